Context: an optimization exercise on an open-source flow, tuned for small area and a short achievable clock period. The choices shown serve that exercise and are no tape-out recipe. Where RTL was checked, it was by simulation tests only, not by an equivalence proof against the original. The runs stand in the order in which they began. Some may have run side by side, so a run need not build on the results above it, and the first need not be the original design. The series may have gaps, and a smaller design here may also do less where the tests do not look. The RTL of runs 4, 5, 21 and 22 was laid out without a check of its function. Power figures rest on the tool's default switching activity, not on a simulated workload.

==> flow/design.v <==
module SW2dec (switches, dec, leds);
	input [9:0]	 switches;
	output [9:0] leds;
	output [3:0] dec;
	reg [9:0] leds;
	reg [3:0] dec;
	always @(switches) begin
		casex(switches)
			10'bxxxxxxxxx1:dec = 4'd0;
			10'bxxxxxxxx10:dec = 4'd1;
			10'bxxxxxxx100:dec = 4'd2;
			10'bxxxxxx1000:dec = 4'd3;
			10'bxxxxx10000:dec = 4'd4;
			10'bxxxx100000:dec = 4'd5;
			10'bxxx1000000:dec = 4'd6;
			10'bxx10000000:dec = 4'd7;
			10'bx100000000:dec = 4'd8;
			10'b1000000000:dec = 4'd9;
			default:dec = 4'd0;
		endcase
		leds = 1<<dec;
	end
endmodule
module seven_seg_driver(din,HEX);
	input [3:0] din;
	output [6:0] HEX;
	reg [6:0] HEX;
	always@(*) begin
		case(din)
			4'b0000: HEX = 7'b100_0000;
			4'b0001: HEX = 7'b111_1001;
			4'b0010: HEX = 7'b010_0100;
			4'b0011: HEX = 7'b011_0000;
			4'b0100: HEX = 7'b001_1001;
			4'b0101: HEX = 7'b001_0010;
			4'b0110: HEX = 7'b000_0010;
			4'b0111: HEX = 7'b111_1000;
			4'b1000: HEX = 7'b000_0000;
			4'b1001: HEX = 7'b001_1000;
			4'b1010: HEX = 7'b000_1000;
			4'b1011: HEX = 7'b000_0011;
			4'b1100: HEX = 7'b100_0110;            
			4'b1101: HEX = 7'b010_0001;            
			4'b1110: HEX = 7'b000_0110;            
			4'b1111: HEX = 7'b000_1110;
		endcase
	end
endmodule
module keypressed(clock, reset, enable_in, enable_out);
	input  clock;			 
	input	 reset;			 
	input  enable_in;		 
	output enable_out;	 
	reg    enable_out;
	reg [1:0] key_state, next_key_state;
	parameter [1:0] KEY_FREE = 2'b00, KEY_PRESSED = 2'b01, KEY_RELEASED = 2'b10;
	always @(posedge clock or negedge reset) begin
		if(reset == 1'b0)
			key_state <= KEY_FREE;
		else
			key_state <= next_key_state;
	end
	always@(key_state or enable_in) begin
		next_key_state = key_state;
		case(key_state)
			KEY_FREE: begin
				if(enable_in == 1'b0)
					next_key_state = KEY_PRESSED;
			end
			KEY_PRESSED: begin
				if(enable_in == 1'b1)
					next_key_state = KEY_RELEASED;
				end
			KEY_RELEASED: next_key_state = KEY_FREE;
			default: next_key_state = 2'bxx;
		endcase
	end
	always@(key_state) begin
		enable_out = 1'b0;
		case (key_state)
			KEY_FREE: enable_out = 1'b0;
			KEY_PRESSED: enable_out = 1'b0;
			KEY_RELEASED: enable_out = 1'b1;
			default: enable_out = 1'bx;
		endcase
	end
endmodule
module newton(in_dec, out_dec);
   input [23:0] in_dec;
   output [23:0] out_dec;   
   wire [31:0] inVal;
   reg  [31:0] outVal;
   assign inVal = in_dec[23:20]*20'd100000 +
						 in_dec[19:16]*20'd10000 +
						 in_dec[15:12]*20'd1000 +
						 in_dec[11:8]*20'd100 +
						 in_dec[7:4]*20'd10 +
						 in_dec[3:0];
   	assign out_dec[23:20] = (outVal/20'd100000) ;
   	assign out_dec[19:16] = (outVal - out_dec[23:20] *20'd100000) / 20'd10000;
   	assign out_dec[15:12] = (outVal - out_dec[23:20] *20'd100000 - 
										out_dec[19:16] * 20'd10000) / 20'd1000;
   	assign out_dec[11:8] = (outVal - out_dec[23:20] *20'd100000 - 
										out_dec[19:16] * 20'd10000 -
										out_dec[15:12] *20'd1000) / 20'd100;
	assign out_dec[7:4] = (outVal - out_dec[23:20] *20'd100000 - 
									out_dec[19:16] * 20'd10000 -
									out_dec[15:12] *20'd1000 - 
									out_dec[11:8]*20'd100) / 20'd10;
	assign out_dec[3:0] = (outVal - out_dec[23:20] *20'd100000 - 
									out_dec[19:16] * 20'd10000 -
									out_dec[15:12] *20'd1000 - 
									out_dec[11:8]*20'd100- 
									out_dec[7:4]*20'd10) ;
function [15:0] sqrt;
    input [31:0] num;   
    reg [31:0] a;
    reg [15:0] q;
    reg [17:0] left,right,r;    
    integer i;
begin
    a = num;
    q = 0;
    i = 0;
    left = 0;    
    right = 0;   
    r = 0;   
    for(i=0;i<16;i=i+1) begin 
        right = {q,r[17],1'b1};
        left = {r[15:0],a[31:30]};
        a = {a[29:0],2'b00};     
        if (r[17] == 1)  
            r = left + right;
        else     
            r = left - right;
        q = {q[14:0],!r[17]};       
    end
    sqrt = q;    
end
endfunction  
always @(*) begin
		outVal = sqrt(inVal);
end
endmodule
module project3Top(CLOCK_50, SW, KEY, LED, HEX0, HEX1, HEX2, HEX3, HEX4, HEX5);
	input        CLOCK_50;
	input  [9:0] SW;
	input  [2:0] KEY;
	output [9:0] LED;
	output [6:0] HEX0, HEX1, HEX2, HEX3, HEX4, HEX5;
	wire 		push, sqrt, reset;
	wire [3:0]	push_num;
	wire [23:0] sqrt_dec;
	reg [23:0] hexDigits, input_num_dec;
	reg 		state;
	parameter get_num=1'b0, get_root=1'b1;
	SW2dec F1 (.switches(SW),
			   .dec(push_num),
			   .leds(LED));
	newton F2 (.in_dec(input_num_dec), .out_dec(sqrt_dec));
	assign reset = KEY[1];
	seven_seg_driver S0(hexDigits[3:0],HEX0);
	seven_seg_driver S1(hexDigits[7:4],HEX1);
	seven_seg_driver S2(hexDigits[11:8],HEX2);
	seven_seg_driver S3(hexDigits[15:12],HEX3);
	seven_seg_driver S4(hexDigits[19:16],HEX4);
	seven_seg_driver S5(hexDigits[23:20],HEX5);
	keypressed U1 (.clock(CLOCK_50),			 
				  .reset(reset),				 
				  .enable_in(KEY[2]),			 
				  .enable_out(push));			 
	keypressed U2 (.clock(CLOCK_50),			 
				  .reset(reset),				 
				  .enable_in(KEY[0]),			 
				  .enable_out(sqrt));			 
	always @(posedge CLOCK_50 or negedge reset) begin
		if (reset==1'b0) begin
			state = get_num;
			input_num_dec = 24'h000000;
			hexDigits = 24'h000000;
		end
		else begin
			case(state)
				get_num: begin
					if(sqrt)
						state = get_root;	 
					else if(push && input_num_dec[23:20]==4'b0000) begin	 
						input_num_dec = input_num_dec<<4;	 
						input_num_dec = input_num_dec + push_num;
					end
					hexDigits = input_num_dec;
				end
				get_root: begin
					hexDigits = sqrt_dec;
				end
			endcase
		end
	end
endmodule
==> flow/run.sh <==
#!/bin/bash
# synth_recipe.tcl (not shown) runs the flow's synth.tcl, then flattens the netlist and writes it again
# the make line also repeats each setting of config.mk as NAME=value (left out here)
make -C /OpenROAD-flow-scripts/flow DESIGN_CONFIG=/design/flow/config.mk WORK_HOME=/design/flow/orfs CLKGATE_MAP_FILE= SYNTH_SCRIPT=/design/flow/synth_recipe.tcl finish
==> flow/config.mk <==
export PLATFORM = sky130hd
export DESIGN_NAME = project3Top
export DESIGN_NICKNAME = project3Top
export VERILOG_FILES = /design/flow/design.v
export SDC_FILE = /design/flow/constraint.sdc
export NUM_CORES = 4
export LEC_CHECK = 0
export ABC_CLOCK_PERIOD_IN_PS = 120000
export CAP_MARGIN = 20
export CORE_MARGIN = 2
export CORE_UTILIZATION = 40
export SETUP_SLACK_MARGIN = 5
export SLEW_MARGIN = 20
==> flow/constraint.sdc <==
create_clock -name core_clock -period 120.0 [get_ports {CLOCK_50}]
set_input_delay 24.0000 -clock core_clock [delete_from_list [all_inputs] [get_ports {CLOCK_50}]]
set_output_delay 24.0000 -clock core_clock [all_outputs]
set_load 0.01 [all_outputs]
==> flow_summary.toml, run 1 <==
[drt]
vias = 42012
wl_per_cell_um = 19.1
firstDrtPassIters = 6
ant_nets = 0
drc = 0
via_per_inst = 6.19
drt_iter0_drc = 3528
drt-total-wl_mm = 130

[synthesis]
yosysUniqueCellTypes = 157
yosysSeqAreaShare_pct = 3.43
synth_area_um2 = 38700
syn_area_per_cell_um2 = 7.00
synthArstFlopShare_pct = 100
synth_seq_cells = 53
ys.flop_type = "dfrtp_1"
ys_warn_count = 5
synth_area_leaders = "ha_1 11%, xnor2_1 9.7%, nor2_1 5.1%, nand2_1 5.1%, a21oi_1 4.7%"
synth_edf_count = 0
syn_inst = 5528
synth_top_area_share_pct = 10.9
yosysTopAreaCell = "ha_1"

[cells_and_area]
diodes = 0
num-fill-cells = 10070
nets = 5912
area_delta_synth_final_pct = 6.26
multiInputGateArea_um2 = 35900
seq_area_um2 = 1330
utilization_pct = 42.7
final_layout_size_suffix_gt1_share_pct = 7.91

[placement]
gp_congestion = 0.962
dp_hpwl_mm = 104
numPortBuffers = 65

[die]
die_h_um = 315
pin_count = 66
initial_core_util_pct = 40.2
core-area_um2 = 96300
die_x_um = 315
fp-row-count = 114
design.die.area_um2 = 99300

[clocking]
clockBufferDepth = 2
hold_buffers = 0
root_buffer = "clkbuf_16"
htree_levels = 2
numCtsBuffers = 5
cts_sinks = 53
cts_tree = "built"
clock_latency_ns = 0.31
clk_pin_slew_worst_paths_ns = 0.08

[critical_path]
r2r_setup_slack_ns = 13.37
ff2ff_path_depth = 431
r2r-end = "hexDigits[3]"
cp_max_fo = 32
end_kind = "register"
start_kind = "register"
critical_path_class = "reg -> reg"
startpoint = "input_num_dec[14]"
cp_slowest_stage_delay_ns = 0.71
worstPathRequired_ns = 120.17
path_common_cell = "a21oi_1"
arrival_ns = 106.80
rr_startpoint = "input_num_dec[14]"
crit_path_top_delay_cell = "xor2_1"

[worst_hold_path]
worstHoldStart = "input_num_dec[1]"
holdPathEnd = "input_num_dec[5]"
holdPathStages = 2
hold_class = "reg -> reg"

[sta]
fin_crit_ns = 106.63
finalHoldViolCount = 0
drv_slew = 0
setup_viol = 0
tightest_slew_ns = 1.13
fin_tns_setup_ns = 0
finalCritPeriodShare_pct = 88.9
skew_ns = 0.00904
timing.fmax_mhz = 9.38
relSlewSlack_pct = 24.4
rsz0062_at_grt = "false"

[global_routing]
antenna_found_initial = 1
grt_max_degree = 54
grt_pass1_vias = 38923
grtUsageTotal_pct = 24.8
globalRouteOverflowTotal = 0
grt_pass1_wl_mm = 206

[outcome]
status = "finished clean"

[job]
maxCapViolCount = 0
## worst max-delay path, delay by kind of cell, from the launching register on
| family | cells | cell delay (ns) |
|---|---|---|
| fa+ha+maj | 36 | 12.59 |
| compound gates | 192 | 45.95 |
| simple gates | 120 | 27.03 |
| flops | 1 | 0.52 |
| xor+xnor | 46 | 11.75 |
| buf+inv | 28 | 5.68 |
| mux | 9 | 2.78 |
## cells by family (layout without fill, tap and decap cells)
| logic type | count (synthesis) | in the layout | synth area share [%] |
|---|---|---|---|
| DFF | 53 | 53 | 3.43 |
| buffers and inverters | 459 | 403 | 4.99 |
| AOI/OAI and AO/OA | 1772 | 1772 | 32.7 |
| muxes | 126 | 126 | 3.44 |
| xor gates and xnor gates | 606 | 606 | 14.1 |
| other | 1 | 39 | 0.00969 |
| adders and majority gates | 394 | 394 | 13.7 |
| and+or+nand+nor | 2117 | 2117 | 27.6 |
## how the worst max path moves through the flow
| stage | to | depth (start not counted) |
|---|---|---|
| final | hexDigits[3] | 431 |
| after global routing | hexDigits[3] | 436 |
| after CTS | hexDigits[3] | 435 |
| after detailed placement | hexDigits[3] | 436 |
| after global placement | hexDigits[3] | 437 |
| after floorplan | hexDigits[3] | 459 |
## synthesized netlist by cell type, types with 22 or more instances
master / instances
ha_1: 337
and3_1: 73
a31o_2: 27
nand3b_1: 22
xor2_1: 162
clkbuf_1: 100
nor2b_1: 61
o22ai_1: 35
fa_1: 52
o211ai_1: 67
nand4_1: 66
nand2b_1: 62
o31ai_1: 42
and4_1: 22
nand3_1: 158
buf_4: 32
dfrtp_1: 53
nor3_1: 192
a211oi_1: 73
and2_1: 58
or2_2: 62
o2111ai_1: 29
o21ai_1: 54
or4_1: 33
a21o_1: 96
nor4_1: 56
mux2_2: 30
a21oi_1: 366
buf_2: 38
o211a_1: 26
or3_1: 67
a211o_1: 32
inv_1: 252
o31a_1: 25
o21bai_1: 37
xnor2_1: 428
a31oi_1: 111
nand2_1: 524
o21a_1: 87
mux2i_1: 89
o21ai_0: 301
nor2_1: 530
## timing repair
| item | 4_1_cts | 5_1_grt |
|---|---|---|
| endpoints found under the setup margin | 0 | 7 |
| gates resized for setup | 0 | 57 |
| setup buffers | 0 | 11 |
## routing by layer
metal	track usage [%]	share of wire, %	up-vias
li1	-	-	20528
met3	1.74	5.6	200
met2	41.8	46	1411
met1	34.1	46	19873
met4	6.47	2.9	0
met5	0	0	-
## per-stage QoR
stage          hold slack [ns]  worst slack [ns]  std cells  area (µm²)
5_1_grt                  0.630              4.83       6786       41100
6_report                 0.589             13.37       6786       41100
3_3_place_gp             0.580             10.78       6767       40600
2_1_floorplan            0.504             23.15       5566       38900
4_1_cts                  0.600              7.86       6775       40800
3_5_place_dp             0.582              8.26       6767       40600
## cells in the final DEF (no fill, tap or decap), drive strengths merged, types with 71 or more instances in the layout
master	instances
nor2	539
nand2	527
xnor2	439
a21oi	377
o21ai	365
ha	337
inv	263
nor3	196
xor2	164
nand3	158
a31oi	116
a21o	96
mux2i	94
o21a	87
a211oi	85
or2	83
and3	73
o211ai	71
## state kept, by name (all words and copies together), names as in the netlist
register and flops:
hexDigits 24, U2.key_state 2, state 1, U1.key_state 2, input_num_dec 24
## layout make-up
type / instances / area share (%)
clock buffer: 5 / 0.304
sequential: 53 / 3.22
multi-input combinational: 5054 / 87.3
inverter: 264 / 2.42
clock inverter: 3 / 0.0639
timing repair buffer: 131 / 2.77
tap: 1276 / 3.88
Power of run 1 is left out: the tool's default activity adds up to more than one toggle a clock period on the data nets, which glitch-free logic cannot reach.
==> run 2, diff against run 1 <==
==> flow/design.v (replaced) <==
module SW2dec (switches, dec, leds);
	input [9:0]	 switches;
	output [9:0] leds;
	output [3:0] dec;
	reg [9:0] leds;
	reg [3:0] dec;
	always @(switches) begin
		casex(switches)
			10'bxxxxxxxxx1:dec = 4'd0;
			10'bxxxxxxxx10:dec = 4'd1;
			10'bxxxxxxx100:dec = 4'd2;
			10'bxxxxxx1000:dec = 4'd3;
			10'bxxxxx10000:dec = 4'd4;
			10'bxxxx100000:dec = 4'd5;
			10'bxxx1000000:dec = 4'd6;
			10'bxx10000000:dec = 4'd7;
			10'bx100000000:dec = 4'd8;
			10'b1000000000:dec = 4'd9;
			default:dec = 4'd0;
		endcase
		leds = 1<<dec;
	end
endmodule
module seven_seg_driver(din,HEX);
	input [3:0] din;
	output [6:0] HEX;
	reg [6:0] HEX;
	always@(*) begin
		case(din)
			4'd0: HEX = 7'b100_0000;
			4'd1: HEX = 7'b111_1001;
			4'd2: HEX = 7'b010_0100;
			4'd3: HEX = 7'b011_0000;
			4'd4: HEX = 7'b001_1001;
			4'd5: HEX = 7'b001_0010;
			4'd6: HEX = 7'b000_0010;
			4'd7: HEX = 7'b111_1000;
			4'd8: HEX = 7'b000_0000;
			4'd9: HEX = 7'b001_1000;
			default: HEX = 7'bxxx_xxxx;
		endcase
	end
endmodule
module keypressed(clock, reset, enable_in, enable_out);
	input  clock;
	input  reset;        
	input  enable_in;    
	output enable_out;
	reg [1:0] key_state;    
	always @(posedge clock or negedge reset) begin
		if (reset == 1'b0)
			key_state <= 2'b00;
		else begin
			key_state[0] <= ~key_state[1] & ~enable_in;
			key_state[1] <= key_state[0] & enable_in;
		end
	end
	assign enable_out = key_state[1];
endmodule
module newton(r, y, d, b1, b3);
	input  [15:0] r;
	input  [11:0] y;
	output [15:0] d;
	output b1, b3;
	wire [15:0] ye = {3'b000, y[11], y[10:3], y[2:0], 1'b1};
	wire [3:0] bo;
	genvar i;
	generate for (i = 0; i < 4; i = i + 1) begin : dig
		wire bi = (i == 0) ? 1'b0 : bo[i-1];
		wire [4:0] t = {1'b0, r[4*i+3:4*i]} - {1'b0, ye[4*i+3:4*i]} - bi;
		assign bo[i] = t[4];
		assign d[4*i+3:4*i] = t[4] ? t[3:0] - 4'd6 : t[3:0];
	end endgenerate
	assign b1 = bo[1];
	assign b3 = bo[3];
endmodule
module project3Top(CLOCK_50, SW, KEY, LED, HEX0, HEX1, HEX2, HEX3, HEX4, HEX5);
	input        CLOCK_50;
	input  [9:0] SW;
	input  [2:0] KEY;
	output [9:0] LED;
	output [6:0] HEX0, HEX1, HEX2, HEX3, HEX4, HEX5;
	wire        push, sqrt, reset;
	wire [3:0]  push_num;
	reg  [23:0] num;      
	reg         state;    
	reg  [3:0]  ph;       
	reg  [11:0] y;        
	assign reset = KEY[1];
	SW2dec F1 (.switches(SW), .dec(push_num), .leds(LED));
	seven_seg_driver S0(num[3:0],HEX0);
	seven_seg_driver S1(num[7:4],HEX1);
	seven_seg_driver S2(num[11:8],HEX2);
	seven_seg_driver S3(num[15:12],HEX3);
	seven_seg_driver S4(num[19:16],HEX4);
	seven_seg_driver S5(num[23:20],HEX5);
	keypressed U1 (.clock(CLOCK_50), .reset(reset), .enable_in(KEY[2]), .enable_out(push));
	keypressed U2 (.clock(CLOCK_50), .reset(reset), .enable_in(KEY[0]), .enable_out(sqrt));
	wire [15:0] diff;
	wire        b1, b3;
	newton F2 (.r(num[15:0]), .y(y), .d(diff), .b1(b1), .b3(b3));
	wire rot   = (ph == 4'd0) | (ph == 4'd1) | (ph == 4'd3) | (ph == 4'd4) |
	             (ph == 4'd6) | (ph == 4'd7);
	wire sub   = (ph == 4'd2) | (ph == 4'd5) | (ph == 4'd8);
	wire zero  = (ph == 4'd9) | (ph == 4'd10) | (ph == 4'd11);
	wire outd  = (ph == 4'd12) | (ph == 4'd13) | (ph == 4'd14);
	wire ysh   = (ph == 4'd1) | (ph == 4'd4) | (ph == 4'd7) | (ph == 4'd12) | (ph == 4'd13);
	wire ge    = (ph == 4'd2) ? ~b1 : (~b3 | (ph == 4'd8 & num[16]));
	wire take  = sub & ge;
	wire [3:0] qd  = {1'b0, y[10:8]} + (y[11] ? 4'd5 : 4'd0);
	wire [3:0] ins = rot ? num[23:20] : outd ? qd : 4'd0;
	always @(posedge CLOCK_50 or negedge reset) begin
		if (reset == 1'b0) begin
			state <= 1'b0;
			num   <= 24'h000000;
		end else if (state == 1'b0) begin
			if (sqrt)
				state <= 1'b1;
			else if (push && num[23:20] == 4'd0)
				num <= {num[19:0], push_num};
		end else begin
			if (rot | zero | outd)
				num <= {num[19:0], ins};
			else if (take) begin
				num[15:0] <= diff;
				num[16]   <= num[16] & ~b3;
			end
		end
	end
	always @(posedge CLOCK_50) begin
		if (state == 1'b0) begin
			ph <= 4'd0;
			y  <= 12'd0;           
		end else begin
			if (!take && ph != 4'd15)
				ph <= ph + 4'd1;
			if (take) begin
				y[2:0] <= (y[2:0] == 3'd4) ? 3'd0 : y[2:0] + 3'd1;
				y[3]   <= y[3] | (y[2:0] == 3'd4);
			end else if (ysh)
				y <= {y[7], y[6:3], y[2:0], 1'b0, 3'd0};
		end
	end
endmodule
==> run 2 against run 1 <==
  * Critical path depth fell by 424
  * Still clean on timing, DRC and antenna
  * Global-route usage fell by 6.2 points
  * Highest routed layer unchanged
  * Count of clock-buffer cells in the layout did not move
  * Critical endpoint is now LED[5]
  * Non-clock buffer count fell by 64
  * Sequential share of layout area rose by 17 points
  * Clock skew rose by 0.0070 ns
  * Wire length fell by 92%
  * Final cell count fell by 90%
  * Core utilization rose by 6.7 points
==> flow_summary.toml, run 2 <==
[drt]
via_per_inst = 5.29
firstDrtPassIters = 4
ant_nets = 0
drc = 0
vias = 3761
wl_per_cell_um = 14.6
drt-total-wl_mm = 10.4
drt_iter0_drc = 251

[synthesis]
ys.flop_type = "dfrtp_1"
synth_edf_count = 0
synthArstFlopShare_pct = 64.4
yosysMostFrequentCell = "nor2_1"
synth_top_area_share_pct = 18.2
syn_inst = 519
ys_warn_count = 4
synth_area_leaders = "ha_1 18%, dfrtp_1 17%, dfxtp_1 7.6%, nor2_1 6.4%, a21oi_1 6.2%"
yosysUniqueCellTypes = 64
synth_seq_cells = 45
yosys-top-cells-count = "72 x nor2_1, 61 x ha_1, 52 x a21oi_1"
yosysTopAreaCell = "ha_1"
synth_area_um2 = 4190
syn_area_per_cell_um2 = 8.08
yosysSeqAreaShare_pct = 25.0

[sta]
fin_crit_ns = 50.40
skew_ns = 0.0161
drv_slew = 0
tightest_slew_ns = 0.996
setup_ws_ns = 69.60
finalCritPeriodShare_pct = 42.0
timing.fmax_mhz = 19.8
fin_tns_setup_ns = 0
relSlewSlack_pct = 33.6
rsz0062_at_grt = "false"
finalHoldViolCount = 0
setup_viol = 0

[global_routing]
antenna_found_initial = 0
grt_pass1_vias = 3499
grt_max_degree = 30
globalRouteOverflowTotal = 0
grtUsageTotal_pct = 18.6
grt_pass1_wl_mm = 17.1

[cells_and_area]
top_register = "num"
final_cell_mix = "72 x nor2_1, 65 x clkdlybuf4s50_1, 61 x ha_1"
layout_commonest_cell = "nor2_1"
diodes = 0
final_layout_size_suffix_gt1_share_pct = 4.70
nets = 654
largest_register_ffs = 24
final_cells = 711
finalInstanceArea_um2 = 5060
area_delta_synth_final_pct = 20.7
num-fill-cells = 990

[placement]
dp_hpwl_mm = 7.80
gp_congestion = 0.809
dp.cells = 703
numPortBuffers = 65
placed_cell_area_um2 = 4930
dp_slack_ns = 69.58

[clocking]
clock_latency_ns = 0.32
numCtsBuffers = 5
clk_pin_slew_worst_paths_ns = 0.09
root_buffer = "clkbuf_8"
cts_setup_buffers = 0
clockBufferDepth = 2
hold_buffers = 0
htree_levels = 2
cts_resized = 0
cts_tree = "built"
cts_sinks = 45

[critical_path]
worstPathRequired_ns = 96.00
cp_max_fo = 6
path_cells = "clkdlybuf4s50_1 > nor4_2 > nand3_1 > nor3b_2 > a21oi_1 > nor3b_1 > clkdlybuf4s50_1"
start_kind = "input pin"
end_kind = "output port"
cp_slowest_stage_delay_ns = 0.58
critical_path_class = "in -> out"
path_common_cell = "clkdlybuf4s50_1"
arrival_ns = 26.40
crit_path_top_delay_cell = "clkdlybuf4s50_1"

[worst_hold_path]
hold_class = "reg -> reg"

[die]
die_x_um = 106
fp-row-count = 37
core-area_um2 = 10200
design.die.area_um2 = 11300
initial_core_util_pct = 41.0
pin_count = 66
die_h_um = 106

[job]
maxCapViolCount = 0

[outcome]
status = "finished clean"
-- run 2: changes by cell type in the layout (fill, tap and decap cells not counted), moves of 154 or more --
cell     previous run  this run
inv_1             252        50
nor2_1            525        72
xor2_1            159         3
o21ai_0           299        36
nand3_1           158         4
nand2_1           523        39
nor3_1            188         9
a21oi_1           362        52
xnor2_1           418        17
ha_1              337        61
-- run 2: kinds of logic after synthesis --
| group | after synthesis | synth area share (%) |
|---|---|---|
| and+or+nand+nor | 168 | 18.9 |
| AOI/OAI and AO/OA | 136 | 20.9 |
| buffers and inverters | 70 | 6.98 |
| adders and majority gates | 66 | 20.6 |
| DFF | 45 | 25.0 |
| xor gates and xnor gates | 20 | 4.18 |
| muxes | 14 | 3.55 |
-- run 2: final timing paths --
check / start / endpoint / slack, ns / depth (start not counted)
setup reg to reg: num[2] / num[6] / 112.45 / 24
min in group asynchronous: KEY[1] / num[14] / 24.07 / 2
setup / recovery: SW[0] / LED[5] / 69.60 / 7
hold / removal: U2.key_state[1] / U2.key_state[0] / 0.44 / 1
max in group asynchronous: KEY[1] / num[2] / 95.64 / 2
hold reg to reg: U2.key_state[1] / U2.key_state[0] / 0.44 / 1
-- run 2: final cells by class --
| type | instances | area [µm²] | share of cell area (%) |
|---|---|---|---|
| clock buffers | 5 | 68.8 | 1.36 |
| clock inverters | 3 | 65.1 | 1.29 |
| multi-input cells | 404 | 2850 | 56.4 |
| inverters | 51 | 191 | 3.78 |
| flip-flops and latches | 45 | 1050 | 20.7 |
| well taps | 136 | 170 | 3.36 |
| repair buffers | 67 | 666 | 13.2 |
-- run 2: through the flow --
| step | hold WS, ns | util, % |
|---|---|---|
| final | 0.438 | 49.5 |
| after global routing | 0.466 | 49.5 |
| after CTS | 0.443 | 49.5 |
| after detailed placement | 0.434 | 48.1 |
| after global placement | 0.427 | 48.1 |
| after floorplan | 0.399 | - |
-- run 2: layer usage --
metal	routed length, µm	vias up	GRT usage (%)
met5	0	-	0
met3	364	14	2.39
met4	199	0	6.30
met1	4890	1780	25.4
met2	4900	73	30.4
li1	-	1894	-
-- run 2: critical path: cells and delay by family --
family / cells / cell delay [ns]
AOI/OAI and AO/OA: 1 / 0.09
buffers and inverters: 2 / 1.09
and+or+nand+nor: 4 / 1.21
Power of run 2 is not shown: the default activity estimate is doubtful for this run.
==> run 3, diff against run 2 <==
==> flow/flow/run.sh (new file) <==
#!/bin/bash
# Own layout flow: the standard ORFS flow, with two changes:
#  - synthesis maps logic with an area-oriented ABC script (flow/abc.script)
#    and without the half/full-adder cell extraction;
#  - the port buffers are buf_1 cells.
# Everything else (registers, floorplan, power grid, CTS, routing) is standard.
set -euo pipefail
W=$(pwd)
F=$W/flow

# ORFS's synth.tcl, with the abc call pointed at our script
sed 's#^\( *\)log_cmd abc {\*}$abc_args#\1set abc_args [lreplace $abc_args 1 1 '"$F"'/abc.script]\n\1log_cmd abc {*}$abc_args#' \
  "$FLOW_HOME/scripts/synth.tcl" > "$W/own_synth.tcl"
grep -q "$F/abc.script" "$W/own_synth.tcl"
sed 's#source \$::env(SCRIPTS_DIR)/synth.tcl#source '"$W"'/own_synth.tcl#' "$W/synth_recipe.tcl" > "$W/own_synth_recipe.tcl"
grep -q own_synth.tcl "$W/own_synth_recipe.tcl"

bash "$W/standard.sh" ADDER_MAP_FILE= SYNTH_SCRIPT="$W/own_synth_recipe.tcl" \
  "BUFFER_PORTS_ARGS=-buffer_cell sky130_fd_sc_hd__buf_1" finish > "$W/orfs_flow.log" 2>&1
==> flow/flow/abc.script (new file) <==
strash
&get -n
&deepsyn -T 30
&put
dch -f
map -a
topo
==> flow/standard.sh (new file) <==
#!/bin/bash
# synth_recipe.tcl (not shown) runs the flow's synth.tcl, then flattens the netlist and writes it again
# the make line also repeats each setting of config.mk as NAME=value (left out here)
make -C /OpenROAD-flow-scripts/flow DESIGN_CONFIG=/design/flow/config.mk WORK_HOME=/design/flow/orfs CLKGATE_MAP_FILE= SYNTH_SCRIPT=/design/flow/synth_recipe.tcl "${@:-finish}"
removed: flow/run.sh
==> run 3 against run 2 <==
  * Critical path type unchanged
  * Non-clock buffer count increased by 2
  * Still clean on timing, DRC and antenna
  * Worst setup slack improved by 1.0 ns
  * Die area decreased by 29%
  * Largest cell class unchanged
==> flow_summary.toml, run 3 <==
[cells_and_area]
final_cell_mix = "82 x nor2_1, 80 x clkinv_1, 65 x buf_1"
utilization_pct = 47.7
nets = 531
largest_register_ffs = 24
final_layout_size_suffix_gt1_share_pct = 2.70
layout_commonest_cell = "nor2_1"
area_delta_synth_final_pct = 16.3
top_register = "num"
diodes = 0

[sta]
hold_ws_ns = 0.439
drv_slew = 0
timing.fmax_mhz = 20.3
finalHoldViolCount = 0
rsz0062_at_grt = "false"
relSlewSlack_pct = 54.3
setup_viol = 0
setup_ws_ns = 70.62
skew_ns = 0.00959
tightest_slew_ns = 0.678
fin_crit_ns = 49.38
fin_tns_setup_ns = 0
finalCritPeriodShare_pct = 41.2

[synthesis]
yosysTopAreaCell = "dfrtp_1"
synth_seq_cells = 45
yosysMostFrequentCell = "nor2_1"
yosys-top-cells-count = "82 x nor2_1, 80 x clkinv_1, 53 x nand2_1"
synth_edf_count = 0
synth_area_leaders = "dfrtp_1 25%, dfxtp_1 11%, nor2_1 10%, clkinv_1 10%, nand2_1 6.8%"
ys.flop_type = "dfrtp_1"
syn_inst = 441
synthArstFlopShare_pct = 64.4
yosysSeqAreaShare_pct = 35.6
yosysUniqueCellTypes = 29
syn_area_per_cell_um2 = 6.67
ys_warn_count = 4
synth_area_um2 = 2940
synth_top_area_share_pct = 24.7

[placement]
dp_hpwl_mm = 6.30
dp_slack_ns = 70.62
gp_congestion = 0.944
numPortBuffers = 65

[clocking]
cts_resized = 0
cts_tree = "built"
clk_pin_slew_worst_paths_ns = 0.07
hold_buffers = 0
clock_latency_ns = 0.30
cts_setup_buffers = 0
clockBufferDepth = 2
root_buffer = "clkbuf_8"
numCtsBuffers = 5
cts_sinks = 45
htree_levels = 2

[die]
die_h_um = 89.8
die_x_um = 89.8
core-area_um2 = 7180
initial_core_util_pct = 41.0
design.die.area_um2 = 8060
pin_count = 66
fp-row-count = 31

[outcome]
status = "finished clean"

[drt]
firstDrtPassIters = 4
met1Wirelength_mm = 3.89
wl_per_cell_um = 13.1
via_per_inst = 5.23
wl_met3_um = 322
ant_nets = 0
top_layer = "met4"
wl_met2_mm = 3.75
drc = 0
drt-total-wl_mm = 8.06
drt_iter0_drc = 142
vias = 3226

[critical_path]
start_kind = "input pin"
ff2ff_path_depth = 35
rr_startpoint = "num[0]"
arrival_ns = 25.38
worstPathRequired_ns = 96.00
critical_path_class = "in -> out"
startpoint = "SW[0]"
cp_max_fo = 5
end_kind = "output port"
r2r_setup_slack_ns = 114.01

[job]
maxCapViolCount = 0

[global_routing]
grt_pass1_wl_mm = 13.9
grtUsageTotal_pct = 20.8
grt_max_degree = 30
grt_pass1_vias = 2966
antenna_found_initial = 0
globalRouteOverflowTotal = 0

[worst_hold_path]
holdPathStages = 1
worstHoldStart = "U1.key_state[1]"
hold_class = "reg -> reg"
## run 3: kinds of logic (layout without fill, tap and decap cells)
| logic type | after synthesis | after routing | share of synthesized area (%) |
|---|---|---|---|
| and+or+nand+nor | 186 | 186 | 26.7 |
| buffers and inverters | 80 | 157 | 10.2 |
| xor gates and xnor gates | 14 | 14 | 4.17 |
| AOI/OAI and AO/OA | 116 | 116 | 23.4 |
| DFF | 45 | 45 | 35.6 |
## run 3: worst paths after layout
kind,to
max reg2reg,num[8]
min,U1.key_state[0]
max in group asynchronous,num[20]
min in group asynchronous,num[8]
min reg2reg,U1.key_state[0]
max,LED[9]
## run 3: per-layer routing
layer	track usage, %	vias up
li1	-	1669
met1	28.1	1486
met2	34.7	62
met3	3.44	9
met4	5.38	0
met5	0	-
## run 3: layout make-up
cell class | count | area, µm²
Sequential cell | 45 | 1050
Tap cell | 99 | 124
Fill cell | 754 | 3750
Inverter | 80 | 300
Multi-Input combinational cell | 316 | 1600
Timing Repair Buffer | 69 | 274
Clock buffer | 7 | 76.3
Clock inverter | 1 | 5.00
## run 3: metrics by stage
stage	area [µm²]	instances
final	3420	617
after global routing	3420	617
after CTS	3420	617
after detailed placement	3340	609
after global placement	3340	609
after floorplan	2940	441
## run 3: critical path, cell delays in order
cell and delay (ns):
buf_1 0.13, nor2_1 0.12, clkinv_1 0.12, nor3_1 0.38, nand4_1 0.27, nor3_1 0.20
buf_1 0.17
Power of run 3 is not shown: the default activity estimate is doubtful for this run.
==> run 4, diff against run 3 <==
==> flow/design.v (replaced) <==
module SW2dec (switches, dec, leds);
	input  [9:0] switches;
	output [9:0] leds;
	output [3:0] dec;
	wire [9:0] below;    
	assign below[0] = 1'b0;
	genvar k;
	generate for (k = 1; k < 10; k = k + 1) begin : pre
		assign below[k] = below[k-1] | switches[k-1];
	end endgenerate
	assign leds[0]   = switches[0] | ~(below[9] | switches[9]);
	assign leds[9:1] = switches[9:1] & ~below[9:1];
	assign dec[0] = leds[1] | leds[3] | leds[5] | leds[7] | leds[9];
	assign dec[1] = leds[2] | leds[3] | leds[6] | leds[7];
	assign dec[2] = leds[4] | leds[5] | leds[6] | leds[7];
	assign dec[3] = leds[8] | leds[9];
endmodule
module seven_seg_driver(din,HEX);
	input  [3:0] din;
	output [6:0] HEX;
	wire D = din[3], C = din[2], B = din[1], A = din[0];
	assign HEX[0] = (~D & ~C & ~B & A) | (C & ~B & ~A);
	assign HEX[1] = C & (B ^ A);
	assign HEX[2] = ~C & B & ~A;
	assign HEX[3] = (~C & ~B & A) | (C & ~B & ~A) | (C & B & A);
	assign HEX[4] = A | (C & ~B);
	assign HEX[5] = (~C & B) | (B & A) | (~D & ~C & A);
	assign HEX[6] = (~D & ~C & ~B) | (C & B & A);
endmodule
module keypressed(clock, reset, enable_in, enable_out);
	input  clock;
	input  reset;        
	input  enable_in;    
	output enable_out;
	reg [1:0] key_state;    
	always @(posedge clock or negedge reset) begin
		if (reset == 1'b0)
			key_state <= 2'b00;
		else begin
			key_state[0] <= ~key_state[1] & ~enable_in;
			key_state[1] <= key_state[0] & enable_in;
		end
	end
	assign enable_out = key_state[1];
endmodule
module newton(r, y, d, b1, b3);
	input  [15:0] r;
	input  [11:0] y;
	output [15:0] d;
	output b1, b3;
	wire [15:0] ye = {3'b000, y[11], y[10:3], y[2:0], 1'b1};
	wire [4:0] bo;
	assign bo[0] = 1'b0;
	genvar i;
	generate for (i = 0; i < 4; i = i + 1) begin : dig
		wire [4:0] t = {1'b0, r[4*i+3:4*i]} - {1'b0, ye[4*i+3:4*i]} - bo[i];
		assign bo[i+1] = t[4];
		assign d[4*i+3:4*i] = t[4] ? t[3:0] + 4'd10 : t[3:0];
	end endgenerate
	assign b1 = bo[2];
	assign b3 = bo[4];
endmodule
module project3Top(CLOCK_50, SW, KEY, LED, HEX0, HEX1, HEX2, HEX3, HEX4, HEX5);
	input        CLOCK_50;
	input  [9:0] SW;
	input  [2:0] KEY;
	output [9:0] LED;
	output [6:0] HEX0, HEX1, HEX2, HEX3, HEX4, HEX5;
	wire        push, sqrt, reset;
	wire [3:0]  push_num;
	reg  [23:0] num;      
	reg  [3:0]  ph;       
	reg  [11:0] y;        
	assign reset = KEY[1];
	SW2dec F1 (.switches(SW), .dec(push_num), .leds(LED));
	seven_seg_driver S0(num[3:0],HEX0);
	seven_seg_driver S1(num[7:4],HEX1);
	seven_seg_driver S2(num[11:8],HEX2);
	seven_seg_driver S3(num[15:12],HEX3);
	seven_seg_driver S4(num[19:16],HEX4);
	seven_seg_driver S5(num[23:20],HEX5);
	keypressed U1 (.clock(CLOCK_50), .reset(reset), .enable_in(KEY[2]), .enable_out(push));
	keypressed U2 (.clock(CLOCK_50), .reset(reset), .enable_in(KEY[0]), .enable_out(sqrt));
	wire [15:0] diff;
	wire        b1, b3;
	newton F2 (.r(num[15:0]), .y(y), .d(diff), .b1(b1), .b3(b3));
	wire entry = (ph == 4'd0);
	wire sub   = (ph == 4'd3) | (ph == 4'd5) | (ph == 4'd7);
	wire ge    = (ph == 4'd3) ? ~b1 : (~b3 | ((ph == 4'd7) & num[16]));
	wire take  = sub & ge;
	wire rot   = (ph >= 4'd1) & (ph <= 4'd6);
	wire outd  = (ph >= 4'd10) & (ph <= 4'd12);
	wire ysh   = (ph == 4'd2) | (ph == 4'd4) | (ph == 4'd6) | (ph == 4'd10) | (ph == 4'd11);
	wire shift = entry ? (push & ~sqrt & (num[23:20] == 4'd0)) : (~take & (ph != 4'd13));
	wire [3:0] qd  = y[11] ? {1'b0, y[10:8]} + 4'd5 : {1'b0, y[10:8]};
	wire [3:0] ins = entry ? push_num : rot ? num[23:20] : outd ? qd : 4'd0;
	always @(posedge CLOCK_50 or negedge reset) begin
		if (reset == 1'b0) begin
			ph  <= 4'd0;
			num <= 24'h000000;
		end else begin
			if (entry ? sqrt : (~take & (ph != 4'd13)))
				ph <= ph + 4'd1;
			if (shift)
				num <= {num[19:0], ins};
			else if (take) begin
				num[15:0] <= diff;
				num[16]   <= num[16] & ~b3;
			end
		end
	end
	always @(posedge CLOCK_50) begin
		if (entry)
			y <= 12'd0;            
		else if (take) begin
			y[2:0] <= (y[2:0] == 3'd4) ? 3'd0 : y[2:0] + 3'd1;
			y[3]   <= y[3] | (y[2:0] == 3'd4);
		end else if (ysh)
			y <= {y[7], y[6:3], y[2:0], 1'b0, 3'd0};
	end
endmodule
==> flow/flow/abc.script (replaced) <==
strash
&get -n
&deepsyn -T 30
&put
dch -f
amap
topo
==> run 4 against run 3 <==
  * Still clean
  * Hold slack improved by 0.0050 ns
  * Via count decreased by 5.6%
  * Sequential share of layout area increased by 1.7 points
  * Global-route usage decreased by 0.085 points
  * Count of clock-buffer cells in the layout decreased by 1
  * Register-to-register slack got worse by 0.64 ns
  * Cell area decreased by 5.7%
  * Flip-flop and latch count decreased by 1
  * Critical path depth increased by 1
  * Core utilization increased by 0.34 points
  * Largest cell class unchanged
==> flow_summary.toml, run 4 <==
[outcome]
status = "finished clean"

[synthesis]
syn_inst = 385
synth_area_um2 = 2760
yosysTopAreaCell = "dfrtp_1"
ys_warn_count = 2
syn_area_per_cell_um2 = 7.16
ys.flop_type = "dfrtp_1"
synth_top_area_share_pct = 29.0
yosysUniqueCellTypes = 32
yosys-top-cells-count = "79 x nor2_1, 55 x clkinv_1, 42 x a21oi_1"
synthArstFlopShare_pct = 72.7
yosysSeqAreaShare_pct = 37.7
yosysMostFrequentCell = "nor2_1"
synth_area_leaders = "dfrtp_1 29%, nor2_1 11%, dfxtp_1 8.7%, a21oi_1 7.6%, clkinv_1 7.5%"
synth_seq_cells = 44
synth_edf_count = 0

[clocking]
cts_resized = 0
root_buffer = "clkbuf_8"
cts_sinks = 44
numCtsBuffers = 5
hold_buffers = 0
htree_levels = 2
clk_pin_slew_worst_paths_ns = 0.09
clockBufferDepth = 2
clock_latency_ns = 0.29
cts_tree = "built"
cts_setup_buffers = 0

[global_routing]
grt_max_degree = 33
grt_pass1_wl_mm = 12.5
grt_pass1_vias = 2649
globalRouteOverflowTotal = 0
grtUsageTotal_pct = 20.7
antenna_found_initial = 0

[die]
fp-row-count = 30
initial_core_util_pct = 41.0
die_h_um = 87.0
pin_count = 66
core-area_um2 = 6720
die_x_um = 87.0
design.die.area_um2 = 7570

[sta]
rsz0062_at_grt = "false"
finalCritPeriodShare_pct = 41.9
skew_ns = 0.00403
drv_slew = 0
setup_viol = 0
relSlewSlack_pct = 29.8
fin_crit_ns = 50.25
tightest_slew_ns = 1.05
timing.fmax_mhz = 19.9
fin_tns_setup_ns = 0
finalHoldViolCount = 0

[critical_path]
end_kind = "output port"
start_kind = "input pin"
r2r_setup_slack_ns = 113.37
arrival_ns = 26.25
critical_path_class = "in -> out"
cp_max_fo = 4
worstPathRequired_ns = 96.00

[drt]
drt-total-wl_mm = 7.58
vias = 3045
ant_nets = 0
firstDrtPassIters = 4
via_per_inst = 5.64
drt_iter0_drc = 199
drc = 0
wl_per_cell_um = 14.0

[cells_and_area]
area_delta_synth_final_pct = 17.0
final_cell_mix = "79 x nor2_1, 64 x buf_1, 55 x clkinv_1"
layout_commonest_cell = "nor2_1"
nets = 473
num-fill-cells = 677
final_layout_size_suffix_gt1_share_pct = 2.17
top_register = "num"
diodes = 0
largest_register_ffs = 24

[placement]
numPortBuffers = 65
gp_congestion = 0.796
dp_hpwl_mm = 5.73

[worst_hold_path]
hold_class = "reg -> reg"

[job]
maxCapViolCount = 0
## run 4: worst max-delay path, cell delays in order
cell and delay, ns:
buf_1 0.11, or3_1 0.39, or3_1 0.39, or3_1 0.38, nor3_1 0.32, clkinv_1 0.20
nor3b_1 0.28, buf_1 0.19
## run 4: metal layers
| layer | routed length [µm] | GRT usage, % | vias up | share of wire [%] |
|---|---|---|---|---|
| met2 | 3620 | 34.0 | 70 | 48 |
| met1 | 3550 | 27.3 | 1423 | 47 |
| met4 | 155 | 7.24 | 0 | 2.0 |
| met3 | 256 | 3.60 | 12 | 3.4 |
| li1 | - | - | 1540 | - |
| met5 | 0 | 0 | - | 0 |
## run 4: worst paths after layout
check | depth (start not counted) | from | to
max | 8 | SW[0] | LED[9]
max reg2reg | 29 | num[1] | num[13]
min in group asynchronous | 1 | KEY[1] | U2.key_state[1]
min | 1 | U1.key_state[1] | U1.key_state[0]
max in group asynchronous | 1 | KEY[1] | num[4]
min reg2reg | 1 | U1.key_state[1] | U1.key_state[0]
## run 4: cell type report
class	instances	area (µm²)	area share, %
clock inverters	2	35.0	1.09
inverters	55	206	6.40
flip-flops and latches	44	1040	32.3
multi-input cells	286	1510	46.8
clock buffers	6	72.6	2.25
repair buffers	67	260	8.07
well taps	80	100	3.10
## run 4: through the flow
step	cell area, µm²	utilization (%)	instances	worst slack [ns]	hold slack, ns
3_5_place_dp	3120	46.4	532	69.77	0.421
6_report	3230	48.0	540	69.75	0.444
3_3_place_gp	3120	46.4	532	69.79	0.431
5_1_grt	3230	48.0	540	69.57	0.487
2_1_floorplan	2760	-	385	70.08	0.399
4_1_cts	3230	48.0	540	69.76	0.447
## run 4: kinds of logic (layout without fill, tap and decap cells)
group	count (synthesis)	after routing	share of synthesized area, %
DFF	44	44	37.7
and+or+nand+nor	148	148	24.2
buffers and inverters	55	130	7.49
AOI/OAI and AO/OA	138	138	30.6
Power of run 4 is not shown: the default activity estimate is doubtful for this run.
==> run 5, diff against run 4 <==
==> flow/flow/run.sh (replaced) <==
#!/bin/bash
# Own layout flow: the standard ORFS flow, with these changes:
#  - synthesis maps logic with ABC scripts of our own (flow/abc_pass.tcl):
#    delay-oriented for the SW -> LED cone, area-oriented for the rest,
#    and without the half/full-adder cell extraction;
#  - the port buffers are buf_1 cells.
# Registers, floorplan, power grid, CTS and routing are the standard flow's.
set -euo pipefail
W=$(pwd)
F=$W/flow

# ORFS's synth.tcl, with its abc call replaced by flow/abc_pass.tcl
sed 's#^\( *\)log_cmd abc {\*}$abc_args#\1set ::own_flow_dir '"$F"'\n\1source '"$F"'/abc_pass.tcl#' \
  "$FLOW_HOME/scripts/synth.tcl" > "$W/own_synth.tcl"
grep -q "abc_pass.tcl" "$W/own_synth.tcl"
sed 's#source \$::env(SCRIPTS_DIR)/synth.tcl#source '"$W"'/own_synth.tcl#' "$W/synth_recipe.tcl" > "$W/own_synth_recipe.tcl"
grep -q own_synth.tcl "$W/own_synth_recipe.tcl"

bash "$W/standard.sh" ADDER_MAP_FILE= SYNTH_SCRIPT="$W/own_synth_recipe.tcl" \
  "BUFFER_PORTS_ARGS=-buffer_cell sky130_fd_sc_hd__buf_1" finish > "$W/orfs_flow.log" 2>&1
==> flow/flow/abc_fast.script (new file) <==
strash
dch -f
map {D}
topo
buffer -p
upsize {D}
dnsize {D}
==> flow/flow/abc_pass.tcl (new file) <==
# Replaces ORFS's single abc call (sourced from own_synth.tcl).
# The LED outputs' cone (combinational from SW, the paths that set the
# achieved period) gets a delay-oriented mapping; the rest an area one.
set fast_args [lreplace $abc_args 1 1 $::own_flow_dir/abc_fast.script]
set i [lsearch -exact $fast_args -D]
if {$i >= 0} { set fast_args [lreplace $fast_args $i [expr {$i+1}]] }
lappend fast_args -D 100
log_cmd abc {*}$fast_args w:LED %ci*
set abc_args [lreplace $abc_args 1 1 $::own_flow_dir/abc.script]
log_cmd abc {*}$abc_args
==> run 5 against run 4 <==
  * Synthesized cell count is 3.6% higher
  * Non-clock buffer count rose by 2
  * Worst setup slack improved by 1.2 ns
  * Maximum frequency is 2.5% higher
  * Global-route usage fell by 0.081 points
  * Via count is 0.79% higher
  * Flip-flop and latch count unchanged
  * Cell area is 2.1% higher
  * Critical endpoint is now LED[7]
  * Highest routed layer unchanged
==> flow_summary.toml, run 5 <==
[critical_path]
ff2ff_path_depth = 34
worstPathRequired_ns = 96.00
critical_path_class = "in -> out"
r2r_setup_slack_ns = 112.98
start_kind = "input pin"
r2r-end = "num[14]"
end_kind = "output port"
rr_startpoint = "num[0]"
cp_max_fo = 4
arrival_ns = 25.04

[synthesis]
synth_area_um2 = 2820
syn_area_per_cell_um2 = 7.06
yosysMostFrequentCell = "nor2_1"
synth_top_area_share_pct = 28.4
yosys-top-cells-count = "78 x nor2_1, 60 x clkinv_1, 33 x o21ai_0"
syn_inst = 399
synth_edf_count = 0
yosysUniqueCellTypes = 36
yosysTopAreaCell = "dfrtp_1"
ys_warn_count = 2
yosysSeqAreaShare_pct = 37.0
synth_area_leaders = "dfrtp_1 28%, nor2_1 10%, dfxtp_1 8.5%, clkinv_1 8.0%, o22ai_1 6.0%"
ys.flop_type = "dfrtp_1"
synthArstFlopShare_pct = 72.7
synth_seq_cells = 44

[cells_and_area]
nets = 489
layout_commonest_cell = "nor2_1"
largest_register_ffs = 24
final_cell_mix = "78 x nor2_1, 64 x buf_1, 60 x clkinv_1"
final_layout_size_suffix_gt1_share_pct = 2.94
num-fill-cells = 700
top_register = "num"
final_cells = 572
seq_area_um2 = 1040
area_delta_synth_final_pct = 16.9
diodes = 0
multiInputGateArea_um2 = 1510

[placement]
numPortBuffers = 65
dp_slack_ns = 70.97
dp.cells = 564
gp_congestion = 0.850
dp_hpwl_mm = 5.75

[clocking]
cts_setup_buffers = 0
clock_latency_ns = 0.29
htree_levels = 2
numCtsBuffers = 5
root_buffer = "clkbuf_8"
cts_tree = "built"
clk_pin_slew_worst_paths_ns = 0.08
hold_buffers = 0
cts_sinks = 44
cts_resized = 0
clockBufferDepth = 2

[sta]
setup_viol = 0
skew_ns = 0.0101
fin_crit_ns = 49.04
drv_slew = 0
setup_ws_ns = 70.96
finalCritPeriodShare_pct = 40.9
finalHoldViolCount = 0
rsz0062_at_grt = "false"
timing.fmax_mhz = 20.4
tightest_slew_ns = 0.829
relSlewSlack_pct = 44.7
fin_tns_setup_ns = 0

[drt]
via_per_inst = 5.37
firstDrtPassIters = 4
drc = 0
drt_iter0_drc = 150
ant_nets = 0
drt-total-wl_mm = 7.69
vias = 3069
wl_per_cell_um = 13.5

[global_routing]
globalRouteOverflowTotal = 0
grt_pass1_wl_mm = 12.6
antenna_found_initial = 0
grt_pass1_vias = 2658
grtUsageTotal_pct = 20.6
grt_max_degree = 33

[die]
core-area_um2 = 6790
design.die.area_um2 = 7730
die_h_um = 87.9
fp-row-count = 30
initial_core_util_pct = 41.5
die_x_um = 87.9
pin_count = 66

[worst_hold_path]
holdPathStages = 1
worstHoldStart = "U1.key_state[1]"
holdPathEnd = "U1.key_state[0]"
hold_class = "reg -> reg"

[job]
maxCapViolCount = 0

[outcome]
status = "finished clean"
==> run 5: cell types whose count changed after synthesis, sizes merged, moves of 3 or more <==
cell / delta
a21oi: -11
a31oi: -3
nor4: +6
nand4: +4
a221oi: -4
or3: -7
nand2: +7
clkinv: +5
a22oi: +6
inv: +10
or2: -5
nor2b: -5
nor3: +3
nor3b: -3
==> run 5: per-stage QoR <==
step           util [%]  hold slack [ns]  area (µm²)
2_1_floorplan         -            0.391        2820
3_3_place_gp       47.3            0.397        3210
3_5_place_dp       47.3            0.426        3210
4_1_cts            48.5            0.435        3290
5_1_grt            48.5            0.461        3290
6_report           48.5            0.426        3290
==> run 5: worst max-delay path by stage <==
stage | cells after the start | slack [ns] | to | startpoint
2_1_floorplan | 3 | 71.24 | LED[8] | SW[3]
3_3_place_gp | 5 | 70.99 | LED[9] | SW[3]
3_5_place_dp | 5 | 70.97 | LED[9] | SW[3]
4_1_cts | 5 | 70.96 | LED[9] | SW[3]
5_1_grt | 5 | 70.83 | LED[9] | SW[1]
6_report | 5 | 70.96 | LED[7] | SW[3]
==> run 5: worst max-delay path, cell delays in order <==
cell,delay [ns]
buf_1,0.09
nor4_2,0.30
nand4_1,0.20
nor2_1,0.27
buf_1,0.18
==> run 5: cell type report <==
| cell class | count | share of cell area, % |
|---|---|---|
| multi-input cells | 285 | 45.9 |
| flip-flops and latches | 44 | 31.6 |
| repair buffers | 69 | 8.36 |
| inverters | 70 | 7.98 |
| well taps | 96 | 3.65 |
| clock buffers | 7 | 2.32 |
| clock inverters | 1 | 0.152 |
==> run 5: cells by family after synthesis <==
kind of cell | share of synthesized area [%]
buffers and inverters | 9.33
AND/OR/NAND/NOR | 24.3
flip-flops | 37.0
AO/OA/AOI/OAI | 29.4
==> run 5: layer usage <==
layer	part of all wire, %	GRT usage [%]
met1	48	28.0
met2	47	34.2
met3	4.4	3.58
met4	0.49	4.90
met5	0	0
Power of run 5 is not shown: the default activity estimate is doubtful for this run.
==> run 6, diff against run 5 <==
--- a/flow/design.v
+++ b/flow/design.v
@@ -12,18 +12,17 @@
 	assign leds[9:1] = switches[9:1] & ~below[9:1];
-	assign dec[0] = leds[1] | leds[3] | leds[5] | leds[7] | leds[9];
-	assign dec[1] = leds[2] | leds[3] | leds[6] | leds[7];
-	assign dec[2] = leds[4] | leds[5] | leds[6] | leds[7];
-	assign dec[3] = leds[8] | leds[9];
+	assign dec[0] = |(leds & 10'b0001101100);
+	assign dec[1] = |(leds & 10'b1111101100);
+	assign dec[2] = |(leds & 10'b0010001110);
+	assign dec[3] = |(leds & 10'b1010111010);
 endmodule
-module seven_seg_driver(din,HEX);
-	input  [3:0] din;
+module seven_seg_driver(din, HEX);
+	input [3:0] din;
 	output [6:0] HEX;
-	wire D = din[3], C = din[2], B = din[1], A = din[0];
-	assign HEX[0] = (~D & ~C & ~B & A) | (C & ~B & ~A);
-	assign HEX[1] = C & (B ^ A);
-	assign HEX[2] = ~C & B & ~A;
-	assign HEX[3] = (~C & ~B & A) | (C & ~B & ~A) | (C & B & A);
-	assign HEX[4] = A | (C & ~B);
-	assign HEX[5] = (~C & B) | (B & A) | (~D & ~C & A);
-	assign HEX[6] = (~D & ~C & ~B) | (C & B & A);
+	assign HEX[0] = (din[3] & ~din[1]);
+	assign HEX[1] = (~din[2] & din[0]);
+	assign HEX[2] = (~din[3] & din[2]);
+	assign HEX[3] = (din[3] & ~din[0]);
+	assign HEX[4] = (din[3]);
+	assign HEX[5] = (din[2]);
+	assign HEX[6] = (~din[3] & ~din[1]) | (din[2] & ~din[0]);
 endmodule
@@ -62,2 +61,18 @@
 endmodule
+module conv(c, d);
+	input [3:0] c;
+	output [3:0] d;
+	assign d[0] = (c[3] & c[1]) | (c[2] & ~c[0]);
+	assign d[1] = (~c[3] & c[0]) | (c[2] & c[1]);
+	assign d[2] = (~c[2] & c[0]) | (c[3] & ~c[2] & ~c[1]) | (c[2] & c[1] & ~c[0]);
+	assign d[3] = (~c[2] & c[1] & ~c[0]);
+endmodule
+module qdig(u, c);
+	input [3:0] u;
+	output [3:0] c;
+	assign c[0] = (~u[3] & u[1]) | (u[3] & ~u[2] & ~u[1]);
+	assign c[1] = (u[1]) | (u[3]);
+	assign c[2] = (~u[3] & u[0]) | (u[1] & ~u[0]);
+	assign c[3] = (~u[3] & u[0]) | (u[2]) | (u[3] & ~u[0]);
+endmodule
 module project3Top(CLOCK_50, SW, KEY, LED, HEX0, HEX1, HEX2, HEX3, HEX4, HEX5);
@@ -94,4 +109,6 @@
 	wire shift = entry ? (push & ~sqrt & (num[23:20] == 4'd0)) : (~take & (ph != 4'd13));
-	wire [3:0] qd  = y[11] ? {1'b0, y[10:8]} + 4'd5 : {1'b0, y[10:8]};
-	wire [3:0] ins = entry ? push_num : rot ? num[23:20] : outd ? qd : 4'd0;
+	wire [3:0] qd, top_bcd;
+	qdig Q (.u({y[11], y[10:8]}), .c(qd));
+	conv C (.c(num[23:20]), .d(top_bcd));
+	wire [3:0] ins = entry ? push_num : rot ? top_bcd : outd ? qd : 4'd0;
 	always @(posedge CLOCK_50 or negedge reset) begin
==> run 6 against run 5 <==
  * Non-clock buffer count is 1 lower
  * Synthesized area is 4.7% lower
  * Via count is 10% lower
  * Core utilization is 0.45 points lower
  * Global-route usage is 0.25 points higher
  * Wire length is 3.4% lower
  * Cell area is 6.3% lower
  * Hold slack better by 0.0044 ns
  * Flip-flop and latch count stayed put
  * Die area is 4.5% lower
==> flow_summary.toml, run 6 <==
[placement]
numPortBuffers = 65
gp_congestion = 0.852
dp_hpwl_mm = 5.66

[critical_path]
end_kind = "output port"
path_common_cell = "buf_1"
cp_max_fo = 5
cp_slowest_stage_delay_ns = 0.31
worstPathRequired_ns = 96.00
start_kind = "input pin"
arrival_ns = 25.07
critical_path_class = "in -> out"
path_cells = "buf_1 > nor4_2 > nand4_1 > nor3_1 > buf_1"
crit_path_top_delay_cell = "nor4_2"

[clocking]
clk_pin_slew_worst_paths_ns = 0.08
clockBufferDepth = 2
cts_sinks = 44
clock_latency_ns = 0.30
cts_setup_buffers = 0
hold_buffers = 0
numCtsBuffers = 5
root_buffer = "clkbuf_8"
cts_tree = "built"
htree_levels = 2
cts_resized = 0

[cells_and_area]
top_register = "num"
diodes = 0
area_delta_synth_final_pct = 14.9
nets = 440
largest_register_ffs = 24
layout_commonest_cell = "nor2_1"
final_cell_mix = "78 x nor2_1, 64 x buf_1, 58 x clkinv_1"
final_layout_size_suffix_gt1_share_pct = 3.28

[drt]
via_per_inst = 5.46
drc = 0
ant_nets = 0
wl_per_cell_um = 14.7
drt_iter0_drc = 192
firstDrtPassIters = 4
drt-total-wl_mm = 7.43
vias = 2751

[sta]
tightest_slew_ns = 1.03
rsz0062_at_grt = "false"
finalHoldViolCount = 0
timing.fmax_mhz = 20.4
skew_ns = 0.00455
drv_slew = 0
setup_viol = 0
relSlewSlack_pct = 30.8
finalCritPeriodShare_pct = 40.9
fin_crit_ns = 49.07
fin_tns_setup_ns = 0

[synthesis]
synth_area_leaders = "dfrtp_1 30%, nor2_1 11%, dfxtp_1 9.0%, clkinv_1 8.1%, o22ai_1 5.6%"
synth_edf_count = 0
synth_seq_cells = 44
ys_warn_count = 2
synth_area_um2 = 2680
syn_inst = 363
synthArstFlopShare_pct = 72.7
yosysMostFrequentCell = "nor2_1"
yosysUniqueCellTypes = 34
yosysTopAreaCell = "dfrtp_1"
synth_top_area_share_pct = 29.8
ys.flop_type = "dfrtp_1"
yosysSeqAreaShare_pct = 38.8
yosys-top-cells-count = "78 x nor2_1, 58 x clkinv_1, 32 x dfrtp_1"
syn_area_per_cell_um2 = 7.39

[job]
maxCapViolCount = 0

[global_routing]
antenna_found_initial = 0
use_met1_pct = 28.1
grt_pass1_wl_mm = 12.2
grt.busiest_layer = "met2"
met2_usage_pct = 35.1
globalRouteOverflowTotal = 0
grtUsageTotal_pct = 20.8
grt_use_met3_pct = 3.08
grt_max_degree = 33
grt_pass1_vias = 2580

[die]
die_h_um = 85.9
die_x_um = 85.9
fp-row-count = 29
pin_count = 66
core-area_um2 = 6420
design.die.area_um2 = 7380
initial_core_util_pct = 41.8

[outcome]
status = "finished clean"

[worst_hold_path]
hold_class = "reg -> reg"
run 6: cell count changes in the layout (fill, tap and decap cells not counted), sizes merged, moves of 4 or more:
| cell | delta |
|---|---|
| a211oi | -4 |
| a21oi | -15 |
| a222oi | +7 |
| nor3 | -12 |
| nor4 | -4 |
| o21ai | -6 |
| or2 | -4 |
run 6: cell type report:
class / count / area [µm²]
tap: 77 / 96.3
clock inverter: 1 / 30.0
fill: 661 / 3340
timing repair buffer: 68 / 268
sequential: 44 / 1040
inverter: 68 / 255
clock buffer: 7 / 96.3
multi-input combinational: 239 / 1300
run 6: routing by layer:
layer  share of wire (%)  vias up
li1                    -     1420
met1                  48     1261
met2                  46       63
met3                 4.4        7
met4                 1.0        0
met5                   0        -
run 6: final timing paths:
check                           cells after the start             from  slack [ns]              end
min in group asynchronous                           1           KEY[1]       23.79          num[15]
worst min register to register                      1  U1.key_state[1]        0.43  U1.key_state[0]
worst max register to register                     30           num[0]      112.44          num[15]
worst max-delay path                                5            SW[1]       70.93           LED[8]
worst min-delay path                                1  U1.key_state[1]        0.43  U1.key_state[0]
max in group asynchronous                           1           KEY[1]       95.67  U2.key_state[1]
run 6: cell families after synthesis:
kind of cell	count (synthesis)	synth area share, %
AOI/OAI and AO/OA	114	28.4
and+or+nand+nor	125	20.0
DFF	44	38.8
buffers and inverters	80	12.9
run 6: worst max-delay path, delay by kind of cell:
kind | cells | cell delay [ns]
simple gates | 3 | 0.75
buf+inv | 2 | 0.32
run 6: stage by stage:
stage          hold WS (ns)  utilization, %  cells  area [µm²]  setup WS [ns]
5_1_grt               0.455            48.0    504        3080          70.78
3_5_place_dp          0.423            46.1    496        2960          70.91
3_3_place_gp          0.428            46.1    496        2960          70.98
2_1_floorplan         0.391               -    363        2680          71.23
6_report              0.431            48.0    504        3080          70.93
4_1_cts               0.436            48.0    504        3080          70.91
Power of run 6 is not shown: the default activity estimate is doubtful for this run.
==> run 7, diff against run 6 <==
--- a/flow/design.v
+++ b/flow/design.v
@@ -83,6 +83,7 @@
 	output [6:0] HEX0, HEX1, HEX2, HEX3, HEX4, HEX5;
-	wire        push, sqrt, reset;
+	wire        reset;
 	wire [3:0]  push_num;
 	reg  [23:0] num;      
-	reg  [3:0]  ph;       
+	reg         mode;     
+	reg  [3:0]  ks;       
 	reg  [11:0] y;        
@@ -96,4 +97,6 @@
 	seven_seg_driver S5(num[23:20],HEX5);
-	keypressed U1 (.clock(CLOCK_50), .reset(reset), .enable_in(KEY[2]), .enable_out(push));
-	keypressed U2 (.clock(CLOCK_50), .reset(reset), .enable_in(KEY[0]), .enable_out(sqrt));
+	wire push = ks[3];
+	wire sqrt = ks[1];
+	wire [1:0] push_next = {ks[2] & KEY[2], ~ks[3] & ~KEY[2]};
+	wire [1:0] sqrt_next = {ks[0] & KEY[0], ~ks[1] & ~KEY[0]};
 	wire [15:0] diff;
@@ -101,10 +104,11 @@
 	newton F2 (.r(num[15:0]), .y(y), .d(diff), .b1(b1), .b3(b3));
-	wire entry = (ph == 4'd0);
-	wire sub   = (ph == 4'd3) | (ph == 4'd5) | (ph == 4'd7);
-	wire ge    = (ph == 4'd3) ? ~b1 : (~b3 | ((ph == 4'd7) & num[16]));
-	wire take  = sub & ge;
-	wire rot   = (ph >= 4'd1) & (ph <= 4'd6);
-	wire outd  = (ph >= 4'd10) & (ph <= 4'd12);
-	wire ysh   = (ph == 4'd2) | (ph == 4'd4) | (ph == 4'd6) | (ph == 4'd10) | (ph == 4'd11);
-	wire shift = entry ? (push & ~sqrt & (num[23:20] == 4'd0)) : (~take & (ph != 4'd13));
+	wire [3:0] ph = ks;
+	wire sub   = (ph == 4'd2) | (ph == 4'd4) | (ph == 4'd6);
+	wire ge    = (ph == 4'd2) ? ~b1 : (~b3 | ((ph == 4'd6) & num[16]));
+	wire take  = mode & sub & ge;
+	wire rot   = (ph <= 4'd5);
+	wire outd  = (ph >= 4'd9) & (ph <= 4'd11);
+	wire ysh   = (ph == 4'd1) | (ph == 4'd3) | (ph == 4'd5) | (ph == 4'd9) | (ph == 4'd10);
+	wire done  = (ph == 4'd12);
+	wire shift = ~mode ? (push & ~sqrt & (num[23:20] == 4'd0)) : (~take & ~done);
 	wire [3:0] qd, top_bcd;
@@ -112,10 +116,17 @@
 	conv C (.c(num[23:20]), .d(top_bcd));
-	wire [3:0] ins = entry ? push_num : rot ? top_bcd : outd ? qd : 4'd0;
+	wire [3:0] ins = ~mode ? push_num : rot ? top_bcd : outd ? qd : 4'd0;
 	always @(posedge CLOCK_50 or negedge reset) begin
 		if (reset == 1'b0) begin
-			ph  <= 4'd0;
-			num <= 24'h000000;
+			mode <= 1'b0;
+			ks   <= 4'd0;
+			num  <= 24'h000000;
 		end else begin
-			if (entry ? sqrt : (~take & (ph != 4'd13)))
-				ph <= ph + 4'd1;
+			if (~mode) begin
+				if (sqrt) begin
+					mode <= 1'b1;
+					ks   <= 4'd0;
+				end else
+					ks <= {push_next, sqrt_next};
+			end else if (~take & ~done)
+				ks <= ks + 4'd1;
 			if (shift)
@@ -129,3 +140,3 @@
 	always @(posedge CLOCK_50) begin
-		if (entry)
+		if (~mode)
 			y <= 12'd0;            
==> flow/flow/abc.script (replaced) <==
strash
&get -n
&deepsyn -J 200 -T 200
&put
dch -f
amap
topo
==> run 7 against run 6 <==
  * Still clean on timing, DRC and antenna
  * Clock skew increased by 0.0054 ns
  * Global-route usage decreased by 0.24 points
  * Cell area decreased by 3.0%
  * Die area decreased by 3.2%
  * Critical path depth unchanged
==> flow_summary.toml, run 7 <==
[drt]
drt_iter0_drc = 242
wl_per_cell_um = 14.4
firstDrtPassIters = 7
vias = 2802
drc = 0
via_per_inst = 5.63
ant_nets = 0
drt-total-wl_mm = 7.19

[clocking]
clock_latency_ns = 0.30
clockBufferDepth = 2
cts_resized = 0
htree_levels = 2
clk_pin_slew_worst_paths_ns = 0.08
cts_sinks = 41
cts_tree = "built"
cts_setup_buffers = 0
numCtsBuffers = 5
hold_buffers = 0
root_buffer = "clkbuf_8"

[critical_path]
crit_buf_inv = 2
crit_path_top_delay_cell = "nor4_2"
worstPathRequired_ns = 96.00
path_common_cell = "buf_1"
cp_slowest_stage_delay_ns = 0.32
crit_family = "simple AND/OR/NAND/NOR gates"
arrival_ns = 25.07
cp_max_fo = 5
path_cells = "buf_1 > nor4_2 > nand4_1 > nor3_1 > buf_1"
critical_path_class = "in -> out"
start_kind = "input pin"
end_kind = "output port"

[global_routing]
antenna_found_initial = 0
grt_pass1_vias = 2499
grt_pass1_wl_mm = 12.0
globalRouteOverflowTotal = 0
grt_max_degree = 30
grtUsageTotal_pct = 20.6

[synthesis]
synthAdderAreaFrac_pct = 0
ys_warn_count = 1
synth_area_um2 = 2590
yosysUniqueCellTypes = 34
synth_simple_gate_area_share_pct = 20.6
ys.flop_type = "dfrtp_1"
synth_edf_count = 0
synth_top_area_share_pct = 28.0
yosysMostFrequentCell = "nor2_1"
syn_inst = 358
yosys-top-cells-count = "75 x nor2_1, 55 x clkinv_1, 29 x dfrtp_1"
yosysTopAreaCell = "dfrtp_1"
synth_compound_area_share_pct = 29.2
synth_xor_xnor_area_share_pct = 0
synth_area_leaders = "dfrtp_1 28%, nor2_1 11%, dfxtp_1 9.3%, clkinv_1 8.0%, o22ai_1 6.3%"
synth_seq_cells = 41
syn_area_per_cell_um2 = 7.25
yosysSeqAreaShare_pct = 37.2
synth_top_family_by_area = "compound AO/OA/AOI/OAI gates"
synthMuxAreaShare_pct = 0
synthArstFlopShare_pct = 70.7

[sta]
setup_viol = 0
tightest_slew_ns = 0.910
drv_slew = 0
rsz0062_at_grt = "false"
skew_ns = 0.00994
finalCritPeriodShare_pct = 40.9
fin_crit_ns = 49.07
fin_tns_setup_ns = 0
timing.fmax_mhz = 20.4
relSlewSlack_pct = 38.9
finalHoldViolCount = 0

[die]
initial_core_util_pct = 41.1
core-area_um2 = 6310
pin_count = 66
design.die.area_um2 = 7140
die_x_um = 84.5
fp-row-count = 29
die_h_um = 84.5

[cells_and_area]
final_layout_size_suffix_gt1_share_pct = 3.09
diodes = 0
layout_commonest_cell = "nor2_1"
seq_area_um2 = 966
nets = 434
largest_register_ffs = 24
final_cell_mix = "75 x nor2_1, 65 x buf_1, 55 x clkinv_1"
num-fill-cells = 675
area_delta_synth_final_pct = 15.4
top_register = "num"
utilization_pct = 47.4
multiInputGateArea_um2 = 1320

[placement]
numPortBuffers = 65
dp_hpwl_mm = 5.40
gp_congestion = 0.845

[job]
maxCapViolCount = 0

[outcome]
status = "finished clean"

[worst_hold_path]
hold_class = "reg -> reg"
==> run 7: cell types whose count changed in the layout (fill, tap and decap cells not counted), moves of 4 or more <==
cell	delta
a21oi_1	+10
nand2_1	-5
nor3_1	+6
o21ai_0	-6
o31ai_1	+4
==> run 7: stage by stage <==
stage | hold WS (ns) | cell area [µm²] | instances | setup WS [ns]
after global placement | 0.488 | 2880 | 490 | 70.96
after global routing | 0.542 | 2990 | 498 | 70.75
after CTS | 0.505 | 2990 | 498 | 70.92
after floorplan | 0.462 | 2590 | 358 | 71.22
after detailed placement | 0.491 | 2880 | 490 | 70.93
final | 0.506 | 2990 | 498 | 70.93
==> run 7: cell type report <==
type	instances	share of cell area, %
inverters	65	8.15
well taps	77	3.22
multi-input cells	240	44.0
flip-flops and latches	41	32.3
clock buffers	8	3.72
repair buffers	67	8.65
==> run 7: final timing paths <==
kind / start / endpoint / slack (ns) / cells after the start
setup reg to reg: num[0] / num[9] / 112.92 / 30
setup / recovery: SW[1] / LED[8] / 70.93 / 5
min in group asynchronous: KEY[1] / mode / 23.69 / 2
hold reg to reg: y[3] / y[3] / 0.51 / 2
max in group asynchronous: KEY[1] / num[5] / 96.01 / 2
hold / removal: y[3] / y[3] / 0.51 / 2
==> run 7: routing by layer <==
| layer | global-route usage [%] | up-vias | part of all wire [%] |
|---|---|---|---|
| met2 | 33.5 | 77 | 47 |
| met1 | 28.3 | 1324 | 47 |
| met3 | 3.54 | 11 | 4.8 |
| met4 | 5.92 | 0 | 1.9 |
| met5 | 0 | - | 0 |
| li1 | - | 1390 | - |
==> run 7: worst min-delay path, stage by stage, from the launching register on <==
cell and delay, ns:
dfxtp_1 0.33, clkinv_1 0.08, a21oi_1 0.06
==> run 7: cells by family (layout without fill, tap and decap cells) <==
family,count (synthesis),count (layout)
flops,41,41
compound gates,116,116
buf+inv,77,140
simple gates,124,124
Power of run 7 is not shown: the default activity estimate is doubtful for this run.
==> run 8, diff against run 7 <==
--- a/flow/config.mk
+++ b/flow/config.mk
@@ -11,2 +11,3 @@
 export CORE_UTILIZATION = 40
+export CTS_BUF_LIST = sky130_fd_sc_hd__clkbuf_8
 export SETUP_SLACK_MARGIN = 5
==> run 8 against run 7 <==
  * Still clean
  * Count of clock-buffer cells in the layout shrank 2
  * Register-to-register slack got worse by 0.03 ns
  * Core utilization is 0.079 points higher
  * First-iteration DRC count fell by 0.41%
  * Synthesized cell count unchanged
  * Hold slack better by 0.00063 ns
  * Global-route usage did not move
  * Via count grew 0.82%
  * Critical endpoint unchanged
==> flow_summary.toml, run 8 <==
[synthesis]
synth_edf_count = 0
synthArstFlopShare_pct = 70.7
yosysTopAreaCell = "dfrtp_1"
yosysMostFrequentCell = "nor2_1"
synth_area_leaders = "dfrtp_1 28%, nor2_1 11%, dfxtp_1 9.3%, clkinv_1 8.0%, o22ai_1 6.3%"
synth_area_um2 = 2590
syn_inst = 358
synth_seq_cells = 41
yosysSeqAreaShare_pct = 37.2
syn_area_per_cell_um2 = 7.25
synth_simple_gate_area_share_pct = 20.6
synth_xor_xnor_area_share_pct = 0
synth_compound_area_share_pct = 29.2
ys_warn_count = 1
synth_top_family_by_area = "compound AO/OA/AOI/OAI gates"
yosys-top-cells-count = "75 x nor2_1, 55 x clkinv_1, 29 x dfrtp_1"
synthMuxAreaShare_pct = 0
yosysUniqueCellTypes = 34
ys.flop_type = "dfrtp_1"
synth_top_area_share_pct = 28.0
synthAdderAreaFrac_pct = 0

[cells_and_area]
final_layout_size_suffix_gt1_share_pct = 3.09
num-fill-cells = 675
nets = 434
diodes = 0
utilization_pct = 47.5
finalInstanceArea_um2 = 3000
area_delta_synth_final_pct = 15.6
largest_register_ffs = 24
final_cell_mix = "75 x nor2_1, 65 x buf_1, 55 x clkinv_1"
top_register = "num"
layout_commonest_cell = "nor2_1"

[sta]
fin_crit_ns = 49.07
timing.fmax_mhz = 20.4
tightest_slew_ns = 0.925
rsz0062_at_grt = "false"
skew_ns = 0.00904
setup_viol = 0
fin_tns_setup_ns = 0
finalCritPeriodShare_pct = 40.9
drv_slew = 0
relSlewSlack_pct = 37.9
finalHoldViolCount = 0

[placement]
dp_hpwl_mm = 5.40
gp_congestion = 0.845
placed_cell_area_um2 = 2880
numPortBuffers = 65

[global_routing]
grt_pass1_vias = 2505
grtUsageTotal_pct = 20.6
globalRouteOverflowTotal = 0
grt_pass1_wl_mm = 12.0
grt_max_degree = 30
antenna_found_initial = 0

[clocking]
root_buffer = "clkbuf_8"
clock_latency_ns = 0.30
cts_setup_buffers = 0
cts_tree = "built"
numCtsBuffers = 5
htree_levels = 2
clk_pin_slew_worst_paths_ns = 0.08
clockBufferDepth = 2
cts_sinks = 41
cts_resized = 0
hold_buffers = 0

[drt]
firstDrtPassIters = 5
drt_iter0_drc = 241
wl_per_cell_um = 14.4
drc = 0
via_per_inst = 5.67
ant_nets = 0
drt-total-wl_mm = 7.18
vias = 2825

[critical_path]
r2r_setup_slack_ns = 112.89
crit_end = "LED[8]"
cp_max_fo = 5
startpoint = "SW[1]"
end_kind = "output port"
worstPathRequired_ns = 96.00
arrival_ns = 25.07
critical_path_class = "in -> out"
start_kind = "input pin"
r2r-end = "num[9]"
ff2ff_path_depth = 30
rr_startpoint = "num[1]"

[worst_hold_path]
worstHoldStart = "y[0]"
hold_class = "reg -> reg"

[die]
die_h_um = 84.5
pin_count = 66
fp-row-count = 29
die_x_um = 84.5
design.die.area_um2 = 7140
core-area_um2 = 6310
initial_core_util_pct = 41.1

[job]
maxCapViolCount = 0

[outcome]
status = "finished clean"
-- run 8: cell count changes in the layout (fill, tap and decap cells not counted) --
cell       change
clkbuf_16      -1
bufinv_16      +1
inv_1          +1
clkbuf_1       -1
-- run 8: routing by layer --
layer | vias to the layer above | track usage, % | routed length (µm)
met5 | - | 0 | 0
met1 | 1316 | 28.3 | 3210
met3 | 10 | 3.54 | 454
met4 | 0 | 5.92 | 127
li1 | 1392 | - | -
met2 | 107 | 33.5 | 3390
-- run 8: how the worst min path moves through the flow --
| stage | endpoint | slack (ns) | cells after the start |
|---|---|---|---|
| final | y[0] | 0.51 | 2 |
| after global routing | y[0] | 0.54 | 2 |
| after CTS | y[3] | 0.51 | 2 |
| after detailed placement | y[3] | 0.49 | 2 |
| after global placement | y[3] | 0.49 | 2 |
| after floorplan | y[3] | 0.46 | 2 |
-- run 8: area by class of cell --
cell class | instances | area, µm² | share of cell area, %
clock buffers | 6 | 82.6 | 2.75
well taps | 77 | 96.3 | 3.21
multi-input cells | 240 | 1320 | 43.9
inverters | 65 | 244 | 8.14
repair buffers | 67 | 259 | 8.64
flip-flops and latches | 41 | 966 | 32.2
clock inverters | 2 | 33.8 | 1.13
-- run 8: cell families (layout without fill, tap and decap cells) --
logic type	after synthesis	count (layout)
AO/OA/AOI/OAI	116	116
flip-flops	41	41
AND/OR/NAND/NOR	124	124
buffers and inverters	77	140
-- run 8: worst max-delay path, stage by stage --
cell	delay [ns]
buf_1	0.13
nor4_2	0.32
nand4_1	0.20
nor3_1	0.24
buf_1	0.18
-- run 8: through the flow --
step / hold slack [ns] / instances / worst slack, ns
final: 0.507 / 498 / 70.93
after CTS: 0.505 / 498 / 70.92
after global routing: 0.542 / 498 / 70.75
after detailed placement: 0.491 / 490 / 70.93
after global placement: 0.488 / 490 / 70.96
after floorplan: 0.462 / 358 / 71.22
Power of run 8 is not shown: the default activity estimate is doubtful for this run.
==> run 9, diff against run 8 <==
--- a/flow/flow/run.sh
+++ b/flow/flow/run.sh
@@ -5,3 +5,4 @@
 #    and without the half/full-adder cell extraction;
-#  - the port buffers are buf_1 cells.
+#  - the port buffers are buf_1 cells;
+#  - clock tree synthesis adds no dummy loads.
 # Registers, floorplan, power grid, CTS and routing are the standard flow's.
@@ -19,2 +20,3 @@
 bash "$W/standard.sh" ADDER_MAP_FILE= SYNTH_SCRIPT="$W/own_synth_recipe.tcl" \
-  "BUFFER_PORTS_ARGS=-buffer_cell sky130_fd_sc_hd__buf_1" finish > "$W/orfs_flow.log" 2>&1
+  "BUFFER_PORTS_ARGS=-buffer_cell sky130_fd_sc_hd__buf_1" \
+  "CTS_ARGS=-sink_clustering_enable -repair_clock_nets -dont_use_dummy_load" finish > "$W/orfs_flow.log" 2>&1
--- a/flow/config.mk
+++ b/flow/config.mk
@@ -11,3 +11,2 @@
 export CORE_UTILIZATION = 40
-export CTS_BUF_LIST = sky130_fd_sc_hd__clkbuf_8
 export SETUP_SLACK_MARGIN = 5
==> run 9 against run 8 <==
  * Still clean
  * Synthesized cell count is the same
  * Die area is the same
  * Via count shrank 1.5%
  * Sequential share of layout area grew 0.52 points
  * Clock skew grew 0.0034 ns
  * Cell area shrank 1.6%
  * Maximum frequency is the same
  * Global-route usage is essentially flat
  * First-iteration DRC count grew 5.8%
  * Final cell count shrank 0.60%
  * Critical path depth is the same
  * Register-to-register slack is essentially flat
  * Highest routed layer unchanged
==> flow_summary.toml, run 9 <==
[outcome]
status = "finished clean"

[clocking]
clockBufferDepth = 2
htree_levels = 2
root_buffer = "clkbuf_8"
clk_pin_slew_worst_paths_ns = 0.08
numCtsBuffers = 5
clock_latency_ns = 0.30
cts_resized = 0
cts_sinks = 41
cts_tree = "built"
cts_setup_buffers = 0
hold_buffers = 0

[sta]
rsz0062_at_grt = "false"
drv_slew = 0
skew_ns = 0.0124
hold_ws_ns = 0.508
tightest_slew_ns = 0.907
setup_ws_ns = 70.93
finalHoldViolCount = 0
setup_viol = 0
timing.fmax_mhz = 20.4
finalCritPeriodShare_pct = 40.9
fin_tns_setup_ns = 0
fin_crit_ns = 49.07
relSlewSlack_pct = 39.1

[critical_path]
arrival_ns = 25.07
cp_max_fo = 5
worstPathRequired_ns = 96.00
start_kind = "input pin"
end_kind = "output port"
critical_path_class = "in -> out"

[cells_and_area]
diodes = 0
largest_register_ffs = 24
top_register = "num"
final_cell_mix = "75 x nor2_1, 65 x buf_1, 55 x clkinv_1"
nets = 434
layout_commonest_cell = "nor2_1"
area_delta_synth_final_pct = 13.7
final_layout_size_suffix_gt1_share_pct = 2.63

[die]
design.die.area_um2 = 7140
die_x_um = 84.5
initial_core_util_pct = 41.1
fp-row-count = 29
pin_count = 66
core-area_um2 = 6310
die_h_um = 84.5

[drt]
vias = 2782
ant_nets = 0
firstDrtPassIters = 6
via_per_inst = 5.62
drc = 0
drt_iter0_drc = 255
wl_per_cell_um = 14.5
drt-total-wl_mm = 7.15

[synthesis]
yosysUniqueCellTypes = 34
synth_seq_cells = 41
syn_area_per_cell_um2 = 7.25
synth_xor_xnor_area_share_pct = 0
synthAdderAreaFrac_pct = 0
synth_area_um2 = 2590
synth_top_family_by_area = "compound AO/OA/AOI/OAI gates"
synth_simple_gate_area_share_pct = 20.6
ys.flop_type = "dfrtp_1"
synth_compound_area_share_pct = 29.2
synthMuxAreaShare_pct = 0
yosys-top-cells-count = "75 x nor2_1, 55 x clkinv_1, 29 x dfrtp_1"
yosysSeqAreaShare_pct = 37.2
synth_area_leaders = "dfrtp_1 28%, nor2_1 11%, dfxtp_1 9.3%, clkinv_1 8.0%, o22ai_1 6.3%"
synthArstFlopShare_pct = 70.7
yosysTopAreaCell = "dfrtp_1"
synth_top_area_share_pct = 28.0
yosysMostFrequentCell = "nor2_1"
synth_edf_count = 0
ys_warn_count = 1
syn_inst = 358

[global_routing]
antenna_found_initial = 0
grt_max_degree = 30
grtUsageTotal_pct = 20.6
grt_pass1_wl_mm = 12.0
grt_pass1_vias = 2502
globalRouteOverflowTotal = 0

[job]
maxCapViolCount = 0

[placement]
dp_hpwl_mm = 5.40
gp_congestion = 0.845
dp_slack_ns = 70.93
numPortBuffers = 65

[worst_hold_path]
hold_class = "reg -> reg"
-- run 9: metrics by stage --
step / cell area [µm²] / std cells / util (%)
after global placement: 2880 / 490 / 45.6
after detailed placement: 2880 / 490 / 45.6
after global routing: 2950 / 495 / 46.7
after CTS: 2950 / 495 / 46.7
after floorplan: 2590 / 358 / -
final: 2950 / 495 / 46.7
-- run 9: logic make-up after synthesis --
logic type             after synthesis
flip-flops                          41
buffers and inverters               77
AND/OR/NAND/NOR                    124
AO/OA/AOI/OAI                      116
-- run 9: final timing paths --
| kind | slack [ns] | start | cells after the start | endpoint |
|---|---|---|---|---|
| setup / recovery | 70.93 | SW[1] | 5 | LED[8] |
| setup reg to reg | 112.89 | num[1] | 30 | num[9] |
| max in group asynchronous | 95.99 | KEY[1] | 2 | num[6] |
| min in group asynchronous | 23.70 | KEY[1] | 2 | num[9] |
| hold / removal | 0.51 | y[0] | 2 | y[0] |
| hold reg to reg | 0.51 | y[0] | 2 | y[0] |
-- run 9: critical path, stage by stage --
cell     delay, ns
buf_1         0.13
nor4_2        0.32
nand4_1       0.20
nor3_1        0.24
buf_1         0.18
-- run 9: layer usage --
metal,part of all wire [%],wire [µm],track usage (%)
met1,45,3250,28.2
met2,48,3400,33.3
met3,5.6,401,3.64
met4,1.5,106,6.35
met5,0,0,0
-- run 9: layout make-up --
type	count	area, µm²
Clock buffer	5	68.8
Fill cell	673	3360
Inverter	65	244
Multi-Input combinational cell	240	1320
Sequential cell	41	966
Tap cell	77	96.3
Timing Repair Buffer	67	259
Power of run 9 is not shown: the default activity estimate is doubtful for this run.
==> run 10, diff against run 9 <==
--- a/flow/flow/run.sh
+++ b/flow/flow/run.sh
@@ -21,2 +21,2 @@
   "BUFFER_PORTS_ARGS=-buffer_cell sky130_fd_sc_hd__buf_1" \
-  "CTS_ARGS=-sink_clustering_enable -repair_clock_nets -dont_use_dummy_load" finish > "$W/orfs_flow.log" 2>&1
+  "CTS_ARGS=-sink_clustering_enable -sink_clustering_size 45 -repair_clock_nets -dont_use_dummy_load" finish > "$W/orfs_flow.log" 2>&1
==> run 10 against run 9 <==
  * Still clean on timing, DRC and antenna
  * Final cell count unchanged
  * Sequential share of layout area unchanged
  * Wire length stayed put
  * Die area unchanged
  * Via count unchanged
  * Cell area stayed put
  * Global-route usage unchanged
  * Non-clock buffer count unchanged
  * First-iteration DRC count unchanged
  * Register-to-register slack barely moved
  * Critical endpoint unchanged
==> flow_summary.toml, run 10 <==
[sta]
tightest_slew_ns = 0.907
rsz0062_at_grt = "false"
skew_ns = 0.0124
setup_viol = 0
relSlewSlack_pct = 39.1
finalCritPeriodShare_pct = 40.9
fin_tns_setup_ns = 0
finalHoldViolCount = 0
timing.fmax_mhz = 20.4
fin_crit_ns = 49.07
drv_slew = 0

[clocking]
cts_sinks = 41
numCtsBuffers = 5
cts_setup_buffers = 0
hold_buffers = 0
htree_levels = 2
root_buffer = "clkbuf_8"
cts_resized = 0
clk_pin_slew_worst_paths_ns = 0.08
clockBufferDepth = 2
clock_latency_ns = 0.30
cts_tree = "built"

[cells_and_area]
layout_commonest_cell = "nor2_1"
nets = 434
diodes = 0
largest_register_ffs = 24
num-fill-cells = 673
top_register = "num"
seq_area_um2 = 966
multiInputGateArea_um2 = 1320
finalInstanceArea_um2 = 2950
area_delta_synth_final_pct = 13.7
final_cell_mix = "75 x nor2_1, 65 x buf_1, 55 x clkinv_1"
final_layout_size_suffix_gt1_share_pct = 2.63

[die]
design.die.area_um2 = 7140
core-area_um2 = 6310
die_x_um = 84.5
pin_count = 66
fp-row-count = 29
initial_core_util_pct = 41.1
die_h_um = 84.5

[drt]
via_per_inst = 5.62
vias = 2782
wl_per_cell_um = 14.5
ant_nets = 0
drt-total-wl_mm = 7.15
firstDrtPassIters = 6
drt_iter0_drc = 255
drc = 0

[global_routing]
grt_pass1_vias = 2502
met2_usage_pct = 33.3
grt_pass1_wl_mm = 12.0
globalRouteOverflowTotal = 0
grt.busiest_layer = "met2"
grt_use_met3_pct = 3.64
grt_max_degree = 30
antenna_found_initial = 0
use_met1_pct = 28.2
grtUsageTotal_pct = 20.6

[synthesis]
yosysSeqAreaShare_pct = 37.2
ys_warn_count = 1
yosysUniqueCellTypes = 34
syn_area_per_cell_um2 = 7.25
synth_seq_cells = 41
synth_edf_count = 0
synth_area_leaders = "dfrtp_1 28%, nor2_1 11%, dfxtp_1 9.3%, clkinv_1 8.0%, o22ai_1 6.3%"
yosys-top-cells-count = "75 x nor2_1, 55 x clkinv_1, 29 x dfrtp_1"
synth_top_area_share_pct = 28.0
yosysTopAreaCell = "dfrtp_1"
ys.flop_type = "dfrtp_1"
syn_inst = 358
yosysMostFrequentCell = "nor2_1"
synthArstFlopShare_pct = 70.7
synth_area_um2 = 2590

[critical_path]
end_kind = "output port"
arrival_ns = 25.07
ff2ff_path_depth = 30
crit_path_top_delay_cell = "nor4_2"
crit_family = "simple AND/OR/NAND/NOR gates"
start_kind = "input pin"
cp_num_cells = 5
path_cells = "buf_1 > nor4_2 > nand4_1 > nor3_1 > buf_1"
cp_slowest_stage_delay_ns = 0.32
critical_path_class = "in -> out"
path_common_cell = "buf_1"
worstPathRequired_ns = 96.00
cp_max_fo = 5
crit_buf_inv = 2

[placement]
numPortBuffers = 65
placed_cell_area_um2 = 2880
dp_hpwl_mm = 5.40
gp_congestion = 0.845

[job]
maxCapViolCount = 0

[worst_hold_path]
hold_class = "reg -> reg"
holdPathStages = 2

[outcome]
status = "finished clean"
==> run 10: cell counts in the layout (fill, tap and decap cells not counted) <==
Identical to the previous run, type by type.
==> run 10: kinds of logic (layout without fill, tap and decap cells) <==
family / Yosys count / count (layout) / share of synthesized area (%)
simple gates: 124 / 124 / 20.6
compound gates: 116 / 116 / 29.2
buf+inv: 77 / 137 / 12.9
flops: 41 / 41 / 37.2
==> run 10: worst register-to-register path: cells and delay by family, from the launching register on <==
family	cells	cell delay [ns]
buffers and inverters	5	1.16
AOI/OAI and AO/OA	15	2.80
DFF	1	0.40
and+or+nand+nor	10	2.56
==> run 10: per-stage QoR <==
stage / hold slack (ns) / util [%] / setup WS (ns) / instances
floorplan: 0.462 / - / 71.22 / 358
global placement: 0.488 / 45.6 / 70.96 / 490
detailed placement: 0.491 / 45.6 / 70.93 / 490
CTS: 0.505 / 46.7 / 70.92 / 495
global route: 0.542 / 46.7 / 70.75 / 495
finish: 0.508 / 46.7 / 70.93 / 495
==> run 10: area by class of cell <==
type | count | area share [%]
Sequential cell | 41 | 32.7
Timing Repair Buffer | 67 | 8.78
Clock buffer | 5 | 2.33
Tap cell | 77 | 3.27
Inverter | 65 | 8.27
Multi-Input combinational cell | 240 | 44.6
==> run 10: worst paths after layout <==
| check | slack, ns | to | startpoint |
|---|---|---|---|
| worst max-delay path | 70.93 | LED[8] | SW[1] |
| worst min-delay path | 0.51 | y[0] | y[0] |
| worst max register to register | 112.89 | num[9] | num[1] |
| worst min register to register | 0.51 | y[0] | y[0] |
| max in group asynchronous | 95.99 | num[6] | KEY[1] |
| min in group asynchronous | 23.70 | num[9] | KEY[1] |
==> run 10: metal layers <==
layer / part of all wire, % / routed length (µm)
met2: 48 / 3400
met1: 45 / 3250
met3: 5.6 / 401
met5: 0 / 0
met4: 1.5 / 106
Power of run 10 is not shown: the default activity estimate is doubtful for this run.
==> run 11, diff against run 10 <==
--- a/flow/flow/run.sh
+++ b/flow/flow/run.sh
@@ -21,2 +21,2 @@
   "BUFFER_PORTS_ARGS=-buffer_cell sky130_fd_sc_hd__buf_1" \
-  "CTS_ARGS=-sink_clustering_enable -sink_clustering_size 45 -repair_clock_nets -dont_use_dummy_load" finish > "$W/orfs_flow.log" 2>&1
+  "CTS_ARGS=-sink_clustering_enable -sink_clustering_size 25 -repair_clock_nets -dont_use_dummy_load" finish > "$W/orfs_flow.log" 2>&1
==> run 11 against run 10 <==
  * Clock skew is the same
  * Maximum frequency unchanged
  * First-iteration DRC count unchanged
  * Non-clock buffer count stayed put
  * Critical endpoint unchanged
  * Largest cell class unchanged
==> flow_summary.toml, run 11 <==
[synthesis]
synthMuxAreaShare_pct = 0
synth_seq_cells = 41
synth_xor_xnor_area_share_pct = 0
synth_edf_count = 0
yosysSeqAreaShare_pct = 37.2
synthArstFlopShare_pct = 70.7
synth_simple_gate_area_share_pct = 20.6
synth_top_area_share_pct = 28.0
yosysTopAreaCell = "dfrtp_1"
syn_inst = 358
synth_area_leaders = "dfrtp_1 28%, nor2_1 11%, dfxtp_1 9.3%, clkinv_1 8.0%, o22ai_1 6.3%"
synth_area_um2 = 2590
yosysMostFrequentCell = "nor2_1"
yosys-top-cells-count = "75 x nor2_1, 55 x clkinv_1, 29 x dfrtp_1"
ys.flop_type = "dfrtp_1"
synth_compound_area_share_pct = 29.2
syn_area_per_cell_um2 = 7.25
yosysUniqueCellTypes = 34
synth_top_family_by_area = "compound AO/OA/AOI/OAI gates"
ys_warn_count = 1
synthAdderAreaFrac_pct = 0

[drt]
wl_per_cell_um = 14.5
drc = 0
wl_met3_um = 401
ant_nets = 0
top_layer = "met4"
wl_met2_mm = 3.40
drt-total-wl_mm = 7.15
via_per_inst = 5.62
met1Wirelength_mm = 3.25
vias = 2782
drt_iter0_drc = 255
firstDrtPassIters = 6

[critical_path]
crit_buf_inv = 2
path_cells = "buf_1 > nor4_2 > nand4_1 > nor3_1 > buf_1"
cp_max_fo = 5
rr_startpoint = "num[1]"
start_kind = "input pin"
cp_slowest_stage_delay_ns = 0.32
path_common_cell = "buf_1"
startpoint = "SW[1]"
worstPathRequired_ns = 96.00
arrival_ns = 25.07
r2r_setup_slack_ns = 112.89
crit_family = "simple AND/OR/NAND/NOR gates"
crit_path_top_delay_cell = "nor4_2"
end_kind = "output port"
critical_path_class = "in -> out"

[placement]
placed_cell_area_um2 = 2880
dp.cells = 490
numPortBuffers = 65
dp_hpwl_mm = 5.40
gp_congestion = 0.845

[cells_and_area]
largest_register_ffs = 24
final_layout_size_suffix_gt1_share_pct = 2.63
layout_commonest_cell = "nor2_1"
final_cell_mix = "75 x nor2_1, 65 x buf_1, 55 x clkinv_1"
nets = 434
diodes = 0
final_cells = 495
top_register = "num"
finalInstanceArea_um2 = 2950
area_delta_synth_final_pct = 13.7
utilization_pct = 46.7

[sta]
finalCritPeriodShare_pct = 40.9
relSlewSlack_pct = 39.1
setup_viol = 0
tightest_slew_ns = 0.907
timing.fmax_mhz = 20.4
fin_tns_setup_ns = 0
rsz0062_at_grt = "false"
drv_slew = 0
skew_ns = 0.0124
fin_crit_ns = 49.07
finalHoldViolCount = 0

[clocking]
hold_buffers = 0
root_buffer = "clkbuf_8"
numCtsBuffers = 5
cts_setup_buffers = 0
htree_levels = 2
cts_tree = "built"
clockBufferDepth = 2
clock_latency_ns = 0.30
clk_pin_slew_worst_paths_ns = 0.08
cts_sinks = 41
cts_resized = 0

[die]
die_x_um = 84.5
design.die.area_um2 = 7140
initial_core_util_pct = 41.1
core-area_um2 = 6310
die_h_um = 84.5
fp-row-count = 29
pin_count = 66

[global_routing]
grtUsageTotal_pct = 20.6
grt_pass1_vias = 2502
grt_pass1_wl_mm = 12.0
globalRouteOverflowTotal = 0
antenna_found_initial = 0
grt_max_degree = 30

[job]
maxCapViolCount = 0

[outcome]
status = "finished clean"

[worst_hold_path]
worstHoldStart = "y[0]"
hold_class = "reg -> reg"
## run 11: cell counts after synthesis
Identical to the previous run, type by type.
## run 11: final cells by class
type | count | area (µm²)
Fill cell | 673 | 3360
Multi-Input combinational cell | 240 | 1320
Sequential cell | 41 | 966
Timing Repair Buffer | 67 | 259
Inverter | 65 | 244
Tap cell | 77 | 96.3
Clock buffer | 5 | 68.8
## run 11: cell families (layout without fill, tap and decap cells)
| group | after synthesis | in the layout |
|---|---|---|
| AND/OR/NAND/NOR | 124 | 124 |
| buffers and inverters | 77 | 137 |
| flip-flops | 41 | 41 |
| AO/OA/AOI/OAI | 116 | 116 |
## run 11: routing by layer
layer | up-vias | global-route usage [%]
met3 | 10 | 3.64
met1 | 1289 | 28.2
met2 | 88 | 33.3
li1 | 1395 | -
met4 | 0 | 6.35
met5 | - | 0
## run 11: final timing paths
| path | to | cells past startpoint |
|---|---|---|
| worst max-delay path | LED[8] | 5 |
| worst min-delay path | y[0] | 2 |
| worst max register to register | num[9] | 30 |
| worst min register to register | y[0] | 2 |
| max in group asynchronous | num[6] | 2 |
| min in group asynchronous | num[9] | 2 |
## run 11: through the flow
step / hold WS, ns / setup slack (ns)
6_report: 0.508 / 70.93
3_3_place_gp: 0.488 / 70.96
5_1_grt: 0.542 / 70.75
3_5_place_dp: 0.491 / 70.93
4_1_cts: 0.505 / 70.92
2_1_floorplan: 0.462 / 71.22
## run 11: worst reg2reg max path, delay by kind of cell (launching register included)
family,cells,cell delay (ns)
AO/OA/AOI/OAI,15,2.80
AND/OR/NAND/NOR,10,2.56
buffers and inverters,5,1.16
flip-flops,1,0.40
Power of run 11 is not shown: the default activity estimate is doubtful for this run.
==> run 12, diff against run 11 <==
--- a/flow/flow/run.sh
+++ b/flow/flow/run.sh
@@ -21,2 +21,2 @@
   "BUFFER_PORTS_ARGS=-buffer_cell sky130_fd_sc_hd__buf_1" \
-  "CTS_ARGS=-sink_clustering_enable -sink_clustering_size 25 -repair_clock_nets -dont_use_dummy_load" finish > "$W/orfs_flow.log" 2>&1
+  "CTS_ARGS=-buf_list sky130_fd_sc_hd__clkbuf_4 -root_buf sky130_fd_sc_hd__clkbuf_4 -sink_clustering_enable -repair_clock_nets -dont_use_dummy_load" finish > "$W/orfs_flow.log" 2>&1
==> run 12 against run 11 <==
  * Register-to-register slack is essentially flat
  * Clock skew rose by 0.0075 ns
  * Non-clock buffer count did not move
  * First-iteration DRC count rose by 0.39%
  * Sequential share of layout area is 0.35 points higher
  * Synthesized area unchanged
  * Core utilization decreased by 0.50 points
  * Wire length rose by 0.59%
  * Flip-flop and latch count stayed put
  * Via count grew 0.47%
  * Global-route usage unchanged
  * Critical path type unchanged
  * Critical endpoint unchanged
==> flow_summary.toml, run 12 <==
[synthesis]
synthAdderAreaFrac_pct = 0
yosysSeqAreaShare_pct = 37.2
synth_top_area_share_pct = 28.0
synth_edf_count = 0
synth_top_family_by_area = "compound AO/OA/AOI/OAI gates"
synth_compound_area_share_pct = 29.2
syn_area_per_cell_um2 = 7.25
synth_area_leaders = "dfrtp_1 28%, nor2_1 11%, dfxtp_1 9.3%, clkinv_1 8.0%, o22ai_1 6.3%"
synth_seq_cells = 41
yosysTopAreaCell = "dfrtp_1"
synthArstFlopShare_pct = 70.7
synthMuxAreaShare_pct = 0
synth_xor_xnor_area_share_pct = 0
yosys-top-cells-count = "75 x nor2_1, 55 x clkinv_1, 29 x dfrtp_1"
ys.flop_type = "dfrtp_1"
syn_inst = 358
synth_simple_gate_area_share_pct = 20.6
synth_area_um2 = 2590
yosysMostFrequentCell = "nor2_1"
yosysUniqueCellTypes = 34
ys_warn_count = 1

[cells_and_area]
top_register = "num"
nets = 434
final_layout_size_suffix_gt1_share_pct = 2.63
area_delta_synth_final_pct = 12.5
layout_commonest_cell = "nor2_1"
final_cell_mix = "75 x nor2_1, 65 x buf_1, 55 x clkinv_1"
diodes = 0
largest_register_ffs = 24

[sta]
relSlewSlack_pct = 37.8
setup_viol = 0
fin_tns_setup_ns = 0
rsz0062_at_grt = "false"
finalHoldViolCount = 0
drv_slew = 0
skew_ns = 0.0199
finalCritPeriodShare_pct = 40.9
fin_crit_ns = 49.07
timing.fmax_mhz = 20.4
tightest_slew_ns = 0.926

[critical_path]
end_kind = "output port"
r2r_setup_slack_ns = 112.88
critical_path_class = "in -> out"
path_common_cell = "buf_1"
worstPathRequired_ns = 96.00
crit_buf_inv = 2
arrival_ns = 25.07
crit_path_top_delay_cell = "nor4_2"
cp_slowest_stage_delay_ns = 0.32
crit_family = "simple AND/OR/NAND/NOR gates"
cp_max_fo = 5
path_cells = "buf_1 > nor4_2 > nand4_1 > nor3_1 > buf_1"
start_kind = "input pin"

[die]
core-area_um2 = 6310
design.die.area_um2 = 7140
fp-row-count = 29
pin_count = 66
die_x_um = 84.5
initial_core_util_pct = 41.1
die_h_um = 84.5

[drt]
drt_iter0_drc = 256
wl_per_cell_um = 14.5
vias = 2795
drc = 0
via_per_inst = 5.65
drt-total-wl_mm = 7.20
ant_nets = 0
firstDrtPassIters = 8

[clocking]
clk_pin_slew_worst_paths_ns = 0.12
numCtsBuffers = 5
cts_sinks = 41
cts_tree = "built"
cts_setup_buffers = 0
cts_resized = 0
htree_levels = 2
clock_latency_ns = 0.36
clockBufferDepth = 2
hold_buffers = 0
root_buffer = "clkbuf_4"

[global_routing]
grt_max_degree = 30
grt_pass1_vias = 2508
grtUsageTotal_pct = 20.6
grt_pass1_wl_mm = 12.0
antenna_found_initial = 0
globalRouteOverflowTotal = 0

[worst_hold_path]
hold_class = "reg -> reg"

[outcome]
status = "finished clean"

[placement]
gp_congestion = 0.845
numPortBuffers = 65
dp_hpwl_mm = 5.40

[job]
maxCapViolCount = 0
==> run 12: cell counts after synthesis <==
No cell type changed its count.
==> run 12: cell families after synthesis <==
logic type	Yosys count
AO/OA/AOI/OAI	116
buffers and inverters	77
flip-flops	41
AND/OR/NAND/NOR	124
==> run 12: path summary, 6_finish.rpt <==
path                       startpoint  endpoint  depth (start not counted)
setup reg to reg               num[1]    num[9]                         30
setup / recovery                SW[1]    LED[8]                          5
hold / removal                   y[0]      y[0]                          2
min in group asynchronous      KEY[1]      mode                          2
hold reg to reg                  y[0]      y[0]                          2
max in group asynchronous      KEY[1]    num[5]                          2
==> run 12: layer usage <==
| layer | global-route usage (%) | part of all wire, % | wire [µm] |
|---|---|---|---|
| met1 | 28.1 | 46 | 3280 |
| met2 | 33.4 | 47 | 3350 |
| met3 | 3.34 | 5.6 | 401 |
| met4 | 6.78 | 2.2 | 157 |
| met5 | 0 | 0 | 0 |
==> run 12: stage by stage <==
step | utilization [%] | hold WS (ns) | instance area [µm²] | instances | setup slack, ns
after CTS | 46.2 | 0.511 | 2920 | 495 | 70.92
after global routing | 46.2 | 0.547 | 2920 | 495 | 70.75
after floorplan | - | 0.462 | 2590 | 358 | 71.22
after detailed placement | 45.6 | 0.491 | 2880 | 490 | 70.93
final | 46.2 | 0.513 | 2920 | 495 | 70.93
after global placement | 45.6 | 0.488 | 2880 | 490 | 70.96
==> run 12: layout make-up <==
type	instances	area, µm²
fill	674	3390
inverter	65	244
clock buffer	5	37.5
timing repair buffer	67	259
multi-input combinational	240	1320
sequential	41	966
tap	77	96.3
==> run 12: worst register-to-register path, delay by kind of cell (launching register included) <==
| kind | cells | cell delay, ns |
|---|---|---|
| DFF | 1 | 0.42 |
| and+or+nand+nor | 10 | 2.57 |
| AOI/OAI and AO/OA | 15 | 2.82 |
| buffers and inverters | 5 | 1.16 |
Power of run 12 is not shown: the default activity estimate is doubtful for this run.
==> run 13, diff against run 12 <==
--- a/flow/flow/run.sh
+++ b/flow/flow/run.sh
@@ -21,2 +21,2 @@
   "BUFFER_PORTS_ARGS=-buffer_cell sky130_fd_sc_hd__buf_1" \
-  "CTS_ARGS=-buf_list sky130_fd_sc_hd__clkbuf_4 -root_buf sky130_fd_sc_hd__clkbuf_4 -sink_clustering_enable -repair_clock_nets -dont_use_dummy_load" finish > "$W/orfs_flow.log" 2>&1
+  "CTS_ARGS=-buf_list sky130_fd_sc_hd__clkbuf_8 -root_buf sky130_fd_sc_hd__clkbuf_4 -sink_clustering_enable -sink_clustering_max_diameter 100 -repair_clock_nets -dont_use_dummy_load" finish > "$W/orfs_flow.log" 2>&1
==> run 13 against run 12 <==
  * Synthesized area unchanged
  * Sequential share of layout area unchanged
  * Critical path type unchanged
  * Critical endpoint unchanged
  * Via count unchanged
==> flow_summary.toml, run 13 <==
[clocking]
clockBufferDepth = 2
cts_resized = 0
clk_pin_slew_worst_paths_ns = 0.12
htree_levels = 2
root_buffer = "clkbuf_4"
cts_tree = "built"
numCtsBuffers = 5
cts_sinks = 41
hold_buffers = 0
clock_latency_ns = 0.36
cts_setup_buffers = 0

[critical_path]
r2r-end = "num[9]"
worstPathRequired_ns = 96.00
cp_max_fo = 5
r2r_setup_slack_ns = 112.88
rr_startpoint = "num[1]"
end_kind = "output port"
start_kind = "input pin"
ff2ff_path_depth = 30
critical_path_class = "in -> out"
arrival_ns = 25.07

[cells_and_area]
final_layout_size_suffix_gt1_share_pct = 2.63
largest_register_ffs = 24
nets = 434
top_register = "num"
num-fill-cells = 674
area_delta_synth_final_pct = 12.5
final_cell_mix = "75 x nor2_1, 65 x buf_1, 55 x clkinv_1"
diodes = 0
layout_commonest_cell = "nor2_1"

[synthesis]
ys_warn_count = 1
yosysSeqAreaShare_pct = 37.2
syn_inst = 358
synth_area_leaders = "dfrtp_1 28%, nor2_1 11%, dfxtp_1 9.3%, clkinv_1 8.0%, o22ai_1 6.3%"
synth_edf_count = 0
yosys-top-cells-count = "75 x nor2_1, 55 x clkinv_1, 29 x dfrtp_1"
synthArstFlopShare_pct = 70.7
synth_area_um2 = 2590
yosysUniqueCellTypes = 34
ys.flop_type = "dfrtp_1"
syn_area_per_cell_um2 = 7.25
synth_top_area_share_pct = 28.0
synth_seq_cells = 41
yosysMostFrequentCell = "nor2_1"
yosysTopAreaCell = "dfrtp_1"

[drt]
drt_iter0_drc = 256
ant_nets = 0
via_per_inst = 5.65
firstDrtPassIters = 8
vias = 2795
drt-total-wl_mm = 7.20
drc = 0
wl_per_cell_um = 14.5

[global_routing]
grt_pass1_vias = 2508
antenna_found_initial = 0
globalRouteOverflowTotal = 0
grt_max_degree = 30
grtUsageTotal_pct = 20.6
grt_pass1_wl_mm = 12.0

[sta]
drv_slew = 0
tightest_slew_ns = 0.926
setup_viol = 0
rsz0062_at_grt = "false"
fin_tns_setup_ns = 0
relSlewSlack_pct = 37.8
fin_crit_ns = 49.07
finalCritPeriodShare_pct = 40.9
skew_ns = 0.0199
timing.fmax_mhz = 20.4
finalHoldViolCount = 0

[worst_hold_path]
worstHoldStart = "y[0]"
hold_class = "reg -> reg"
holdPathEnd = "y[0]"
holdPathStages = 2

[outcome]
status = "finished clean"

[die]
pin_count = 66
core-area_um2 = 6310
die_h_um = 84.5
die_x_um = 84.5
fp-row-count = 29
initial_core_util_pct = 41.1
design.die.area_um2 = 7140

[placement]
gp_congestion = 0.845
dp_hpwl_mm = 5.40
numPortBuffers = 65

[job]
maxCapViolCount = 0
## run 13: cell counts in the layout (fill, tap and decap cells not counted)
No cell type changed its count.
## run 13: how the worst max path moves through the flow
stage / startpoint / endpoint / depth (start not counted)
global placement: SW[1] / LED[8] / 5
finish: SW[1] / LED[8] / 5
floorplan: SW[1] / LED[8] / 3
CTS: SW[1] / LED[8] / 5
global route: SW[0] / LED[8] / 5
detailed placement: SW[1] / LED[8] / 5
## run 13: per-stage QoR
step	util (%)	hold WS (ns)	setup WS (ns)	area (µm²)	std cells
floorplan	-	0.462	71.22	2590	358
global placement	45.6	0.488	70.96	2880	490
detailed placement	45.6	0.491	70.93	2880	490
CTS	46.2	0.511	70.92	2920	495
global route	46.2	0.547	70.75	2920	495
finish	46.2	0.513	70.93	2920	495
## run 13: routing by layer
metal	global-route usage, %	part of all wire, %	up-vias
met5	0	0	-
li1	-	-	1393
met3	3.34	5.6	12
met1	28.1	46	1298
met4	6.78	2.2	0
met2	33.4	47	92
## run 13: cells by family after synthesis
kind of cell / Yosys count / synth area share [%]
AO/OA/AOI/OAI: 116 / 29.2
buffers and inverters: 77 / 12.9
AND/OR/NAND/NOR: 124 / 20.6
flip-flops: 41 / 37.2
## run 13: layout make-up
| cell class | instances | area (µm²) | area share, % |
|---|---|---|---|
| multi-input cells | 240 | 1320 | 45.1 |
| flip-flops and latches | 41 | 966 | 33.1 |
| repair buffers | 67 | 259 | 8.87 |
| inverters | 65 | 244 | 8.36 |
| well taps | 77 | 96.3 | 3.30 |
| clock buffers | 5 | 37.5 | 1.29 |
## run 13: critical path: stages
cell and delay [ns]:
buf_1 0.13, nor4_2 0.32, nand4_1 0.20, nor3_1 0.24
buf_1 0.18
Power of run 13 is not shown: the default activity estimate is doubtful for this run.
==> run 14, diff against run 13 <==
--- a/flow/flow/run.sh
+++ b/flow/flow/run.sh
@@ -21,2 +21,2 @@
   "BUFFER_PORTS_ARGS=-buffer_cell sky130_fd_sc_hd__buf_1" \
-  "CTS_ARGS=-buf_list sky130_fd_sc_hd__clkbuf_8 -root_buf sky130_fd_sc_hd__clkbuf_4 -sink_clustering_enable -sink_clustering_max_diameter 100 -repair_clock_nets -dont_use_dummy_load" finish > "$W/orfs_flow.log" 2>&1
+  "CTS_ARGS=-buf_list sky130_fd_sc_hd__clkbuf_4 -root_buf sky130_fd_sc_hd__clkbuf_8 -sink_clustering_enable -repair_clock_nets -dont_use_dummy_load" finish > "$W/orfs_flow.log" 2>&1
==> run 14 against run 13 <==
  * Flip-flop and latch count stayed put
  * Count of clock-buffer cells in the layout stayed put
  * Critical path depth stayed put
  * Core utilization grew 0.50 points
  * Synthesized cell count unchanged
  * Critical path type unchanged
  * Critical endpoint unchanged
  * Largest cell class unchanged
==> flow_summary.toml, run 14 <==
[clocking]
clk_pin_slew_worst_paths_ns = 0.08
cts_resized = 0
clock_latency_ns = 0.30
clockBufferDepth = 2
cts_sinks = 41
cts_tree = "built"
numCtsBuffers = 5
cts_setup_buffers = 0
htree_levels = 2
root_buffer = "clkbuf_8"
hold_buffers = 0

[sta]
skew_ns = 0.0124
finalHoldViolCount = 0
timing.fmax_mhz = 20.4
relSlewSlack_pct = 39.1
drv_slew = 0
setup_viol = 0
tightest_slew_ns = 0.907
fin_tns_setup_ns = 0
rsz0062_at_grt = "false"
finalCritPeriodShare_pct = 40.9
fin_crit_ns = 49.07

[cells_and_area]
top_register = "num"
layout_commonest_cell = "nor2_1"
area_delta_synth_final_pct = 13.7
diodes = 0
num-fill-cells = 673
largest_register_ffs = 24
nets = 434
seq_area_um2 = 966
multiInputGateArea_um2 = 1320
final_layout_size_suffix_gt1_share_pct = 2.63
final_cell_mix = "75 x nor2_1, 65 x buf_1, 55 x clkinv_1"

[global_routing]
grt_max_degree = 30
met2_usage_pct = 33.3
grt_pass1_vias = 2502
grt.busiest_layer = "met2"
grt_use_met3_pct = 3.64
grt_pass1_wl_mm = 12.0
use_met1_pct = 28.2
antenna_found_initial = 0
grtUsageTotal_pct = 20.6
globalRouteOverflowTotal = 0

[critical_path]
path_common_cell = "buf_1"
worstPathRequired_ns = 96.00
arrival_ns = 25.07
cp_slowest_stage_delay_ns = 0.32
path_cells = "buf_1 > nor4_2 > nand4_1 > nor3_1 > buf_1"
critical_path_class = "in -> out"
crit_buf_inv = 2
cp_max_fo = 5
end_kind = "output port"
crit_path_top_delay_cell = "nor4_2"
start_kind = "input pin"
crit_family = "simple AND/OR/NAND/NOR gates"

[synthesis]
syn_area_per_cell_um2 = 7.25
yosysTopAreaCell = "dfrtp_1"
synth_area_um2 = 2590
synth_area_leaders = "dfrtp_1 28%, nor2_1 11%, dfxtp_1 9.3%, clkinv_1 8.0%, o22ai_1 6.3%"
synth_edf_count = 0
syn_inst = 358
synth_seq_cells = 41
yosysUniqueCellTypes = 34
ys.flop_type = "dfrtp_1"
yosysMostFrequentCell = "nor2_1"
synth_top_area_share_pct = 28.0
yosysSeqAreaShare_pct = 37.2
ys_warn_count = 1
synthArstFlopShare_pct = 70.7
yosys-top-cells-count = "75 x nor2_1, 55 x clkinv_1, 29 x dfrtp_1"

[drt]
vias = 2782
drt-total-wl_mm = 7.15
wl_per_cell_um = 14.5
drc = 0
ant_nets = 0
drt_iter0_drc = 255
firstDrtPassIters = 6
via_per_inst = 5.62

[die]
core-area_um2 = 6310
initial_core_util_pct = 41.1
die_h_um = 84.5
design.die.area_um2 = 7140
fp-row-count = 29
die_x_um = 84.5
pin_count = 66

[placement]
dp_hpwl_mm = 5.40
gp_congestion = 0.845
numPortBuffers = 65

[outcome]
status = "finished clean"

[worst_hold_path]
hold_class = "reg -> reg"

[job]
maxCapViolCount = 0
## run 14: cell counts after synthesis
Identical to the previous run, type by type.
## run 14: area by class of cell
cell class | count | share of cell area (%)
clock buffer | 5 | 2.33
tap | 77 | 3.27
sequential | 41 | 32.7
timing repair buffer | 67 | 8.78
inverter | 65 | 8.27
multi-input combinational | 240 | 44.6
## run 14: path summary, 6_finish.rpt
check                           slack [ns]    from     end  depth (start not counted)
min in group asynchronous            23.70  KEY[1]  num[9]                          2
max in group asynchronous            95.99  KEY[1]  num[6]                          2
worst max-delay path                 70.93   SW[1]  LED[8]                          5
worst min-delay path                  0.51    y[0]    y[0]                          2
worst max register to register      112.89  num[1]  num[9]                         30
worst min register to register        0.51    y[0]    y[0]                          2
## run 14: kinds of logic (layout without fill, tap and decap cells)
family                 after synthesis  count (layout)  share of synthesized area, %
AOI/OAI and AO/OA                  116             116                          29.2
and+or+nand+nor                    124             124                          20.6
buffers and inverters               77             137                          12.9
DFF                                 41              41                          37.2
## run 14: tightest hold or removal path, cell delays in order, from the launching register on
cell     delay [ns]
dfxtp_1        0.33
nor2_1         0.10
nor2_1         0.04
## run 14: metrics by stage
step	setup WS, ns	hold slack, ns	area [µm²]	utilization, %	std cells
finish	70.93	0.508	2950	46.7	495
global route	70.75	0.542	2950	46.7	495
CTS	70.92	0.505	2950	46.7	495
detailed placement	70.93	0.491	2880	45.6	490
global placement	70.96	0.488	2880	45.6	490
floorplan	71.22	0.462	2590	-	358
## run 14: per-layer routing
layer | up-vias | part of all wire, %
met2 | 88 | 48
met3 | 10 | 5.6
li1 | 1395 | -
met5 | - | 0
met1 | 1289 | 45
met4 | 0 | 1.5
Power of run 14 is not shown: the default activity estimate is doubtful for this run.
==> run 15, diff against run 14 <==
--- a/flow/flow/run.sh
+++ b/flow/flow/run.sh
@@ -21,2 +21,2 @@
   "BUFFER_PORTS_ARGS=-buffer_cell sky130_fd_sc_hd__buf_1" \
-  "CTS_ARGS=-buf_list sky130_fd_sc_hd__clkbuf_4 -root_buf sky130_fd_sc_hd__clkbuf_8 -sink_clustering_enable -repair_clock_nets -dont_use_dummy_load" finish > "$W/orfs_flow.log" 2>&1
+  "CTS_ARGS=-sink_clustering_enable -repair_clock_nets -dont_use_dummy_load" finish > "$W/orfs_flow.log" 2>&1
==> flow/flow/abc.script (replaced) <==
strash
&get -n
&deepsyn -J 1000
&put
dch -f
amap
topo
==> run 15 against run 14 <==
  * Worst setup slack got worse by 0.060 ns
  * Critical endpoint unchanged
  * Die area about the same
  * Flip-flop and latch count unchanged
  * First-iteration DRC count decreased by 22%
  * Hold slack improved by 0.019 ns
  * Synthesized area about the same
  * Critical path depth unchanged
  * Cell area decreased by 0.42%
  * Final cell count increased by 0.20%
  * Synthesized cell count unchanged
  * Register-to-register slack improved by 1.2 ns
==> flow_summary.toml, run 15 <==
[critical_path]
worstPathRequired_ns = 96.00
crit_path_top_delay_cell = "nor4_2"
end_kind = "output port"
critical_path_class = "in -> out"
arrival_ns = 25.13
cp_slowest_stage_delay_ns = 0.33
crit_buf_inv = 2
crit_family = "simple AND/OR/NAND/NOR gates"
cp_max_fo = 5
start_kind = "input pin"
path_common_cell = "buf_1"
path_cells = "buf_1 > nor4_2 > nand4_1 > nor3_1 > buf_1"

[global_routing]
grt_pass1_vias = 2476
grt_max_degree = 30
globalRouteOverflowTotal = 0
antenna_found_initial = 0
grtUsageTotal_pct = 21.1
grt_pass1_wl_mm = 12.1

[synthesis]
synthArstFlopShare_pct = 70.7
synth_edf_count = 0
synth_area_um2 = 2600
ys_warn_count = 1
syn_area_per_cell_um2 = 7.25
ys.flop_type = "dfrtp_1"
yosysTopAreaCell = "dfrtp_1"
yosysUniqueCellTypes = 35
syn_inst = 358
yosys-top-cells-count = "76 x nor2_1, 50 x clkinv_1, 29 x dfrtp_1"
synth_area_leaders = "dfrtp_1 28%, nor2_1 11%, dfxtp_1 9.3%, clkinv_1 7.2%, o22ai_1 6.3%"
yosysSeqAreaShare_pct = 37.2
synth_top_area_share_pct = 28.0
synth_seq_cells = 41
yosysMostFrequentCell = "nor2_1"

[drt]
drt-total-wl_mm = 7.50
drc = 0
firstDrtPassIters = 6
met1Wirelength_mm = 3.54
top_layer = "met4"
wl_met3_um = 434
vias = 2802
wl_per_cell_um = 15.1
wl_met2_mm = 3.42
ant_nets = 0
drt_iter0_drc = 200
via_per_inst = 5.65

[cells_and_area]
num-fill-cells = 682
area_delta_synth_final_pct = 13.2
layout_commonest_cell = "nor2_1"
final_cell_mix = "76 x nor2_1, 65 x buf_1, 50 x clkinv_1"
seq_area_um2 = 966
multiInputGateArea_um2 = 1320
largest_register_ffs = 24
nets = 435
top_register = "num"
diodes = 0
final_layout_size_suffix_gt1_share_pct = 2.39

[sta]
finalHoldViolCount = 0
timing.fmax_mhz = 20.4
finalCritPeriodShare_pct = 40.9
fin_tns_setup_ns = 0
fin_crit_ns = 49.13
drv_slew = 0
rsz0062_at_grt = "false"
relSlewSlack_pct = 43.2
skew_ns = 0.00864
setup_viol = 0
tightest_slew_ns = 0.849

[clocking]
clock_latency_ns = 0.30
cts_setup_buffers = 0
htree_levels = 2
numCtsBuffers = 5
cts_resized = 0
cts_sinks = 41
clk_pin_slew_worst_paths_ns = 0.07
cts_tree = "built"
root_buffer = "clkbuf_8"
hold_buffers = 0
clockBufferDepth = 2

[die]
initial_core_util_pct = 41.1
fp-row-count = 29
pin_count = 66
die_h_um = 84.6
die_x_um = 84.6
core-area_um2 = 6310
design.die.area_um2 = 7150

[job]
maxCapViolCount = 0

[placement]
dp_hpwl_mm = 5.58
numPortBuffers = 65
gp_congestion = 0.823

[worst_hold_path]
hold_class = "reg -> reg"

[outcome]
status = "finished clean"
## run 15: cells by family (layout without fill, tap and decap cells)
group           Yosys count  count (layout)  share of synthesized area [%]
flops                    41              41                           37.2
compound gates          112             112                           28.6
buf+inv                  72             133                           12.1
simple gates            133             133                           22.1
## run 15: worst register-to-register path, delay by kind of cell (launching register included)
family	cells	cell delay (ns)
compound gates	15	2.94
simple gates	10	1.76
buf+inv	2	0.67
flops	1	0.48
## run 15: metal layers
layer  up-vias  global-route usage [%]
li1       1400                       -
met1      1294                    30.2
met2        99                    33.3
met3         9                    2.95
met4         0                    5.92
met5         -                       0
## run 15: area by class of cell
cell class,count,area share (%)
flip-flops and latches,41,32.9
multi-input cells,245,44.8
well taps,77,3.28
clock buffers,5,2.34
inverters,60,7.67
repair buffers,68,9.07
## run 15: final timing paths
check	start	to	slack, ns	cells past startpoint
setup / recovery	SW[1]	LED[8]	70.87	5
hold / removal	y[7]	y[11]	0.53	2
setup reg to reg	num[1]	num[1]	114.05	27
hold reg to reg	y[7]	y[11]	0.53	2
max in group asynchronous	KEY[1]	num[7]	95.97	2
min in group asynchronous	KEY[1]	num[22]	23.71	2
## run 15: per-stage QoR
stage,area (µm²),util [%],setup WS [ns],hold WS [ns],std cells
floorplan,2600,-,71.23,0.466,358
global placement,2870,45.4,70.97,0.496,491
detailed placement,2870,45.4,70.90,0.506,491
CTS,2940,46.5,70.89,0.515,496
global route,2940,46.5,70.78,0.543,496
finish,2940,46.5,70.87,0.527,496
Power of run 15 is not shown: the default activity estimate is doubtful for this run.
==> run 16, diff against run 15 <==
--- a/flow/flow/run.sh
+++ b/flow/flow/run.sh
@@ -21,2 +21,2 @@
   "BUFFER_PORTS_ARGS=-buffer_cell sky130_fd_sc_hd__buf_1" \
-  "CTS_ARGS=-sink_clustering_enable -repair_clock_nets -dont_use_dummy_load" finish > "$W/orfs_flow.log" 2>&1
+  "CTS_ARGS=-buf_list sky130_fd_sc_hd__clkbuf_4 -root_buf sky130_fd_sc_hd__clkbuf_4 -sink_clustering_enable -sink_clustering_size 10 -repair_clock_nets -dont_use_dummy_load" finish > "$W/orfs_flow.log" 2>&1
==> flow/flow/abc.script (replaced) <==
strash
&get -n
&deepsyn -J 200 -T 200
&put
dch -f
amap
topo
==> run 16 against run 15 <==
  * Global-route usage is 0.47 points lower
  * Worst setup slack improved by 0.060 ns
  * Flip-flop and latch count unchanged
  * Die area about the same
  * Highest routed layer unchanged
  * First-iteration DRC count increased by 28%
  * Still clean on timing, DRC and antenna
  * Critical path depth unchanged
  * Via count down 0.25%
  * Wire length fell by 4.0%
  * Sequential share of layout area up 0.21 points
  * Core utilization decreased by 0.30 points
  * Final cell count fell by 0.20%
==> flow_summary.toml, run 16 <==
[synthesis]
yosysUniqueCellTypes = 34
synth_xor_xnor_area_share_pct = 0
synth_seq_cells = 41
yosysMostFrequentCell = "nor2_1"
ys.flop_type = "dfrtp_1"
syn_area_per_cell_um2 = 7.25
yosysSeqAreaShare_pct = 37.2
synth_top_area_share_pct = 28.0
synth_area_leaders = "dfrtp_1 28%, nor2_1 11%, dfxtp_1 9.3%, clkinv_1 8.0%, o22ai_1 6.3%"
synth_top_family_by_area = "compound AO/OA/AOI/OAI gates"
yosys-top-cells-count = "75 x nor2_1, 55 x clkinv_1, 29 x dfrtp_1"
synthAdderAreaFrac_pct = 0
synth_simple_gate_area_share_pct = 20.6
synthArstFlopShare_pct = 70.7
ys_warn_count = 1
syn_inst = 358
synth_area_um2 = 2590
synth_edf_count = 0
synthMuxAreaShare_pct = 0
yosysTopAreaCell = "dfrtp_1"
synth_compound_area_share_pct = 29.2

[cells_and_area]
largest_register_ffs = 24
top_register = "num"
diodes = 0
final_layout_size_suffix_gt1_share_pct = 2.63
layout_commonest_cell = "nor2_1"
nets = 434
final_cell_mix = "75 x nor2_1, 65 x buf_1, 55 x clkinv_1"
area_delta_synth_final_pct = 12.5

[sta]
relSlewSlack_pct = 37.8
finalCritPeriodShare_pct = 40.9
skew_ns = 0.0199
tightest_slew_ns = 0.926
timing.fmax_mhz = 20.4
fin_crit_ns = 49.07
fin_tns_setup_ns = 0
setup_viol = 0
drv_slew = 0
rsz0062_at_grt = "false"
finalHoldViolCount = 0

[placement]
numPortBuffers = 65
gp_congestion = 0.845
dp_hpwl_mm = 5.40

[critical_path]
critical_path_class = "in -> out"
cp_max_fo = 5
start_kind = "input pin"
path_common_cell = "buf_1"
r2r_setup_slack_ns = 112.88
r2r-end = "num[9]"
crit_path_top_delay_cell = "nor4_2"
path_cells = "buf_1 > nor4_2 > nand4_1 > nor3_1 > buf_1"
cp_slowest_stage_delay_ns = 0.32
arrival_ns = 25.07
rr_startpoint = "num[1]"
end_kind = "output port"
ff2ff_path_depth = 30
worstPathRequired_ns = 96.00

[clocking]
clockBufferDepth = 2
cts_tree = "built"
cts_setup_buffers = 0
numCtsBuffers = 5
clock_latency_ns = 0.36
htree_levels = 2
cts_resized = 0
clk_pin_slew_worst_paths_ns = 0.12
cts_sinks = 41
root_buffer = "clkbuf_4"
hold_buffers = 0

[drt]
firstDrtPassIters = 8
drt-total-wl_mm = 7.20
wl_met2_mm = 3.35
via_per_inst = 5.65
wl_per_cell_um = 14.5
met1Wirelength_mm = 3.28
drt_iter0_drc = 256
ant_nets = 0
drc = 0
vias = 2795
wl_met3_um = 401
top_layer = "met4"

[global_routing]
grt_max_degree = 30
grtUsageTotal_pct = 20.6
grt_pass1_vias = 2508
antenna_found_initial = 0
globalRouteOverflowTotal = 0
grt_pass1_wl_mm = 12.0

[worst_hold_path]
holdPathStages = 2
hold_class = "reg -> reg"
worstHoldStart = "y[0]"
holdPathEnd = "y[0]"

[die]
core-area_um2 = 6310
fp-row-count = 29
design.die.area_um2 = 7140
die_h_um = 84.5
pin_count = 66
initial_core_util_pct = 41.1
die_x_um = 84.5

[job]
maxCapViolCount = 0

[outcome]
status = "finished clean"
run 16: cell count changes in the layout (fill, tap and decap cells not counted), moves of 4 or more:
cell,change
nor3_1,-4
nand3_1,+5
nand2_1,-7
clkbuf_4,+5
a21oi_1,+9
clkbuf_8,-5
clkinv_1,+5
run 16: worst max path at each step:
stage	from	endpoint	slack [ns]	cells past startpoint
3_3_place_gp	SW[1]	LED[8]	70.96	5
3_5_place_dp	SW[1]	LED[8]	70.93	5
2_1_floorplan	SW[1]	LED[8]	71.22	3
4_1_cts	SW[1]	LED[8]	70.92	5
5_1_grt	SW[0]	LED[8]	70.75	5
6_report	SW[1]	LED[8]	70.93	5
run 16: critical path, delay by kind of cell:
family / cells / cell delay (ns)
AND/OR/NAND/NOR: 3 / 0.76
buffers and inverters: 2 / 0.31
run 16: per-layer routing:
| layer | vias up | GRT usage, % |
|---|---|---|
| met5 | - | 0 |
| met4 | 0 | 6.78 |
| met3 | 12 | 3.34 |
| met2 | 92 | 33.4 |
| met1 | 1298 | 28.1 |
| li1 | 1393 | - |
run 16: kinds of logic (layout without fill, tap and decap cells):
group	Yosys count	count (layout)
AND/OR/NAND/NOR	124	124
flip-flops	41	41
buffers and inverters	77	137
AO/OA/AOI/OAI	116	116
run 16: layout make-up:
| type | instances | area [µm²] |
|---|---|---|
| Fill cell | 674 | 3390 |
| Multi-Input combinational cell | 240 | 1320 |
| Sequential cell | 41 | 966 |
| Timing Repair Buffer | 67 | 259 |
| Inverter | 65 | 244 |
| Tap cell | 77 | 96.3 |
| Clock buffer | 5 | 37.5 |
run 16: through the flow:
stage,worst slack [ns],cell area [µm²],instances,util [%],hold slack [ns]
2_1_floorplan,71.22,2590,358,-,0.462
3_3_place_gp,70.96,2880,490,45.6,0.488
3_5_place_dp,70.93,2880,490,45.6,0.491
4_1_cts,70.92,2920,495,46.2,0.511
5_1_grt,70.75,2920,495,46.2,0.547
6_report,70.93,2920,495,46.2,0.513
Power of run 16 is not shown: the default activity estimate is doubtful for this run.
==> run 17, diff against run 16 <==
--- a/flow/flow/run.sh
+++ b/flow/flow/run.sh
@@ -7,3 +7,3 @@
 #  - clock tree synthesis adds no dummy loads.
-# Registers, floorplan, power grid, CTS and routing are the standard flow's.
+# Registers, floorplan, power grid, placement and routing are the standard flow's.
 set -euo pipefail
@@ -21,2 +21,2 @@
   "BUFFER_PORTS_ARGS=-buffer_cell sky130_fd_sc_hd__buf_1" \
-  "CTS_ARGS=-buf_list sky130_fd_sc_hd__clkbuf_4 -root_buf sky130_fd_sc_hd__clkbuf_4 -sink_clustering_enable -sink_clustering_size 10 -repair_clock_nets -dont_use_dummy_load" finish > "$W/orfs_flow.log" 2>&1
+  "CTS_ARGS=-sink_clustering_enable -repair_clock_nets -dont_use_dummy_load" finish > "$W/orfs_flow.log" 2>&1
==> flow/flow/abc.script (replaced) <==
strash
&get -n
&deepsyn -J 1000
&put
dch -f
amap
topo
==> run 17 against run 16 <==
  * Final cell count is 0.20% higher
  * Critical endpoint unchanged
  * Largest cell class unchanged
  * Maximum frequency is 0.12% lower
  * Sequential share of layout area is 0.21 points lower
  * Clock skew is 0.011 ns lower
  * Count of clock-buffer cells in the layout stayed put
  * Wire length is 4.2% higher
  * Synthesized cell count stayed put
==> flow_summary.toml, run 17 <==
[outcome]
status = "finished clean"

[clocking]
cts_setup_buffers = 0
root_buffer = "clkbuf_8"
clk_pin_slew_worst_paths_ns = 0.07
numCtsBuffers = 5
cts_tree = "built"
clockBufferDepth = 2
cts_resized = 0
hold_buffers = 0
cts_sinks = 41
htree_levels = 2
clock_latency_ns = 0.30

[drt]
wl_per_cell_um = 15.1
firstDrtPassIters = 6
ant_nets = 0
drc = 0
via_per_inst = 5.65
drt_iter0_drc = 200
vias = 2802
drt-total-wl_mm = 7.50

[sta]
fin_tns_setup_ns = 0
fin_crit_ns = 49.13
finalHoldViolCount = 0
tightest_slew_ns = 0.849
drv_slew = 0
skew_ns = 0.00864
finalCritPeriodShare_pct = 40.9
rsz0062_at_grt = "false"
relSlewSlack_pct = 43.2
setup_viol = 0
timing.fmax_mhz = 20.4

[cells_and_area]
final_layout_size_suffix_gt1_share_pct = 2.39
layout_commonest_cell = "nor2_1"
largest_register_ffs = 24
top_register = "num"
area_delta_synth_final_pct = 13.2
utilization_pct = 46.5
diodes = 0
final_cell_mix = "76 x nor2_1, 65 x buf_1, 50 x clkinv_1"
nets = 435

[synthesis]
synth_area_leaders = "dfrtp_1 28%, nor2_1 11%, dfxtp_1 9.3%, clkinv_1 7.2%, o22ai_1 6.3%"
ys_warn_count = 1
syn_area_per_cell_um2 = 7.25
yosysUniqueCellTypes = 35
yosysSeqAreaShare_pct = 37.2
synthArstFlopShare_pct = 70.7
yosys-top-cells-count = "76 x nor2_1, 50 x clkinv_1, 29 x dfrtp_1"
synth_area_um2 = 2600
ys.flop_type = "dfrtp_1"
yosysMostFrequentCell = "nor2_1"
synth_top_area_share_pct = 28.0
synth_edf_count = 0
yosysTopAreaCell = "dfrtp_1"
synth_seq_cells = 41
syn_inst = 358

[die]
die_x_um = 84.6
initial_core_util_pct = 41.1
core-area_um2 = 6310
die_h_um = 84.6
fp-row-count = 29
design.die.area_um2 = 7150
pin_count = 66

[critical_path]
critical_path_class = "in -> out"
path_cells = "buf_1 > nor4_2 > nand4_1 > nor3_1 > buf_1"
cp_max_fo = 5
cp_slowest_stage_delay_ns = 0.33
crit_path_top_delay_cell = "nor4_2"
r2r_setup_slack_ns = 114.05
worstPathRequired_ns = 96.00
start_kind = "input pin"
path_common_cell = "buf_1"
arrival_ns = 25.13
startpoint = "SW[1]"
rr_startpoint = "num[1]"
end_kind = "output port"

[global_routing]
antenna_found_initial = 0
grt_max_degree = 30
grt_pass1_vias = 2476
grtUsageTotal_pct = 21.1
grt_pass1_wl_mm = 12.1
globalRouteOverflowTotal = 0

[placement]
numPortBuffers = 65
dp_hpwl_mm = 5.58
gp_congestion = 0.823

[worst_hold_path]
worstHoldStart = "y[7]"
hold_class = "reg -> reg"

[job]
maxCapViolCount = 0
run 17: worst max-delay path: cells and delay by family:
family / cells / cell delay (ns)
buffers and inverters: 2 / 0.31
AND/OR/NAND/NOR: 3 / 0.82
run 17: worst paths after layout:
kind / depth (start not counted) / to
min in group asynchronous: 2 / num[22]
worst min register to register: 2 / y[11]
max in group asynchronous: 2 / num[7]
worst min-delay path: 2 / y[11]
worst max-delay path: 5 / LED[8]
worst max register to register: 27 / num[1]
run 17: cells by family after synthesis:
family                 after synthesis  share of synthesized area (%)
AO/OA/AOI/OAI                      112                           28.6
AND/OR/NAND/NOR                    133                           22.1
flip-flops                          41                           37.2
buffers and inverters               72                           12.1
run 17: area by class of cell:
class / count / area [µm²]
Inverter: 60 / 225
Tap cell: 77 / 96.3
Fill cell: 682 / 3380
Sequential cell: 41 / 966
Clock buffer: 5 / 68.8
Timing Repair Buffer: 68 / 267
Multi-Input combinational cell: 245 / 1320
run 17: metrics by stage:
step,area (µm²),hold WS (ns),worst slack (ns),instances
2_1_floorplan,2600,0.466,71.23,358
3_3_place_gp,2870,0.496,70.97,491
3_5_place_dp,2870,0.506,70.90,491
4_1_cts,2940,0.515,70.89,496
5_1_grt,2940,0.543,70.78,496
6_report,2940,0.527,70.87,496
run 17: per-layer routing:
layer / wire length [µm] / global-route usage (%) / part of all wire [%] / vias up
met2: 3420 / 33.3 / 46 / 99
met3: 434 / 2.95 / 5.8 / 9
met1: 3540 / 30.2 / 47 / 1294
met4: 102 / 5.92 / 1.4 / 0
met5: 0 / 0 / 0 / -
li1: - / - / - / 1400
Power of run 17 is not shown: the default activity estimate is doubtful for this run.
==> run 18, diff against run 17 <==
--- a/flow/flow/run.sh
+++ b/flow/flow/run.sh
@@ -7,3 +7,3 @@
 #  - clock tree synthesis adds no dummy loads.
-# Registers, floorplan, power grid, placement and routing are the standard flow's.
+# Registers, floorplan, power grid, CTS and routing are the standard flow's.
 set -euo pipefail
@@ -21,2 +21,2 @@
   "BUFFER_PORTS_ARGS=-buffer_cell sky130_fd_sc_hd__buf_1" \
-  "CTS_ARGS=-sink_clustering_enable -repair_clock_nets -dont_use_dummy_load" finish > "$W/orfs_flow.log" 2>&1
+  "CTS_ARGS=-root_buf sky130_fd_sc_hd__clkbuf_8 -sink_clustering_buffer sky130_fd_sc_hd__clkbuf_16 -sink_clustering_enable -sink_clustering_max_diameter 500 -repair_clock_nets -dont_use_dummy_load" finish > "$W/orfs_flow.log" 2>&1
==> flow/flow/abc.script (replaced) <==
strash
&get -n
&deepsyn -J 200 -T 200
&put
dch -f
amap
topo
==> run 18 against run 17 <==
  * Maximum frequency grew 0.12%
  * Synthesized area is essentially flat
  * Synthesized cell count is the same
  * Core utilization grew 0.20 points
  * Count of clock-buffer cells in the layout is the same
  * Final cell count shrank 0.20%
  * Critical path depth is the same
  * Via count shrank 0.71%
==> flow_summary.toml, run 18 <==
[synthesis]
synth_top_family_by_area = "compound AO/OA/AOI/OAI gates"
yosysSeqAreaShare_pct = 37.2
yosys-top-cells-count = "75 x nor2_1, 55 x clkinv_1, 29 x dfrtp_1"
synth_xor_xnor_area_share_pct = 0
syn_area_per_cell_um2 = 7.25
yosysUniqueCellTypes = 34
yosysTopAreaCell = "dfrtp_1"
ys_warn_count = 1
syn_inst = 358
synth_compound_area_share_pct = 29.2
synth_simple_gate_area_share_pct = 20.6
synth_seq_cells = 41
synth_edf_count = 0
ys.flop_type = "dfrtp_1"
synthArstFlopShare_pct = 70.7
synth_top_area_share_pct = 28.0
synth_area_um2 = 2590
synthMuxAreaShare_pct = 0
synth_area_leaders = "dfrtp_1 28%, nor2_1 11%, dfxtp_1 9.3%, clkinv_1 8.0%, o22ai_1 6.3%"
yosysMostFrequentCell = "nor2_1"
synthAdderAreaFrac_pct = 0

[drt]
via_per_inst = 5.62
drt-total-wl_mm = 7.15
drc = 0
drt_iter0_drc = 255
ant_nets = 0
wl_per_cell_um = 14.5
vias = 2782
firstDrtPassIters = 6

[sta]
setup_ws_ns = 70.93
tightest_slew_ns = 0.907
drv_slew = 0
relSlewSlack_pct = 39.1
finalHoldViolCount = 0
timing.fmax_mhz = 20.4
fin_tns_setup_ns = 0
finalCritPeriodShare_pct = 40.9
setup_viol = 0
skew_ns = 0.0124
fin_crit_ns = 49.07
rsz0062_at_grt = "false"

[critical_path]
start_kind = "input pin"
rr_startpoint = "num[1]"
startpoint = "SW[1]"
end_kind = "output port"
arrival_ns = 25.07
cp_max_fo = 5
worstPathRequired_ns = 96.00
critical_path_class = "in -> out"

[placement]
numPortBuffers = 65
dp_slack_ns = 70.93
gp_congestion = 0.845
dp_hpwl_mm = 5.40
placed_cell_area_um2 = 2880
dp.cells = 490

[clocking]
cts_setup_buffers = 0
cts_tree = "built"
cts_sinks = 41
numCtsBuffers = 5
clk_pin_slew_worst_paths_ns = 0.08
root_buffer = "clkbuf_8"
htree_levels = 2
hold_buffers = 0
clockBufferDepth = 2
clock_latency_ns = 0.30
cts_resized = 0

[cells_and_area]
largest_register_ffs = 24
final_layout_size_suffix_gt1_share_pct = 2.63
diodes = 0
multiInputGateArea_um2 = 1320
num-fill-cells = 673
final_cell_mix = "75 x nor2_1, 65 x buf_1, 55 x clkinv_1"
area_delta_synth_final_pct = 13.7
finalInstanceArea_um2 = 2950
layout_commonest_cell = "nor2_1"
seq_area_um2 = 966
final_cells = 495
nets = 434
top_register = "num"

[die]
die_x_um = 84.5
die_h_um = 84.5
core-area_um2 = 6310
pin_count = 66
fp-row-count = 29
design.die.area_um2 = 7140
initial_core_util_pct = 41.1

[global_routing]
grt_max_degree = 30
antenna_found_initial = 0
grtUsageTotal_pct = 20.6
globalRouteOverflowTotal = 0
grt_pass1_wl_mm = 12.0
grt_pass1_vias = 2502

[worst_hold_path]
worstHoldStart = "y[0]"
hold_class = "reg -> reg"

[job]
maxCapViolCount = 0

[outcome]
status = "finished clean"
## run 18: cell count changes in the layout (fill, tap and decap cells not counted), moves of 4 or more
cell	previous run	this run
a21oi_1	17	26
nand2_1	23	16
clkinv_1	50	55
nand3_1	1	6
nor3_1	18	14
## run 18: path summary, 6_finish.rpt
| check | cells past startpoint | slack, ns | to |
|---|---|---|---|
| worst min-delay path | 2 | 0.51 | y[0] |
| worst max register to register | 30 | 112.89 | num[9] |
| max in group asynchronous | 2 | 95.99 | num[6] |
| worst min register to register | 2 | 0.51 | y[0] |
| worst max-delay path | 5 | 70.93 | LED[8] |
| min in group asynchronous | 2 | 23.70 | num[9] |
## run 18: kinds of logic after synthesis
| kind of cell | Yosys count |
|---|---|
| DFF | 41 |
| buffers and inverters | 77 |
| and+or+nand+nor | 124 |
| AOI/OAI and AO/OA | 116 |
## run 18: per-layer routing
layer / track usage, % / wire (µm) / up-vias
met2: 33.3 / 3400 / 88
met3: 3.64 / 401 / 10
met4: 6.35 / 106 / 0
li1: - / - / 1395
met1: 28.2 / 3250 / 1289
met5: 0 / 0 / -
## run 18: critical path: stages
cell     delay, ns
buf_1         0.13
nor4_2        0.32
nand4_1       0.20
nor3_1        0.24
buf_1         0.18
## run 18: layout make-up
type,count,share of cell area [%]
well taps,77,3.27
multi-input cells,240,44.6
flip-flops and latches,41,32.7
repair buffers,67,8.78
clock buffers,5,2.33
inverters,65,8.27
## run 18: per-stage QoR
stage                     utilization [%]  hold slack [ns]
after floorplan                         -            0.462
after global placement               45.6            0.488
after detailed placement             45.6            0.491
after CTS                            46.7            0.505
after global routing                 46.7            0.542
final                                46.7            0.508
Power of run 18 is not shown: the default activity estimate is doubtful for this run.
==> run 19, diff against run 18 <==
--- a/flow/flow/run.sh
+++ b/flow/flow/run.sh
@@ -21,2 +21,2 @@
   "BUFFER_PORTS_ARGS=-buffer_cell sky130_fd_sc_hd__buf_1" \
-  "CTS_ARGS=-root_buf sky130_fd_sc_hd__clkbuf_8 -sink_clustering_buffer sky130_fd_sc_hd__clkbuf_16 -sink_clustering_enable -sink_clustering_max_diameter 500 -repair_clock_nets -dont_use_dummy_load" finish > "$W/orfs_flow.log" 2>&1
+  "CTS_ARGS=-buf_list sky130_fd_sc_hd__clkbuf_16 -root_buf sky130_fd_sc_hd__clkbuf_16 -sink_clustering_buffer sky130_fd_sc_hd__clkbuf_16 -sink_clustering_enable -sink_clustering_max_diameter 500 -repair_clock_nets -dont_use_dummy_load" finish > "$W/orfs_flow.log" 2>&1
==> run 19 against run 18 <==
  * Non-clock buffer count did not move
  * Cell area rose by 1.9%
  * Die area did not move
  * Wire length rose by 0.25%
  * Largest cell class unchanged
==> flow_summary.toml, run 19 <==
[outcome]
status = "finished clean"

[cells_and_area]
area_delta_synth_final_pct = 15.9
nets = 434
final_layout_size_suffix_gt1_share_pct = 2.63
layout_commonest_cell = "nor2_1"
num-fill-cells = 665
largest_register_ffs = 24
utilization_pct = 47.6
final_cell_mix = "75 x nor2_1, 65 x buf_1, 55 x clkinv_1"
diodes = 0
top_register = "num"
final_cells = 495

[critical_path]
critical_path_class = "in -> out"
crit_end = "LED[8]"
path_common_cell = "buf_1"
crit_buf_inv = 2
start_kind = "input pin"
path_cells = "buf_1 > nor4_2 > nand4_1 > nor3_1 > buf_1"
r2r_setup_slack_ns = 112.93
crit_path_top_delay_cell = "nor4_2"
r2r-end = "num[9]"
ff2ff_path_depth = 30
worstPathRequired_ns = 96.00
cp_num_cells = 5
crit_family = "simple AND/OR/NAND/NOR gates"
arrival_ns = 25.07
cp_slowest_stage_delay_ns = 0.32
startpoint = "SW[1]"
end_kind = "output port"
rr_startpoint = "num[1]"
cp_max_fo = 5

[die]
initial_core_util_pct = 41.1
fp-row-count = 29
core-area_um2 = 6310
design.die.area_um2 = 7140
pin_count = 66
die_x_um = 84.5
die_h_um = 84.5

[sta]
skew_ns = 0.00866
fin_crit_ns = 49.07
rsz0062_at_grt = "false"
setup_viol = 0
tightest_slew_ns = 0.893
finalCritPeriodShare_pct = 40.9
fin_tns_setup_ns = 0
setup_ws_ns = 70.93
timing.fmax_mhz = 20.4
drv_slew = 0
finalHoldViolCount = 0
relSlewSlack_pct = 40.0

[clocking]
clk_pin_slew_worst_paths_ns = 0.06
cts_setup_buffers = 0
cts_resized = 0
root_buffer = "clkbuf_16"
clockBufferDepth = 2
htree_levels = 2
hold_buffers = 0
cts_sinks = 41
clock_latency_ns = 0.28
numCtsBuffers = 5
cts_tree = "built"

[synthesis]
syn_area_per_cell_um2 = 7.25
synth_seq_cells = 41
synth_area_um2 = 2590
ys.flop_type = "dfrtp_1"
synthArstFlopShare_pct = 70.7
syn_inst = 358
yosysMostFrequentCell = "nor2_1"
synth_top_area_share_pct = 28.0
synth_edf_count = 0
yosysTopAreaCell = "dfrtp_1"
yosysUniqueCellTypes = 34
yosys-top-cells-count = "75 x nor2_1, 55 x clkinv_1, 29 x dfrtp_1"
ys_warn_count = 1
yosysSeqAreaShare_pct = 37.2
synth_area_leaders = "dfrtp_1 28%, nor2_1 11%, dfxtp_1 9.3%, clkinv_1 8.0%, o22ai_1 6.3%"

[drt]
wl_per_cell_um = 14.5
via_per_inst = 5.67
firstDrtPassIters = 6
vias = 2805
drt_iter0_drc = 224
drc = 0
ant_nets = 0
drt-total-wl_mm = 7.17

[global_routing]
antenna_found_initial = 0
grt_pass1_wl_mm = 12.0
globalRouteOverflowTotal = 0
grt_pass1_vias = 2500
grt_max_degree = 30
grtUsageTotal_pct = 20.6

[job]
maxCapViolCount = 0

[placement]
dp_slack_ns = 70.93
dp.cells = 490
numPortBuffers = 65
gp_congestion = 0.845
dp_hpwl_mm = 5.40

[worst_hold_path]
hold_class = "reg -> reg"
run 19: kinds of logic (layout without fill, tap and decap cells):
logic type      count (synthesis)  count (layout)  synth area share (%)
buf+inv                        77             137                  12.9
simple gates                  124             124                  20.6
flops                          41              41                  37.2
compound gates                116             116                  29.2
run 19: layer usage:
| metal | global-route usage (%) | wire length, µm | vias up |
|---|---|---|---|
| met5 | 0 | 0 | - |
| met4 | 6.78 | 118 | 0 |
| met3 | 3.64 | 375 | 10 |
| met2 | 33.3 | 3390 | 80 |
| met1 | 28.1 | 3280 | 1315 |
| li1 | - | - | 1400 |
run 19: cell type report:
type	instances	area [µm²]	area share [%]
inverters	65	244	8.11
repair buffers	67	259	8.61
clock buffers	5	125	4.16
flip-flops and latches	41	966	32.1
multi-input cells	240	1320	43.8
well taps	77	96.3	3.20
run 19: worst reg2reg max path, delay by kind of cell, from the launching register on:
kind | cells | cell delay [ns]
buffers and inverters | 5 | 1.17
DFF | 1 | 0.39
AOI/OAI and AO/OA | 15 | 2.80
and+or+nand+nor | 10 | 2.52
run 19: metrics by stage:
stage	hold slack (ns)	area (µm²)
floorplan	0.462	2590
global placement	0.488	2880
detailed placement	0.491	2880
CTS	0.502	3010
global route	0.538	3010
finish	0.504	3010
run 19: how the worst min path moves through the flow:
stage	from	endpoint	slack, ns	depth (start not counted)
floorplan	y[3]	y[3]	0.46	2
global placement	y[3]	y[3]	0.49	2
detailed placement	y[3]	y[3]	0.49	2
CTS	y[3]	y[3]	0.50	2
global route	y[0]	y[0]	0.54	2
finish	y[0]	y[0]	0.50	2
Power of run 19 is not shown: the default activity estimate is doubtful for this run.
==> run 20, diff against run 19 <==
--- a/flow/design.v
+++ b/flow/design.v
@@ -4,10 +4,18 @@
 	output [3:0] dec;
-	wire [9:0] below;    
-	assign below[0] = 1'b0;
-	genvar k;
-	generate for (k = 1; k < 10; k = k + 1) begin : pre
-		assign below[k] = below[k-1] | switches[k-1];
-	end endgenerate
-	assign leds[0]   = switches[0] | ~(below[9] | switches[9]);
-	assign leds[9:1] = switches[9:1] & ~below[9:1];
+	wire [9:0] s = switches;
+	wire n01 = ~(s[0] | s[1]);
+	wire n23 = ~(s[2] | s[3]);
+	wire n45 = ~(s[4] | s[5]);
+	wire n67 = ~(s[6] | s[7]);
+	wire n89 = ~(s[8] | s[9]);
+	assign leds[0] = s[0] | (n01 & n23 & n45 & n67 & n89);
+	assign leds[1] = s[1] & ~s[0];
+	assign leds[2] = s[2] & n01;
+	assign leds[3] = s[3] & ~s[2] & n01;
+	assign leds[4] = s[4] & n01 & n23;
+	assign leds[5] = s[5] & ~s[4] & n01 & n23;
+	assign leds[6] = s[6] & n01 & n23 & n45;
+	assign leds[7] = s[7] & ~s[6] & n01 & n23 & n45;
+	assign leds[8] = s[8] & n01 & n23 & n45 & n67;
+	assign leds[9] = s[9] & ~s[8] & n01 & n23 & n45 & n67;
 	assign dec[0] = |(leds & 10'b0001101100);
--- a/flow/flow/run.sh
+++ b/flow/flow/run.sh
@@ -7,3 +7,3 @@
 #  - clock tree synthesis adds no dummy loads.
-# Registers, floorplan, power grid, CTS and routing are the standard flow's.
+# Registers, floorplan, power grid, placement and routing are the standard flow's.
 set -euo pipefail
@@ -21,2 +21,2 @@
   "BUFFER_PORTS_ARGS=-buffer_cell sky130_fd_sc_hd__buf_1" \
-  "CTS_ARGS=-buf_list sky130_fd_sc_hd__clkbuf_16 -root_buf sky130_fd_sc_hd__clkbuf_16 -sink_clustering_buffer sky130_fd_sc_hd__clkbuf_16 -sink_clustering_enable -sink_clustering_max_diameter 500 -repair_clock_nets -dont_use_dummy_load" finish > "$W/orfs_flow.log" 2>&1
+  "CTS_ARGS=-sink_clustering_enable -repair_clock_nets -dont_use_dummy_load" finish > "$W/orfs_flow.log" 2>&1
==> flow/flow/abc.script (replaced) <==
strash
&get -n
&deepsyn -J 1000
&put
dch -f
amap
topo
==> run 20 against run 19 <==
  * Cell area fell by 1.6%
  * Synthesized area increased by 0.68%
  * Non-clock buffer count is 1 higher
  * Wire length up 2.8%
  * Synthesized cell count is 3.1% higher
  * Final cell count up 2.4%
  * Worst setup slack better by 0.28 ns
  * Hold slack improved by 0.018 ns
  * Count of clock-buffer cells in the layout unchanged
  * Largest cell class unchanged
==> flow_summary.toml, run 20 <==
[sta]
drv_slew = 0
fin_crit_ns = 48.79
fin_tns_setup_ns = 0
timing.fmax_mhz = 20.5
relSlewSlack_pct = 47.8
finalCritPeriodShare_pct = 40.7
skew_ns = 0.0166
setup_viol = 0
rsz0062_at_grt = "false"
tightest_slew_ns = 0.783
finalHoldViolCount = 0

[die]
design.die.area_um2 = 7190
fp-row-count = 29
pin_count = 66
initial_core_util_pct = 41.4
die_h_um = 84.8
die_x_um = 84.8
core-area_um2 = 6310

[global_routing]
grtUsageTotal_pct = 20.7
globalRouteOverflowTotal = 0
grt_pass1_wl_mm = 12.1
grt_pass1_vias = 2542
antenna_found_initial = 0
grt_max_degree = 30

[synthesis]
synth_area_um2 = 2610
synthAdderAreaFrac_pct = 0
synth_edf_count = 0
yosysMostFrequentCell = "nor2_1"
synth_seq_cells = 41
yosysTopAreaCell = "dfrtp_1"
syn_area_per_cell_um2 = 7.08
synth_xor_xnor_area_share_pct = 0
synth_top_area_share_pct = 27.8
synth_top_family_by_area = "compound AO/OA/AOI/OAI gates"
synth_area_leaders = "dfrtp_1 28%, nor2_1 13%, dfxtp_1 9.2%, o22ai_1 7.2%, clkinv_1 7.0%"
yosys-top-cells-count = "91 x nor2_1, 49 x clkinv_1, 30 x o22ai_1"
syn_inst = 369
synth_simple_gate_area_share_pct = 24.1
yosysUniqueCellTypes = 35
synthMuxAreaShare_pct = 0
synthArstFlopShare_pct = 70.7
ys_warn_count = 1
synth_compound_area_share_pct = 27.9
yosysSeqAreaShare_pct = 37.0
ys.flop_type = "dfrtp_1"

[placement]
gp_congestion = 0.903
numPortBuffers = 65
dp_hpwl_mm = 5.49

[drt]
wl_per_cell_um = 14.5
via_per_inst = 5.52
drt-total-wl_mm = 7.37
vias = 2800
drt_iter0_drc = 188
drc = 0
firstDrtPassIters = 4
ant_nets = 0

[clocking]
numCtsBuffers = 5
clockBufferDepth = 2
hold_buffers = 0
clock_latency_ns = 0.30
root_buffer = "clkbuf_8"
cts_resized = 0
htree_levels = 2
cts_sinks = 41
cts_setup_buffers = 0
clk_pin_slew_worst_paths_ns = 0.07
cts_tree = "built"

[critical_path]
rr_startpoint = "num[0]"
arrival_ns = 24.79
end_kind = "output port"
start_kind = "input pin"
critical_path_class = "in -> out"
r2r-end = "num[15]"
crit_end = "LED[5]"
worstPathRequired_ns = 96.00
startpoint = "SW[2]"
ff2ff_path_depth = 31
r2r_setup_slack_ns = 113.64
cp_max_fo = 3

[cells_and_area]
layout_commonest_cell = "nor2_1"
final_cell_mix = "91 x nor2_1, 65 x buf_1, 49 x clkinv_1"
nets = 446
area_delta_synth_final_pct = 13.3
top_register = "num"
diodes = 0
largest_register_ffs = 24
final_layout_size_suffix_gt1_share_pct = 3.26

[worst_hold_path]
hold_class = "reg -> reg"
worstHoldStart = "y[4]"

[outcome]
status = "finished clean"

[job]
maxCapViolCount = 0
## run 20: cell type report
cell class | instances | area [µm²]
sequential | 41 | 966
multi-input combinational | 263 | 1360
inverter | 53 | 199
tap | 77 | 96.3
timing repair buffer | 68 | 267
clock buffer | 5 | 68.8
fill | 671 | 3360
## run 20: layer usage
layer	track usage (%)	vias to the layer above	routed length [µm]
met4	6.35	0	102
met5	0	-	0
met2	34.4	85	3470
met3	3.34	11	401
met1	27.9	1288	3400
li1	-	1416	-
## run 20: kinds of logic after synthesis
logic type             after synthesis
flip-flops                          41
buffers and inverters               65
AND/OR/NAND/NOR                    150
AO/OA/AOI/OAI                      113
## run 20: through the flow
stage | hold WS, ns | worst slack [ns] | cell area [µm²] | util (%) | std cells
2_1_floorplan | 0.473 | 71.52 | 2610 | - | 369
3_3_place_gp | 0.498 | 71.30 | 2890 | 45.8 | 502
3_5_place_dp | 0.507 | 71.23 | 2890 | 45.8 | 502
4_1_cts | 0.518 | 71.23 | 2960 | 46.8 | 507
5_1_grt | 0.549 | 71.15 | 2960 | 46.8 | 507
6_report | 0.522 | 71.21 | 2960 | 46.8 | 507
## run 20: worst max-delay path, cell delays in order
cell,delay (ns)
buf_1,0.10
nor2_2,0.18
nand2_1,0.09
nor2_1,0.22
buf_1,0.19
## run 20: worst min path at each step
stage            end  slack, ns  cells past startpoint
2_1_floorplan  ks[2]       0.47                      1
3_3_place_gp    y[8]       0.50                      2
3_5_place_dp    y[8]       0.51                      2
4_1_cts         y[8]       0.52                      2
5_1_grt         y[7]       0.55                      2
6_report        y[8]       0.52                      2
Power of run 20 is not shown: the default activity estimate is doubtful for this run.
==> run 21, diff against run 20 <==
--- a/flow/design.v
+++ b/flow/design.v
@@ -4,18 +4,10 @@
 	output [3:0] dec;
-	wire [9:0] s = switches;
-	wire n01 = ~(s[0] | s[1]);
-	wire n23 = ~(s[2] | s[3]);
-	wire n45 = ~(s[4] | s[5]);
-	wire n67 = ~(s[6] | s[7]);
-	wire n89 = ~(s[8] | s[9]);
-	assign leds[0] = s[0] | (n01 & n23 & n45 & n67 & n89);
-	assign leds[1] = s[1] & ~s[0];
-	assign leds[2] = s[2] & n01;
-	assign leds[3] = s[3] & ~s[2] & n01;
-	assign leds[4] = s[4] & n01 & n23;
-	assign leds[5] = s[5] & ~s[4] & n01 & n23;
-	assign leds[6] = s[6] & n01 & n23 & n45;
-	assign leds[7] = s[7] & ~s[6] & n01 & n23 & n45;
-	assign leds[8] = s[8] & n01 & n23 & n45 & n67;
-	assign leds[9] = s[9] & ~s[8] & n01 & n23 & n45 & n67;
+	wire [9:0] below;    
+	assign below[0] = 1'b0;
+	genvar k;
+	generate for (k = 1; k < 10; k = k + 1) begin : pre
+		assign below[k] = below[k-1] | switches[k-1];
+	end endgenerate
+	assign leds[0]   = switches[0] | ~(below[9] | switches[9]);
+	assign leds[9:1] = switches[9:1] & ~below[9:1];
 	assign dec[0] = |(leds & 10'b0001101100);
@@ -113,9 +105,9 @@
 	wire [3:0] ph = ks;
-	wire sub   = (ph == 4'd2) | (ph == 4'd4) | (ph == 4'd6);
-	wire ge    = (ph == 4'd2) ? ~b1 : (~b3 | ((ph == 4'd6) & num[16]));
+	wire sub   = ~ph[3] & ~ph[0] & (ph[2] | ph[1]);            
+	wire ge    = ~ph[2] ? ~b1 : (~b3 | (ph[1] & num[16]));     
 	wire take  = mode & sub & ge;
-	wire rot   = (ph <= 4'd5);
-	wire outd  = (ph >= 4'd9) & (ph <= 4'd11);
-	wire ysh   = (ph == 4'd1) | (ph == 4'd3) | (ph == 4'd5) | (ph == 4'd9) | (ph == 4'd10);
-	wire done  = (ph == 4'd12);
+	wire rot   = ~ph[3] & ~(ph[2] & ph[1]);                    
+	wire outd  = ph[3] & ~ph[2] & (ph[1] | ph[0]);             
+	wire ysh   = (rot & ph[0]) | outd;                           
+	wire done  = ph[3] & ph[2];                                
 	wire shift = ~mode ? (push & ~sqrt & (num[23:20] == 4'd0)) : (~take & ~done);
==> run 21 against run 20 <==
  * Still clean
  * Count of clock-buffer cells in the layout stayed put
  * Register-to-register slack better by 0.63 ns
  * Synthesized area is 0.86% higher
  * Flip-flop and latch count stayed put
  * Global-route usage is 0.32 points higher
  * Synthesized cell count is 0.81% higher
  * Die area is 0.83% higher
  * Critical endpoint is now LED[8]
==> flow_summary.toml, run 21 <==
[synthesis]
yosysMostFrequentCell = "nor2_1"
yosysUniqueCellTypes = 36
synth_area_um2 = 2630
synth_seq_cells = 41
yosys-top-cells-count = "85 x nor2_1, 57 x clkinv_1, 29 x dfrtp_1"
yosysTopAreaCell = "dfrtp_1"
synth_area_leaders = "dfrtp_1 28%, nor2_1 12%, dfxtp_1 9.1%, clkinv_1 8.1%, o22ai_1 6.7%"
yosysSeqAreaShare_pct = 36.7
synth_top_area_share_pct = 27.6
synthArstFlopShare_pct = 70.7
syn_area_per_cell_um2 = 7.08
synth_edf_count = 0
ys_warn_count = 1
ys.flop_type = "dfrtp_1"
syn_inst = 372

[critical_path]
end_kind = "output port"
ff2ff_path_depth = 29
start_kind = "input pin"
critical_path_class = "in -> out"
cp_max_fo = 3
r2r_setup_slack_ns = 114.27
arrival_ns = 25.06
worstPathRequired_ns = 96.00

[global_routing]
grt_pass1_wl_mm = 12.3
grt_max_degree = 30
grtUsageTotal_pct = 21.1
antenna_found_initial = 0
grt_pass1_vias = 2614
globalRouteOverflowTotal = 0

[cells_and_area]
final_layout_size_suffix_gt1_share_pct = 2.76
layout_commonest_cell = "nor2_1"
final_cell_mix = "85 x nor2_1, 65 x buf_1, 57 x clkinv_1"
area_delta_synth_final_pct = 13.3
nets = 450
top_register = "num"
utilization_pct = 47.0
diodes = 0
largest_register_ffs = 24

[die]
pin_count = 66
initial_core_util_pct = 41.5
fp-row-count = 29
design.die.area_um2 = 7250
die_x_um = 85.1
die_h_um = 85.1
core-area_um2 = 6350

[clocking]
cts_sinks = 41
clk_pin_slew_worst_paths_ns = 0.08
cts_setup_buffers = 0
clock_latency_ns = 0.30
numCtsBuffers = 5
htree_levels = 2
cts_resized = 0
cts_tree = "built"
hold_buffers = 0
clockBufferDepth = 2
root_buffer = "clkbuf_8"

[worst_hold_path]
holdPathStages = 2
hold_class = "reg -> reg"

[sta]
fin_crit_ns = 49.06
fin_tns_setup_ns = 0
finalCritPeriodShare_pct = 40.9
setup_viol = 0
relSlewSlack_pct = 52.0
hold_ws_ns = 0.515
rsz0062_at_grt = "false"
tightest_slew_ns = 0.712
timing.fmax_mhz = 20.4
drv_slew = 0
finalHoldViolCount = 0
skew_ns = 0.0102

[power_and_ir_drop]
leakagePower_nw = 1.12
vdd_drop_max_mv = 0.0113
powerDensity_nw_per_um2 = 26.1

[placement]
numPortBuffers = 65
dp_hpwl_mm = 5.65
gp_congestion = 0.878

[outcome]
status = "finished clean"

[drt]
ant_nets = 0
firstDrtPassIters = 4
via_per_inst = 5.62
vias = 2871
drc = 0
drt-total-wl_mm = 7.45
wl_per_cell_um = 14.6
drt_iter0_drc = 206

[job]
maxCapViolCount = 0
==> run 21: changes by cell type in the layout (fill, tap and decap cells not counted), moves of 4 or more <==
cell / before / now
a21oi_1: 23 / 27
o221ai_1: 1 / 5
nor2_1: 91 / 85
a22oi_1: 9 / 5
o21a_1: 6 / 2
nand2_1: 29 / 19
clkinv_1: 49 / 57
inv_1: 4 / 10
==> run 21: critical path: stages <==
cell	delay, ns
buf_1	0.10
nor4_2	0.31
nand4_1	0.20
nor3_1	0.26
buf_1	0.18
==> run 21: final timing paths <==
kind	startpoint	end
worst max-delay path	SW[3]	LED[8]
worst min-delay path	y[3]	y[7]
worst max register to register	y[0]	num[16]
worst min register to register	y[3]	y[7]
max in group asynchronous	KEY[1]	num[18]
min in group asynchronous	KEY[1]	num[5]
==> run 21: layout make-up <==
class                           instances  area (µm²)
Fill cell                             667        3370
Multi-Input combinational cell        252        1330
Sequential cell                        41         966
Timing Repair Buffer                   69         274
Inverter                               67         251
Tap cell                               77        96.3
Clock buffer                            5        68.8
==> run 21: power by group <==
group	switching [mW]	internal (mW)	total, mW	leakage [nW]
Combinational	0.0291	0.0154	0.0446	0.646
Clock	0.00459	0.00375	0.00834	0.0359
Sequential	0.00631	0.0186	0.0249	0.439
Total	0.0400	0.0377	0.0778	1.12
==> run 21: logic make-up (layout without fill, tap and decap cells) <==
family          Yosys count  count (layout)  share of synthesized area [%]
flops                    41              41                           36.7
simple gates            134             134                           21.8
compound gates          118             118                           28.6
buf+inv                  79             141                           13.0
==> run 21: layer usage <==
layer / global-route usage [%] / part of all wire (%)
met1: 27.3 / 43
met3: 3.99 / 7.1
met5: 0 / 0
met2: 35.9 / 48
met4: 5.63 / 1.6
==> run 21: per-stage QoR <==
step / cell area, µm² / std cells / power (mW) / setup WS [ns]
finish: 2980 / 511 / 0.0778 / 70.94
global route: 2980 / 511 / 0.0856 / 70.88
global placement: 2910 / 506 / 0.0690 / 71.01
detailed placement: 2910 / 506 / 0.0697 / 70.96
floorplan: 2630 / 372 / 0.0576 / 71.23
CTS: 2980 / 511 / 0.0783 / 70.95
==> run 22, diff against run 21 <==
--- a/flow/design.v
+++ b/flow/design.v
@@ -105,9 +105,9 @@
 	wire [3:0] ph = ks;
-	wire sub   = ~ph[3] & ~ph[0] & (ph[2] | ph[1]);            
-	wire ge    = ~ph[2] ? ~b1 : (~b3 | (ph[1] & num[16]));     
+	wire sub   = (ph == 4'd2) | (ph == 4'd4) | (ph == 4'd6);
+	wire ge    = (ph == 4'd2) ? ~b1 : (~b3 | ((ph == 4'd6) & num[16]));
 	wire take  = mode & sub & ge;
-	wire rot   = ~ph[3] & ~(ph[2] & ph[1]);                    
-	wire outd  = ph[3] & ~ph[2] & (ph[1] | ph[0]);             
-	wire ysh   = (rot & ph[0]) | outd;                           
-	wire done  = ph[3] & ph[2];                                
+	wire rot   = (ph <= 4'd5);
+	wire outd  = (ph >= 4'd9) & (ph <= 4'd11);
+	wire ysh   = ~mode | (ph == 4'd1) | (ph == 4'd3) | (ph == 4'd5) | (ph == 4'd9) | (ph == 4'd10);
+	wire done  = (ph == 4'd12);
 	wire shift = ~mode ? (push & ~sqrt & (num[23:20] == 4'd0)) : (~take & ~done);
@@ -140,5 +140,3 @@
 	always @(posedge CLOCK_50) begin
-		if (~mode)
-			y <= 12'd0;            
-		else if (take) begin
+		if (take) begin
 			y[2:0] <= (y[2:0] == 3'd4) ? 3'd0 : y[2:0] + 3'd1;
==> run 22 against run 21 <==
  * Still clean
  * Cell area is 0.96% higher
  * Via count fell by 4.7%
  * Flip-flop and latch count is the same
  * Non-clock buffer count is 1 higher
  * Die area is 0.76% higher
==> flow_summary.toml, run 22 <==
[sta]
drv_slew = 0
finalCritPeriodShare_pct = 40.9
finalHoldViolCount = 0
setup_viol = 0
rsz0062_at_grt = "false"
relSlewSlack_pct = 60.3
timing.fmax_mhz = 20.4
fin_crit_ns = 49.06
skew_ns = 0.0190
fin_tns_setup_ns = 0
tightest_slew_ns = 0.589

[global_routing]
grt_max_degree = 30
grtUsageTotal_pct = 20.5
grt_pass1_vias = 2599
globalRouteOverflowTotal = 0
antenna_found_initial = 0
grt_pass1_wl_mm = 12.2

[placement]
dp_hpwl_mm = 5.39
gp_congestion = 0.947
numPortBuffers = 65

[critical_path]
rr_startpoint = "y[0]"
cp_slowest_stage_delay_ns = 0.29
crit_buf_inv = 2
start_kind = "input pin"
worstPathRequired_ns = 96.00
startpoint = "SW[2]"
path_common_cell = "buf_1"
arrival_ns = 25.06
cp_max_fo = 3
path_cells = "buf_1 > nor4_2 > nand4_1 > nor3_1 > buf_1"
crit_family = "simple AND/OR/NAND/NOR gates"
critical_path_class = "in -> out"
crit_path_top_delay_cell = "nor4_2"
end_kind = "output port"

[synthesis]
synth_top_area_share_pct = 27.3
yosys-top-cells-count = "84 x nor2_1, 49 x clkinv_1, 30 x nand2_1"
yosysMostFrequentCell = "nor2_1"
yosysTopAreaCell = "dfrtp_1"
ys_warn_count = 1
synthArstFlopShare_pct = 70.7
synth_edf_count = 12
syn_area_per_cell_um2 = 7.48
synth_area_um2 = 2660
yosysSeqAreaShare_pct = 40.9
synth_seq_cells = 41
syn_inst = 355
yosysUniqueCellTypes = 32
synth_area_leaders = "dfrtp_1 27%, edfxtp_1 14%, nor2_1 12%, clkinv_1 6.9%, o21ai_0 4.3%"
ys.flop_type = "dfrtp_1"

[die]
die_h_um = 85.5
design.die.area_um2 = 7310
fp-row-count = 29
die_x_um = 85.5
pin_count = 66
core-area_um2 = 6390
initial_core_util_pct = 41.6

[job]
maxCapViolCount = 0

[drt]
drt-total-wl_mm = 7.19
wl_per_cell_um = 14.5
drc = 0
ant_nets = 0
firstDrtPassIters = 5
drt_iter0_drc = 154
via_per_inst = 5.53
vias = 2736

[clocking]
cts_setup_buffers = 0
clockBufferDepth = 2
numCtsBuffers = 5
root_buffer = "clkbuf_8"
cts_tree = "built"
clock_latency_ns = 0.29
cts_resized = 0
hold_buffers = 0
cts_sinks = 41
clk_pin_slew_worst_paths_ns = 0.08
htree_levels = 2

[worst_hold_path]
worstHoldStart = "y[6]"
hold_class = "reg -> reg"

[cells_and_area]
largest_register_ffs = 24
final_cell_mix = "84 x nor2_1, 65 x buf_1, 49 x clkinv_1"
layout_commonest_cell = "nor2_1"
diodes = 0
nets = 434
final_layout_size_suffix_gt1_share_pct = 3.11
area_delta_synth_final_pct = 13.4
top_register = "num"
num-fill-cells = 657

[outcome]
status = "finished clean"
[run 22: changes by cell type after synthesis, moves of 2 or more]
cell	delta
a31o_1	+2
nor3_1	+3
clkinv_1	-8
nand2_1	+11
dfxtp_1	-12
a21oi_1	-5
a31oi_1	-4
edfxtp_1	+12
o22ai_1	-13
o311ai_0	+2
a221oi_1	+3
[run 22: final timing paths]
path	endpoint	slack (ns)	cells after the start
worst min register to register	y[10]	0.47	0
worst max register to register	num[16]	114.04	29
max in group asynchronous	num[2]	95.97	2
worst max-delay path	LED[8]	70.94	5
min in group asynchronous	num[22]	23.72	2
worst min-delay path	y[10]	0.47	0
[run 22: layer usage]
layer | wire [µm] | vias to the layer above | share of wire, % | track usage [%]
li1 | - | 1367 | - | -
met1 | 3400 | 1273 | 47 | 28.5
met2 | 3360 | 87 | 47 | 33.3
met3 | 349 | 9 | 4.9 | 3.40
met4 | 80 | 0 | 1.1 | 5.34
met5 | 0 | - | 0 | 0
[run 22: through the flow]
step                      std cells  util [%]  worst slack (ns)  hold WS [ns]  cell area, µm²
after global routing            495      47.2             70.80         0.489            3010
after CTS                       495      47.2             70.95         0.475            3010
after global placement          490      46.1             71.02         0.448            2940
final                           495      47.2             70.94         0.474            3010
after detailed placement        490      46.1             70.95         0.454            2940
after floorplan                 355         -             71.23         0.435            2660
[run 22: layout make-up]
type | instances | area (µm²) | area share, %
tap | 77 | 96.3 | 3.20
clock buffer | 5 | 68.8 | 2.29
sequential | 41 | 1090 | 36.1
multi-input combinational | 243 | 1260 | 41.8
timing repair buffer | 70 | 282 | 9.35
inverter | 59 | 221 | 7.35
[run 22: kinds of logic (layout without fill, tap and decap cells)]
group / Yosys count / count (layout) / share of synthesized area [%]
buffers and inverters: 71 / 134 / 11.7
AO/OA/AOI/OAI: 98 / 98 / 24.3
AND/OR/NAND/NOR: 145 / 145 / 23.1
flip-flops: 41 / 41 / 40.9
Power of run 22 is not shown: the default activity estimate is doubtful for this run.
==> run 23, diff against run 22 <==
--- a/flow/design.v
+++ b/flow/design.v
@@ -110,3 +110,3 @@
 	wire outd  = (ph >= 4'd9) & (ph <= 4'd11);
-	wire ysh   = ~mode | (ph == 4'd1) | (ph == 4'd3) | (ph == 4'd5) | (ph == 4'd9) | (ph == 4'd10);
+	wire ysh   = (ph == 4'd1) | (ph == 4'd3) | (ph == 4'd5) | (ph == 4'd9) | (ph == 4'd10);
 	wire done  = (ph == 4'd12);
@@ -140,3 +140,5 @@
 	always @(posedge CLOCK_50) begin
-		if (take) begin
+		if (~mode)
+			y <= 12'd0;            
+		else if (take) begin
 			y[2:0] <= (y[2:0] == 3'd4) ? 3'd0 : y[2:0] + 3'd1;
==> flow/flow/abc.script (replaced) <==
strash
&get -n
&deepsyn -J 1000
&put
dch -f
amap -F 10 -A 10
topo
==> run 23 against run 22 <==
  * Core utilization fell by 0.81 points
  * Register-to-register slack got worse by 0.15 ns
  * Sequential share of layout area fell by 3.1 points
  * Flip-flop and latch count unchanged
  * Highest routed layer unchanged
  * Clock skew up 0.0047 ns
  * First-iteration DRC count increased by 51%
  * Still clean
==> flow_summary.toml, run 23 <==
[sta]
timing.fmax_mhz = 20.4
setup_viol = 0
rsz0062_at_grt = "false"
finalHoldViolCount = 0
relSlewSlack_pct = 32.9
setup_ws_ns = 70.89
skew_ns = 0.0236
tightest_slew_ns = 1.00
finalCritPeriodShare_pct = 40.9
hold_ws_ns = 0.506
fin_crit_ns = 49.11
drv_slew = 0
fin_tns_setup_ns = 0

[critical_path]
crit_buf_inv = 2
worstPathRequired_ns = 96.00
crit_family = "simple AND/OR/NAND/NOR gates"
start_kind = "input pin"
rr_startpoint = "num[1]"
cp_max_fo = 5
cp_slowest_stage_delay_ns = 0.32
crit_path_top_delay_cell = "nor4_2"
r2r_setup_slack_ns = 113.89
path_cells = "buf_1 > nor4_2 > nand4_1 > nor3_1 > buf_1"
path_common_cell = "buf_1"
critical_path_class = "in -> out"
end_kind = "output port"
r2r-end = "num[0]"
arrival_ns = 25.11
ff2ff_path_depth = 30

[clocking]
clock_latency_ns = 0.31
cts_resized = 0
root_buffer = "clkbuf_8"
cts_setup_buffers = 0
clockBufferDepth = 2
cts_tree = "built"
cts_sinks = 41
clk_pin_slew_worst_paths_ns = 0.09
hold_buffers = 0
numCtsBuffers = 5
htree_levels = 2

[global_routing]
grt_max_degree = 30
antenna_found_initial = 0
grtUsageTotal_pct = 20.8
met2_usage_pct = 34.2
grt_use_met3_pct = 4.23
grt.busiest_layer = "met2"
grt_pass1_wl_mm = 12.1
grt_pass1_vias = 2454
globalRouteOverflowTotal = 0
use_met1_pct = 27.8

[drt]
ant_nets = 0
drt_iter0_drc = 233
via_per_inst = 5.73
wl_per_cell_um = 15.1
firstDrtPassIters = 6
vias = 2791
drt-total-wl_mm = 7.35
drc = 0

[cells_and_area]
multiInputGateArea_um2 = 1280
layout_commonest_cell = "buf_1"
final_layout_size_suffix_gt1_share_pct = 2.44
largest_register_ffs = 24
nets = 426
num-fill-cells = 676
top_register = "num"
diodes = 0
seq_area_um2 = 966
finalInstanceArea_um2 = 2930
final_cell_mix = "65 x buf_1, 62 x nor2_1, 58 x clkinv_1"
area_delta_synth_final_pct = 13.0

[placement]
placed_cell_area_um2 = 2860
dp_slack_ns = 70.90
gp_congestion = 0.887
numPortBuffers = 65
dp_hpwl_mm = 5.41

[synthesis]
yosysMostFrequentCell = "nor2_1"
ys.flop_type = "dfrtp_1"
yosys-top-cells-count = "63 x nor2_1, 58 x clkinv_1, 37 x o22ai_1"
yosysTopAreaCell = "dfrtp_1"
synth_top_family_by_area = "compound AO/OA/AOI/OAI gates"
synth_edf_count = 0
syn_area_per_cell_um2 = 7.40
synthAdderAreaFrac_pct = 0
synth_top_area_share_pct = 28.0
synth_xor_xnor_area_share_pct = 0
synth_area_leaders = "dfrtp_1 28%, dfxtp_1 9.3%, nor2_1 9.1%, o22ai_1 8.9%, clkinv_1 8.4%"
synthArstFlopShare_pct = 70.7
synth_simple_gate_area_share_pct = 18.6
yosysSeqAreaShare_pct = 37.3
synthMuxAreaShare_pct = 0
syn_inst = 350
yosysUniqueCellTypes = 35
synth_area_um2 = 2590
synth_compound_area_share_pct = 30.8
ys_warn_count = 1
synth_seq_cells = 41

[die]
core-area_um2 = 6310
design.die.area_um2 = 7130
initial_core_util_pct = 41.0
pin_count = 66
die_x_um = 84.5
die_h_um = 84.5
fp-row-count = 29

[worst_hold_path]
worstHoldStart = "y[7]"
holdPathEnd = "y[11]"
hold_class = "reg -> reg"
holdPathStages = 2

[outcome]
status = "finished clean"

[job]
maxCapViolCount = 0
[run 23: worst max-delay path by stage]
stage / start / to / slack, ns / cells after the start
finish: SW[1] / LED[8] / 70.89 / 5
global route: SW[1] / LED[8] / 70.77 / 5
CTS: SW[1] / LED[8] / 70.89 / 5
detailed placement: SW[1] / LED[8] / 70.90 / 5
global placement: SW[1] / LED[8] / 70.95 / 5
floorplan: SW[1] / LED[8] / 71.23 / 3
[run 23: final cells by class]
class	instances	area share [%]
Sequential cell	41	33.0
Timing Repair Buffer	67	8.85
Inverter	68	8.72
Tap cell	77	3.29
Multi-Input combinational cell	229	43.8
Clock buffer	5	2.35
[run 23: stage by stage]
stage	instances	util [%]
finish	487	46.4
CTS	487	46.3
detailed placement	482	45.2
global route	487	46.4
global placement	482	45.2
floorplan	350	-
[run 23: logic make-up (layout without fill, tap and decap cells)]
kind of cell	Yosys count	in the layout
AO/OA/AOI/OAI	119	119
buffers and inverters	80	140
AND/OR/NAND/NOR	110	110
flip-flops	41	41
[run 23: layer usage]
metal | routed length, µm | up-vias
li1 | - | 1386
met5 | 0 | -
met4 | 110 | 0
met2 | 3520 | 82
met1 | 3300 | 1312
met3 | 430 | 11
[run 23: worst min-delay path, delay by kind of cell, from the launching register on]
kind            cells  cell delay [ns]
compound gates      1             0.08
buf+inv             1             0.08
flops               1             0.31
Power of run 23 is not shown: the default activity estimate is doubtful for this run.
==> run 24, diff against run 23 <==
==> flow/flow/abc.script (replaced) <==
strash
&get -n
&deepsyn -J 1000
&put
dch -f
amap -F 20 -A 20
topo
==> run 24 against run 23 <==
  * Still clean
  * Sequential share of layout area is 0.085 points higher
  * Final cell count is 0.21% lower
  * Critical path depth stayed put
  * Flip-flop and latch count stayed put
  * Synthesized area is 0.19% lower
  * Cell area is 0.26% lower
  * Hold slack better by 0.0072 ns
  * Register-to-register slack worse by 0.08 ns
  * First-iteration DRC count is 17% lower
  * Non-clock buffer count stayed put
  * Clock skew is 0.011 ns lower
  * Synthesized cell count is 0.29% lower
  * Critical path type unchanged
  * Largest cell class unchanged
==> flow_summary.toml, run 24 <==
[sta]
drv_slew = 0
hold_ws_ns = 0.513
tightest_slew_ns = 1.06
setup_viol = 0
rsz0062_at_grt = "false"
timing.fmax_mhz = 20.4
setup_ws_ns = 70.89
fin_crit_ns = 49.11
finalCritPeriodShare_pct = 40.9
fin_tns_setup_ns = 0
skew_ns = 0.0126
relSlewSlack_pct = 28.7
finalHoldViolCount = 0

[drt]
drt_iter0_drc = 194
wl_per_cell_um = 14.9
drc = 0
ant_nets = 0
drt-total-wl_mm = 7.25
via_per_inst = 5.65
vias = 2744
firstDrtPassIters = 6

[synthesis]
yosys-top-cells-count = "63 x nor2_1, 58 x clkinv_1, 37 x o22ai_1"
synth_top_area_share_pct = 28.1
synth_area_leaders = "dfrtp_1 28%, dfxtp_1 9.3%, nor2_1 9.1%, o22ai_1 9.0%, clkinv_1 8.4%"
yosysUniqueCellTypes = 36
yosysMostFrequentCell = "nor2_1"
yosysSeqAreaShare_pct = 37.4
synth_edf_count = 0
synth_seq_cells = 41
synth_area_um2 = 2580
yosysTopAreaCell = "dfrtp_1"
syn_area_per_cell_um2 = 7.41
synthArstFlopShare_pct = 70.7
ys.flop_type = "dfrtp_1"
ys_warn_count = 1
syn_inst = 349

[critical_path]
cp_max_fo = 6
arrival_ns = 25.11
ff2ff_path_depth = 29
worstPathRequired_ns = 96.00
critical_path_class = "in -> out"
start_kind = "input pin"
r2r-end = "num[10]"
r2r_setup_slack_ns = 113.81
end_kind = "output port"
rr_startpoint = "num[0]"

[worst_hold_path]
worstHoldStart = "y[7]"
hold_class = "reg -> reg"
holdPathEnd = "y[11]"
holdPathStages = 2

[placement]
numPortBuffers = 65
dp_hpwl_mm = 5.42
dp_slack_ns = 70.89
dp.cells = 481
gp_congestion = 0.846

[clocking]
cts_sinks = 41
clk_pin_slew_worst_paths_ns = 0.08
root_buffer = "clkbuf_8"
cts_setup_buffers = 0
numCtsBuffers = 5
cts_resized = 0
cts_tree = "built"
hold_buffers = 0
htree_levels = 2
clockBufferDepth = 2
clock_latency_ns = 0.30

[die]
pin_count = 66
design.die.area_um2 = 7120
core-area_um2 = 6310
die_x_um = 84.4
fp-row-count = 29
die_h_um = 84.4
initial_core_util_pct = 40.9

[cells_and_area]
top_register = "num"
num-fill-cells = 677
final_cell_mix = "65 x buf_1, 63 x nor2_1, 58 x clkinv_1"
nets = 425
area_delta_synth_final_pct = 12.9
final_cells = 486
multiInputGateArea_um2 = 1270
diodes = 0
largest_register_ffs = 24
seq_area_um2 = 966
layout_commonest_cell = "buf_1"
final_layout_size_suffix_gt1_share_pct = 2.20

[global_routing]
grtUsageTotal_pct = 20.7
globalRouteOverflowTotal = 0
grt_max_degree = 30
grt_pass1_wl_mm = 12.1
antenna_found_initial = 0
grt_pass1_vias = 2505

[job]
maxCapViolCount = 0

[outcome]
status = "finished clean"
run 24: cell type report:
class                   instances  share of cell area (%)
clock buffers                   5                    2.36
inverters                      68                    8.74
multi-input cells             228                    43.6
flip-flops and latches         41                    33.1
well taps                      77                    3.30
repair buffers                 67                    8.87
run 24: kinds of logic after synthesis:
| kind of cell | share of synthesized area (%) |
|---|---|
| DFF | 37.4 |
| AOI/OAI and AO/OA | 30.7 |
| and+or+nand+nor | 18.5 |
| buffers and inverters | 13.4 |
run 24: per-layer routing:
metal  global-route usage (%)  part of all wire [%]
met4                     6.49                   1.8
met5                        0                     0
met3                     4.13                   5.8
met1                     28.1                    46
met2                     33.3                    47
run 24: worst max path at each step:
stage / start / cells after the start / slack [ns] / end
after global routing: SW[0] / 5 / 70.77 / LED[9]
after global placement: SW[1] / 5 / 70.94 / LED[9]
final: SW[0] / 5 / 70.89 / LED[9]
after detailed placement: SW[0] / 5 / 70.89 / LED[9]
after floorplan: SW[1] / 3 / 71.23 / LED[8]
after CTS: SW[0] / 5 / 70.89 / LED[9]
run 24: per-stage QoR:
stage	utilization (%)	area, µm²
finish	46.2	2920
global route	46.2	2920
CTS	46.2	2920
detailed placement	45.1	2850
global placement	45.1	2850
floorplan	-	2580
run 24: worst max-delay path: stages:
cell and delay (ns):
buf_1 0.14, nor4_2 0.30, nand4_1 0.20, nor4_2 0.28
buf_1 0.19
Power of run 24 is not shown: the default activity estimate is doubtful for this run.
==> run 25, diff against run 24 <==
--- a/flow/design.v
+++ b/flow/design.v
@@ -4,10 +4,18 @@
 	output [3:0] dec;
-	wire [9:0] below;    
-	assign below[0] = 1'b0;
-	genvar k;
-	generate for (k = 1; k < 10; k = k + 1) begin : pre
-		assign below[k] = below[k-1] | switches[k-1];
-	end endgenerate
-	assign leds[0]   = switches[0] | ~(below[9] | switches[9]);
-	assign leds[9:1] = switches[9:1] & ~below[9:1];
+	wire [9:0] s = switches;
+	wire n01 = ~(s[0] | s[1]);
+	wire n23 = ~(s[2] | s[3]);
+	wire n45 = ~(s[4] | s[5]);
+	wire n67 = ~(s[6] | s[7]);
+	wire n89 = ~(s[8] | s[9]);
+	assign leds[0] = s[0] | (n01 & n23 & n45 & n67 & n89);
+	assign leds[1] = s[1] & ~s[0];
+	assign leds[2] = s[2] & n01;
+	assign leds[3] = s[3] & ~s[2] & n01;
+	assign leds[4] = s[4] & n01 & n23;
+	assign leds[5] = s[5] & ~s[4] & n01 & n23;
+	assign leds[6] = s[6] & n01 & n23 & n45;
+	assign leds[7] = s[7] & ~s[6] & n01 & n23 & n45;
+	assign leds[8] = s[8] & n01 & n23 & n45 & n67;
+	assign leds[9] = s[9] & ~s[8] & n01 & n23 & n45 & n67;
 	assign dec[0] = |(leds & 10'b0001101100);
==> run 25 against run 24 <==
  * Flip-flop and latch count stayed put
  * Sequential share of layout area increased by 0.10 points
  * Highest routed layer unchanged
  * Non-clock buffer count did not move
  * Worst setup slack better by 0.32 ns
  * Maximum frequency up 0.65%
  * Global-route usage increased by 0.18 points
  * Largest cell class unchanged
  * Synthesized cell count is 1.1% lower
==> flow_summary.toml, run 25 <==
[synthesis]
synth_top_area_share_pct = 28.2
synth_area_um2 = 2580
synth_seq_cells = 41
yosysMostFrequentCell = "clkinv_1"
synth_edf_count = 0
yosys-top-cells-count = "57 x clkinv_1, 56 x nor2_1, 42 x o22ai_1"
syn_inst = 345
yosysUniqueCellTypes = 38
yosysTopAreaCell = "dfrtp_1"
ys.flop_type = "dfrtp_1"
ys_warn_count = 1
yosysSeqAreaShare_pct = 37.5
synthArstFlopShare_pct = 70.7
syn_area_per_cell_um2 = 7.47
synth_area_leaders = "dfrtp_1 28%, o22ai_1 10%, dfxtp_1 9.3%, clkinv_1 8.3%, nor2_1 8.2%"

[drt]
drt-total-wl_mm = 7.17
drc = 0
top_layer = "met4"
drt_iter0_drc = 184
wl_per_cell_um = 14.9
vias = 2797
ant_nets = 0
wl_met2_mm = 3.28
via_per_inst = 5.80
firstDrtPassIters = 5
met1Wirelength_mm = 3.32
wl_met3_um = 482

[die]
initial_core_util_pct = 41.0
die_h_um = 84.3
core-area_um2 = 6280
die_x_um = 84.3
design.die.area_um2 = 7100
pin_count = 66
fp-row-count = 29

[clocking]
htree_levels = 2
hold_buffers = 0
cts_sinks = 41
numCtsBuffers = 5
clk_pin_slew_worst_paths_ns = 0.09
clock_latency_ns = 0.30
cts_resized = 0
cts_setup_buffers = 0
root_buffer = "clkbuf_8"
clockBufferDepth = 2
cts_tree = "built"

[cells_and_area]
nets = 421
layout_commonest_cell = "buf_1"
final_cell_mix = "65 x buf_1, 57 x clkinv_1, 56 x nor2_1"
num-fill-cells = 653
largest_register_ffs = 24
final_layout_size_suffix_gt1_share_pct = 2.96
top_register = "num"
area_delta_synth_final_pct = 13.0
diodes = 0
finalInstanceArea_um2 = 2910

[worst_hold_path]
worstHoldStart = "y[5]"
hold_class = "reg -> reg"

[critical_path]
path_cells = "buf_1 > nor2_2 > nand4_2 > nor2_1 > buf_1"
path_common_cell = "buf_1"
cp_max_fo = 3
crit_path_top_delay_cell = "nor2_1"
end_kind = "output port"
cp_slowest_stage_delay_ns = 0.19
rr_startpoint = "num[0]"
worstPathRequired_ns = 96.00
critical_path_class = "in -> out"
start_kind = "input pin"
arrival_ns = 24.79
startpoint = "SW[2]"

[sta]
timing.fmax_mhz = 20.5
finalCritPeriodShare_pct = 40.7
tightest_slew_ns = 0.874
rsz0062_at_grt = "false"
setup_viol = 0
finalHoldViolCount = 0
drv_slew = 0
fin_crit_ns = 48.79
fin_tns_setup_ns = 0
skew_ns = 0.0158
relSlewSlack_pct = 41.6

[placement]
dp_hpwl_mm = 5.35
gp_congestion = 0.893
numPortBuffers = 65
placed_cell_area_um2 = 2840

[global_routing]
grt_pass1_vias = 2552
antenna_found_initial = 0
grtUsageTotal_pct = 20.9
grt_max_degree = 30
grt_pass1_wl_mm = 12.1
globalRouteOverflowTotal = 0

[job]
maxCapViolCount = 0

[outcome]
status = "finished clean"
[run 25: kinds of logic after synthesis]
family / share of synthesized area, %
AO/OA/AOI/OAI: 33.1
buffers and inverters: 12.4
flip-flops: 37.5
AND/OR/NAND/NOR: 17.0
[run 25: worst paths after layout]
kind	slack (ns)	cells after the start	end
setup / recovery	71.21	5	LED[9]
hold / removal	0.52	2	y[9]
setup reg to reg	113.21	28	num[7]
hold reg to reg	0.52	2	y[9]
max in group asynchronous	96.00	2	num[4]
min in group asynchronous	23.70	2	num[21]
[run 25: area by class of cell]
type,count,area [µm²],area share [%]
Clock buffer,5,68.8,2.36
Inverter,61,229,7.87
Multi-Input combinational cell,231,1290,44.4
Sequential cell,41,966,33.2
Tap cell,77,96.3,3.31
Timing Repair Buffer,67,259,8.90
[run 25: critical path, delay by kind of cell]
family / cells / cell delay, ns
buf+inv: 2 / 0.27
simple gates: 3 / 0.51
[run 25: layer usage]
layer	vias to the layer above	track usage (%)
met4	0	6.60
li1	1385	-
met2	109	33.9
met5	-	0
met3	9	3.93
met1	1294	28.1
[run 25: stage by stage]
stage / setup slack [ns] / std cells / util (%) / hold WS, ns
2_1_floorplan: 71.50 / 345 / - / 0.471
3_3_place_gp: 71.26 / 477 / 45.3 / 0.493
3_5_place_dp: 71.20 / 477 / 45.3 / 0.501
4_1_cts: 71.19 / 482 / 46.4 / 0.516
5_1_grt: 71.10 / 482 / 46.4 / 0.524
6_report: 71.21 / 482 / 46.4 / 0.517
Power of run 25 is not shown: the default activity estimate is doubtful for this run.

static timing again, ports no longer ideal:
Ports are ideal in the flow. The routed layouts listed here were re-timed in OpenROAD.
Step 1 sets driving cells, clkbuf_16 on the clock port and buf_2 on the other inputs (assumed; they add their load-dependent delay and slew).
Step 2, shift: input delay + t, output delay - t, t = (earliest + latest rising clock arrival at the registers) / 2. This alone moves slack from input paths to output paths.
Slacks: no drivers / after step 1 / after step 2; pairs: no drivers / after step 1.
run | t (ns) | slack for setup (ns) | worst setup path after step 2 | clock arrival spread, ns | cell pins on the clock port's net
run 1 | 0.342 | 13.374 / 13.374 / 13.374 | register to register | 0.009 / 0.009 | 1
run 2 | 0.344 | 69.604 / 69.582 / 69.582 | input to output | 0.016 / 0.016 | 1
run 3 | 0.323 | 70.618 / 70.597 / 70.597 | input to output | 0.009 / 0.010 | 1
run 4 | 0.321 | 69.749 / 69.725 / 69.725 | input to output | 0.004 / 0.004 | 1
run 5 | 0.316 | 70.956 / 70.934 / 70.934 | input to output | 0.010 / 0.011 | 1
run 6 | 0.327 | 70.927 / 70.907 / 70.907 | input to output | 0.004 / 0.004 | 1
run 7 | 0.326 | 70.929 / 70.910 / 70.910 | input to output | 0.010 / 0.010 | 1
run 8 | 0.323 | 70.930 / 70.910 / 70.910 | input to output | 0.009 / 0.009 | 1
run 9 | 0.321 | 70.930 / 70.910 / 70.910 | input to output | 0.013 / 0.013 | 1
run 10 | 0.321 | 70.930 / 70.910 / 70.910 | input to output | 0.013 / 0.013 | 1
run 11 | 0.321 | 70.930 / 70.910 / 70.910 | input to output | 0.013 / 0.013 | 1
run 12 | 0.377 | 70.930 / 70.910 / 70.910 | input to output | 0.020 / 0.020 | 1
run 13 | 0.377 | 70.930 / 70.910 / 70.910 | input to output | 0.020 / 0.020 | 1
run 14 | 0.321 | 70.930 / 70.910 / 70.910 | input to output | 0.013 / 0.013 | 1
run 15 | 0.323 | 70.870 / 70.850 / 70.850 | input to output | 0.008 / 0.008 | 1
run 16 | 0.377 | 70.930 / 70.910 / 70.910 | input to output | 0.020 / 0.020 | 1
run 17 | 0.323 | 70.870 / 70.850 / 70.850 | input to output | 0.008 / 0.008 | 1
run 18 | 0.321 | 70.930 / 70.910 / 70.910 | input to output | 0.013 / 0.013 | 1
run 19 | 0.315 | 70.934 / 70.914 / 70.914 | input to output | 0.009 / 0.009 | 1
run 20 | 0.319 | 71.210 / 71.189 / 71.189 | input to output | 0.017 / 0.016 | 1
run 21 | 0.320 | 70.945 / 70.920 / 70.920 | input to output | 0.010 / 0.010 | 1
run 22 | 0.309 | 70.940 / 70.921 / 70.921 | input to output | 0.019 / 0.019 | 1
run 23 | 0.325 | 70.890 / 70.861 / 70.861 | input to output | 0.024 / 0.024 | 1
run 24 | 0.317 | 70.889 / 70.867 / 70.867 | input to output | 0.012 / 0.012 | 1
run 25 | 0.320 | 71.208 / 71.188 / 71.188 | input to output | 0.016 / 0.015 | 1
After both steps setup and hold are still met in every run listed. For run 23, which loses most, drivers alone change the setup slack by -0.029 ns; drivers and shift together by -0.029 ns.
